What follows belongs to an exercise in optimizing a design on an open flow for a short achievable clock period and few clock cycles; a production flow would make more cautious choices. At most, simulation tests tie the RTL to the original design; equivalence was not proved. Order is by start time. A run may have started before the one above it ended, and the first run may already hold edits. Not every run is shown, and edits may drop behaviour that the tests do not exercise. Function not checked in runs 2 to 4: the RTL went through the layout flow alone. Power is estimated from default activity; no workload was simulated.

$ cat flow/config.mk
export PLATFORM = sky130hd
export DESIGN_NAME = proc
export DESIGN_NICKNAME = proc
export VERILOG_FILES = /design/flow/design.v
export SDC_FILE = /design/flow/constraint.sdc
export NUM_CORES = 4
export LEC_CHECK = 0
export CAP_MARGIN = 20
export CORE_MARGIN = 2
export CORE_UTILIZATION = 40
export SLEW_MARGIN = 20
$ cat flow/constraint.sdc
create_clock -name core_clock -period 10.0 [get_ports {clk}]
set_input_delay 2.0000 -clock core_clock [delete_from_list [all_inputs] [get_ports {clk}]]
set_output_delay 2.0000 -clock core_clock [all_outputs]
set_load 0.01 [all_outputs]
$ cat flow/design.v
module dff (q, d, clk, rst);
    output         q;
    input          d;
    input          clk;
    input          rst;
    reg            state;
    assign q = state;
    always @(posedge clk) begin
      state <= rst? 1'b0 : d;
    end
endmodule
module reg_cell(q, in, en, clk, rst);
	output q;
	input in, en, clk, rst;
	wire w1;
	wire            state;
    	assign q = state;
    	mux2_1 mux0(.Out(w1), .S(en), .InA(state), .InB(in));
	dff dff0(.q(state), .d(w1), .clk(clk), .rst(rst));
endmodule
module register(in, clk, rst, en, out);
	input [15:0] in;
	input clk, rst, en;
	output [15:0] out;
	reg_cell r0(.q(out[0]), .in(in[0]), .en(en), .clk(clk), .rst(rst));
	reg_cell r1(.q(out[1]), .in(in[1]), .en(en), .clk(clk), .rst(rst));
	reg_cell r2(.q(out[2]), .in(in[2]), .en(en), .clk(clk), .rst(rst));
	reg_cell r3(.q(out[3]), .in(in[3]), .en(en), .clk(clk), .rst(rst));
	reg_cell r4(.q(out[4]), .in(in[4]), .en(en), .clk(clk), .rst(rst));
	reg_cell r5(.q(out[5]), .in(in[5]), .en(en), .clk(clk), .rst(rst));
	reg_cell r6(.q(out[6]), .in(in[6]), .en(en), .clk(clk), .rst(rst));
	reg_cell r7(.q(out[7]), .in(in[7]), .en(en), .clk(clk), .rst(rst));
	reg_cell r8(.q(out[8]), .in(in[8]), .en(en), .clk(clk), .rst(rst));
	reg_cell r9(.q(out[9]), .in(in[9]), .en(en), .clk(clk), .rst(rst));
	reg_cell r10(.q(out[10]), .in(in[10]), .en(en), .clk(clk), .rst(rst));
	reg_cell r11(.q(out[11]), .in(in[11]), .en(en), .clk(clk), .rst(rst));
	reg_cell r12(.q(out[12]), .in(in[12]), .en(en), .clk(clk), .rst(rst));
	reg_cell r13(.q(out[13]), .in(in[13]), .en(en), .clk(clk), .rst(rst));
	reg_cell r14(.q(out[14]), .in(in[14]), .en(en), .clk(clk), .rst(rst));
	reg_cell r15(.q(out[15]), .in(in[15]), .en(en), .clk(clk), .rst(rst));
endmodule
module mux2_1(Out, S, InA, InB);
	output Out;
	input S, InA, InB;
	wire W1, W2, W3;
	not1 NOT0(.out(W3), .in1(S));
	nor2 NOR0(.out(W1), .in1(InA), .in2(S)),
	     NOR1(.out(W2), .in1(InB), .in2(W3)),
	     NOR2(.out(Out), .in1(W1), .in2(W2));
endmodule 
module mux4_1(Out, S, InA, InB, InC, InD);
	input [1:0] S;
	input InA, InB, InC, InD;
	output Out;
	wire W1, W2;
	mux2_1 mux0(.Out(W1), .S(S[0]),
		    .InA(InA), .InB(InB));
	mux2_1 mux1(.Out(W2), .S(S[0]),
		    .InA(InC), .InB(InD));
	mux2_1 mux2(.Out(Out), .S(S[1]),
		    .InA(W1), .InB(W2));
endmodule
module mux8_1(Out, S, InA, InB, InC, InD, InE, InF, InG, InH);
	output Out;
	input [2:0] S;
	input InA, InB, InC, InD, InE, InF, InG, InH;
	wire w1, w2;
	mux4_1 mux1(.Out(w2), .S(S[1:0]), .InA(InE), .InB(InF),
		.InC(InG), .InD(InH)); 
	mux4_1 mux0(.Out(w1), .S(S[1:0]), .InA(InA), .InB(InB), 
		.InC(InC), .InD(InD));
	mux2_1 mux2(.Out(Out), .S(S[2]), .InA(w1), .InB(w2));
endmodule
module eightmux8_1(Out, S, InA, InB, InC, InD, InE, InF, InG, InH);
	input [2:0] S;
	input [15:0] InA, InB, InC, InD, InE, InF, InG, InH;
	output [15:0] Out;
	mux8_1 mux15(.Out(Out[15]), .S(S[2:0]), .InA(InA[15]), .InB(InB[15]), .InC(InC[15]),
		.InD(InD[15]), .InE(InE[15]), .InF(InF[15]), .InG(InG[15]),
		.InH(InH[15]));
	mux8_1 mux14(.Out(Out[14]), .S(S[2:0]), .InA(InA[14]), .InB(InB[14]), .InC(InC[14]),
		.InD(InD[14]), .InE(InE[14]), .InF(InF[14]), .InG(InG[14]),
		.InH(InH[14]));
	mux8_1 mux13(.Out(Out[13]), .S(S[2:0]), .InA(InA[13]), .InB(InB[13]), .InC(InC[13]),
		.InD(InD[13]), .InE(InE[13]), .InF(InF[13]), .InG(InG[13]),
		.InH(InH[13]));
	mux8_1 mux12(.Out(Out[12]), .S(S[2:0]), .InA(InA[12]), .InB(InB[12]), .InC(InC[12]),
		.InD(InD[12]), .InE(InE[12]), .InF(InF[12]), .InG(InG[12]),
		.InH(InH[12]));
	mux8_1 mux11(.Out(Out[11]), .S(S[2:0]), .InA(InA[11]), .InB(InB[11]), .InC(InC[11]),
		.InD(InD[11]), .InE(InE[11]), .InF(InF[11]), .InG(InG[11]),
		.InH(InH[11]));
	mux8_1 mux10(.Out(Out[10]), .S(S[2:0]), .InA(InA[10]), .InB(InB[10]), .InC(InC[10]),
		.InD(InD[10]), .InE(InE[10]), .InF(InF[10]), .InG(InG[10]),
		.InH(InH[10]));
	mux8_1 mux9(.Out(Out[9]), .S(S[2:0]), .InA(InA[9]), .InB(InB[9]), .InC(InC[9]),
		.InD(InD[9]), .InE(InE[9]), .InF(InF[9]), .InG(InG[9]),
		.InH(InH[9]));
	mux8_1 mux8(.Out(Out[8]), .S(S[2:0]), .InA(InA[8]), .InB(InB[8]), .InC(InC[8]),
		.InD(InD[8]), .InE(InE[8]), .InF(InF[8]), .InG(InG[8]),
		.InH(InH[8]));
	mux8_1 mux7(.Out(Out[7]), .S(S[2:0]), .InA(InA[7]), .InB(InB[7]), .InC(InC[7]),
		.InD(InD[7]), .InE(InE[7]), .InF(InF[7]), .InG(InG[7]),
		.InH(InH[7]));
	mux8_1 mux6(.Out(Out[6]), .S(S[2:0]), .InA(InA[6]), .InB(InB[6]), .InC(InC[6]),
		.InD(InD[6]), .InE(InE[6]), .InF(InF[6]), .InG(InG[6]),
		.InH(InH[6]));
	mux8_1 mux5(.Out(Out[5]), .S(S[2:0]), .InA(InA[5]), .InB(InB[5]), .InC(InC[5]),
		.InD(InD[5]), .InE(InE[5]), .InF(InF[5]), .InG(InG[5]),
		.InH(InH[5]));
	mux8_1 mux4(.Out(Out[4]), .S(S[2:0]), .InA(InA[4]), .InB(InB[4]), .InC(InC[4]),
		.InD(InD[4]), .InE(InE[4]), .InF(InF[4]), .InG(InG[4]),
		.InH(InH[4]));
	mux8_1 mux3(.Out(Out[3]), .S(S[2:0]), .InA(InA[3]), .InB(InB[3]), .InC(InC[3]),
		.InD(InD[3]), .InE(InE[3]), .InF(InF[3]), .InG(InG[3]),
		.InH(InH[3]));
	mux8_1 mux2(.Out(Out[2]), .S(S[2:0]), .InA(InA[2]), .InB(InB[2]), .InC(InC[2]),
		.InD(InD[2]), .InE(InE[2]), .InF(InF[2]), .InG(InG[2]),
		.InH(InH[2]));
	mux8_1 mux1(.Out(Out[1]), .S(S[2:0]), .InA(InA[1]), .InB(InB[1]), .InC(InC[1]),
		.InD(InD[1]), .InE(InE[1]), .InF(InF[1]), .InG(InG[1]),
		.InH(InH[1]));
	mux8_1 mux0(.Out(Out[0]), .S(S[2:0]), .InA(InA[0]), .InB(InB[0]), .InC(InC[0]),
		.InD(InD[0]), .InE(InE[0]), .InF(InF[0]), .InG(InG[0]),
		.InH(InH[0]));
endmodule
module decoder3_8(Out, InA, InB, InC);
	output [7:0] Out;
	input InA, InB, InC;
	assign Out[7] = (~InC) & (~InB) & (~InA);
	assign Out[6] = (~InC) & (~InB) & (InA);
	assign Out[5] = (~InC) & (InB) & (~InA);
	assign Out[4] = (~InC) & (InB) & (InA);
	assign Out[3] = (InC) & (~InB) & (~InA);
	assign Out[2] = (InC) & (~InB) & (InA);
	assign Out[1] = (InC) & (InB) & (~InA);
	assign Out[0] = (InC) & (InB) & (InA);
endmodule 
module not1 (in1,out);
input in1;
output out;
assign out = ~in1;
endmodule
module nor2 (in1,in2,out);
input in1,in2;
output out;
assign out = ~(in1 | in2);
endmodule
module nor3 (in1,in2,in3,out);
input in1,in2,in3;
output out;
assign out = ~(in1 | in2 | in3);
endmodule
module nand2 (in1,in2,out);
input in1,in2;
output out;
assign out = ~(in1 & in2);
endmodule
module nand3 (in1,in2,in3,out);
   input in1,in2,in3;
   output out;
   assign out = ~(in1 & in2 & in3);
endmodule
module xor2 (in1,in2,out);
input in1,in2;
output out;
assign out = in1 ^ in2;
endmodule
module xor3 (in1,in2,in3,out);
   input in1,in2,in3;
   output out;
   assign out = in1 ^ in2 ^ in3;
endmodule
module cla4 (a, b, cin, sum, cout, pg, gg);
input [3:0] a, b;
input cin;
output [3:0] sum;
output pg, gg, cout;
wire c1, c2, c3, p0, p1, p2, p3, g0, g1, g2, g3;
assign sum[0] = a[0] ^ b[0] ^ cin;
assign p0 = (a[0] | b[0]);
assign g0 = (a[0] & b[0]);
assign c1 = g0 | ( p0 & cin);
assign sum[1] = a[1] ^ b[1] ^ c1;
assign p1 = (a[1] | b[1]);
assign g1 = (a[1] & b[1]);
assign c2 = g1 | ( p1 & c1 );
assign sum[2] = a[2] ^ b[2] ^ c2;
assign p2 = (a[2] | b[2]);
assign g2 = (a[2] & b[2]);
assign c3 = g2 | ( p2 & c2 );
assign sum[3] = a[3] ^ b[3] ^ c3;
assign p3 = (a[3] | b[3]);
assign g3 = (a[3] & b[3]);
assign cout = g3 | ( p3 & c3 );
assign gg = g3 | (g2 & p3) | (g1 & p3 & p2) | (g0 & p3 & p2 & p1);
assign pg = p0 & p1 & p2 & p3;
endmodule
module cla16 (a, b, cin, sum, cout, ofl, sign);
	input [15:0] a, b;
	input cin, sign;
	output cout;
	output ofl;
	output [15:0] sum;
	wire c4, c8, c12, 
	     g0, g1, g2, g3, 
             p0, p1, p2, p3;
	assign c4 = g0 | (p0 & cin);
	assign c8 = g1 | (p1 & c4);
	assign c12 = g2 | (p2 & c8);
	cla4 cl0(.a(a[3:0]), .b(b[3:0]),
		 .cin(cin), .gg(g0), .pg(p0),
		 .sum(sum[3:0]), .cout());
	cla4 cl1(.a(a[7:4]), .b(b[7:4]),
		 .cin(c4), .gg(g1), .pg(p1),
		 .sum(sum[7:4]), .cout());
	cla4 cl2(.a(a[11:8]), .b(b[11:8]),
		 .cin(c8), .gg(g2), .pg(p2),
		 .sum(sum[11:8]), .cout());
	cla4 cl3(.a(a[15:12]), .b(b[15:12]),
		 .cin(c12), .gg(g3), .pg(p3),
		 .sum(sum[15:12]), .cout());
	assign cout = g3 | ( p3 & c12 );
	assign ofl = 1'b0;
endmodule
module addr16(A, B, Sub, Ofl, Sign, Out, Cout);
	input [15:0] A, B;
	input Sub, Sign;
	output [15:0] Out;
	output Ofl, Cout;
	wire [15:0] b_sub;
	assign b_sub = Sub ? ~B : B;
	cla16 adder(.a(A), .b(b_sub), .cin(Sub), .sum(Out), .cout(Cout), 
		    .ofl(Ofl), .sign(Sign));
endmodule
module alu_arith_block(A, B, isAdd, isCompare, Ofl, Cout, Out, eq, neq, ge, lt);
	input [15:0] A, B;
	input isAdd, isCompare;
	output eq, neq, ge, lt;
	output [15:0] Out;
	output Ofl, Cout;
	wire [15:0] adder_out;
	addr16 add_or_sub (.A(A), .B(B), .Sub(~isAdd), .Ofl(Ofl), .Sign(1'b1), .Out(adder_out), .Cout(Cout));
	assign eq = (adder_out == 0);
	assign neq = (adder_out != 0);
	assign ge = ~((adder_out[15] & ~A[15] & ~B[15]) | (adder_out[15] & A[15] & B[15]) | (A[15] & ~B[15]));
	assign lt = ( (adder_out[15] & ~A[15] & ~B[15]) | (adder_out[15] & A[15] & B[15]) | (A[15] & ~B[15]));
	assign Out = adder_out; 
endmodule
module shift_rotate_0(Out, In, Op, Cnt);
	input [15:0] In;
	input [3:0] Cnt;
	input [1:0] Op;
	output[15:0] Out;
	wire[15:0] op_res;
	assign op_res = Op[0] ? 
			(Op[1] ? {In[14:0], In[15]} 
			: {In[0], In[15:1]}) : 
			(Op[1] ? {1'b0, In[15:1]} : 
			{In[14:0], 1'b0});
	assign Out = Cnt[0] ? op_res : In;
endmodule
module shift_rotate_2(Out, In, Op, Cnt);
	input [15:0] In;
	input [3:0] Cnt;
	input [1:0] Op;
	output[15:0] Out;
	wire[15:0] op_res;
	assign op_res = Op[0] ? 
			(Op[1] ? {In[13:0], In[15:14]} 
			: {In[1:0], In[15:2]}) : 
			(Op[1] ? {{2{1'b0}}, In[15:2]} : 
			{In[13:0], {2{1'b0}}});
	assign Out = Cnt[1] ? op_res : In;
endmodule
module shift_rotate_4(Out, In, Op, Cnt);
	input [15:0] In;
	input [3:0] Cnt;
	input [1:0] Op;
	output[15:0] Out;
	wire[15:0] op_res;
	assign op_res = Op[0] ? 
			(Op[1] ? {In[11:0], In[15:12]} 
			: {In[3:0], In[15:4]}) : 
			(Op[1] ? {{4{1'b0}}, In[15:4]} : 
			{In[11:0], {4{1'b0}}});
	assign Out = Cnt[2] ? op_res : In;
endmodule
module shift_rotate_8(Out, In, Op, Cnt);
	input [15:0] In;
	input [3:0] Cnt;
	input [1:0] Op;
	output[15:0] Out;
	wire[15:0] op_res;
	assign op_res = Op[0] ? 
			(Op[1] ? {In[7:0], In[15:8]} 
			: {In[7:0], In[15:8]}) : 
			(Op[1] ? {{8{1'b0}}, In[15:8]} : 
			{In[7:0], {8{1'b0}}});
	assign Out = Cnt[3] ? op_res : In;
endmodule
module shift_rotate(In, Cnt, Op, Out);
	input [15:0] In;
	input [3:0]  Cnt;
	input [1:0]  Op;
	output [15:0] Out;
	wire [15:0] s0_s2, s2_s4, s4_s8;
	shift_rotate_0 s0(.Out(s0_s2), .In(In), .Op(Op), .Cnt(Cnt));
	shift_rotate_2 s2(.Out(s2_s4), .In(s0_s2), .Op(Op), .Cnt(Cnt));
	shift_rotate_4 s4(.Out(s4_s8), .In(s2_s4), .Op(Op), .Cnt(Cnt));
	shift_rotate_8 s8(.Out(Out), .In(s4_s8), .Op(Op), .Cnt(Cnt));
endmodule
module alu(A, B, Op, Out, Ofl, Eqz, Nez, Ltz, Gez);
	input [15:0] A, B;
	input [3:0] Op;
	output reg [15:0] Out;
	output Ofl, Eqz, Nez, Ltz, Gez; 
	reg isAdd, isCompare, eq, neq, ge, lt;
	wire [15:0] arith_out, shift_out;
	wire Cout;
	reg [15:0] tmp_A, tmp_B;
	alu_arith_block arith_block(.A(tmp_A), .B(tmp_B), .isAdd(isAdd), .isCompare(isCompare), .Ofl(Ofl), .Cout(Cout), .Out(arith_out), .eq(Eqz), .neq(Nez), .ge(Gez), .lt(Ltz));
	shift_rotate shifter(.In(A), .Cnt(B[3:0]), .Op(Op[1:0]), .Out(shift_out));
	always @ (*) begin
		isAdd = 1'b0;
		isCompare = 1'b0;
		eq = 1'b0;
		neq = 1'b0;
		ge = 1'b0;
		lt = 1'b0;
		Out = 16'h0000;
		tmp_A = A;
		tmp_B = B;
		casex(Op)
			4'b0000: begin
				isAdd = 1'b1;
				Out = arith_out;
			end
			4'b0001: begin
				isAdd = 1'b0;
				Out = arith_out;
				tmp_A = B;
				tmp_B = A;
			end
			4'b0010: begin
				isAdd = 1'b0;
				Out = A^B;
			end
			4'b0011: begin
				isAdd = 1'b0;
				Out = A & ~B;
			end
			4'b0100: begin
				Out = shift_out;
			end
			4'b0101: begin
				Out = shift_out;			
			end
			4'b0110: begin
				Out = shift_out;
			end
			4'b0111: begin
				Out = shift_out;
			end
			4'b1000: begin
				isAdd = 1'b0;
				isCompare = 1'b1; 
			end
			4'b1001: begin
				isAdd = 1'b0;
				isCompare = 1'b1;
			end
			4'b1010: begin
				isAdd = 1'b0;
				isCompare = 1'b1;
			end
			4'b1011: begin
				isAdd = 1'b0;
				isCompare = 1'b1;
			end
			4'b1100: begin
				isAdd = 1'b1;
				Out = {{15{1'b0}}, Cout};
			end
			4'b1101: begin
				isAdd = 1'b0;
				isCompare = 1'b1;
				Out = {{15{1'b0}}, Eqz};
			end
			4'b1110: begin
				isAdd = 1'b0;
				isCompare = 1'b1;
				Out = {{15{1'b0}}, Ltz};			
			end
			4'b1111: begin
				isAdd = 1'b0;
				isCompare = 1'b1;
				Out = {{15{1'b0}}, (Eqz | Ltz)};
			end
		endcase
	end
endmodule
module alu_control(Instr, instr_type, alu_op);
	input [15:0] Instr;
	input [1:0] instr_type;
	output reg [3:0] alu_op;
	always @ (*) begin
		alu_op = 4'b0000;
		casex({instr_type, Instr[15:11], Instr[1:0]})
			9'b00_xxxxx_xx: alu_op = 4'b0000;
			9'b01_01000_xx: alu_op = 4'b0000;
			9'b01_10000_xx: alu_op = 4'b0000;
			9'b01_10001_xx: alu_op = 4'b0000;
			9'b01_10011_xx: alu_op = 4'b0000;
			9'b01_01001_xx: alu_op = 4'b0001;
			9'b01_01010_xx: alu_op = 4'b0010;
			9'b01_01011_xx: alu_op = 4'b0011;
			9'b01_10100_xx: alu_op = 4'b0111;
			9'b01_10101_xx: alu_op = 4'b0100;
			9'b01_10110_xx: alu_op = 4'b0101;
			9'b01_10111_xx: alu_op = 4'b0110;		
			9'b10_01100_xx: alu_op = 4'b1000;
			9'b10_01101_xx: alu_op = 4'b1001;
			9'b10_01110_xx: alu_op = 4'b1010; 
			9'b10_01111_xx: alu_op = 4'b1011;
			9'b10_00101_xx: alu_op = 4'b0000;
			9'b10_00111_XX: alu_op = 4'b0000;
			9'b11_11011_00: alu_op = 4'b0000;
			9'b11_11011_01: alu_op = 4'b0001;
			9'b11_11011_10: alu_op = 4'b0010;
			9'b11_11011_11: alu_op = 4'b0011;
			9'b11_11010_00: alu_op = 4'b0111;
			9'b11_11010_01: alu_op = 4'b0100;
			9'b11_11010_10: alu_op = 4'b0101;
			9'b11_11010_11: alu_op = 4'b0110;
			9'b11_11100_xx: alu_op = 4'b1101;
			9'b11_11101_xx: alu_op = 4'b1110;
			9'b11_11110_xx: alu_op = 4'b1111;
			9'b11_11111_xx: alu_op = 4'b1100;
		endcase
	end
endmodule
module non_alu(read_data, instr, non_alu_res, ALU_res_ctrl);
	input [15:0] read_data;
	input [15:0] instr;
	output reg [15:0] non_alu_res;
	output ALU_res_ctrl;
	assign ALU_res_ctrl = (instr[15:11] == 5'b11001) || (instr[15:11] == 5'b11000) || (instr[15:11] == 5'b10010);
	always @ (*) begin
		non_alu_res = 16'h0000;
		casex(instr[15:11])
			5'b11001: begin
				non_alu_res = {read_data[0], read_data[1], read_data[2], read_data[3], 
						read_data[4], read_data[5], read_data[6], read_data[7], 
						read_data[8], read_data[9], read_data[10], read_data[11], 
						read_data[12], read_data[13], read_data[14], read_data[15]}	;
			end
			5'b11000: begin
				non_alu_res = {{8{instr[7]}}, instr[7:0]};
			end
			5'b10010: begin
				non_alu_res = {read_data[7:0], {8{1'b0}}} | {{8{1'b0}}, instr[7:0]};
			end
		endcase
	end
endmodule 
module branch_control(eqz, neqz, ltz, gez, taken, instr);
	input [4:0] instr;
	input eqz, neqz, ltz, gez;
	output reg taken;
	always @ (*) begin
		taken = 0;
		casex(instr)
			5'b01100: begin
				taken = eqz;
			end
			5'b01101: begin
				taken = neqz;
			end
			5'b01110: begin
				taken = ltz;
			end
			5'b01111: begin
				taken = gez;
			end
			default: begin
				taken = 0;
			end
		endcase
	end
endmodule
module control(Instr, jumpType, regWrite, RegDst, isSTU, jmp, Branch, memWrite, memRead, memToReg, ALUSrc, instrType, noOp);
	input [15:0] Instr;
	output reg jumpType, regWrite, RegDst, isSTU, jmp, Branch, memWrite, memRead, memToReg, ALUSrc, noOp;
	output reg [1:0] instrType;
	always @(*) begin
		jumpType = 1'b0;
		regWrite = 1'b0;
		RegDst = 1'b0;
		isSTU = 1'b0;
		jmp = 1'b0;
		Branch = 1'b0;
		memWrite = 1'b0;
		memRead = 1'b0;
		memToReg = 1'b0;
		ALUSrc = 1'b0;
		noOp = 1'b0;
		instrType = 2'b00;
		casex({Instr[15:11], Instr[1:0]})
			7'b0_1000_xx: begin
				instrType = 2'b01;
				jumpType = 1'b0;
				regWrite = 1'b1;
				RegDst = 1'b0;
				isSTU = 1'b0;
				jmp = 1'b0;
				Branch = 1'b0;
				memWrite = 1'b0;
				memRead = 1'b0;
				memToReg = 1'b0;
				ALUSrc = 1'b1;
				noOp = 1'b0;
			end
			7'b0_1001_xx: begin
				instrType = 2'b01;
				jumpType = 1'b0;
				regWrite = 1'b1;
				RegDst = 1'b0;
				isSTU = 1'b0;
				jmp = 1'b0;
				Branch = 1'b0;
				memWrite = 1'b0;
				memRead = 1'b0;
				memToReg = 1'b0;
				ALUSrc = 1'b1;
				noOp = 1'b0;
			end
			7'b0_1010_xx: begin
				instrType = 2'b01;
				jumpType = 1'b0;
				regWrite = 1'b1;
				RegDst = 1'b0;
				isSTU = 1'b0;
				jmp = 1'b0;
				Branch = 1'b0;
				memWrite = 1'b0;
				memRead = 1'b0;
				memToReg = 1'b0;
				ALUSrc = 1'b1;
				noOp = 1'b0;
			end
			7'b0_1011_xx: begin
				instrType = 2'b01;
				jumpType = 1'b0;
				regWrite = 1'b1;
				RegDst = 1'b0;
				isSTU = 1'b0;
				jmp = 1'b0;
				Branch = 1'b0;
				memWrite = 1'b0;
				memRead = 1'b0;
				memToReg = 1'b0;
				ALUSrc = 1'b1;
				noOp = 1'b0;
			end	
			7'b1_0100_xx: begin
				instrType = 2'b01;
				jumpType = 1'b0;
				regWrite = 1'b1;
				RegDst = 1'b0;
				isSTU = 1'b0;
				jmp = 1'b0;
				Branch = 1'b0;
				memWrite = 1'b0;
				memRead = 1'b0;
				memToReg = 1'b0;
				ALUSrc = 1'b1;
				noOp = 1'b0;
			end	
			7'b1_0101_xx: begin
				instrType = 2'b01;
				jumpType = 1'b0;
				regWrite = 1'b1;
				RegDst = 1'b0;
				isSTU = 1'b0;
				jmp = 1'b0;
				Branch = 1'b0;
				memWrite = 1'b0;
				memRead = 1'b0;
				memToReg = 1'b0;
				ALUSrc = 1'b1;
				noOp = 1'b0;
			end	
			7'b1_0110_xx: begin
				instrType = 2'b01;
				jumpType = 1'b0;
				regWrite = 1'b1;
				RegDst = 1'b0;
				isSTU = 1'b0;
				jmp = 1'b0;
				Branch = 1'b0;
				memWrite = 1'b0;
				memRead = 1'b0;
				memToReg = 1'b0;
				ALUSrc = 1'b1;
				noOp = 1'b0;
			end
			7'b1_0111_xx: begin
				instrType = 2'b01;
				jumpType = 1'b0;
				regWrite = 1'b1;
				RegDst = 1'b0;
				isSTU = 1'b0;
				jmp = 1'b0;
				Branch = 1'b0;
				memWrite = 1'b0;
				memRead = 1'b0;
				memToReg = 1'b0;
				ALUSrc = 1'b1;
				noOp = 1'b0;
			end
			7'b1_0000_xx: begin
				instrType = 2'b01;
				jumpType = 1'b0;
				regWrite = 1'b0;
				RegDst = 1'b0;
				isSTU = 1'b0;
				jmp = 1'b0;
				Branch = 1'b0;
				memWrite = 1'b1;
				memRead = 1'b0;
				memToReg = 1'b0;
				ALUSrc = 1'b1;
				noOp = 1'b0;
			end
			7'b1_0001_xx: begin
				instrType = 2'b01;
				jumpType = 1'b0;
				regWrite = 1'b1;
				RegDst = 1'b0;
				isSTU = 1'b0;
				jmp = 1'b0;
				Branch = 1'b0;
				memWrite = 1'b0;
				memRead = 1'b1;
				memToReg = 1'b1;
				ALUSrc = 1'b1;
				noOp = 1'b0;
			end
			7'b1_0011_xx: begin
				instrType = 2'b01;
				jumpType = 1'b0;
				regWrite = 1'b1;
				RegDst = 1'b0;
				isSTU = 1'b1;
				jmp = 1'b0;
				Branch = 1'b0;
				memWrite = 1'b1;
				memRead = 1'b0;
				memToReg = 1'b0;
				ALUSrc = 1'b1;
				noOp = 1'b0;
			end
			7'b1_1011_00: begin
				instrType = 2'b11;
				jumpType = 1'b0;
				regWrite = 1'b1;
				RegDst = 1'b1;
				isSTU = 1'b0;
				jmp = 1'b0;
				Branch = 1'b0;
				memWrite = 1'b0;
				memRead = 1'b0;
				memToReg = 1'b0;
				ALUSrc = 1'b0;
				noOp = 1'b0;
			end
			7'b1_1011_01: begin
				instrType = 2'b11;
				jumpType = 1'b0;
				regWrite = 1'b1;
				RegDst = 1'b1;
				isSTU = 1'b0;
				jmp = 1'b0;
				Branch = 1'b0;
				memWrite = 1'b0;
				memRead = 1'b0;
				memToReg = 1'b0;
				ALUSrc = 1'b0;
				noOp = 1'b0;
			end
			7'b1_1011_10: begin
				instrType = 2'b11;
				jumpType = 1'b0;
				regWrite = 1'b1;
				RegDst = 1'b1;
				isSTU = 1'b0;
				jmp = 1'b0;
				Branch = 1'b0;
				memWrite = 1'b0;
				memRead = 1'b0;
				memToReg = 1'b0;
				ALUSrc = 1'b0;
				noOp = 1'b0;
			end
			7'b1_1011_11: begin
				instrType = 2'b11;
				jumpType = 1'b0;
				regWrite = 1'b1;
				RegDst = 1'b1;
				isSTU = 1'b0;
				jmp = 1'b0;
				Branch = 1'b0;
				memWrite = 1'b0;
				memRead = 1'b0;
				memToReg = 1'b0;
				ALUSrc = 1'b0;
				noOp = 1'b0;
			end
			7'b1_1010_00: begin
				instrType = 2'b11;
				jumpType = 1'b0;
				regWrite = 1'b1;
				RegDst = 1'b1;
				isSTU = 1'b0;
				jmp = 1'b0;
				Branch = 1'b0;
				memWrite = 1'b0;
				memRead = 1'b0;
				memToReg = 1'b0;
				ALUSrc = 1'b0;
				noOp = 1'b0;
			end
			7'b1_1010_01: begin
				instrType = 2'b11;
				jumpType = 1'b0;
				regWrite = 1'b1;
				RegDst = 1'b1;
				isSTU = 1'b0;
				jmp = 1'b0;
				Branch = 1'b0;
				memWrite = 1'b0;
				memRead = 1'b0;
				memToReg = 1'b0;
				ALUSrc = 1'b0;
				noOp = 1'b0;
			end
			7'b1_1010_10: begin
				instrType = 2'b11;
				jumpType = 1'b0;
				regWrite = 1'b1;
				RegDst = 1'b1;
				isSTU = 1'b0;
				jmp = 1'b0;
				Branch = 1'b0;
				memWrite = 1'b0;
				memRead = 1'b0;
				memToReg = 1'b0;
				ALUSrc = 1'b0;
				noOp = 1'b0;
			end
			7'b1_1010_11: begin
				instrType = 2'b11;
				jumpType = 1'b0;
				regWrite = 1'b1;
				RegDst = 1'b1;
				isSTU = 1'b0;
				jmp = 1'b0;
				Branch = 1'b0;
				memWrite = 1'b0;
				memRead = 1'b0;
				memToReg = 1'b0;
				ALUSrc = 1'b0;
				noOp = 1'b0;
			end
			7'b1_1100_xx: begin
				instrType = 2'b11;
				jumpType = 1'b0;
				regWrite = 1'b1;
				RegDst = 1'b1;
				isSTU = 1'b0;
				jmp = 1'b0;
				Branch = 1'b0;
				memWrite = 1'b0;
				memRead = 1'b0;
				memToReg = 1'b0;
				ALUSrc = 1'b0;
				noOp = 1'b0;
			end
			7'b1_1101_xx: begin
				instrType = 2'b11;
				jumpType = 1'b0;
				regWrite = 1'b1;
				RegDst = 1'b1;
				isSTU = 1'b0;
				jmp = 1'b0;
				Branch = 1'b0;
				memWrite = 1'b0;
				memRead = 1'b0;
				memToReg = 1'b0;
				ALUSrc = 1'b0;
				noOp = 1'b0;
			end
			7'b1_1110_xx: begin
				instrType = 2'b11;
				jumpType = 1'b0;
				regWrite = 1'b1;
				RegDst = 1'b1;
				isSTU = 1'b0;
				jmp = 1'b0;
				Branch = 1'b0;
				memWrite = 1'b0;
				memRead = 1'b0;
				memToReg = 1'b0;
				ALUSrc = 1'b0;
				noOp = 1'b0;
			end
			7'b1_1111_xx: begin
				instrType = 2'b11;
				jumpType = 1'b0;
				regWrite = 1'b1;
				RegDst = 1'b1;
				isSTU = 1'b0;
				jmp = 1'b0;
				Branch = 1'b0;
				memWrite = 1'b0;
				memRead = 1'b0;
				memToReg = 1'b0;
				ALUSrc = 1'b0;
				noOp = 1'b0;
			end
			7'b1_1001_xx: begin
				instrType = 2'b11;
				jumpType = 1'b0;
				regWrite = 1'b1;
				RegDst = 1'b1;
				isSTU = 1'b0;
				jmp = 1'b0;
				Branch = 1'b0;
				memWrite = 1'b0;
				memRead = 1'b0;
				memToReg = 1'b0;
				ALUSrc = 1'b0;
				noOp = 1'b0;
			end
			7'b1_1000_xx: begin
				instrType = 2'b10;
				jumpType = 1'b0;
				regWrite = 1'b1;
				RegDst = 1'b1;
				isSTU = 1'b1;
				jmp = 1'b0;
				Branch = 1'b0;
				memWrite = 1'b0;
				memRead = 1'b0;
				memToReg = 1'b0;
				ALUSrc = 1'b0;
				noOp = 1'b0;
			end
			7'b1_0010_xx: begin
				instrType = 2'b10;
				jumpType = 1'b0;
				regWrite = 1'b1;
				RegDst = 1'b1;
				isSTU = 1'b1;
				jmp = 1'b0;
				Branch = 1'b0;
				memWrite = 1'b0;
				memRead = 1'b0;
				memToReg = 1'b0;
				ALUSrc = 1'b0;
				noOp = 1'b0;
			end
			7'b0_1100_xx: begin
				instrType = 2'b10;
				jumpType = 1'b0;
				regWrite = 1'b0;
				RegDst = 1'b0;
				isSTU = 1'b0;
				jmp = 1'b0;
				Branch = 1'b1;
				memWrite = 1'b0;
				memRead = 1'b0;
				memToReg = 1'b0;
				ALUSrc = 1'b1;
				noOp = 1'b0;
			end
			7'b0_1101_xx: begin
				instrType = 2'b10;
				jumpType = 1'b0;
				regWrite = 1'b0;
				RegDst = 1'b0;
				isSTU = 1'b0;
				jmp = 1'b0;
				Branch = 1'b1;
				memWrite = 1'b0;
				memRead = 1'b0;
				memToReg = 1'b0;
				ALUSrc = 1'b1;
				noOp = 1'b0;
			end	
			7'b0_1110_xx: begin
				instrType = 2'b10;
				jumpType = 1'b0;
				regWrite = 1'b0;
				RegDst = 1'b0;
				isSTU = 1'b0;
				jmp = 1'b0;
				Branch = 1'b1;
				memWrite = 1'b0;
				memRead = 1'b0;
				memToReg = 1'b0;
				ALUSrc = 1'b1;
				noOp = 1'b0;
			end
			7'b0_1111_xx: begin
				instrType = 2'b10;
				jumpType = 1'b0;
				regWrite = 1'b0;
				RegDst = 1'b0;
				isSTU = 1'b0;
				jmp = 1'b0;
				Branch = 1'b1;
				memWrite = 1'b0;
				memRead = 1'b0;
				memToReg = 1'b0;
				ALUSrc = 1'b1;
				noOp = 1'b0;
			end
			7'b0_0111_xx: begin
				instrType = 2'b10;
				jumpType = 1'b0;
				regWrite = 1'b1;
				RegDst = 1'b0;
				isSTU = 1'b0;
				jmp = 1'b1;
				Branch = 1'b0;
				memWrite = 1'b0;
				memRead = 1'b0;
				memToReg = 1'b0;
				ALUSrc = 1'b1;
				noOp = 1'b0;
			end
			7'b0_0101_xx: begin
				instrType = 2'b10;
				jumpType = 1'b0;
				regWrite = 1'b0;
				RegDst = 1'b0;
				isSTU = 1'b0;
				jmp = 1'b1;
				Branch = 1'b0;
				memWrite = 1'b0;
				memRead = 1'b0;
				memToReg = 1'b0;
				ALUSrc = 1'b1;
				noOp = 1'b0;
			end
			7'b0_0100_xx: begin
				instrType = 2'b00;
				jumpType = 1'b1;
				regWrite = 1'b0;
				RegDst = 1'b0;
				isSTU = 1'b0;
				jmp = 1'b1;
				Branch = 1'b0;
				memWrite = 1'b0;
				memRead = 1'b0;
				memToReg = 1'b0;
				ALUSrc = 1'b0;
				noOp = 1'b0;
			end
			7'b0_0110_xx: begin
				instrType = 2'b00;
				jumpType = 1'b1;
				regWrite = 1'b1;
				RegDst = 1'b0;
				isSTU = 1'b0;
				jmp = 1'b1;
				Branch = 1'b0;
				memWrite = 1'b0;
				memRead = 1'b0;
				memToReg = 1'b0;
				ALUSrc = 1'b0;
				noOp = 1'b0;
			end
			7'b0_0001_xx: begin
				instrType = 2'b00;
				jumpType = 1'b0;
				regWrite = 1'b0;
				RegDst = 1'b0;
				isSTU = 1'b0;
				jmp = 1'b0;
				Branch = 1'b0;
				memWrite = 1'b0;
				memRead = 1'b0;
				memToReg = 1'b0;
				ALUSrc = 1'b0;
				noOp = 1'b0;
			end
		endcase
	end
endmodule
module sign_extend( Instr, instr5, instr8, instr_type, out);
	input [15:0] Instr;
	input [4:0] instr5;
	input [7:0] instr8;
	input [1:0] instr_type;
	output [15:0] out;
	wire is_zero_ext;
	assign is_zero_ext = (Instr[15:11]==5'b0_1011) | (Instr[15:11]==5'b0_1010);
	assign out = is_zero_ext ? {{11{1'b0}}, instr5} :
			((instr_type == 2'b10)? {{8{instr8[7]}}, instr8} : {{11{instr5[4]}}, instr5});
endmodule
module computewritereg(Instr, RegDst, isSTU, jmp, writereg);
	input [15:0] Instr;
	input RegDst, isSTU, jmp;
	output [2:0] writereg;
	assign writereg = jmp ? 3'b111 : (isSTU ? Instr[10:8] : (RegDst ? Instr[4:2] : Instr[7:5]));
endmodule
module rf (
           read1data, read2data, err,
           clk, rst, read1regsel, read2regsel, writeregsel, writedata, write
           );
   input clk, rst;
   input [2:0] read1regsel;
   input [2:0] read2regsel;
   input [2:0] writeregsel;
   input [15:0] writedata;
   input        write;
   output [15:0] read1data;
   output [15:0] read2data;
   output        err;
   assign err = 1'b0;
   wire [7:0] w1;
   wire [7:0] w2;
   wire [15:0] w3, w4, w5, w6, w7, w8, w9, w10;
   decoder3_8 d0(.Out(w1), .InA(writeregsel[0]), .InB(writeregsel[1]),
   	.InC(writeregsel[2]));
   assign w2 = w1 & {8{write}};
   register r7(.in(writedata), .clk(clk), .rst(rst), .en(w2[0]), .out(w10));
   register r6(.in(writedata), .clk(clk), .rst(rst), .en(w2[1]), .out(w9));
   register r5(.in(writedata), .clk(clk), .rst(rst), .en(w2[2]), .out(w8));
   register r4(.in(writedata), .clk(clk), .rst(rst), .en(w2[3]), .out(w7));
   register r3(.in(writedata), .clk(clk), .rst(rst), .en(w2[4]), .out(w6));
   register r2(.in(writedata), .clk(clk), .rst(rst), .en(w2[5]), .out(w5));
   register r1(.in(writedata), .clk(clk), .rst(rst), .en(w2[6]), .out(w4));
   register r0(.in(writedata), .clk(clk), .rst(rst), .en(w2[7]), .out(w3));
   eightmux8_1 mux1(.Out(read2data), .S(read2regsel), .InA(w3), .InB(w4),
   	.InC(w5), .InD(w6), .InE(w7), .InF(w8), .InG(w9), .InH(w10));
   eightmux8_1 mux0(.Out(read1data), .S(read1regsel), .InA(w3), .InB(w4),
   	.InC(w5), .InD(w6), .InE(w7), .InF(w8), .InG(w9), .InH(w10));
endmodule
module rf_bypass (
           read1data, read2data, err,
           clk, rst, read1regsel, read2regsel, writeregsel, writedata, write
           );
   input clk, rst;
   input [2:0] read1regsel;
   input [2:0] read2regsel;
   input [2:0] writeregsel;
   input [15:0] writedata;
   input        write;
   output [15:0] read1data;
   output [15:0] read2data;
   output        err;
   assign err = 1'b0;
   wire [15:0] bypass1, bypass2, reg_read1data, reg_read2data;
   wire reg_err;
   rf regfile(.read1data(reg_read1data), .read2data(reg_read2data), .err(reg_err), .clk(clk), .rst(rst), .read1regsel(read1regsel), .read2regsel(read2regsel), .writeregsel(writeregsel), .writedata(writedata), .write(write));
   assign bypass1 = {16{(read1regsel == writeregsel) & write}};
   assign bypass2 = {16{(read2regsel == writeregsel) & write}};
   mux2_1 mux0 [15:0](.Out(read1data), .S(bypass1), .InA(reg_read1data), .InB(writedata));
   mux2_1 mux1 [15:0](.Out(read2data), .S(bypass2), .InA(reg_read2data), .InB(writedata));
endmodule
module decode(Instr, memOut, clk, rst, regWrite_in, WBwriteReg, sign_ext, read1data, read2data, 
		jumpType, jmp, Branch, memWrite, memRead, memToReg, ALUSrc, noOp, instrType, regWrite_out, writereg);
	input [15:0] Instr, memOut;
	input [2:0] WBwriteReg;
	input clk, rst, regWrite_in;
	output jumpType, jmp, Branch, memWrite, memRead, memToReg, ALUSrc, noOp, regWrite_out;
	output [1:0] instrType;
	output [2:0] writereg;
	output [15:0] sign_ext, read1data, read2data;
	wire [2:0] read2regsel, read1regsel;
	wire RegDst, isSTU;
	assign read1regsel = Instr[10:8];
	assign read2regsel = Instr[7:5];
  	rf_bypass reg_file(.read1data(read1data), .read2data(read2data), 
			.read2regsel(read2regsel),.read1regsel(read1regsel), .writeregsel(WBwriteReg), 
			.writedata(memOut), .write(regWrite_in), .clk(clk), .rst(rst) , .err(reg_err));
	control superHugeCaseStament(.Instr(Instr), .jumpType(jumpType), .regWrite(regWrite_out), 
					.RegDst(RegDst), .isSTU(isSTU), .jmp(jmp), 
					.Branch(Branch), .memWrite(memWrite), 
					.memRead(memRead), .memToReg(memToReg), .ALUSrc(ALUSrc), 
					.instrType(instrType), .noOp(noOp));
	sign_extend sign_extend0( .Instr(Instr), .instr5(Instr[4:0]), .instr8(Instr[7:0]), .instr_type(instrType), .out(sign_ext));
	computewritereg computeregwrite0(.Instr(Instr), .RegDst(RegDst), .isSTU(isSTU), .jmp(jmp), .writereg(writereg));
endmodule
module branchjump(Instr, dest, alu_out, jump_type, sign_ext, taken, jump, pc_in, pc_2_w, IE_pc_2_w_out);
	input [15:0] Instr, alu_out, sign_ext, IE_pc_2_w_out;
	input [10:0] dest;
	input jump_type, taken, jump;
	output [15:0] pc_in, pc_2_w;
	wire [15:0] pc_2_dest_w;
	wire [15:0] jump_addr, branch_addr, branch_res;
	wire cout1, cout2, cout3, ofl1, ofl2, ofl3;
	cla16 pc_2_jmp(.a(Instr), .b(16'h0002), .cin(1'b0), .cout(cout1), .ofl(ofl1), .sign(1'b0), .sum(pc_2_w));
	cla16 pc_2_dest_jmp(.a(IE_pc_2_w_out), .b({{5{dest[10]}},dest[10:0]}), .cin(1'b0), .cout(cout2), .ofl(ofl2), .sign(1'b0), .sum(pc_2_dest_w));
	assign jump_addr = jump_type ? pc_2_dest_w : alu_out;
	cla16 pc_2_branch(.a(IE_pc_2_w_out), .b(sign_ext), .cin(1'b0), .cout(cout3), .ofl(ofl3), .sign(1'b0), .sum(branch_addr));
	assign branch_res = taken ? branch_addr : pc_2_w;
	assign pc_in = jump ? jump_addr : branch_res;
endmodule
module fetch(imem_addr, imem_rdata, jumpType, ALU_res, sign_ext, BranchTaken, jmp, Instr, pc_2_w, clk, rst, stall, halt, PC_stall, PC_val, PC_next, IE_pc_2_w_out, IE_Instr_out);
	input jumpType, BranchTaken, jmp, clk, rst, stall;
	output halt;
	input [15:0] ALU_res, sign_ext, PC_stall, IE_pc_2_w_out, IE_Instr_out;
	output [15:0] Instr, pc_2_w, PC_val, PC_next;
	output [15:0] imem_addr;
	input [15:0] imem_rdata;
	assign halt = (Instr[15:11] == 5'b00000) & !rst;
	branchjump branch_datapath(.Instr(PC_val), .dest(IE_Instr_out[10:0]), 
			.alu_out(ALU_res), .jump_type(jumpType), .sign_ext(sign_ext), 
			.taken(BranchTaken), .jump(jmp), .pc_in(PC_next), .pc_2_w(pc_2_w), .IE_pc_2_w_out(IE_pc_2_w_out));
	assign imem_addr = PC_val;
	assign Instr = imem_rdata;
	dff PC[15:0](.d(PC_stall), .q(PC_val), .clk(clk), .rst(rst));
endmodule
module execute(ALUSrc, Branch, sign_ext, read1data, read2data, Instr, instrType, ALU_res, BranchTaken);
	input ALUSrc, Branch;
	input [1:0] instrType;
	input [15:0] read1data, read2data, Instr, sign_ext;
	output BranchTaken;
	output [15:0] ALU_res;
	wire Eqz, Nez, Ltz, Gez, ALU_res_ctrl;
	wire [3:0] alu_op;
	wire [15:0] ALU_out, non_ALU_res, alu_b;
	assign alu_b = Branch ? (16'h0000) :
			(ALUSrc ? sign_ext : read2data);
   	alu_control alu_ctrl(.Instr(Instr), .instr_type(instrType), .alu_op(alu_op));
	alu alu0(.A(read1data), .B(alu_b), .Op(alu_op), 
			.Out(ALU_out), .Ofl(Ofl), .Eqz(Eqz), .Nez(Nez), .Ltz(Ltz), .Gez(Gez));
	non_alu non_alu0(.read_data(read1data), .instr(Instr), .non_alu_res(non_ALU_res), .ALU_res_ctrl(ALU_res_ctrl));
	assign ALU_res = ALU_res_ctrl ? non_ALU_res : ALU_out;
	branch_control branch_control0(.eqz(Eqz), .neqz(Nez), .ltz(Ltz), .gez(Gez), .taken(BranchTaken), .instr(Instr[15:11]));
endmodule
module memory(ALU_res, memWrite, read2data, clk, rst, memtoRegMux,
		dmem_addr, dmem_wdata, dmem_we, dmem_rdata);
	input clk, rst, memWrite;
	input [15:0] ALU_res, read2data;
	output [15:0] memtoRegMux;
	output [15:0] dmem_addr, dmem_wdata;
	output dmem_we;
	input [15:0] dmem_rdata;
	assign dmem_addr = ALU_res;
	assign dmem_wdata = read2data;
	assign dmem_we = memWrite;
	assign memtoRegMux = dmem_rdata;
endmodule
module writeback(memToReg, ALU_res, noOp, jmp, pc_2_w, memToRegMux, memOut);
	input memToReg, noOp, jmp;
	input [15:0] ALU_res, pc_2_w, memToRegMux;
	output [15:0] memOut;
	assign memOut = jmp ? pc_2_w :
				(noOp ? 16'h0000 : (
				memToReg ? memToRegMux : ALU_res));
endmodule
module forwarding (IE_Instr_out, IE_read1data_out, IE_read2data_out,
			M_regWrite_out, M_writereg_out, M_ALU_res_out,
			WB_regWrite_out, WB_writereg_out, memOut,
			forward_A_data, forward_B_data);
	input M_regWrite_out;
	input [2:0] M_writereg_out;
	input [15:0] IE_Instr_out, M_ALU_res_out;
	wire [1:0] forward_A;
	input WB_regWrite_out;
	input [2:0] WB_writereg_out;
	input [15:0] memOut;
	wire [1:0] forward_B;
	input [15:0] IE_read1data_out, IE_read2data_out;
	output reg [15:0] forward_A_data, forward_B_data;
	assign forward_A = M_regWrite_out && (M_writereg_out == IE_Instr_out[10:8]) ? 2'b10
			   : (WB_regWrite_out && !(M_regWrite_out && (M_writereg_out == IE_Instr_out[10:8])) && (WB_writereg_out == IE_Instr_out[10:8])) ? 2'b01 : 2'b00;
	assign forward_B = M_regWrite_out && (M_writereg_out == IE_Instr_out[7:5]) ? 2'b10 
			   : (WB_regWrite_out && !(M_regWrite_out && (M_writereg_out == IE_Instr_out[7:5])) && (WB_writereg_out == IE_Instr_out[7:5])) ? 2'b01 : 2'b00;
	always @ (*) begin
		casex(forward_A)
			2'b10: forward_A_data = M_ALU_res_out;		
			2'b01: forward_A_data = memOut;
			default: forward_A_data = IE_read1data_out;
		endcase	
	end
	always @ (*) begin
		casex(forward_B)
			2'b10: forward_B_data = M_ALU_res_out;		
			2'b01: forward_B_data = memOut;
			default: forward_B_data = IE_read2data_out;
		endcase	
	end
endmodule
module stall(ID_Instr_out, IE_Instr_out, IE_memRead_out, 
		rst, clk, stall, 
		PC_stall, PC_val, PC_next, 
		IF_Instr_in, Instr_stall, 
		IF_pc_2_w_in, ID_pc_2_w_out, pc_2_w_stall,
		IF_halt_in, ID_halt_out, halt_stall, 
		ID_Branch_in, ID_ALUsrc_in, ID_memWrite_in, ID_memRead_in, ID_memToReg_in,
	        ID_noOp_in, ID_jmp_in, ID_jumpType_in, ID_regWrite_in, ID_halt_in,
                ID_instrType_in, ID_Instr_in,
		ID_writereg_in, ID_read2data_in, ID_read1data_in, ID_pc_2_w_in, ID_sign_ext_in,
		Branch_bubble, ALUsrc_bubble, memWrite_bubble, memRead_bubble, memToReg_bubble, 
	        noOp_bubble, jmp_bubble, jumpType_bubble, regWrite_bubble, halt_bubble,
		instrType_bubble, Instr_bubble, writereg_bubble, read2data_bubble, read1data_bubble, 
		sign_ext_bubble, pc_2_w_bubble);
	input rst, clk;
	input IE_memRead_out, IF_halt_in, ID_halt_out;
	input [15:0] IE_Instr_out, ID_Instr_out;
	input [15:0] PC_val, PC_next;
	input [15:0] IF_Instr_in, IF_pc_2_w_in, ID_pc_2_w_out;
	output stall, halt_stall;
	output [15:0] PC_stall, Instr_stall, pc_2_w_stall;
	input ID_Branch_in, ID_ALUsrc_in, ID_memWrite_in, ID_memRead_in, ID_memToReg_in,
	      ID_noOp_in, ID_jmp_in, ID_jumpType_in, ID_regWrite_in, ID_halt_in;
	input [1:0] ID_instrType_in;
	input [2:0] ID_writereg_in;
	input [15:0] ID_Instr_in, ID_read2data_in, ID_read1data_in, ID_sign_ext_in, ID_pc_2_w_in;
	output Branch_bubble, ALUsrc_bubble, memWrite_bubble, memRead_bubble, memToReg_bubble, 
	       noOp_bubble, jmp_bubble, jumpType_bubble, regWrite_bubble, halt_bubble;
	output [1:0] instrType_bubble;
	output [2:0] writereg_bubble;
	output [15:0] Instr_bubble, read2data_bubble, read1data_bubble, sign_ext_bubble, pc_2_w_bubble;
        assign stall = IE_memRead_out && ((IE_Instr_out[7:5] == ID_Instr_out[10:8]) || (IE_Instr_out[7:5] == ID_Instr_out[7:5]));
	assign PC_stall = stall ?  PC_val : PC_next;
	assign Instr_stall = stall ?  ID_Instr_out : IF_Instr_in;
	assign pc_2_w_stall = stall ? ID_pc_2_w_out : IF_pc_2_w_in;
	assign halt_stall = stall ? ID_halt_out : IF_halt_in;
	assign Instr_bubble = stall ? 16'h0000 : ID_Instr_in;
	assign Branch_bubble = stall ? 1'b0 : ID_Branch_in; 
        assign instrType_bubble = stall ? 2'b00 : ID_instrType_in;
        assign ALUsrc_bubble = stall ? 1'b0 : ID_ALUsrc_in;  
        assign memWrite_bubble = stall ? 1'b0 : ID_memWrite_in; 
        assign memRead_bubble = stall ? 1'b0 : ID_memRead_in; 
        assign memToReg_bubble = stall ? 1'b0 : ID_memToReg_in; 
 	assign noOp_bubble = stall ? 1'b0 : ID_noOp_in; 
        assign jmp_bubble = stall ? 1'b0 : ID_jmp_in; 
        assign jumpType_bubble = stall ? 1'b0 : ID_jumpType_in; 
        assign regWrite_bubble = stall ? 1'b0 : ID_regWrite_in; 
        assign halt_bubble = stall ? 1'b0 : ID_halt_in; 
	assign writereg_bubble = stall ? 3'b000: ID_writereg_in;
        assign read2data_bubble = stall ? 16'h0000 : ID_read2data_in;
	assign read1data_bubble = stall ? 16'h0000 : ID_read1data_in;
        assign sign_ext_bubble = stall ? 16'h0000 : ID_sign_ext_in;
        assign pc_2_w_bubble = stall ? 16'h0000 : ID_pc_2_w_in;
endmodule
module flush(	BranchTaken, jmp,
		IF_Instr_in, IF_Instr_flush,
		IF_pc_2_w_in, IF_pc_2_w_flush, 
		IF_halt_in, IF_halt_flush,
		ID_Instr_in, ID_Instr_flush,
		ID_read2data_in, ID_read2data_flush,
		ID_read1data_in, ID_read1data_flush,
		ID_sign_ext_in, ID_sign_ext_flush,
		ID_Branch_in, ID_Branch_flush,
		ID_instrType_in, ID_instrType_flush,
		ID_ALUsrc_in, ID_ALUsrc_flush,
		ID_memWrite_in, ID_memWrite_flush,
		ID_memRead_in, ID_memRead_flush,
		ID_memToReg_in, ID_memToReg_flush,
		ID_noOp_in, ID_noOp_flush,
		ID_jmp_in, ID_jmp_flush,
		ID_pc_2_w_in, ID_pc_2_w_flush,
		ID_jumpType_in, ID_jumpType_flush,
		ID_regWrite_in, ID_regWrite_flush,
		ID_writereg_in, ID_writereg_flush,
		ID_halt_in, ID_halt_flush,
		branch_or_jmp);
	input BranchTaken, jmp;	
	input [15:0] IF_Instr_in, IF_pc_2_w_in; 
	input IF_halt_in;
	output [15:0] IF_Instr_flush, IF_pc_2_w_flush;
	output IF_halt_flush;
	input [15:0] ID_Instr_in, ID_read2data_in, ID_read1data_in,ID_sign_ext_in, ID_pc_2_w_in;
	input ID_Branch_in, ID_ALUsrc_in, ID_memWrite_in, ID_memRead_in, ID_memToReg_in, ID_noOp_in, ID_jmp_in, ID_jumpType_in, ID_regWrite_in, ID_halt_in;
	input [1:0] ID_instrType_in;
	input [2:0] ID_writereg_in;
	output [15:0] ID_Instr_flush, ID_read2data_flush, ID_read1data_flush,ID_sign_ext_flush, ID_pc_2_w_flush;
	output ID_Branch_flush, ID_ALUsrc_flush, ID_memWrite_flush, ID_memRead_flush, ID_memToReg_flush, ID_noOp_flush, ID_jmp_flush, ID_jumpType_flush, ID_regWrite_flush, ID_halt_flush;
	output [1:0] ID_instrType_flush;
	output [2:0] ID_writereg_flush;
	output branch_or_jmp;
	assign branch_or_jmp = BranchTaken | jmp;
	assign IF_Instr_flush = branch_or_jmp ? 16'h0000 : IF_Instr_in;
	assign IF_pc_2_w_flush = branch_or_jmp ? 16'h0000 : IF_pc_2_w_in;
	assign IF_halt_flush = branch_or_jmp ? 1'b0 : IF_halt_in;
	assign ID_Instr_flush = branch_or_jmp ? 16'h0000 : ID_Instr_in;
	assign ID_read2data_flush = branch_or_jmp ? 16'h0000 : ID_read2data_in;
	assign ID_read1data_flush = branch_or_jmp ? 16'h0000: ID_read1data_in;
	assign ID_sign_ext_flush = branch_or_jmp ? 16'h0000 : ID_sign_ext_in;
	assign ID_pc_2_w_flush = branch_or_jmp ? 16'h0000: ID_pc_2_w_in;
	assign ID_Branch_flush = branch_or_jmp ? 1'b0 : ID_Branch_in;
	assign ID_ALUsrc_flush = branch_or_jmp ? 1'b0 : ID_ALUsrc_in;
	assign ID_memWrite_flush = branch_or_jmp ? 1'b0 : ID_memWrite_in;
	assign ID_memRead_flush = branch_or_jmp ? 1'b0 : ID_memRead_in;
	assign ID_memToReg_flush = branch_or_jmp ? 1'b0 : ID_memToReg_in;
	assign ID_noOp_flush = branch_or_jmp ? 1'b0 : ID_noOp_in;
	assign ID_jmp_flush = branch_or_jmp ? 1'b0 : ID_jmp_in;
	assign ID_jumpType_flush = branch_or_jmp ? 1'b0 : ID_jumpType_in;
	assign ID_regWrite_flush = branch_or_jmp ? 1'b0 : ID_regWrite_in;
	assign ID_halt_flush = branch_or_jmp ? 1'b0 : ID_halt_in;
	assign ID_instrType_flush = branch_or_jmp ? 2'b00 : ID_instrType_in;
	assign ID_writereg_flush = branch_or_jmp ? 3'b000 : ID_writereg_in;	
endmodule
module stall_flush(
		ID_Instr_out, IE_Instr_out, IE_memRead_out, 
		rst, clk, stall, 
		IF_PC_sf, PC_val, PC_next, 
		IF_Instr_in, IF_Instr_sf, 
		IF_pc_2_w_in, ID_pc_2_w_out, IF_pc_2_w_sf,
		IF_halt_in, ID_halt_out, IF_halt_sf, 
		ID_Branch_in, ID_ALUsrc_in, ID_memWrite_in, ID_memRead_in, ID_memToReg_in,
	        ID_noOp_in, ID_jmp_in, ID_jumpType_in, ID_regWrite_in, ID_halt_in,
                ID_instrType_in, ID_Instr_in,
		ID_writereg_in, ID_read2data_in, ID_read1data_in, ID_pc_2_w_in, ID_sign_ext_in,
		ID_Branch_sf, ID_ALUsrc_sf, ID_memWrite_sf, ID_memRead_sf, ID_memToReg_sf, 
	        ID_noOp_sf, ID_jmp_sf, ID_jumpType_sf, ID_regWrite_sf, ID_halt_sf,
		ID_instrType_sf, ID_Instr_sf, ID_writereg_sf, ID_read2data_sf, ID_read1data_sf, 
		ID_sign_ext_sf, ID_pc_2_w_sf,
		IE_BranchTaken_out, IE_jmp_out);
        input rst, clk;
	input IE_memRead_out, IF_halt_in, ID_halt_out;
	input [15:0] IE_Instr_out, ID_Instr_out;
	input [15:0] PC_val, PC_next;
	input [15:0] IF_Instr_in, IF_pc_2_w_in, ID_pc_2_w_out;
	output stall;
	wire halt_stall;
	wire [15:0] PC_stall, Instr_stall, pc_2_w_stall;
	input ID_Branch_in, ID_ALUsrc_in, ID_memWrite_in, ID_memRead_in, ID_memToReg_in,
	      ID_noOp_in, ID_jmp_in, ID_jumpType_in, ID_regWrite_in, ID_halt_in;
	input [1:0] ID_instrType_in;
	input [2:0] ID_writereg_in;
	input [15:0] ID_Instr_in, ID_read2data_in, ID_read1data_in, ID_pc_2_w_in, ID_sign_ext_in;
	wire Branch_bubble, ALUsrc_bubble, memWrite_bubble, memRead_bubble, memToReg_bubble, 
	       noOp_bubble, jmp_bubble, jumpType_bubble, regWrite_bubble, halt_bubble;
	wire [1:0] instrType_bubble;
	wire [2:0] writereg_bubble;
	wire [15:0] Instr_bubble, read2data_bubble, read1data_bubble, 
		sign_ext_bubble, pc_2_w_bubble;
        stall stall0(.ID_Instr_out(ID_Instr_out), .IE_Instr_out(IE_Instr_out), 
			.IE_memRead_out(IE_memRead_out), 
			.rst(rst), .clk(clk), 
			.stall(stall), 
			.PC_stall(PC_stall), .PC_val(PC_val), .PC_next(PC_next), 
			.IF_Instr_in(IF_Instr_in), .Instr_stall(Instr_stall), 
			.IF_pc_2_w_in(IF_pc_2_w_in), .ID_pc_2_w_out(ID_pc_2_w_out), .pc_2_w_stall(pc_2_w_stall),
			.IF_halt_in(IF_halt_in), .ID_halt_out(ID_halt_out), .halt_stall(halt_stall), 
			.ID_Branch_in(ID_Branch_in), .Branch_bubble(Branch_bubble),
			.ID_ALUsrc_in(ID_ALUsrc_in), .ALUsrc_bubble(ALUsrc_bubble),
			.ID_memWrite_in(ID_memWrite_in), .memWrite_bubble(memWrite_bubble),
	        	.ID_memRead_in(ID_memRead_in), .memRead_bubble(memRead_bubble),
			.ID_memToReg_in(ID_memToReg_in), .memToReg_bubble(memToReg_bubble),
			.ID_noOp_in(ID_noOp_in), .noOp_bubble(noOp_bubble),
			.ID_jmp_in(ID_jmp_in), .jmp_bubble(jmp_bubble),
			.ID_jumpType_in(ID_jumpType_in), .jumpType_bubble(jumpType_bubble),
			.ID_regWrite_in(ID_regWrite_in), .regWrite_bubble(regWrite_bubble),
			.ID_halt_in(ID_halt_in), .halt_bubble(halt_bubble), 
			.ID_instrType_in(ID_instrType_in), .instrType_bubble(instrType_bubble),
			.ID_Instr_in(ID_Instr_in), .Instr_bubble(Instr_bubble),
			.ID_writereg_in(ID_writereg_in), .writereg_bubble(writereg_bubble),
			.ID_read2data_in(ID_read2data_in), .read2data_bubble(read2data_bubble),
			.ID_read1data_in(ID_read1data_in), .read1data_bubble(read1data_bubble),
			.ID_pc_2_w_in(ID_pc_2_w_in), .pc_2_w_bubble(pc_2_w_bubble),
			.ID_sign_ext_in(ID_sign_ext_in), .sign_ext_bubble(sign_ext_bubble));
	input IE_BranchTaken_out, IE_jmp_out;	
	wire [15:0] IF_Instr_flush, IF_pc_2_w_flush;
	wire IF_halt_flush;
	wire [15:0] ID_Instr_flush, ID_read2data_flush, ID_read1data_flush, ID_sign_ext_flush, ID_pc_2_w_flush;
	wire ID_Branch_flush, ID_ALUsrc_flush, ID_memWrite_flush, ID_memRead_flush, ID_memToReg_flush, ID_noOp_flush, ID_jmp_flush, ID_jumpType_flush, ID_regWrite_flush, ID_halt_flush;
	wire [1:0] ID_instrType_flush;
	wire [2:0] ID_writereg_flush;
	wire branch_or_jmp;
	flush flush0(	.BranchTaken(IE_BranchTaken_out), .jmp(IE_jmp_out),
		.IF_Instr_in(IF_Instr_in), .IF_Instr_flush(IF_Instr_flush),
		.IF_pc_2_w_in(IF_pc_2_w_in), .IF_pc_2_w_flush(IF_pc_2_w_flush), 
		.IF_halt_in(IF_halt_in), .IF_halt_flush(IF_halt_flush),
		.ID_Instr_in(ID_Instr_in), .ID_Instr_flush(ID_Instr_flush),
		.ID_read2data_in(ID_read2data_in), .ID_read2data_flush(ID_read2data_flush),
		.ID_read1data_in(ID_read1data_in), .ID_read1data_flush(ID_read1data_flush),
		.ID_sign_ext_in(ID_sign_ext_in), .ID_sign_ext_flush(ID_sign_ext_flush),
		.ID_Branch_in(ID_Branch_in), .ID_Branch_flush(ID_Branch_flush),
		.ID_instrType_in(ID_instrType_in), .ID_instrType_flush(ID_instrType_flush),
		.ID_ALUsrc_in(ID_ALUsrc_in), .ID_ALUsrc_flush(ID_ALUsrc_flush),
		.ID_memWrite_in(ID_memWrite_in), .ID_memWrite_flush(ID_memWrite_flush),
		.ID_memRead_in(ID_memRead_in), .ID_memRead_flush(ID_memRead_flush),
		.ID_memToReg_in(ID_memToReg_in), .ID_memToReg_flush(ID_memToReg_flush),
		.ID_noOp_in(ID_noOp_in), .ID_noOp_flush(ID_noOp_flush),
		.ID_jmp_in(ID_jmp_in), .ID_jmp_flush(ID_jmp_flush),
		.ID_pc_2_w_in(ID_pc_2_w_in), .ID_pc_2_w_flush(ID_pc_2_w_flush),
		.ID_jumpType_in(ID_jumpType_in), .ID_jumpType_flush(ID_jumpType_flush),
		.ID_regWrite_in(ID_regWrite_in), .ID_regWrite_flush(ID_regWrite_flush),
		.ID_writereg_in(ID_writereg_in), .ID_writereg_flush(ID_writereg_flush),
		.ID_halt_in(ID_halt_in), .ID_halt_flush(ID_halt_flush),
		.branch_or_jmp(branch_or_jmp));
	output IF_halt_sf;
	output [15:0] IF_PC_sf, IF_Instr_sf, IF_pc_2_w_sf;
	output ID_Branch_sf, ID_ALUsrc_sf, ID_memWrite_sf, ID_memRead_sf, ID_memToReg_sf, 
	       ID_noOp_sf, ID_jmp_sf, ID_jumpType_sf, ID_regWrite_sf, ID_halt_sf;
	output [1:0] ID_instrType_sf;
	output [2:0] ID_writereg_sf;
	output [15:0] ID_Instr_sf, ID_read2data_sf, ID_read1data_sf, 
		ID_sign_ext_sf, ID_pc_2_w_sf;
	assign IF_halt_sf = branch_or_jmp ? IF_halt_flush : 
				stall ? halt_stall : 
				IF_halt_in;
	assign IF_PC_sf = PC_stall;
	assign IF_Instr_sf = branch_or_jmp ? IF_Instr_flush :
				stall ? Instr_stall :
				IF_Instr_in;
	assign IF_pc_2_w_sf = branch_or_jmp ? IF_pc_2_w_flush :
				stall ? pc_2_w_stall :
				IF_pc_2_w_in;
	assign ID_Branch_sf = branch_or_jmp ? ID_Branch_flush :
				stall ? Branch_bubble :
				ID_Branch_in;
	assign ID_ALUsrc_sf = branch_or_jmp ? ID_ALUsrc_flush :
				stall ? ALUsrc_bubble :
				ID_ALUsrc_in;
	assign ID_memWrite_sf = branch_or_jmp ? ID_memWrite_flush :
				stall ? memWrite_bubble :
				ID_memWrite_in;
	assign ID_memRead_sf = branch_or_jmp ? ID_memRead_flush :
				stall ? memRead_bubble :
				ID_memRead_in;
	assign ID_memToReg_sf = branch_or_jmp ? ID_memToReg_flush :
				stall ? memToReg_bubble :
				ID_memToReg_in;
	assign ID_noOp_sf = branch_or_jmp ? ID_noOp_flush :
				stall ? noOp_bubble :
				ID_noOp_in;
	assign ID_jmp_sf = branch_or_jmp ? ID_jmp_flush :
				stall ? jmp_bubble :
				ID_jmp_in;
	assign ID_jumpType_sf = branch_or_jmp ? ID_jumpType_flush :
				stall ? jumpType_bubble :
				ID_jumpType_in;
	assign ID_regWrite_sf = branch_or_jmp ? ID_regWrite_flush :
				stall ? regWrite_bubble :
				ID_regWrite_in;
	assign ID_halt_sf = branch_or_jmp ? ID_halt_flush :
				stall ? halt_bubble :
				ID_halt_in;
	assign ID_instrType_sf = branch_or_jmp ? ID_instrType_flush :
				stall ? instrType_bubble :
				ID_instrType_in;
	assign ID_writereg_sf = branch_or_jmp ? ID_writereg_flush :
				stall ? writereg_bubble :
				ID_writereg_in;
	assign ID_Instr_sf = branch_or_jmp ? ID_Instr_flush :
				stall ? Instr_bubble :
				ID_Instr_in;
	assign ID_read2data_sf = branch_or_jmp ? ID_read2data_flush :
				stall ? read2data_bubble :
				ID_read2data_in;
	assign ID_read1data_sf = branch_or_jmp ? ID_read1data_flush :
				stall ? read1data_bubble :
				ID_read1data_in;
	assign ID_sign_ext_sf = branch_or_jmp ? ID_sign_ext_flush :
				stall ? sign_ext_bubble :
				ID_sign_ext_in;
	assign ID_pc_2_w_sf = branch_or_jmp ? ID_pc_2_w_flush :
				stall ? pc_2_w_bubble :
				ID_pc_2_w_in;
endmodule
module proc ( 
   halt, imem_addr, dmem_addr, dmem_wdata, dmem_we,
   clk, rst, imem_rdata, dmem_rdata
   );
   input clk;
   input rst;
   output [15:0] imem_addr;
   input [15:0] imem_rdata;
   output [15:0] dmem_addr, dmem_wdata;
   output dmem_we;
   input [15:0] dmem_rdata;
   output halt;
   wire err;
  assign err = 1'b0;
  wire jumpType, BranchTaken, jmp, stall;
   wire IF_halt_sf;
   wire [15:0] ALU_res, memOut, sign_ext;
   wire [15:0] IF_PC_sf, PC_val, PC_next, IF_Instr_sf, IF_pc_2_w_sf;
	wire ID_Branch_sf, ID_ALUsrc_sf, ID_memWrite_sf, ID_memRead_sf, ID_memToReg_sf, 
	       ID_noOp_sf, ID_jmp_sf, ID_jumpType_sf, ID_regWrite_sf, ID_halt_sf;
	wire [1:0] ID_instrType_sf;
	wire [2:0] ID_writereg_sf;
	wire [15:0] ID_Instr_sf, ID_read2data_sf, ID_read1data_sf, 
		ID_sign_ext_sf, ID_pc_2_w_sf;
   wire [15:0] forward_A_data, forward_B_data;
   wire [15:0] IF_Instr_in, ID_Instr_out, IF_pc_2_w_in, ID_pc_2_w_out;
   wire IF_halt_in, ID_halt_out;
   dff IF_ID_Instr [15:0](.d(IF_Instr_sf), .q(ID_Instr_out), .clk(clk), .rst(rst));
   dff IF_ID_pc_2_w [15:0] (.d(IF_pc_2_w_sf), .q(ID_pc_2_w_out), .clk(clk), .rst(rst));
   dff IF_ID_halt (.d(IF_halt_sf), .q(ID_halt_out), .clk(clk), .rst(rst));
   wire [15:0] ID_Instr_in, IE_Instr_out, ID_read2data_in, IE_read2data_out, ID_read1data_in, IE_read1data_out, 
	       ID_sign_ext_in, IE_sign_ext_out, ID_pc_2_w_in, IE_pc_2_w_out;
   wire ID_Branch_in, IE_Branch_out, ID_ALUsrc_in, IE_ALUsrc_out, ID_memWrite_in, IE_memWrite_out,
	ID_memToReg_in, IE_memToReg_out, ID_noOp_in, IE_noOp_out, ID_jmp_in, IE_jmp_out, ID_memRead_in, IE_memRead_out,
	ID_jumpType_in, IE_jumpType_out, ID_regWrite_in, IE_regWrite_out, ID_halt_in, IE_halt_out;
   wire [2:0] ID_writereg_in, IE_writereg_out;
   wire [1:0] ID_instrType_in, IE_instrType_out;
   assign ID_pc_2_w_in = ID_pc_2_w_out;
   assign ID_Instr_in = ID_Instr_out;
   assign ID_halt_in = ID_halt_out;
   dff ID_IE_Instr [15:0] (.d(ID_Instr_sf), .q(IE_Instr_out), .clk(clk), .rst(rst));
   dff ID_IE_read2data [15:0] (.d(ID_read2data_sf), .q(IE_read2data_out), .clk(clk), .rst(rst));
   dff ID_IE_read1data [15:0] (.d(ID_read1data_sf), .q(IE_read1data_out), .clk(clk), .rst(rst));
   dff ID_IE_sign_ext [15:0] (.d(ID_sign_ext_sf), .q(IE_sign_ext_out), .clk(clk), .rst(rst));
   dff ID_IE_Branch (.d(ID_Branch_sf), .q(IE_Branch_out), .clk(clk), .rst(rst));
   dff ID_IE_instrType [1:0] (.d(ID_instrType_sf), .q(IE_instrType_out), .clk(clk), .rst(rst));
   dff ID_IE_ALUsrc (.d(ID_ALUsrc_sf), .q(IE_ALUsrc_out), .clk(clk), .rst(rst));
   dff ID_IE_regWrite (.d(ID_regWrite_sf), .q(IE_regWrite_out), .clk(clk), .rst(rst));
   dff ID_IE_writereg [2:0] (.d(ID_writereg_sf), .q(IE_writereg_out), .clk(clk), .rst(rst));
   dff ID_IE_halt (.d(ID_halt_sf), .q(IE_halt_out), .clk(clk), .rst(rst));
   dff ID_IE_memWrite (.d(ID_memWrite_sf), .q(IE_memWrite_out), .clk(clk), .rst(rst));
   dff ID_IE_pc_2_w [15:0] (.d(ID_pc_2_w_sf), .q(IE_pc_2_w_out), .clk(clk), .rst(rst));
   dff ID_IE_memToReg (.d(ID_memToReg_sf), .q(IE_memToReg_out), .clk(clk), .rst(rst));
   dff ID_IE_noOp (.d(ID_noOp_sf), .q(IE_noOp_out), .clk(clk), .rst(rst));
   dff ID_IE_jmp (.d(ID_jmp_sf), .q(IE_jmp_out), .clk(clk), .rst(rst));
   dff ID_IE_memRead (.d(ID_memRead_sf), .q(IE_memRead_out), .clk(clk), .rst(rst));
   dff ID_IE_jumpType (.d(ID_jumpType_sf), .q(IE_jumpType_out), .clk(clk), .rst(rst));
   wire [15:0] IE_ALU_res_in, M_ALU_res_out, IE_read2data_in, M_read2data_out, IE_pc_2_w_in, M_pc_2_w_out;
   wire IE_memWrite_in, M_memWrite_out, IE_memToReg_in, M_memToReg_out, IE_noOp_in, M_noOp_out,
        IE_jmp_in, M_jmp_out, IE_memRead_in, M_memRead_out, IE_regWrite_in, M_regWrite_out,
	IE_halt_in, M_halt_out;
   wire [2:0] IE_writereg_in, M_writereg_out;
   assign IE_read2data_in = forward_B_data; 
   assign IE_memWrite_in = IE_memWrite_out;
   assign IE_memToReg_in = IE_memToReg_out;
   assign IE_noOp_in = IE_noOp_out;
   assign IE_jmp_in = IE_jmp_out;
   assign IE_pc_2_w_in = IE_pc_2_w_out;
   assign IE_regWrite_in = IE_regWrite_out;
   assign IE_writereg_in = IE_writereg_out;
   assign IE_halt_in = IE_halt_out;
   assign IE_memRead_in = IE_memRead_out;
   dff IE_M_ALU_res [15:0] (.d(IE_ALU_res_in), .q(M_ALU_res_out), .clk(clk), .rst(rst));
   dff IE_M_read2data [15:0] (.d(IE_read2data_in), .q(M_read2data_out), .clk(clk), .rst(rst));
   dff IE_M_memWrite (.d(IE_memWrite_in), .q(M_memWrite_out), .clk(clk), .rst(rst));
   dff IE_M_regWrite (.d(IE_regWrite_in), .q(M_regWrite_out), .clk(clk), .rst(rst));
   dff IE_M_writereg [2:0] (.d(IE_writereg_in), .q(M_writereg_out), .clk(clk), .rst(rst));
   dff IE_M_halt (.d(IE_halt_in), .q(M_halt_out), .clk(clk), .rst(rst));
   dff IE_M_memRead (.d(IE_memRead_in), .q(M_memRead_out), .clk(clk), .rst(rst));
   dff IE_M_pc_2_w [15:0] (.d(IE_pc_2_w_in), .q(M_pc_2_w_out), .clk(clk), .rst(rst));
   dff IE_M_memToReg (.d(IE_memToReg_in), .q(M_memToReg_out), .clk(clk), .rst(rst));
   dff IE_M_noOp (.d(IE_noOp_in), .q(M_noOp_out), .clk(clk), .rst(rst));
   dff IE_M_jmp (.d(IE_jmp_in), .q(M_jmp_out), .clk(clk), .rst(rst));
   wire [15:0] M_ALU_res_in, WB_ALU_res_out, M_pc_2_w_in, WB_pc_2_w_out, M_memToRegMux_in, WB_memToRegMux_out;
   wire M_memToReg_in, WB_memToReg_out, M_noOp_in, WB_noOp_out, M_jmp_in, WB_jmp_out,
	M_regWrite_in, WB_regWrite_out, M_halt_in, WB_halt_out;
   wire [2:0] M_writereg_in, WB_writereg_out;
   assign M_ALU_res_in = M_ALU_res_out;
   assign M_pc_2_w_in = M_pc_2_w_out;
   assign M_memToReg_in = M_memToReg_out;
   assign M_noOp_in = M_noOp_out;
   assign M_jmp_in = M_jmp_out;
   assign M_regWrite_in = M_regWrite_out;
   assign M_writereg_in = M_writereg_out;
   assign M_halt_in = M_halt_out;
   dff M_WB_ALU_res [15:0] (.d(M_ALU_res_in), .q(WB_ALU_res_out), .clk(clk), .rst(rst));
   dff M_WB_pc_2_w [15:0] (.d(M_pc_2_w_in), .q(WB_pc_2_w_out), .clk(clk), .rst(rst));
   dff M_WB_memToReg (.d(M_memToReg_in), .q(WB_memToReg_out), .clk(clk), .rst(rst));
   dff M_WB_noOp (.d(M_noOp_in), .q(WB_noOp_out), .clk(clk), .rst(rst));
   dff M_WB_jmp (.d(M_jmp_in), .q(WB_jmp_out), .clk(clk), .rst(rst));
   dff M_WB_memToRegMux [15:0] (.d(M_memToRegMux_in), .q(WB_memToRegMux_out), .clk(clk), .rst(rst));
   dff M_WB_regWrite (.d(M_regWrite_in), .q(WB_regWrite_out), .clk(clk), .rst(rst));
   dff M_WB_writereg [2:0] (.d(M_writereg_in), .q(WB_writereg_out), .clk(clk), .rst(rst));
   dff M_WB_halt (.d(M_halt_in), .q(WB_halt_out), .clk(clk), .rst(rst));
   assign ALU_res = IE_ALU_res_in;
   assign jumpType = IE_jumpType_out;
   assign sign_ext = IE_sign_ext_out;
   assign jmp = IE_jmp_out;
	wire proc_halt;
	assign proc_halt = WB_halt_out || (IE_memWrite_in && M_halt_in);
	assign halt = WB_halt_out;
	stall_flush stall_flush0(.ID_Instr_out(ID_Instr_out), .IE_Instr_out(IE_Instr_out), .IE_memRead_out(IE_memRead_out), 
		.rst(rst), .clk(clk), .stall(stall), 
		.IF_PC_sf(IF_PC_sf), .PC_val(PC_val), .PC_next(PC_next), 
		.IF_Instr_in(IF_Instr_in), .IF_Instr_sf(IF_Instr_sf), 
		.IF_pc_2_w_in(IF_pc_2_w_in), .ID_pc_2_w_out(ID_pc_2_w_out), .IF_pc_2_w_sf(IF_pc_2_w_sf),
		.IF_halt_in(IF_halt_in), .ID_halt_out(ID_halt_out), .IF_halt_sf(IF_halt_sf), 
		.ID_Branch_in(ID_Branch_in), .ID_ALUsrc_in(ID_ALUsrc_in), .ID_memWrite_in(ID_memWrite_in), .ID_memRead_in(ID_memRead_in), .ID_memToReg_in(ID_memToReg_in),
	        .ID_noOp_in(ID_noOp_in), .ID_jmp_in(ID_jmp_in), .ID_jumpType_in(ID_jumpType_in), .ID_regWrite_in(ID_regWrite_in), .ID_halt_in(ID_halt_in),
                .ID_instrType_in(ID_instrType_in), .ID_Instr_in(ID_Instr_in),
		.ID_writereg_in(ID_writereg_in), .ID_read2data_in(ID_read2data_in), .ID_read1data_in(ID_read1data_in), .ID_pc_2_w_in(ID_pc_2_w_in), .ID_sign_ext_in(ID_sign_ext_in),
		.ID_Branch_sf(ID_Branch_sf), .ID_ALUsrc_sf(ID_ALUsrc_sf), .ID_memWrite_sf(ID_memWrite_sf), .ID_memRead_sf(ID_memRead_sf), .ID_memToReg_sf(ID_memToReg_sf), 
	        .ID_noOp_sf(ID_noOp_sf), .ID_jmp_sf(ID_jmp_sf), .ID_jumpType_sf(ID_jumpType_sf), .ID_regWrite_sf(ID_regWrite_sf), .ID_halt_sf(ID_halt_sf),
		.ID_instrType_sf(ID_instrType_sf), .ID_Instr_sf(ID_Instr_sf), .ID_writereg_sf(ID_writereg_sf), .ID_read2data_sf(ID_read2data_sf), .ID_read1data_sf(ID_read1data_sf), 
		.ID_sign_ext_sf(ID_sign_ext_sf), .ID_pc_2_w_sf(ID_pc_2_w_sf),
		.IE_BranchTaken_out(BranchTaken), .IE_jmp_out(IE_jmp_out));
   forwarding forward_module(.IE_Instr_out(IE_Instr_out), .IE_read1data_out(IE_read1data_out), .IE_read2data_out(IE_read2data_out),
			.M_regWrite_out(M_regWrite_out), .M_writereg_out(M_writereg_out), .M_ALU_res_out(M_ALU_res_out),
			.WB_regWrite_out(WB_regWrite_out), .WB_writereg_out(WB_writereg_out), .memOut(memOut),
			.forward_A_data(forward_A_data), .forward_B_data(forward_B_data));
   fetch fetch0(.imem_addr(imem_addr), .imem_rdata(imem_rdata), .jumpType(IE_jumpType_out), .ALU_res(IE_ALU_res_in), .sign_ext(IE_sign_ext_out), .BranchTaken(BranchTaken), 
		.jmp(IE_jmp_out), .Instr(IF_Instr_in), .pc_2_w(IF_pc_2_w_in), .clk(clk), .rst(rst), .stall(stall), .halt(IF_halt_in), 
		.PC_stall(IF_PC_sf), .PC_val(PC_val), .PC_next(PC_next), .IE_pc_2_w_out(IE_pc_2_w_out), .IE_Instr_out(IE_Instr_out));
   decode decode0(.Instr(ID_Instr_out), .memOut(memOut), .clk(clk), .rst(rst), 
		  .regWrite_in(WB_regWrite_out), .WBwriteReg(WB_writereg_out), 
		  .sign_ext(ID_sign_ext_in), .read1data(ID_read1data_in), .read2data(ID_read2data_in), 
		  .jumpType(ID_jumpType_in), .jmp(ID_jmp_in), .Branch(ID_Branch_in), .memWrite(ID_memWrite_in), 
		  .memRead(ID_memRead_in), .memToReg(ID_memToReg_in), .ALUSrc(ID_ALUsrc_in), .noOp(ID_noOp_in), 
		  .instrType(ID_instrType_in), .regWrite_out(ID_regWrite_in), .writereg(ID_writereg_in));
   execute execute0(.ALUSrc(IE_ALUsrc_out), .Branch(IE_Branch_out), .sign_ext(IE_sign_ext_out), .read1data(forward_A_data), 
		    .read2data(forward_B_data), .Instr(IE_Instr_out), .instrType(IE_instrType_out), 
		    .ALU_res(IE_ALU_res_in), .BranchTaken(BranchTaken));
   memory memory0(.ALU_res(M_ALU_res_out), .memWrite(M_memWrite_out), .read2data(M_read2data_out), 
		  .clk(clk), .rst(rst), .memtoRegMux(M_memToRegMux_in),
		  .dmem_addr(dmem_addr), .dmem_wdata(dmem_wdata), .dmem_we(dmem_we), .dmem_rdata(dmem_rdata));
   writeback writeback0(.memToReg(WB_memToReg_out), .ALU_res(WB_ALU_res_out), .noOp(WB_noOp_out), .jmp(WB_jmp_out), 
			.pc_2_w(WB_pc_2_w_out), .memToRegMux(WB_memToRegMux_out), .memOut(memOut));
endmodule  
$ cat flow/run.sh
#!/bin/bash
# synth_recipe.tcl (not shown) runs the flow's synth.tcl, then flattens the netlist and writes it again
# the make line also repeats each setting of config.mk as NAME=value (left out here)
make -C /OpenROAD-flow-scripts/flow DESIGN_CONFIG=/design/flow/config.mk WORK_HOME=/design/flow/orfs CLKGATE_MAP_FILE= SYNTH_SCRIPT=/design/flow/synth_recipe.tcl finish
==> results of run 1 <==
## area by class of cell
cell class / count / area, um^2
well taps: 756 / 946
fillers: 5405 / 31100
clock buffers: 57 / 1200
multi-input cells: 1899 / 13500
inverters: 97 / 364
diodes: 1 / 2.50
clock inverters: 14 / 205
repair buffers: 151 / 1360
flip-flops and latches: 368 / 7370
## worst max-delay path, delay by kind of cell, from the launching register on
family	cells	cell delay (ps)
XOR/XNOR	2	610
adder cells (fa/ha/maj)	4	1570
multiplexers	1	470
AND/OR/NAND/NOR	7	1940
buffers and inverters	4	830
flip-flops	1	870
AO/OA/AOI/OAI	12	2810
## layer usage
metal | up-vias | global-route usage | wire (um) | part of all wire
met3 | 210 | 0.0498 | 5960 | 0.071
met5 | - | 0 | 25 | 0.00030
met4 | 4 | 0.151 | 4860 | 0.058
li1 | 8968 | - | - | -
met1 | 9591 | 0.368 | 34500 | 0.41
met2 | 886 | 0.454 | 38000 | 0.46
## through the flow
step                total power, uW  hold slack (ps)  setup WS [ps]  area (um^2)
finish                         3670              435            791        25000
global route                   3800              451           99.4        25000
CTS                            3680              432            856        25000
detailed placement             2110              420            898        23600
global placement               2110              416           1250        23500
floorplan                      1910              414           2820        22500
## path summary, 6_finish.rpt
| kind | from | endpoint | slack [ps] | cells after the start |
|---|---|---|---|---|
| max | M_WB_writereg[1].state | ID_IE_read1data[4].state | 790 | 30 |
| min | IE_M_pc_2_w[11].state | M_WB_pc_2_w[11].state | 440 | 1 |
| max reg2reg | M_WB_writereg[1].state | ID_IE_read1data[4].state | 790 | 30 |
| min reg2reg | IE_M_pc_2_w[11].state | M_WB_pc_2_w[11].state | 440 | 1 |
## placed cells by master, fill, tap and decap left out, drive strengths merged, types with 17 or more instances in the layout
| cell | count |
|---|---|
| nor3 | 39 |
| ha | 95 |
| nand2b | 17 |
| o221ai | 19 |
| o21ai | 118 |
| nand3 | 26 |
| a221oi | 24 |
| nor2b | 70 |
| dfxtp | 368 |
| nand4 | 19 |
| nand2 | 439 |
| a21oi | 243 |
| nor2 | 181 |
| clkbuf | 57 |
| mux4 | 64 |
| mux2i | 87 |
| o22ai | 22 |
| xnor2 | 57 |
| and2 | 46 |
| buf | 69 |
| clkdlybuf4s50 | 82 |
| a211oi | 68 |
| fa | 30 |
| o211ai | 20 |
| inv | 94 |
## where the power goes
part	total [uW]	switching, uW	internal [uW]
sequential	1560	58.2	1500
combinational	534	341	192
clock	1580	655	923
## Yosys cell counts, drive strengths merged (8+ instances only)
cell type	number
nor4	14
nor2	181
o22ai	22
nand2	439
fa	30
a221oi	24
a211oi	68
clkbuf	140
o32ai	12
buf	113
or2	16
nand2b	17
o21a	9
mux2	8
o31ai	13
and2	46
o211ai	20
nand4	19
nor2b	70
dfxtp	368
nand3	26
a21oi	243
o21ai	118
mux4	64
ha	95
xnor2	57
o221ai	19
inv	92
o221a	8
a31oi	16
mux2i	87
o21bai	11
and3	14
nor3	39
## logic make-up (layout without fill, tap and decap cells)
kind of cell / after synthesis / after routing
AO/OA/AOI/OAI: 640 / 640
XOR/XNOR: 62 / 62
adder cells (fa/ha/maj): 125 / 125
buffers and inverters: 350 / 319
flip-flops: 368 / 368
multiplexers: 159 / 159
other: 0 / 1
AND/OR/NAND/NOR: 913 / 913
==> summary.txt, run 1 <==
- TNS Setup: 0 ps
- Crit Path Max Fanout: 27
- Critical Path AT: 9690 ps
- WL final: around 83000 um
- DIE WIDTH: approximately 240 um
- Synth Flop Type: dfxtp_1
- Area Growth Syn to Fin: 10.9%
- Max Slew Vio Count: 0
- Vias in the first global route: 19000
- Flops & latches, synth: 368
- Layout cells sized above 1: 0.133
- Total Routing Usage GR: 0.285
- Die Height: ~240 um
- Worst Hold Class: reg2reg
- Crit Path Class: reg2reg
- PD cells: approximately 150 nW/um^2
- CTS max path bufs: 3
- Clock sink count: roughly 370
- Nets: about 2700
- Setup crit start kind: flop
- Initial DRC Count: about 2000
- Fin crit period: ~9000 ps
- CTS tree: done
- RSZ-0062 raised after global routing: no
- DR WL/cell: roughly 25 um
- Net Count, Synth: roughly 2800
- Root buf cell: clkbuf_16
- Leakage: just over 0.009 uW
- # H-tree levels: 2
- DRC Markers: 0
- Slowest-stage cell, CP: dfxtp_1
- Fin crit share: 0.921
- Top post-synthesis cells by area: dfxtp_1 33%, nand2_1 7.2%, mux4_2 6.4%, a21oi_1 5.3%, ha_1 5.3%
- Initial antenna violation count: 6
- Status: finished clean
- Grt total ovfl: 0
- Crit. End Element: flop
- Synth area leader: dfxtp_1
- Setup Viol. Count Final: 0
- Drt pass-1 iters: 6
- First-pass GRT wire length: around 120000 um
- Util after Layout: 0.446
- Final hold vios: 0
- Via density per instance: a little under 6
- Seq/Total Area, Yosys: 0.327
- Clock Pin Slew Worst Setup and Hold Paths: ~60 ps
- CP peak stage delay: roughly 870 ps
- Post_cts resized: 0
- CP required: between 10000 and 15000 ps
- Clk_skew: around 35 ps
- Largest family of logic cells by synthesized area: compound AO/OA/AOI/OAI gates
- Largest net degree at the start of global routing: about 110
- Max Fclk: 0.109 GHz
- Number of flops mapped to enable cells by yosys: 0
- MaxCap Viol Count: 0
- Cts hold-fix bufs: 0
- Clk latency of the worst-skew pair: between 500 and 600 ps
- Post-Synth Simple-Gate Area: 0.188
- Via count: slightly below 20000
- Least-Margin Pin Slew: 1150 ps
- Yosys top cell area share: 0.327
- Placer congestion estimate: about 1
- VDD IR max: roughly 0.11 mV
- Post-synthesis adder-cell area fraction: 0.0794
- Syn Inst Count: between 2000 and 3000
- Initial Util: 0.402
- Post-synthesis mux area share: 0.107
- Post-synthesis compound-gate area fraction: 0.198
- Top-Level Pins: 84
- Post-CTS Setup Repair Bufs: 0
- DRT antenna net count: 0
- Non-Filler Instances: 3343
- CORE AREA: around 56000 um^2
- FFs w/ async S/R, synth: 0
- Synth Area in XOR/XNOR: 0.0261
- Most used cell, CP: fa_1
- Dpl hpwl: about 60000 um
- Yosys cell types: 113
- Syn Area/Cell: 8.61 um^2
- Synthesis Warnings: 9
- Rows: 87
- Dpl cells: 3271
- Port buffer count: 83
- Rel. slew slack: 0.224
- DIE AREA: around 58000 um^2
- CTS buffer count: 42
- Synth Cell Area: 22500 um^2
Testbench counts, summed over its fixed seeds: cycles 115,842.
==> inputs of run 2 (changes only) <==
==> flow/design.v (replaced) <==
module proc (
   halt, imem_addr, dmem_addr, dmem_wdata, dmem_we,
   clk, rst, imem_rdata, dmem_rdata
   );
   input clk;
   input rst;
   output [15:0] imem_addr;
   input [15:0] imem_rdata;
   output [15:0] dmem_addr, dmem_wdata;
   output dmem_we;
   input [15:0] dmem_rdata;
   output halt;
   localparam BTB_IW = 5;               
   localparam BTB_N  = 1 << BTB_IW;
   localparam TAG_W  = 15 - BTB_IW;     
   reg [15:0] pc;
   reg        d_valid;
   reg [15:0] d_instr;
   reg [15:0] d_pc;
   reg        d_hit;         
   reg        d_ptaken;      
   reg        e_valid;
   reg        e_wr;
   reg [2:0]  e_dst;
   reg        e_load, e_store, e_halt;
   reg        e_bcond;       
   reg [1:0]  e_bop;         
   reg        e_ctl;         
   reg        e_ptaken;
   reg [15:0] e_pc, e_pc2, e_target;
   reg [15:0] e_a, e_b, e_s;
   reg        e_fa_m, e_fa_w, e_fb_m, e_fb_w, e_fs_m, e_fs_w;
   reg        e_r_add, e_r_sub, e_r_xor, e_r_andn, e_r_shift, e_r_btr,
              e_r_slbi, e_r_b, e_r_link, e_r_seq, e_r_slt, e_r_sle, e_r_sco;
   reg [1:0]  e_shop;        
   reg        m_wr, m_load, m_we, m_halt;
   reg [2:0]  m_dst;
   reg [15:0] m_result, m_sdata;
   reg        w_wr;
   reg [2:0]  w_dst;
   reg [15:0] w_data;
   reg [15:0] rf [0:7];
   reg              btb_v   [0:BTB_N-1];
   reg [TAG_W-1:0]  btb_tag [0:BTB_N-1];
   reg [15:0]       btb_tgt [0:BTB_N-1];
   reg [1:0]        btb_ctr [0:BTB_N-1];
   reg        u_en, u_taken;
   reg [15:0] u_pc, u_tgt;
   assign imem_addr = pc;
   wire [BTB_IW-1:0] f_idx = pc[BTB_IW:1];
   wire f_hit    = btb_v[f_idx] & (btb_tag[f_idx] == pc[15:BTB_IW+1]);
   wire f_ptaken = f_hit & btb_ctr[f_idx][1];
   wire [15:0] f_pc2 = pc + 16'd2;
   wire [15:0] f_next = f_ptaken ? btb_tgt[f_idx] : f_pc2;
   wire [4:0] op = d_instr[15:11];
   wire [2:0] rs = d_instr[10:8];
   wire [2:0] rt = d_instr[7:5];
   wire [2:0] rd = d_instr[4:2];
   wire i_halt  = (op == 5'b00000);
   wire i_j     = (op == 5'b00100);
   wire i_jr    = (op == 5'b00101);
   wire i_jal   = (op == 5'b00110);
   wire i_jalr  = (op == 5'b00111);
   wire i_alui  = (op[4:2] == 3'b010);           
   wire i_bcnd  = (op[4:2] == 3'b011);           
   wire i_st    = (op == 5'b10000);
   wire i_ld    = (op == 5'b10001);
   wire i_slbi  = (op == 5'b10010);
   wire i_stu   = (op == 5'b10011);
   wire i_shi   = (op[4:2] == 3'b101);           
   wire i_lbi   = (op == 5'b11000);
   wire i_btr   = (op == 5'b11001);
   wire i_shr   = (op == 5'b11010);
   wire i_alur  = (op == 5'b11011);
   wire i_cmp   = (op[4:2] == 3'b111);           
   wire [15:0] imm5s = {{11{d_instr[4]}}, d_instr[4:0]};
   wire [15:0] imm5z = {11'd0, d_instr[4:0]};
   wire [15:0] imm8s = {{8{d_instr[7]}}, d_instr[7:0]};
   wire [15:0] imm8z = {8'd0, d_instr[7:0]};
   wire [15:0] disps = {{5{d_instr[10]}}, d_instr[10:0]};
   wire use1 = ~(i_halt | (op == 5'b00001) | i_lbi | i_j | i_jal |
                 (op == 5'b00010) | (op == 5'b00011));
   wire use2 = i_alur | i_shr | i_cmp | i_st | i_stu;
   wire x_wr = i_alur | i_shr | i_cmp | i_btr | i_alui | i_shi | i_ld |
               i_stu | i_lbi | i_slbi | i_jal | i_jalr;
   wire [2:0] x_dst = (i_alur | i_shr | i_cmp | i_btr) ? rd :
                      (i_alui | i_shi | i_ld) ? rt :
                      (i_jal | i_jalr) ? 3'd7 : rs;
   wire [15:0] rf1 = (w_wr & (w_dst == rs)) ? w_data : rf[rs];
   wire [15:0] rf2 = (w_wr & (w_dst == rt)) ? w_data : rf[rt];
   wire hz1_e = e_valid & e_wr & (e_dst == rs);
   wire hz2_e = e_valid & e_wr & (e_dst == rt);
   wire hz1_m = m_wr & (m_dst == rs);
   wire hz2_m = m_wr & (m_dst == rt);
   wire ld_use = e_valid & e_load & ((use1 & hz1_e) | (use2 & hz2_e));
   wire jr_any = i_jr | i_jalr;
   wire jr_hz  = jr_any & (hz1_e | (hz1_m & m_load));
   wire d_stall = d_valid & (ld_use | jr_hz);
   wire [15:0] d_pc2 = d_pc + 16'd2;
   wire [15:0] br_tgt = d_pc2 + imm8s;
   wire [15:0] j_tgt  = d_pc2 + disps;
   wire [15:0] jr_a   = hz1_m ? m_result : rf1;
   wire [15:0] jr_tgt = jr_a + imm8s;
   wire bcnd_eff = i_bcnd & (d_instr[7:0] != 8'd0);
   wire jmp_eff  = (i_j | i_jal) & (d_instr[10:0] != 11'd0);
   wire [15:0] ctl_tgt = i_bcnd ? br_tgt : j_tgt;
   wire s_taken = jmp_eff | (bcnd_eff & d_instr[7]);
   wire d_redir_pred = d_valid & ~d_hit & s_taken;
   wire d_redir_jr   = d_valid & jr_any;
   wire d_redirect = d_redir_pred | d_redir_jr;
   wire [15:0] d_redir_pc = jr_any ? jr_tgt : ctl_tgt;
   wire x_ptaken = d_hit ? d_ptaken : s_taken;
   wire [15:0] w_fwd = w_data;
   wire [15:0] a = e_fa_m ? m_result : e_fa_w ? w_fwd : e_a;
   wire [15:0] b = e_fb_m ? m_result : e_fb_w ? w_fwd : e_b;
   wire [15:0] s = e_fs_m ? m_result : e_fs_w ? w_fwd : e_s;
   wire [16:0] sum  = {1'b0, a} + {1'b0, b};
   wire [15:0] diff = b - a;
   wire        seq  = (a == b);
   wire        slt  = ($signed(a) < $signed(b));
   wire [31:0] rl   = {a, a} << b[3:0];
   wire [31:0] rr   = {a, a} >> b[3:0];
   wire [15:0] sh_rol = rl[31:16];
   wire [15:0] sh_sll = a << b[3:0];
   wire [15:0] sh_ror = rr[15:0];
   wire [15:0] sh_srl = a >> b[3:0];
   wire [15:0] shv = (e_shop == 2'b00) ? sh_rol :
                     (e_shop == 2'b01) ? sh_sll :
                     (e_shop == 2'b10) ? sh_ror : sh_srl;
   wire [15:0] btr;
   genvar gi;
   generate for (gi = 0; gi < 16; gi = gi + 1) begin : g_btr
      assign btr[gi] = a[15 - gi];
   end endgenerate
   wire cbit = (e_r_seq & seq) | (e_r_slt & slt) | (e_r_sle & (slt | seq)) |
               (e_r_sco & sum[16]);
   wire [15:0] result =
        ({16{e_r_add}}   & sum[15:0]) |
        ({16{e_r_sub}}   & diff) |
        ({16{e_r_xor}}   & (a ^ b)) |
        ({16{e_r_andn}}  & (a & ~b)) |
        ({16{e_r_shift}} & shv) |
        ({16{e_r_btr}}   & btr) |
        ({16{e_r_slbi}}  & {a[7:0], e_b[7:0]}) |
        ({16{e_r_b}}     & e_b) |
        ({16{e_r_link}}  & e_pc2) |
        {15'd0, cbit};
   wire a_zero = (a == 16'd0);
   wire taken = (e_bop == 2'b00) ? a_zero :
                (e_bop == 2'b01) ? ~a_zero :
                (e_bop == 2'b10) ? a[15] : ~a[15];
   wire e_mispredict = e_valid & e_bcond & (taken ^ e_ptaken);
   wire [15:0] e_fix_pc = taken ? e_target : e_pc2;
   wire [15:0] pc_next = e_mispredict ? e_fix_pc :
                         d_stall ? pc :
                         d_redirect ? d_redir_pc : f_next;
   always @(posedge clk) begin
      if (rst) pc <= 16'd0;
      else pc <= pc_next;
   end
   always @(posedge clk) begin
      if (rst) begin
         d_valid <= 1'b0;
      end else if (e_mispredict) begin
         d_valid <= 1'b0;
      end else if (!d_stall) begin
         d_valid <= ~d_redirect;
      end
   end
   always @(posedge clk) begin
      if (!d_stall) begin
         d_instr  <= imem_rdata;
         d_pc     <= pc;
         d_hit    <= f_hit;
         d_ptaken <= f_ptaken;
      end
   end
   wire x_go = d_valid & ~d_stall & ~e_mispredict;
   always @(posedge clk) begin
      if (rst) e_valid <= 1'b0;
      else e_valid <= x_go;
   end
   always @(posedge clk) begin
      e_wr     <= x_go & x_wr;
      e_load   <= x_go & i_ld;
      e_store  <= x_go & (i_st | i_stu);
      e_halt   <= x_go & i_halt;
      e_bcond  <= x_go & bcnd_eff;
      e_ctl    <= x_go & (bcnd_eff | jmp_eff);
      e_dst    <= x_dst;
      e_bop    <= op[1:0];
      e_ptaken <= x_ptaken;
      e_pc     <= d_pc;
      e_pc2    <= d_pc2;
      e_target <= ctl_tgt;
      e_a      <= rf1;
      e_b      <= (i_alui & ~op[1]) ? imm5s :
                  i_alui ? imm5z :
                  (i_shi | i_st | i_ld | i_stu) ? imm5s :
                  i_lbi ? imm8s :
                  i_slbi ? imm8z : rf2;
      e_s      <= rf2;
      e_fa_m   <= hz1_e;
      e_fa_w   <= ~hz1_e & hz1_m;
      e_fb_m   <= use2 & ~i_st & ~i_stu & hz2_e;
      e_fb_w   <= use2 & ~i_st & ~i_stu & ~hz2_e & hz2_m;
      e_fs_m   <= hz2_e;
      e_fs_w   <= ~hz2_e & hz2_m;
      e_r_add  <= (i_alui & op[1:0] == 2'b00) | (i_alur & d_instr[1:0] == 2'b00) |
                  i_st | i_ld | i_stu;
      e_r_sub  <= (i_alui & op[1:0] == 2'b01) | (i_alur & d_instr[1:0] == 2'b01);
      e_r_xor  <= (i_alui & op[1:0] == 2'b10) | (i_alur & d_instr[1:0] == 2'b10);
      e_r_andn <= (i_alui & op[1:0] == 2'b11) | (i_alur & d_instr[1:0] == 2'b11);
      e_r_shift<= i_shi | i_shr;
      e_shop   <= i_shi ? op[1:0] : d_instr[1:0];
      e_r_btr  <= i_btr;
      e_r_slbi <= i_slbi;
      e_r_b    <= i_lbi;
      e_r_link <= i_jal | i_jalr;
      e_r_seq  <= (op == 5'b11100);
      e_r_slt  <= (op == 5'b11101);
      e_r_sle  <= (op == 5'b11110);
      e_r_sco  <= (op == 5'b11111);
   end
   always @(posedge clk) begin
      if (rst) begin
         m_wr   <= 1'b0;
         m_we   <= 1'b0;
         m_halt <= 1'b0;
         m_load <= 1'b0;
      end else begin
         m_wr   <= e_valid & e_wr;
         m_we   <= e_valid & e_store;
         m_halt <= e_valid & e_halt;
         m_load <= e_valid & e_load;
      end
   end
   always @(posedge clk) begin
      m_dst    <= e_dst;
      m_result <= result;
      m_sdata  <= s;
   end
   assign dmem_addr  = m_result;
   assign dmem_wdata = m_sdata;
   assign dmem_we    = m_we;
   assign halt       = m_halt;
   always @(posedge clk) begin
      if (rst) w_wr <= 1'b0;
      else w_wr <= m_wr;
   end
   always @(posedge clk) begin
      w_dst  <= m_dst;
      w_data <= m_load ? dmem_rdata : m_result;
   end
   integer k;
   always @(posedge clk) begin
      if (rst) begin
         for (k = 0; k < 8; k = k + 1) rf[k] <= 16'd0;
      end else if (w_wr) begin
         rf[w_dst] <= w_data;
      end
   end
   always @(posedge clk) begin
      if (rst) u_en <= 1'b0;
      else u_en <= e_valid & e_ctl;
      u_taken <= e_bcond ? taken : 1'b1;
      u_pc    <= e_pc;
      u_tgt   <= e_target;
   end
   wire [BTB_IW-1:0] u_idx = u_pc[BTB_IW:1];
   wire u_match = btb_v[u_idx] & (btb_tag[u_idx] == u_pc[15:BTB_IW+1]);
   wire [1:0] u_ctr = btb_ctr[u_idx];
   integer j;
   always @(posedge clk) begin
      if (rst) begin
         for (j = 0; j < BTB_N; j = j + 1) btb_v[j] <= 1'b0;
      end else if (u_en) begin
         if (u_taken) begin
            btb_v[u_idx]   <= 1'b1;
            btb_tag[u_idx] <= u_pc[15:BTB_IW+1];
            btb_tgt[u_idx] <= u_tgt;
            btb_ctr[u_idx] <= u_match ? (u_ctr == 2'b11 ? 2'b11 : u_ctr + 2'b01) : 2'b11;
         end else if (u_match) begin
            btb_ctr[u_idx] <= (u_ctr == 2'b00) ? 2'b00 : u_ctr - 2'b01;
         end
      end
   end
endmodule
--- a/flow/config.mk
+++ b/flow/config.mk
@@ -5,7 +5,9 @@
 export SDC_FILE = /design/flow/constraint.sdc
 export NUM_CORES = 4
 export LEC_CHECK = 0
+export ABC_CLOCK_PERIOD_IN_PS = 2500
 export CAP_MARGIN = 20
 export CORE_MARGIN = 2
 export CORE_UTILIZATION = 40
+export SETUP_SLACK_MARGIN = 5
 export SLEW_MARGIN = 20
==> summary.txt, run 2 <==
- Number of flops mapped to enable cells by yosys: 1058
- Fin crit period: about 4700 ps
- Crit. End Element: flop
- Worst setup path startpoint: e_fb_w
- Yosys top cell area share: 0.519
- Synth area leader: edfxtp_1
- Synth Flop Type: edfxtp_1
- Fin crit share: 0.472
- Worst Hold Class: reg2reg
- Antenna diode count: 0
- RR Endpoint: m_result[14]
- CTS tree: done
- WL final: 183000 um
- Via count: 37300
- Final instance area: 69500 um^2
- Drt pass-1 iters: 8
- Crit Path Class: reg2reg
- VDD IR max: between 0.15 and 0.2 mV
- Non-Filler Instances: 6256
- Port buffer count: 83
- # H-tree levels: 4
- Area Growth Syn to Fin: 13.6%
- Setup Viol. Count Final: 0
- Final hold vios: 0
- DRT antenna net count: 0
- CTS buffer count: 145
- Largest net degree at the start of global routing: 106
- Syn Area/Cell: roughly 15 um^2
- Least-Margin Pin Slew: between 1000 and 1500 ps
- CORE AREA: roughly 150000 um^2
- Tot Pwr: ~14000 uW
- Initial Util: 0.403
- Total Routing Usage GR: 0.230
- Max Fclk: 0.212 GHz
- PD cells: around 200 nW/um^2
- First-pass GRT wire length: roughly 260000 um
- Most common cell in the netlist: edfxtp_1
- Largest regs: btb_tgt x512, btb_tag x320, rf x128
- CTS max path bufs: 3
- Nets: about 4200
- Placed Instance Area: roughly 65000 um^2
- Root buf cell: clkbuf_16
- Vias in the first global route: around 37000
- Synthesis Warnings: 1
- FFs w/ async S/R, synth: 0
- Dpl hpwl: approximately 110000 um
- Synth Cell Area: about 61000 um^2
- Leakage: between 0.02 and 0.025 uW
- DIE WIDTH: ~400 um
- Biggest register: btb_tgt
- Most common cell after layout, fill and taps aside: edfxtp_1
- Synth top cells by count: 1058 x edfxtp_1, 400 x mux4_2, 281 x dfxtp_1
- Crit Path Max Fanout: 22
- Rows: approximately 140
- Largest register FFs: between 500 and 600
- Initial antenna violation count: 3
- Grt total ovfl: 0
- Hold path depth: 0
- Clk latency of the worst-skew pair: just under 800 ps
- Top-Level Pins: 84
- Most frequent cells in the layout: 1058 x edfxtp_1, 400 x mux4_2, 261 x dfxtp_1
- TNS Setup: 0 ps
- DR WL/cell: between 20 and 30 um
- Clock sink count: around 1300
- DIE AREA: between 150000 and 200000 um^2
- Net Count, Synth: just over 4000
- Syn Inst Count: 4024
- CP required: around 11000 ps
- Critical Path AT: ~5300 ps
- MaxCap Viol Count: 0
- RSZ-0062 raised after global routing: yes
- Crit path to: m_result[14]
- Setup slack after layout: approximately 5300 ps
- Placer congestion estimate: ~0.93
- Top post-synthesis cells by area: edfxtp_1 52%, mux4_2 15%, dfxtp_1 9.2%, mux2i_1 3.7%, ha_1 1.7%
- Place WS: around 4500 ps
- Dpl cells: between 5000 and 6000
- Worst r2r src: e_fb_w
- Via density per instance: between 5 and 6
- Layout cells sized above 1: 0.216
- Seq/Total Area, Yosys: 0.611
- DRC Markers: 0
- R2R cell count: 17
- Rel. slew slack: 0.139
- Initial DRC Count: around 4300
- Yosys cell types: 81
- Setup crit start kind: flop
- Flops & latches, synth: between 1000 and 1500
- Max Slew Vio Count: 0
- Clock Pin Slew Worst Setup and Hold Paths: roughly 60 ps
- Die Height: 395 um
- Status: finished clean
- Worst reg2reg setup slack: approximately 5300 ps
- Clk_skew: ~54 ps
==> run 2: cell count changes after synthesis, moves of 74 or more <==
cell / change
a22oi_1: +74
a21oi_1: -111
mux4_2: +336
nand2_1: -247
dfxtp_1: -87
and2_1: +115
mux2i_1: +141
edfxtp_1: +1058
==> run 2: stage by stage <==
stage                      util  hold slack [ps]
final                     0.458              324
after global routing      0.458              328
after floorplan               -              310
after detailed placement  0.425              312
after global placement    0.425              313
after CTS                 0.457              323
==> run 2: repair_timing <==
action | in CTS | in global routing
endpoints found under the setup margin | 103 | 120
hold buffers | 0 | 0
setup buffers | 0 | 1
cloned | 0 | 1
gates resized for setup | 6 | 10
==> run 2: where the power goes <==
group          internal (uW)  switching [uW]
clock                   3050            2300
sequential              6290             438
combinational            796             997
total                  10100            3740
==> run 2: cell type report <==
type,instances,area (um^2)
clock buffer,189,3950
clock inverter,82,801
fill,13100,82400
inverter,102,384
multi-input combinational,2313,22600
sequential,1339,37400
tap,2030,2540
timing repair buffer,201,1790
==> run 2: logic make-up (layout without fill, tap and decap cells) <==
| logic type | Yosys count | after routing | share of synthesized area |
|---|---|---|---|
| flip-flops | 1339 | 1339 | 0.611 |
| AND/OR/NAND/NOR | 817 | 817 | 0.0665 |
| multiplexers | 703 | 703 | 0.198 |
| AO/OA/AOI/OAI | 614 | 614 | 0.0674 |
| buffers and inverters | 372 | 574 | 0.0250 |
| XOR/XNOR | 93 | 93 | 0.0137 |
| adder cells (fa/ha/maj) | 86 | 86 | 0.0181 |
==> run 2: worst min path at each step <==
stage / from / endpoint / slack [ps]
after global routing: e_pc[5] / u_pc[5] / 330
final: e_pc[5] / u_pc[5] / 320
after detailed placement: e_pc[13] / u_pc[13] / 310
after global placement: e_pc[4] / u_pc[4] / 310
after CTS: e_pc[7] / u_pc[7] / 320
after floorplan: e_pc[10] / u_pc[10] / 310
==> run 2: routing by layer <==
layer  up-vias  wire (um)  track usage
met5         -          0            0
met4         0       5790       0.0739
met3       308      16000       0.0479
met2      1779      83100        0.352
met1     19200      77700        0.328
li1      16000          -            -
==> run 2: worst max-delay path, cell delays in order, from the launching register on <==
cell and delay [ps]:
dfxtp_2 650, mux2i_1 140, o21a_1 190, buf_4 240
inv_2 390, ha_1 250, inv_1 70, fa_1 460
o21ba_2 230, o21bai_1 220, a21oi_1 140, o31ai_1 360
a211oi_1 140, nor2_1 180, o41ai_1 140, o31ai_1 440
xor2_1 180, o2111ai_1 120
==> inputs of run 3 (changes only) <==
==> flow/flow/run.sh (new file) <==
#!/bin/bash
# The standard layout, with repair_timing aiming for a larger setup margin
# (the clock period and the constraints are unchanged).
sed 's/SETUP_SLACK_MARGIN=[0-9.]*/SETUP_SLACK_MARGIN=7/' standard.sh > standard_margin.sh
bash standard_margin.sh > standard.log 2>&1
==> flow/standard.sh (new file) <==
#!/bin/bash
# synth_recipe.tcl (not shown) runs the flow's synth.tcl, then flattens the netlist and writes it again
# the make line also repeats each setting of config.mk as NAME=value (left out here)
make -C /OpenROAD-flow-scripts/flow DESIGN_CONFIG=/design/flow/config.mk WORK_HOME=/design/flow/orfs CLKGATE_MAP_FILE= SYNTH_SCRIPT=/design/flow/synth_recipe.tcl "${@:-finish}"
removed: flow/run.sh
==> summary.txt, run 3 <==
- CP delay by family, top: compound AO/OA/AOI/OAI gates
- Synth area leader: edfxtp_1
- Dpl hpwl: ~110000 um
- WL final: between 200000 and 250000 um
- Number of flops mapped to enable cells by yosys: 1058
- Clock Pin Slew Worst Setup and Hold Paths: ~70 ps
- Area Growth Syn to Fin: 24.8%
- Total Routing Usage GR: 0.248
- CTS buffer count: about 140
- Rel. slew slack: 0.238
- Net switching power: roughly 4000 uW
- DIE AREA: approximately 160000 um^2
- Port buffer count: a little over 80
- Crit Path Max Fanout: 6
- Cts hold-fix bufs: 0
- CTS tree: done
- Largest register FFs: 512
- Syn Area/Cell: roughly 15 um^2
- Setup crit start kind: flop
- Max Fclk: about 0.25 GHz
- Grt total ovfl: 0
- Non-Filler Instances: roughly 6600
- Synthesis Warnings: 1
- First-pass GRT wire length: roughly 280000 um
- Fin crit period: 3990 ps
- CP required: 10700 ps
- DR WL/cell: about 30 um
- DIE WIDTH: around 400 um
- CP Cell Sequence: buf_12 -> mux4_2 -> mux2i_4 -> a21oi_2 -> mux2_4 -> ha_4 -> or4_4 -> o311ai_4 -> o22ai_2 -> buf_4 -> nor2_4 -> xnor2_2 -> nand2_2 -> a31oi_4 -> a221oi_2 -> a311oi_1
- Status: finished clean
- Flops & latches, synth: 1339
- Initial DRC Count: between 4000 and 5000
- CTS max path bufs: 3
- Root buf cell: clkbuf_16
- # H-tree levels: 4
- Yosys top cell area share: 0.519
- Rows: roughly 140
- Most common cell in the netlist: edfxtp_1
- Via count: approximately 40000
- Clock sink count: approximately 1300
- Setup Viol. Count Final: 0
- PD cells: around 190 nW/um^2
- Clk_skew: between 50 and 60 ps
- Initial antenna violation count: 7
- Most common cell after layout, fill and taps aside: edfxtp_1
- Layout cells sized above 1: 0.356
- Top-Level Pins: 84
- Synth Flop Type: edfxtp_1
- CORE AREA: approximately 150000 um^2
- Worst Hold Class: reg2reg
- Util after Layout: 0.503
- Nets: roughly 4600
- Vias in the first global route: approximately 38000
- Net Count, Synth: approximately 4100
- Crit. End Element: flop
- FFs w/ async S/R, synth: 0
- Largest net degree at the start of global routing: 57
- Seq/Total Area, Yosys: 0.611
- Least-Margin Pin Slew: between 1000 and 1500 ps
- DRC Markers: 0
- Syn Inst Count: 4024
- Int Pwr: 10500 uW
- Sw Ratio: 0.275
- Gate power share: 0.169
- Dpl cells: between 5000 and 6000
- VDD IR max: 0.152 mV
- Clk pwr share: 0.370
- MaxCap Viol Count: 0
- Placer congestion estimate: ~0.95
- Drt pass-1 iters: 9
- Synth top cells by count: 1058 x edfxtp_1, 400 x mux4_2, 281 x dfxtp_1
- Critical Path AT: between 4000 and 5000 ps
- Biggest register: btb_tgt
- Most frequent cells in the layout: 1058 x edfxtp_1, 400 x mux4_2, 263 x buf_4
- Synth Cell Area: between 60000 and 70000 um^2
- TNS Setup: 0 ps
- Top post-synthesis cells by area: edfxtp_1 52%, mux4_2 15%, dfxtp_1 9.2%, mux2i_1 3.7%, ha_1 1.7%
- Leakage: 0.0262 uW
- Final hold vios: 0
- CP peak stage delay: 560 ps
- Hold Startpoint: e_pc[4]
- Largest regs: btb_tgt x512, btb_tag x320, rf x128
- Max Slew Vio Count: 0
- Yosys cell types: 81
- Via density per instance: slightly above 6
- RSZ-0062 raised after global routing: yes
- Slowest-stage cell, CP: or4_4
- Crit Path Class: reg2reg
- DRT antenna net count: 0
- Die Height: a little under 400 um
- Initial Util: 0.403
- Tot Pwr: ~14000 uW
- Fin crit share: 0.399
- Clk latency of the worst-skew pair: roughly 800 ps
- Critical path buffers and inverters: 2
- Seq pwr share: 0.461
- Worst reg2reg setup slack: about 6000 ps
[run 3: cell counts after synthesis]
No cell type changed its count.
[run 3: logic make-up after synthesis]
family / after synthesis / synth area share
buffers and inverters: 372 / 0.0250
AND/OR/NAND/NOR: 817 / 0.0665
AO/OA/AOI/OAI: 614 / 0.0674
multiplexers: 703 / 0.198
adder cells (fa/ha/maj): 86 / 0.0181
XOR/XNOR: 93 / 0.0137
flip-flops: 1339 / 0.611
[run 3: final timing paths]
| path | depth (start not counted) | endpoint |
|---|---|---|
| setup / recovery | 16 | pc[11] |
| hold / removal | 0 | u_pc[4] |
| setup reg to reg | 16 | pc[11] |
| hold reg to reg | 0 | u_pc[4] |
[run 3: what timing repair did]
action                                  in CTS  in global routing
buffers inserted                           220                 85
endpoints found under the setup margin    1292                745
cloned                                      32                 15
pin swaps                                  110                100
endpoints found under the hold margin        0                  0
resized for setup                          759                186
[run 3: final cells by class]
type / count / area, um^2
clock buffers: 178 / 3860
repair buffers: 535 / 6440
multi-input cells: 2319 / 24600
repair inverters: 1 / 5.00
inverters: 102 / 434
clock inverters: 86 / 882
well taps: 2030 / 2540
flip-flops and latches: 1339 / 37600
diodes: 3 / 7.51
fillers: 12400 / 75500
[run 3: metal layers]
metal / vias up / GRT usage / share of wire
met5: - / 0 / 0.00035
met4: 7 / 0.0908 / 0.045
met3: 454 / 0.0517 / 0.096
met2: 2161 / 0.386 / 0.46
met1: 20500 / 0.343 / 0.40
li1: 16700 / - / -
[run 3: power groups by stage]
stage / clock network [uW] / registers [uW] / logic (uW)
final: 5360 / 6680 / 2450
after global routing: 5660 / 6700 / 2560
after CTS: 5440 / 6680 / 2250
after detailed placement: 0 / 6840 / 1800
after global placement: 0 / 6830 / 1790
after floorplan: 0 / 6570 / 1350
[run 3: per-stage QoR]
step           worst slack, ps  hold slack, ps  instance area, um^2
2_1_floorplan             6230             310                62200
3_3_place_gp              5120             313                64900
3_5_place_dp              5210             314                64900
4_1_cts                   5980             323                74500
5_1_grt                   5870             328                76400
6_report                  6010             324                76400
==> inputs of run 4 (changes only) <==
--- a/flow/design.v
+++ b/flow/design.v
@@ -10,22 +10,25 @@
    output dmem_we;
    input [15:0] dmem_rdata;
    output halt;
-   localparam BTB_IW = 5;               
-   localparam BTB_N  = 1 << BTB_IW;
-   localparam TAG_W  = 15 - BTB_IW;     
+   localparam BTB_N  = 8;               
    reg [15:0] pc;
    reg        d_valid;
    reg [15:0] d_instr;
    reg [15:0] d_pc;
    reg        d_hit;         
    reg        d_ptaken;      
+   reg [15:0] d_ptgt;        
    reg        e_valid;
    reg        e_wr;
    reg [2:0]  e_dst;
    reg        e_load, e_store, e_halt;
    reg        e_bcond;       
+   reg        e_jr;          
+   reg        e_imm0;        
    reg [1:0]  e_bop;         
    reg        e_ctl;         
+   reg        e_dtaken;      
+   reg        e_ret;         
    reg        e_ptaken;
    reg [15:0] e_pc, e_pc2, e_target;
    reg [15:0] e_a, e_b, e_s;
@@ -39,19 +42,37 @@
    reg        w_wr;
    reg [2:0]  w_dst;
    reg [15:0] w_data;
-   reg [15:0] rf [0:7];
-   reg              btb_v   [0:BTB_N-1];
-   reg [TAG_W-1:0]  btb_tag [0:BTB_N-1];
+   reg [15:0] rf  [0:7];
+   reg        rfz [0:7];
+   reg [15:0] ras;
+   reg [BTB_N-1:0]  btb_v;
+   reg [14:0]       btb_tag [0:BTB_N-1];    
    reg [15:0]       btb_tgt [0:BTB_N-1];
    reg [1:0]        btb_ctr [0:BTB_N-1];
-   reg        u_en, u_taken;
+   reg              btb_ret [0:BTB_N-1];
+   reg [2:0]        btb_rr;
+   reg        p_valid;
+   reg [15:0] p_tgt;
+   reg        rst_r;
+   reg        u_en, u_taken, u_ret;
    reg [15:0] u_pc, u_tgt;
    assign imem_addr = pc;
-   wire [BTB_IW-1:0] f_idx = pc[BTB_IW:1];
-   wire f_hit    = btb_v[f_idx] & (btb_tag[f_idx] == pc[15:BTB_IW+1]);
-   wire f_ptaken = f_hit & btb_ctr[f_idx][1];
+   reg [BTB_N-1:0] f_hitv;
+   reg [BTB_N-1:0] f_tkv;
+   reg [15:0]      f_ptgt;
+   integer fi;
+   always @(*) begin
+      f_ptgt = 16'd0;
+      for (fi = 0; fi < BTB_N; fi = fi + 1) begin
+         f_hitv[fi] = btb_v[fi] & (btb_tag[fi] == pc[15:1]);
+         f_tkv[fi]  = f_hitv[fi] & btb_ctr[fi][1];
+         f_ptgt = f_ptgt | ({16{f_hitv[fi]}} & (btb_ret[fi] ? ras : btb_tgt[fi]));
+      end
+   end
+   wire f_hit    = |f_hitv;
+   wire f_ptaken = |f_tkv;
    wire [15:0] f_pc2 = pc + 16'd2;
-   wire [15:0] f_next = f_ptaken ? btb_tgt[f_idx] : f_pc2;
+   wire [15:0] f_next = f_ptaken ? f_ptgt : f_pc2;
    wire [4:0] op = d_instr[15:11];
    wire [2:0] rs = d_instr[10:8];
    wire [2:0] rt = d_instr[7:5];
@@ -86,34 +107,41 @@
    wire [2:0] x_dst = (i_alur | i_shr | i_cmp | i_btr) ? rd :
                       (i_alui | i_shi | i_ld) ? rt :
                       (i_jal | i_jalr) ? 3'd7 : rs;
-   wire [15:0] rf1 = (w_wr & (w_dst == rs)) ? w_data : rf[rs];
-   wire [15:0] rf2 = (w_wr & (w_dst == rt)) ? w_data : rf[rt];
+   wire w_hit1 = w_wr & (w_dst == rs);
+   wire w_hit2 = w_wr & (w_dst == rt);
+   wire [15:0] rf1 = w_hit1 ? w_data : rf[rs];
+   wire [15:0] rf2 = w_hit2 ? w_data : rf[rt];
    wire hz1_e = e_valid & e_wr & (e_dst == rs);
    wire hz2_e = e_valid & e_wr & (e_dst == rt);
    wire hz1_m = m_wr & (m_dst == rs);
    wire hz2_m = m_wr & (m_dst == rt);
    wire ld_use = e_valid & e_load & ((use1 & hz1_e) | (use2 & hz2_e));
-   wire jr_any = i_jr | i_jalr;
-   wire jr_hz  = jr_any & (hz1_e | (hz1_m & m_load));
-   wire d_stall = d_valid & (ld_use | jr_hz);
-   wire [15:0] d_pc2 = d_pc + 16'd2;
+   wire d_stall = d_valid & ld_use;
+   reg  [15:0] d_pc2;
    wire [15:0] br_tgt = d_pc2 + imm8s;
    wire [15:0] j_tgt  = d_pc2 + disps;
-   wire [15:0] jr_a   = hz1_m ? m_result : rf1;
-   wire [15:0] jr_tgt = jr_a + imm8s;
    wire bcnd_eff = i_bcnd & (d_instr[7:0] != 8'd0);
    wire jmp_eff  = (i_j | i_jal) & (d_instr[10:0] != 11'd0);
+   wire jr_any   = i_jr | i_jalr;
    wire [15:0] ctl_tgt = i_bcnd ? br_tgt : j_tgt;
+   wire w_zero = (w_data == 16'd0);
+   wire m_zero = (m_result == 16'd0);
+   wire d_zero = hz1_m ? m_zero : w_hit1 ? w_zero : rfz[rs];
+   wire d_sign = hz1_m ? m_result[15] : rf1[15];
+   wire d_ready = ~hz1_e & ~(hz1_m & m_load);
+   wire d_taken = (op[1:0] == 2'b00) ? d_zero :
+                  (op[1:0] == 2'b01) ? ~d_zero :
+                  (op[1:0] == 2'b10) ? d_sign : ~d_sign;
+   wire d_bres = bcnd_eff & d_ready;
    wire s_taken = jmp_eff | (bcnd_eff & d_instr[7]);
-   wire d_redir_pred = d_valid & ~d_hit & s_taken;
-   wire d_redir_jr   = d_valid & jr_any;
-   wire d_redirect = d_redir_pred | d_redir_jr;
-   wire [15:0] d_redir_pc = jr_any ? jr_tgt : ctl_tgt;
+   wire d_redir_res  = d_bres & (d_taken ^ d_ptaken);
+   wire d_redir_pred = ~d_bres & ~d_hit & s_taken;
+   wire d_redirect   = d_valid & (d_redir_res | d_redir_pred);
+   wire [15:0] d_redir_pc = (d_bres & ~d_taken) ? d_pc2 : ctl_tgt;
    wire x_ptaken = d_hit ? d_ptaken : s_taken;
-   wire [15:0] w_fwd = w_data;
-   wire [15:0] a = e_fa_m ? m_result : e_fa_w ? w_fwd : e_a;
-   wire [15:0] b = e_fb_m ? m_result : e_fb_w ? w_fwd : e_b;
-   wire [15:0] s = e_fs_m ? m_result : e_fs_w ? w_fwd : e_s;
+   wire [15:0] a = e_fa_m ? m_result : e_fa_w ? w_data : e_a;
+   wire [15:0] b = e_fb_m ? m_result : e_fb_w ? w_data : e_b;
+   wire [15:0] s = e_fs_m ? m_result : e_fs_w ? w_data : e_s;
    wire [16:0] sum  = {1'b0, a} + {1'b0, b};
    wire [15:0] diff = b - a;
    wire        seq  = (a == b);
@@ -149,11 +177,19 @@
    wire taken = (e_bop == 2'b00) ? a_zero :
                 (e_bop == 2'b01) ? ~a_zero :
                 (e_bop == 2'b10) ? a[15] : ~a[15];
-   wire e_mispredict = e_valid & e_bcond & (taken ^ e_ptaken);
-   wire [15:0] e_fix_pc = taken ? e_target : e_pc2;
-   wire [15:0] pc_next = e_mispredict ? e_fix_pc :
-                         d_stall ? pc :
-                         d_redirect ? d_redir_pc : f_next;
+   wire jr_ok = e_ptaken & e_imm0 & (a == e_target);
+   wire e_mispredict = e_valid & ((e_bcond & (taken ^ e_ptaken)) |
+                                  (e_jr & ~jr_ok));
+   wire [15:0] e_fix_pc = e_jr ? a : taken ? e_target : e_pc2;
+   wire [15:0] pc_d = d_stall ? pc : d_redirect ? d_redir_pc : f_next;
+   wire [15:0] pc_next = p_valid ? p_tgt : e_mispredict ? e_fix_pc : pc_d;
+   wire kill_d = p_valid | e_mispredict;
+   always @(posedge clk) begin
+      if (rst) p_valid <= 1'b0;
+      else p_valid <= e_valid & e_jr & ~e_imm0;
+      p_tgt <= sum[15:0];
+      rst_r <= rst;
+   end
    always @(posedge clk) begin
       if (rst) pc <= 16'd0;
       else pc <= pc_next;
@@ -161,7 +197,7 @@
    always @(posedge clk) begin
       if (rst) begin
          d_valid <= 1'b0;
-      end else if (e_mispredict) begin
+      end else if (kill_d) begin
          d_valid <= 1'b0;
       end else if (!d_stall) begin
          d_valid <= ~d_redirect;
@@ -171,33 +207,43 @@
       if (!d_stall) begin
          d_instr  <= imem_rdata;
          d_pc     <= pc;
+         d_pc2    <= f_pc2;
          d_hit    <= f_hit;
          d_ptaken <= f_ptaken;
+         d_ptgt   <= f_ptgt;
       end
    end
-   wire x_go = d_valid & ~d_stall & ~e_mispredict;
+   wire x_go = d_valid & ~d_stall;
+   always @(posedge clk) begin
+      if (rst) ras <= 16'd0;
+      else if (x_go & (i_jal | i_jalr)) ras <= d_pc2;
+   end
    always @(posedge clk) begin
       if (rst) e_valid <= 1'b0;
-      else e_valid <= x_go;
+      else e_valid <= x_go & ~kill_d;
    end
    always @(posedge clk) begin
       e_wr     <= x_go & x_wr;
       e_load   <= x_go & i_ld;
       e_store  <= x_go & (i_st | i_stu);
       e_halt   <= x_go & i_halt;
-      e_bcond  <= x_go & bcnd_eff;
-      e_ctl    <= x_go & (bcnd_eff | jmp_eff);
+      e_bcond  <= x_go & bcnd_eff & ~d_ready;
+      e_jr     <= x_go & jr_any;
+      e_imm0   <= (d_instr[7:0] == 8'd0);
+      e_ret    <= i_jr & (rs == 3'd7);
+      e_ctl    <= x_go & (bcnd_eff | jmp_eff | jr_any);
+      e_dtaken <= jmp_eff | d_taken;
       e_dst    <= x_dst;
       e_bop    <= op[1:0];
       e_ptaken <= x_ptaken;
       e_pc     <= d_pc;
       e_pc2    <= d_pc2;
-      e_target <= ctl_tgt;
+      e_target <= jr_any ? d_ptgt : ctl_tgt;
       e_a      <= rf1;
       e_b      <= (i_alui & ~op[1]) ? imm5s :
                   i_alui ? imm5z :
                   (i_shi | i_st | i_ld | i_stu) ? imm5s :
-                  i_lbi ? imm8s :
+                  (i_lbi | jr_any) ? imm8s :
                   i_slbi ? imm8z : rf2;
       e_s      <= rf2;
       e_fa_m   <= hz1_e;
@@ -254,34 +300,56 @@
    end
    integer k;
    always @(posedge clk) begin
-      if (rst) begin
-         for (k = 0; k < 8; k = k + 1) rf[k] <= 16'd0;
+      if (rst_r) begin
+         for (k = 0; k < 8; k = k + 1) begin
+            rf[k]  <= 16'd0;
+            rfz[k] <= 1'b1;
+         end
       end else if (w_wr) begin
-         rf[w_dst] <= w_data;
+         rf[w_dst]  <= w_data;
+         rfz[w_dst] <= w_zero;
       end
    end
    always @(posedge clk) begin
       if (rst) u_en <= 1'b0;
       else u_en <= e_valid & e_ctl;
-      u_taken <= e_bcond ? taken : 1'b1;
+      u_taken <= e_jr | (e_bcond ? taken : e_dtaken);
+      u_ret   <= e_ret;
       u_pc    <= e_pc;
-      u_tgt   <= e_target;
+      u_tgt   <= e_jr ? sum[15:0] : e_target;
+   end
+   reg [BTB_N-1:0] u_hitv;
+   reg [1:0]       u_ctr;
+   integer ui;
+   always @(*) begin
+      u_ctr = 2'b00;
+      for (ui = 0; ui < BTB_N; ui = ui + 1) begin
+         u_hitv[ui] = btb_v[ui] & (btb_tag[ui] == u_pc[15:1]);
+         u_ctr = u_ctr | ({2{u_hitv[ui]}} & btb_ctr[ui]);
+      end
    end
-   wire [BTB_IW-1:0] u_idx = u_pc[BTB_IW:1];
-   wire u_match = btb_v[u_idx] & (btb_tag[u_idx] == u_pc[15:BTB_IW+1]);
-   wire [1:0] u_ctr = btb_ctr[u_idx];
+   wire u_match = |u_hitv;
+   wire [1:0] u_inc = (u_ctr == 2'b11) ? 2'b11 : u_ctr + 2'b01;
+   wire [1:0] u_dec = (u_ctr == 2'b00) ? 2'b00 : u_ctr - 2'b01;
    integer j;
    always @(posedge clk) begin
       if (rst) begin
-         for (j = 0; j < BTB_N; j = j + 1) btb_v[j] <= 1'b0;
+         btb_v  <= {BTB_N{1'b0}};
+         btb_rr <= 3'd0;
       end else if (u_en) begin
-         if (u_taken) begin
-            btb_v[u_idx]   <= 1'b1;
-            btb_tag[u_idx] <= u_pc[15:BTB_IW+1];
-            btb_tgt[u_idx] <= u_tgt;
-            btb_ctr[u_idx] <= u_match ? (u_ctr == 2'b11 ? 2'b11 : u_ctr + 2'b01) : 2'b11;
-         end else if (u_match) begin
-            btb_ctr[u_idx] <= (u_ctr == 2'b00) ? 2'b00 : u_ctr - 2'b01;
+         if (u_match) begin
+            for (j = 0; j < BTB_N; j = j + 1) if (u_hitv[j]) begin
+               btb_tgt[j] <= u_taken ? u_tgt : btb_tgt[j];
+               btb_ret[j] <= u_taken ? u_ret : btb_ret[j];
+               btb_ctr[j] <= u_taken ? u_inc : u_dec;
+            end
+         end else if (u_taken) begin
+            btb_v[btb_rr]   <= 1'b1;
+            btb_tag[btb_rr] <= u_pc[15:1];
+            btb_tgt[btb_rr] <= u_tgt;
+            btb_ret[btb_rr] <= u_ret;
+            btb_ctr[btb_rr] <= 2'b11;
+            btb_rr <= btb_rr + 3'd1;
          end
       end
    end
==> summary.txt, run 4 <==
- Leakage: roughly 0.019 uW
- RR Endpoint: m_result[0]
- CORE AREA: roughly 97000 um^2
- Max Fclk: 0.288 GHz
- Clock sink count: about 770
- Top-Level Pins: 84
- Root buf cell: clkbuf_16
- Net switching power: approximately 2700 uW
- Total Routing Usage GR: 0.272
- Util after Layout: 0.518
- Clk latency of the worst-skew pair: about 670 ps
- Metal-1 WL: roughly 58000 um
- Top layer in use: met5
- Synth top cells by count: 449 x edfxtp_1, 318 x dfxtp_1, 303 x mux2i_1
- WL final: between 100000 and 150000 um
- Initial antenna violation count: 4
- Syn Area/Cell: between 10 and 15 um^2
- Seq pwr share: 0.437
- Crit Path Class: reg2reg
- Layout cells sized above 1: 0.294
- DRC Markers: 0
- Int Pwr: between 6000 and 7000 uW
- TNS Setup: 0 ps
- Met2 WL: 64100 um
- Drt pass-1 iters: 6
- Clock Pin Slew Worst Setup and Hold Paths: ~70 ps
- Gate power share: 0.218
- Hold Path End: u_pc[11]
- Tot Pwr: ~8900 uW
- DRT antenna net count: 0
- Seq/Total Area, Yosys: 0.510
- Synth Cell Area: about 39000 um^2
- Port buffer count: 83
- Initial Util: 0.403
- Flops & latches, synth: roughly 770
- Crit. End Element: flop
- Net Count, Synth: 3577
- Top post-synthesis cells by area: edfxtp_1 35%, dfxtp_1 16%, mux2i_1 7.8%, xnor2_1 6.7%, mux4_2 3.9%
- CTS buffer count: 82
- Die Height: approximately 320 um
- RSZ-0062 raised after global routing: yes
- Status: finished clean
- DIE AREA: 99800 um^2
- Synthesis Warnings: 1
- Synth Flop Type: edfxtp_1
- Antenna diode count: 0
- Most frequent cells in the layout: 449 x edfxtp_1, 309 x buf_4, 293 x mux2i_1
- Vias in the first global route: roughly 29000
- Yosys cell types: 93
- Fin crit share: 0.347
- Largest regs: btb_tgt x128, rf x128, btb_tag x120
- Setup Viol. Count Final: 0
- MaxCap Viol Count: 0
- Final hold vios: 0
- Clk pwr share: 0.344
- Placed Instance Area: around 41000 um^2
- Placer congestion estimate: 0.971
- CTS tree: done
- CTS max path bufs: 3
- Most common cell in the netlist: edfxtp_1
- Sw Ratio: 0.305
- # H-tree levels: 3
- Worst reg2reg setup slack: around 6500 ps
- Least-Margin Pin Slew: around 1100 ps
- VDD IR max: between 0.1 and 0.15 mV
- DIE WIDTH: approximately 320 um
- Critical Path AT: ~4000 ps
- FFs w/ async S/R, synth: 0
- Dpl hpwl: 86700 um
- Most common cell after layout, fill and taps aside: edfxtp_1
- Setup crit start kind: flop
- Rows: around 110
- Hold Startpoint: e_pc[11]
- Final instance area: approximately 50000 um^2
- Nets: between 3000 and 4000
- Worst r2r src: e_fa_w
- Syn Inst Count: approximately 3500
- Number of flops mapped to enable cells by yosys: around 450
- DR WL/cell: approximately 27 um
- Yosys top cell area share: 0.346
- R2R cell count: 15
- First-pass GRT wire length: roughly 200000 um
- Via count: a little over 30000
- Max Slew Vio Count: 0
- PD cells: between 150 and 200 nW/um^2
- Hold path depth: 0
- Via density per instance: approximately 6
- Metal3 WL: ~12000 um
- Initial DRC Count: roughly 3400
- Clk_skew: between 50 and 60 ps
- Grt total ovfl: 0
- Worst Hold Class: reg2reg
- Synth area leader: edfxtp_1
- CP required: around 11000 ps
- Crit Path Max Fanout: 7
- Rel. slew slack: 0.235
- Area Growth Syn to Fin: 28.5%
- Largest net degree at the start of global routing: 62
- Fin crit period: approximately 3500 ps
==> run 4: cell count changes after synthesis, moves of 57 or more <==
cell / previous run / this run
xnor2_1: 53 / 297
o21ai_0: 95 / 152
a22oi_1: 78 / 15
edfxtp_1: 1058 / 449
nand4_1: 30 / 88
mux2i_1: 228 / 303
mux4_2: 400 / 67
==> run 4: kinds of logic after synthesis <==
family	after synthesis	share of synthesized area
AOI/OAI and AO/OA	636	0.107
buffers and inverters	364	0.0389
muxes	434	0.135
DFF	767	0.510
and+or+nand+nor	878	0.113
xor gates and xnor gates	320	0.0725
adders and majority gates	73	0.0239
==> run 4: how the worst max path moves through the flow <==
stage                                end  slack, ps   start
after CTS                    m_result[0]       6610  e_fa_w
after floorplan              m_result[0]       6280  e_fb_w
after global routing         m_result[0]       6400  e_fa_w
after global placement     btb_tgt[4][3]       5470     rst
final                        m_result[0]       6530  e_fa_w
after detailed placement  btb_tgt[4][15]       5410     rst
==> run 4: power by group through the flow <==
| stage | combinational, uW | clock (uW) | sequential, uW |
|---|---|---|---|
| floorplan | 886 | 0 | 3770 |
| global placement | 1330 | 0 | 3950 |
| detailed placement | 1330 | 0 | 3950 |
| CTS | 1710 | 3090 | 3870 |
| global route | 2020 | 3210 | 3880 |
| finish | 1940 | 3060 | 3880 |
==> run 4: per-stage QoR <==
step | instances | hold slack [ps] | setup WS [ps]
final | 5202 | 315 | 6530
after global placement | 4659 | 310 | 5470
after floorplan | 3472 | 310 | 6280
after detailed placement | 4659 | 312 | 5410
after CTS | 5094 | 319 | 6610
after global routing | 5202 | 329 | 6400
==> run 4: area by class of cell <==
| class | instances | area (um^2) |
|---|---|---|
| clock buffers | 102 | 2220 |
| clock inverters | 50 | 464 |
| fillers | 8248 | 46500 |
| inverters | 110 | 509 |
| multi-input cells | 2347 | 19400 |
| flip-flops and latches | 767 | 20000 |
| well taps | 1276 | 1600 |
| repair buffers | 549 | 5770 |
| repair inverters | 1 | 8.76 |
==> run 4: repair_timing <==
item,4_1_cts,5_1_grt
hold buffers,0,0
gates resized for setup,702,206
endpoints found under the setup margin,475,299
pin swaps,98,107
cloned,13,9
buffers inserted,270,99
==> run 4: metal layers <==
layer / vias to the layer above / GRT usage
li1: 13500 / -
met1: 15200 / 0.370
met2: 1616 / 0.425
met3: 420 / 0.0426
met4: 4 / 0.132
met5: - / 0
==> run 4: worst max-delay path, cell delays in order (launching register included) <==
cell and delay [ps]:
dfxtp_4 410, mux2i_1 190, o21a_1 190, clkinvlp_4 160, ha_4 200, fa_2 360
nand2b_1 90, a21oi_2 60, o21bai_1 200, a221oi_2 100, o21bai_1 170, a21oi_2 110
o41ai_4 340, o31ai_4 100, a221o_1 330, a2111o_1 360
==> inputs of run 5 (changes only) <==
--- a/flow/design.v
+++ b/flow/design.v
@@ -32,6 +32,8 @@
    reg        e_ptaken;
    reg [15:0] e_pc, e_pc2, e_target;
    reg [15:0] e_a, e_b, e_s;
+   reg        e_az;          
+   reg        e_aeqt;        
    reg        e_fa_m, e_fa_w, e_fb_m, e_fb_w, e_fs_m, e_fs_w;
    reg        e_r_add, e_r_sub, e_r_xor, e_r_andn, e_r_shift, e_r_btr,
               e_r_slbi, e_r_b, e_r_link, e_r_seq, e_r_slt, e_r_sle, e_r_sco;
@@ -145,7 +147,8 @@
    wire [16:0] sum  = {1'b0, a} + {1'b0, b};
    wire [15:0] diff = b - a;
    wire        seq  = (a == b);
-   wire        slt  = ($signed(a) < $signed(b));
+   wire        ltu  = (a[14:0] < b[14:0]);
+   wire        slt  = (a[15] & ~b[15]) | (~(a[15] ^ b[15]) & ltu);    
    wire [31:0] rl   = {a, a} << b[3:0];
    wire [31:0] rr   = {a, a} >> b[3:0];
    wire [15:0] sh_rol = rl[31:16];
@@ -173,11 +176,13 @@
         ({16{e_r_b}}     & e_b) |
         ({16{e_r_link}}  & e_pc2) |
         {15'd0, cbit};
-   wire a_zero = (a == 16'd0);
+   wire a_zero = e_fa_m ? m_zero : e_fa_w ? w_zero : e_az;
+   wire a_eqt  = e_fa_m ? (m_result == e_target) :
+                 e_fa_w ? (w_data == e_target) : e_aeqt;
    wire taken = (e_bop == 2'b00) ? a_zero :
                 (e_bop == 2'b01) ? ~a_zero :
                 (e_bop == 2'b10) ? a[15] : ~a[15];
-   wire jr_ok = e_ptaken & e_imm0 & (a == e_target);
+   wire jr_ok = e_ptaken & e_imm0 & a_eqt;
    wire e_mispredict = e_valid & ((e_bcond & (taken ^ e_ptaken)) |
                                   (e_jr & ~jr_ok));
    wire [15:0] e_fix_pc = e_jr ? a : taken ? e_target : e_pc2;
@@ -240,6 +245,8 @@
       e_pc2    <= d_pc2;
       e_target <= jr_any ? d_ptgt : ctl_tgt;
       e_a      <= rf1;
+      e_az     <= w_hit1 ? w_zero : rfz[rs];
+      e_aeqt   <= (rf1 == d_ptgt);
       e_b      <= (i_alui & ~op[1]) ? imm5s :
                   i_alui ? imm5z :
                   (i_shi | i_st | i_ld | i_stu) ? imm5s :
==> summary.txt, run 5 <==
- Net switching power: 2670 uW
- Largest family of logic cells by synthesized area: multiplexers
- FFs w/ async S/R, synth: 0
- Synth area leader: edfxtp_1
- Fin crit share: 0.347
- Synthesis Warnings: 1
- RSZ-0062 raised after global routing: yes
- Fin crit period: approximately 3500 ps
- CTS max path bufs: 3
- Vias in the first global route: between 20000 and 30000
- Via count: just over 30000
- Non-Filler Instances: between 5000 and 6000
- Nets: ~3900
- Most common cell in the netlist: edfxtp_1
- Via density per instance: 5.91
- Syn Area/Cell: between 10 and 15 um^2
- Number of flops mapped to enable cells by yosys: 449
- Clk latency of the worst-skew pair: between 600 and 700 ps
- Drt pass-1 iters: 6
- Root buf cell: clkbuf_16
- Dpl hpwl: ~88000 um
- First-pass GRT wire length: roughly 200000 um
- Int Pwr: ~6200 uW
- Crit Path Max Fanout: 8
- Largest regs: btb_tgt x128, rf x128, btb_tag x120
- Gate power share: 0.205
- Critical path buffers and inverters: 3
- Largest net degree at the start of global routing: 61
- Hold Path End: u_pc[8]
- RR Endpoint: m_result[8]
- Net Count, Synth: between 3000 and 4000
- Grt total ovfl: 0
- Max Fclk: 0.288 GHz
- Most common cell after layout, fill and taps aside: edfxtp_1
- Top-Level Pins: between 80 and 90
- Yosys top cell area share: 0.344
- Initial Util: 0.405
- Max Slew Vio Count: 0
- Yosys cell types: 80
- Synth Cell Area: slightly below 40000 um^2
- Rows: roughly 110
- Post-synthesis compound-gate area fraction: 0.106
- CORE AREA: a little under 100000 um^2
- Util after Layout: 0.506
- CTS tree: done
- Crit. End Element: flop
- Layout cells sized above 1: 0.265
- VDD IR max: ~0.18 mV
- Initial DRC Count: ~3400
- TNS Setup: 0 ps
- Most frequent cells in the layout: 449 x edfxtp_1, 324 x xnor2_1, 267 x buf_4
- Worst Hold Class: reg2reg
- Seq pwr share: 0.435
- Synth Flop Type: edfxtp_1
- WL final: roughly 140000 um
- Clock sink count: between 700 and 800
- R2R cell count: 16
- CP delay by family, top: compound AO/OA/AOI/OAI gates
- DRC Markers: 0
- Post-synthesis mux area share: 0.137
- Synth Area in XOR/XNOR: 0.0808
- Placer congestion estimate: between 0.9 and 1
- Tot Pwr: roughly 9000 uW
- CTS buffer count: 86
- Area Growth Syn to Fin: 25.2%
- DR WL/cell: ~27 um
- MaxCap Viol Count: 0
- Setup Viol. Count Final: 0
- Clk_skew: roughly 53 ps
- Crit path depth: 16
- Port buffer count: 83
- Worst reg2reg setup slack: between 6000 and 7000 ps
- Clk pwr share: 0.360
- Crit Path Class: reg2reg
- Total Routing Usage GR: 0.273
- CP required: 10560 ps
- Hold path depth: 0
- Worst r2r src: e_fb_w
- Setup crit start kind: flop
- Leakage: 0.0185 uW
- Slowest-stage cell, CP: dfxtp_4
- Status: finished clean
- Post-synthesis adder-cell area fraction: 0.0237
- Cts hold-fix bufs: 0
- Sw Ratio: 0.300
- DRT antenna net count: 0
- Critical Path AT: between 4000 and 5000 ps
- CP peak stage delay: between 400 and 500 ps
- Die Height: roughly 320 um
- Final hold vios: 0
- CP Cell Sequence: mux2i_1 -> o21a_2 -> buf_12 -> ha_4 -> fa_2 -> o21ai_2 -> a21o_1 -> a21o_1 -> a221o_1 -> buf_4 -> buf_6 -> a21oi_4 -> nor2_1 -> a211oi_1 -> a21oi_1 -> or3_1
- Initial antenna violation count: 5
- Flops & latches, synth: 769
- Most used cell, CP: a21o_1
- Hold Startpoint: e_pc[8]
- Rel. slew slack: 0.264
- Dpl cells: between 4000 and 5000
- Clock Pin Slew Worst Setup and Hold Paths: approximately 70 ps
- Syn Inst Count: 3498
- DIE AREA: a little over 100000 um^2
- Top post-synthesis cells by area: edfxtp_1 34%, dfxtp_1 16%, xnor2_1 7.4%, mux2i_1 6.9%, mux4_2 3.8%
- Post-Synth Simple-Gate Area: 0.109
- Synth top cells by count: 449 x edfxtp_1, 332 x xnor2_1, 320 x dfxtp_1
- Least-Margin Pin Slew: 1100 ps
- DIE WIDTH: 317 um
- # H-tree levels: 3
- PD cells: 181 nW/um^2
- Seq/Total Area, Yosys: 0.507
## run 5: cell count changes after synthesis, moves of 12 or more
cell / delta
a211oi_1: +12
clkbuf_2: +14
mux2_2: +42
mux2i_1: -31
nand2_1: -29
nor2b_1: +12
nor3_1: +13
o2111ai_1: +12
o211ai_1: -12
o21ai_0: +12
o22ai_1: -25
or4_1: -15
xnor2_1: +35
## run 5: per-stage QoR
| step | instance area, um^2 | hold slack, ps | setup slack [ps] |
|---|---|---|---|
| final | 49100 | 317 | 6530 |
| after global routing | 49100 | 319 | 6470 |
| after CTS | 47800 | 320 | 6610 |
| after detailed placement | 41600 | 312 | 4940 |
| after global placement | 41600 | 310 | 4980 |
| after floorplan | 39800 | 310 | 6110 |
## run 5: metal layers
metal / vias to the layer above / share of wire / global-route usage
met5: - / 0.00039 / 0
met4: 8 / 0.052 / 0.125
li1: 13400 / - / -
met3: 382 / 0.084 / 0.0559
met2: 1493 / 0.45 / 0.428
met1: 15100 / 0.41 / 0.365
## run 5: worst max path at each step
stage	start	endpoint	slack [ps]
2_1_floorplan	rst	btb_ret[4]	6110
3_3_place_gp	rst	btb_tgt[6][0]	4980
3_5_place_dp	rst	btb_tgt[6][0]	4940
4_1_cts	e_fa_w	m_result[14]	6610
5_1_grt	e_fa_w	m_result[8]	6470
6_report	e_fb_w	m_result[8]	6530
## run 5: power groups by stage
stage	registers (uW)	logic, uW	clock network [uW]
floorplan	3780	916	0
global placement	3960	1340	0
detailed placement	3960	1340	0
CTS	3860	1670	3240
global route	3880	1900	3380
finish	3870	1820	3210
## run 5: final cells by class
cell class,instances,area (um^2)
diodes,1,2.50
clock buffers,109,2350
clock inverters,50,478
fillers,8553,47900
inverters,98,457
multi-input cells,2376,19300
flip-flops and latches,769,20100
well taps,1276,1600
repair buffers,459,4850
repair inverters,1,5.00
## run 5: repair_timing
item	in CTS	in global routing
resized for setup	581	141
endpoints found under the hold margin	0	0
setup buffers	214	71
gates cloned	13	3
setup endpoints to repair	508	238
pin swaps	73	46
## run 5: logic make-up after synthesis
family,Yosys count
and+or+nand+nor,856
DFF,769
AOI/OAI and AO/OA,646
muxes,441
xor gates and xnor gates,358
buffers and inverters,355
adders and majority gates,73
Testbench counts for the RTL of run 5, summed over its fixed seeds: cycles 93,096.
==> inputs of run 6 (changes only) <==
--- a/flow/design.v
+++ b/flow/design.v
@@ -36,9 +36,12 @@
    reg        e_aeqt;        
    reg        e_fa_m, e_fa_w, e_fb_m, e_fb_w, e_fs_m, e_fs_w;
    reg        e_r_add, e_r_sub, e_r_xor, e_r_andn, e_r_shift, e_r_btr,
-              e_r_slbi, e_r_b, e_r_link, e_r_seq, e_r_slt, e_r_sle, e_r_sco;
+              e_r_slbi, e_r_b, e_r_link, e_cmp;
    reg [1:0]  e_shop;        
    reg        m_wr, m_load, m_we, m_halt;
+   reg        m_cmp;         
+   reg [15:0] m_ca, m_cb;
+   reg [1:0]  m_cop;         
    reg [2:0]  m_dst;
    reg [15:0] m_result, m_sdata;
    reg        w_wr;
@@ -117,7 +120,8 @@
    wire hz2_e = e_valid & e_wr & (e_dst == rt);
    wire hz1_m = m_wr & (m_dst == rs);
    wire hz2_m = m_wr & (m_dst == rt);
-   wire ld_use = e_valid & e_load & ((use1 & hz1_e) | (use2 & hz2_e));
+   wire e_late = e_load | e_cmp;
+   wire ld_use = e_valid & e_late & ((use1 & hz1_e) | (use2 & hz2_e));
    wire d_stall = d_valid & ld_use;
    reg  [15:0] d_pc2;
    wire [15:0] br_tgt = d_pc2 + imm8s;
@@ -130,7 +134,7 @@
    wire m_zero = (m_result == 16'd0);
    wire d_zero = hz1_m ? m_zero : w_hit1 ? w_zero : rfz[rs];
    wire d_sign = hz1_m ? m_result[15] : rf1[15];
-   wire d_ready = ~hz1_e & ~(hz1_m & m_load);
+   wire d_ready = ~hz1_e & ~(hz1_m & (m_load | m_cmp));
    wire d_taken = (op[1:0] == 2'b00) ? d_zero :
                   (op[1:0] == 2'b01) ? ~d_zero :
                   (op[1:0] == 2'b10) ? d_sign : ~d_sign;
@@ -144,11 +148,8 @@
    wire [15:0] a = e_fa_m ? m_result : e_fa_w ? w_data : e_a;
    wire [15:0] b = e_fb_m ? m_result : e_fb_w ? w_data : e_b;
    wire [15:0] s = e_fs_m ? m_result : e_fs_w ? w_data : e_s;
-   wire [16:0] sum  = {1'b0, a} + {1'b0, b};
+   wire [15:0] sum  = a + b;
    wire [15:0] diff = b - a;
-   wire        seq  = (a == b);
-   wire        ltu  = (a[14:0] < b[14:0]);
-   wire        slt  = (a[15] & ~b[15]) | (~(a[15] ^ b[15]) & ltu);    
    wire [31:0] rl   = {a, a} << b[3:0];
    wire [31:0] rr   = {a, a} >> b[3:0];
    wire [15:0] sh_rol = rl[31:16];
@@ -163,10 +164,8 @@
    generate for (gi = 0; gi < 16; gi = gi + 1) begin : g_btr
       assign btr[gi] = a[15 - gi];
    end endgenerate
-   wire cbit = (e_r_seq & seq) | (e_r_slt & slt) | (e_r_sle & (slt | seq)) |
-               (e_r_sco & sum[16]);
    wire [15:0] result =
-        ({16{e_r_add}}   & sum[15:0]) |
+        ({16{e_r_add}}   & sum) |
         ({16{e_r_sub}}   & diff) |
         ({16{e_r_xor}}   & (a ^ b)) |
         ({16{e_r_andn}}  & (a & ~b)) |
@@ -174,8 +173,7 @@
         ({16{e_r_btr}}   & btr) |
         ({16{e_r_slbi}}  & {a[7:0], e_b[7:0]}) |
         ({16{e_r_b}}     & e_b) |
-        ({16{e_r_link}}  & e_pc2) |
-        {15'd0, cbit};
+        ({16{e_r_link}}  & e_pc2);
    wire a_zero = e_fa_m ? m_zero : e_fa_w ? w_zero : e_az;
    wire a_eqt  = e_fa_m ? (m_result == e_target) :
                  e_fa_w ? (w_data == e_target) : e_aeqt;
@@ -192,7 +190,7 @@
    always @(posedge clk) begin
       if (rst) p_valid <= 1'b0;
       else p_valid <= e_valid & e_jr & ~e_imm0;
-      p_tgt <= sum[15:0];
+      p_tgt <= sum;
       rst_r <= rst;
    end
    always @(posedge clk) begin
@@ -265,15 +263,12 @@
       e_r_xor  <= (i_alui & op[1:0] == 2'b10) | (i_alur & d_instr[1:0] == 2'b10);
       e_r_andn <= (i_alui & op[1:0] == 2'b11) | (i_alur & d_instr[1:0] == 2'b11);
       e_r_shift<= i_shi | i_shr;
-      e_shop   <= i_shi ? op[1:0] : d_instr[1:0];
+      e_shop   <= i_shi ? op[1:0] : i_cmp ? op[1:0] : d_instr[1:0];
       e_r_btr  <= i_btr;
       e_r_slbi <= i_slbi;
       e_r_b    <= i_lbi;
       e_r_link <= i_jal | i_jalr;
-      e_r_seq  <= (op == 5'b11100);
-      e_r_slt  <= (op == 5'b11101);
-      e_r_sle  <= (op == 5'b11110);
-      e_r_sco  <= (op == 5'b11111);
+      e_cmp    <= i_cmp;
    end
    always @(posedge clk) begin
       if (rst) begin
@@ -281,15 +276,20 @@
          m_we   <= 1'b0;
          m_halt <= 1'b0;
          m_load <= 1'b0;
+         m_cmp  <= 1'b0;
       end else begin
          m_wr   <= e_valid & e_wr;
          m_we   <= e_valid & e_store;
          m_halt <= e_valid & e_halt;
          m_load <= e_valid & e_load;
+         m_cmp  <= e_valid & e_cmp;
       end
    end
    always @(posedge clk) begin
       m_dst    <= e_dst;
+      m_ca     <= a;
+      m_cb     <= b;
+      m_cop    <= e_shop;
       m_result <= result;
       m_sdata  <= s;
    end
@@ -297,13 +297,20 @@
    assign dmem_wdata = m_sdata;
    assign dmem_we    = m_we;
    assign halt       = m_halt;
+   wire [16:0] csum = {1'b0, m_ca} + {1'b0, m_cb};
+   wire        ceq  = (m_ca == m_cb);
+   wire        cltu = (m_ca[14:0] < m_cb[14:0]);
+   wire        clt  = (m_ca[15] & ~m_cb[15]) | (~(m_ca[15] ^ m_cb[15]) & cltu);
+   wire        cbit = (m_cop == 2'b00) ? ceq :
+                      (m_cop == 2'b01) ? clt :
+                      (m_cop == 2'b10) ? (clt | ceq) : csum[16];
    always @(posedge clk) begin
       if (rst) w_wr <= 1'b0;
       else w_wr <= m_wr;
    end
    always @(posedge clk) begin
       w_dst  <= m_dst;
-      w_data <= m_load ? dmem_rdata : m_result;
+      w_data <= m_load ? dmem_rdata : m_cmp ? {15'd0, cbit} : m_result;
    end
    integer k;
    always @(posedge clk) begin
@@ -323,7 +330,7 @@
       u_taken <= e_jr | (e_bcond ? taken : e_dtaken);
       u_ret   <= e_ret;
       u_pc    <= e_pc;
-      u_tgt   <= e_jr ? sum[15:0] : e_target;
+      u_tgt   <= e_jr ? a : e_target;
    end
    reg [BTB_N-1:0] u_hitv;
    reg [1:0]       u_ctr;
==> summary.txt, run 6 <==
- Seq/Total Area, Yosys: 0.508
- Initial antenna violation count: 2
- Setup Viol. Count Final: 0
- Rows: 116
- RSZ-0062 raised after global routing: yes
- VDD IR max: between 0.15 and 0.2 mV
- Most common cell after layout, fill and taps aside: edfxtp_1
- Hold slack: about 320 ps
- Initial DRC Count: between 3000 and 4000
- Vias in the first global route: 30800
- Status: finished clean
- CTS max path bufs: 3
- Via count: around 32000
- Initial Util: 0.404
- Rel. slew slack: 0.261
- TNS Setup: 0 ps
- # H-tree levels: 3
- Nets: ~4100
- Crit Path Max Fanout: 8
- CTS tree: done
- Number of flops mapped to enable cells by yosys: approximately 450
- Total Routing Usage GR: 0.284
- Yosys cell types: 79
- CP Cell Sequence: mux2i_1 -> o21a_2 -> buf_12 -> clkinvlp_4 -> ha_4 -> nor2b_2 -> o21a_1 -> o21bai_2 -> a21oi_2 -> a221oi_2 -> a221o_1 -> o31a_1 -> o31ai_2 -> xnor2_1 -> a221o_1
- CORE AREA: between 100000 and 150000 um^2
- Hold path depth: 0
- R2R cell count: 15
- Max Fclk: around 0.30 GHz
- Critical path buffers and inverters: 2
- Worst reg2reg setup slack: between 6000 and 7000 ps
- Placer congestion estimate: about 1.0
- Layout cells sized above 1: 0.291
- Synth area leader: edfxtp_1
- DR WL/cell: 28.4 um
- Synthesis Warnings: 1
- Area Growth Syn to Fin: 28.4%
- Synth top cells by count: 449 x edfxtp_1, 352 x dfxtp_1, 315 x xnor2_1
- Max Slew Vio Count: 0
- Root buf cell: clkbuf_16
- Largest net degree at the start of global routing: 53
- Clock Pin Slew Worst Setup and Hold Paths: about 60 ps
- Grt total ovfl: 0
- RR Endpoint: m_result[15]
- Synth Cell Area: around 40000 um^2
- Fin crit period: between 3000 and 4000 ps
- Slowest-stage cell, CP: dfxtp_4
- FFs w/ async S/R, synth: 0
- Clk_skew: 39.2 ps
- Leakage: 0.0194 uW
- CP delay by family, top: compound AO/OA/AOI/OAI gates
- Fin crit share: 0.338
- Most used cell, CP: a221o_1
- Flops & latches, synth: 801
- Worst r2r src: e_fb_w
- Most common cell in the netlist: edfxtp_1
- Critical Path AT: 3960 ps
- Top post-synthesis cells by area: edfxtp_1 33%, dfxtp_1 17%, xnor2_1 6.8%, mux2i_1 5.4%, mux4_2 3.8%
- Clk latency of the worst-skew pair: roughly 700 ps
- Syn Area/Cell: between 10 and 15 um^2
- Clock sink count: roughly 800
- DRC Markers: 0
- Die Height: between 300 and 400 um
- Final hold vios: 0
- First-pass GRT wire length: 215000 um
- Yosys top cell area share: 0.334
- Crit Path Class: reg2reg
- Worst Hold Class: reg2reg
- Net Count, Synth: ~3800
- CP required: roughly 11000 ps
- DRT antenna net count: 0
- Most frequent cells in the layout: 449 x edfxtp_1, 309 x buf_4, 304 x xnor2_1
- MaxCap Viol Count: 0
- Drt pass-1 iters: 6
- WL final: 152000 um
- Crit. End Element: flop
- Synth Flop Type: edfxtp_1
- Least-Margin Pin Slew: between 1000 and 1500 ps
- Hold Startpoint: e_pc[13]
- Largest regs: btb_tgt x128, rf x128, btb_tag x120
- Via density per instance: approximately 6
- Setup crit start kind: flop
- Port buffer count: 83
- CP peak stage delay: roughly 410 ps
- Top-Level Pins: 84
- PD cells: about 180 nW/um^2
- DIE WIDTH: between 300 and 400 um
- DIE AREA: between 100000 and 150000 um^2
- CTS buffer count: between 80 and 90
- Cts hold-fix bufs: 0
- Hold Path End: u_pc[13]
- Dpl hpwl: between 90000 and 100000 um
- Fillers: 8587
- Syn Inst Count: 3616
-- run 6: cell types whose count changed in the layout (fill, tap and decap cells not counted), sizes merged, moves of 31 or more --
cell,previous run,this run
buf,418,496
mux2i,272,217
o21ai,179,137
nand2,213,246
dfxtp,320,352
a21oi,148,179
ha,68,99
-- run 6: final cells by class --
type,instances,area (um^2),area share
Timing Repair Buffer,541,5880,0.113
Sequential cell,801,20700,0.399
Antenna cell,2,5.00,0.0000964
Tap cell,1298,1620,0.0313
Multi-Input combinational cell,2447,19900,0.382
Inverter,117,576,0.0111
Clock inverter,56,742,0.0143
Timing Repair inverter,3,35.0,0.000675
Clock buffer,109,2450,0.0473
-- run 6: what timing repair did --
item / 4_1_cts / 5_1_grt
pin swaps: 79 / 78
cloned: 16 / 11
setup endpoints to repair: 499 / 379
resized for setup: 589 / 176
setup buffers: 302 / 65
-- run 6: worst max path at each step --
| stage | from | to | slack (ps) | cells after the start |
|---|---|---|---|---|
| after CTS | flop | pc[10] | 6690 | 11 |
| after detailed placement | u_pc[6] | btb_tgt[5][7] | 4840 | 11 |
| after global routing | e_fb_w | m_result[15] | 6510 | 15 |
| after global placement | u_pc[6] | btb_tgt[5][6] | 4840 | 11 |
| after floorplan | rst | btb_ret[5] | 6060 | 5 |
| final | e_fb_w | m_result[15] | 6620 | 15 |
-- run 6: per-layer routing --
| layer | vias up | part of all wire | track usage |
|---|---|---|---|
| li1 | 14000 | - | - |
| met1 | 15800 | 0.40 | 0.381 |
| met2 | 1916 | 0.44 | 0.429 |
| met4 | 0 | 0.055 | 0.143 |
| met5 | - | 0 | 0 |
| met3 | 447 | 0.11 | 0.0665 |
-- run 6: where the power goes --
part           switching (uW)  leakage [uW]  internal (uW)  total (uW)
sequential                273       0.00737           3730        4010
clock                    1460       0.00155           2100        3560
combinational            1120        0.0105            846        1970
total                    2860        0.0194           6680        9540
-- run 6: metrics by stage --
step / instances / utilization / area [um^2] / worst slack (ps) / power [uW]
CTS: 5296 / 0.503 / 50400 / 6690 / 9370
global route: 5372 / 0.518 / 51900 / 6510 / 9780
detailed placement: 4813 / 0.428 / 42900 / 4840 / 5510
global placement: 4813 / 0.428 / 42900 / 4840 / 5510
finish: 5374 / 0.518 / 51900 / 6620 / 9540
floorplan: 3616 / - / 41100 / 6060 / 4890
-- run 6: cell families (layout without fill, tap and decap cells) --
| kind of cell | Yosys count | count (layout) | share of synthesized area |
|---|---|---|---|
| simple gates | 924 | 929 | 0.115 |
| flops | 801 | 801 | 0.508 |
| compound gates | 656 | 656 | 0.106 |
| mux | 402 | 402 | 0.124 |
| buf+inv | 373 | 826 | 0.0362 |
| xor+xnor | 355 | 355 | 0.0778 |
| fa+ha+maj | 105 | 105 | 0.0329 |
| other cells | 0 | 2 | 0 |
Testbench counts for the RTL of run 6, summed over its fixed seeds: cycles 93,622.
==> inputs of run 7 (changes only) <==
--- a/flow/design.v
+++ b/flow/design.v
@@ -18,6 +18,7 @@
    reg        d_hit;         
    reg        d_ptaken;      
    reg [15:0] d_ptgt;        
+   reg [7:0]  d_rs1h, d_rt1h;    
    reg        e_valid;
    reg        e_wr;
    reg [2:0]  e_dst;
@@ -35,6 +36,7 @@
    reg        e_az;          
    reg        e_aeqt;        
    reg        e_fa_m, e_fa_w, e_fb_m, e_fb_w, e_fs_m, e_fs_w;
+   reg        e_faa_m, e_faa_w, e_fba_m, e_fba_w;
    reg        e_r_add, e_r_sub, e_r_xor, e_r_andn, e_r_shift, e_r_btr,
               e_r_slbi, e_r_b, e_r_link, e_cmp;
    reg [1:0]  e_shop;        
@@ -107,6 +109,8 @@
    wire use1 = ~(i_halt | (op == 5'b00001) | i_lbi | i_j | i_jal |
                  (op == 5'b00010) | (op == 5'b00011));
    wire use2 = i_alur | i_shr | i_cmp | i_st | i_stu;
+   wire x_addsub = (i_alui & ~op[1]) | (i_alur & ~d_instr[1]) | i_st | i_ld | i_stu |
+                   i_jr | i_jalr;
    wire x_wr = i_alur | i_shr | i_cmp | i_btr | i_alui | i_shi | i_ld |
                i_stu | i_lbi | i_slbi | i_jal | i_jalr;
    wire [2:0] x_dst = (i_alur | i_shr | i_cmp | i_btr) ? rd :
@@ -114,8 +118,21 @@
                       (i_jal | i_jalr) ? 3'd7 : rs;
    wire w_hit1 = w_wr & (w_dst == rs);
    wire w_hit2 = w_wr & (w_dst == rt);
-   wire [15:0] rf1 = w_hit1 ? w_data : rf[rs];
-   wire [15:0] rf2 = w_hit2 ? w_data : rf[rt];
+   reg  [15:0] rf_rs, rf_rt;
+   reg         rfz_rs;
+   integer ri;
+   always @(*) begin
+      rf_rs = 16'd0;
+      rf_rt = 16'd0;
+      rfz_rs = 1'b0;
+      for (ri = 0; ri < 8; ri = ri + 1) begin
+         rf_rs = rf_rs | ({16{d_rs1h[ri]}} & rf[ri]);
+         rf_rt = rf_rt | ({16{d_rt1h[ri]}} & rf[ri]);
+         rfz_rs = rfz_rs | (d_rs1h[ri] & rfz[ri]);
+      end
+   end
+   wire [15:0] rf1 = w_hit1 ? w_data : rf_rs;
+   wire [15:0] rf2 = w_hit2 ? w_data : rf_rt;
    wire hz1_e = e_valid & e_wr & (e_dst == rs);
    wire hz2_e = e_valid & e_wr & (e_dst == rt);
    wire hz1_m = m_wr & (m_dst == rs);
@@ -132,7 +149,7 @@
    wire [15:0] ctl_tgt = i_bcnd ? br_tgt : j_tgt;
    wire w_zero = (w_data == 16'd0);
    wire m_zero = (m_result == 16'd0);
-   wire d_zero = hz1_m ? m_zero : w_hit1 ? w_zero : rfz[rs];
+   wire d_zero = hz1_m ? m_zero : w_hit1 ? w_zero : rfz_rs;
    wire d_sign = hz1_m ? m_result[15] : rf1[15];
    wire d_ready = ~hz1_e & ~(hz1_m & (m_load | m_cmp));
    wire d_taken = (op[1:0] == 2'b00) ? d_zero :
@@ -148,8 +165,10 @@
    wire [15:0] a = e_fa_m ? m_result : e_fa_w ? w_data : e_a;
    wire [15:0] b = e_fb_m ? m_result : e_fb_w ? w_data : e_b;
    wire [15:0] s = e_fs_m ? m_result : e_fs_w ? w_data : e_s;
-   wire [15:0] sum  = a + b;
-   wire [15:0] diff = b - a;
+   wire [15:0] aa = e_faa_m ? m_result : e_faa_w ? w_data : e_a;
+   wire [15:0] ba = e_fba_m ? m_result : e_fba_w ? w_data : e_b;
+   wire [15:0] sum  = aa + ba;
+   wire [15:0] diff = ba - aa;
    wire [31:0] rl   = {a, a} << b[3:0];
    wire [31:0] rr   = {a, a} >> b[3:0];
    wire [15:0] sh_rol = rl[31:16];
@@ -214,6 +233,8 @@
          d_hit    <= f_hit;
          d_ptaken <= f_ptaken;
          d_ptgt   <= f_ptgt;
+         d_rs1h   <= 8'd1 << imem_rdata[10:8];
+         d_rt1h   <= 8'd1 << imem_rdata[7:5];
       end
    end
    wire x_go = d_valid & ~d_stall;
@@ -243,7 +264,7 @@
       e_pc2    <= d_pc2;
       e_target <= jr_any ? d_ptgt : ctl_tgt;
       e_a      <= rf1;
-      e_az     <= w_hit1 ? w_zero : rfz[rs];
+      e_az     <= w_hit1 ? w_zero : rfz_rs;
       e_aeqt   <= (rf1 == d_ptgt);
       e_b      <= (i_alui & ~op[1]) ? imm5s :
                   i_alui ? imm5z :
@@ -255,6 +276,10 @@
       e_fa_w   <= ~hz1_e & hz1_m;
       e_fb_m   <= use2 & ~i_st & ~i_stu & hz2_e;
       e_fb_w   <= use2 & ~i_st & ~i_stu & ~hz2_e & hz2_m;
+      e_faa_m  <= x_addsub & hz1_e;
+      e_faa_w  <= x_addsub & ~hz1_e & hz1_m;
+      e_fba_m  <= x_addsub & use2 & ~i_st & ~i_stu & hz2_e;
+      e_fba_w  <= x_addsub & use2 & ~i_st & ~i_stu & ~hz2_e & hz2_m;
       e_fs_m   <= hz2_e;
       e_fs_w   <= ~hz2_e & hz2_m;
       e_r_add  <= (i_alui & op[1:0] == 2'b00) | (i_alur & d_instr[1:0] == 2'b00) |
==> summary.txt, run 7 <==
- Status: finished clean
- DIE WIDTH: ~330 um
- CORE AREA: between 100000 and 150000 um^2
- Most common cell after layout, fill and taps aside: edfxtp_1
- Port buffer count: just over 80
- Largest net degree at the start of global routing: 44
- Placed Instance Area: around 44000 um^2
- Most frequent cells in the layout: 465 x edfxtp_1, 297 x xnor2_1, 284 x nand2_1
- CTS max path bufs: 3
- Via count: around 34000
- R2R cell count: 15
- Initial antenna violation count: 8
- Clock sink count: just over 800
- Flops & latches, synth: a little over 800
- Layout cells sized above 1: 0.226
- Vias in the first global route: 31700
- Leakage: between 0.015 and 0.02 uW
- Most common cell in the netlist: edfxtp_1
- Crit Path Max Fanout: 5
- DRT antenna net count: 0
- Crit. End Element: flop
- Max Slew Vio Count: 0
- Yosys cell types: ~100
- Die Height: 327 um
- Least-Margin Pin Slew: between 1000 and 1500 ps
- Syn Area/Cell: around 11 um^2
- Setup crit start kind: flop
- Fin crit period: approximately 3300 ps
- Worst Hold Class: reg2reg
- MaxCap Viol Count: 0
- PD cells: approximately 180 nW/um^2
- Place WS: just over 5000 ps
- Clk latency of the worst-skew pair: around 700 ps
- Setup Viol. Count Final: 0
- Placer congestion estimate: approximately 0.94
- Crit Path Class: reg2reg
- Area Growth Syn to Fin: 23.0%
- Final instance area: 51300 um^2
- Rows: 118
- TNS Setup: 0 ps
- Syn Inst Count: 3913
- Grt total ovfl: 0
- DR WL/cell: ~27 um
- Net Count, Synth: 4049
- CTS buffer count: 89
- Final hold vios: 0
- DRC Markers: 0
- Cts hold-fix bufs: 0
- CP required: approximately 11000 ps
- Drt pass-1 iters: 7
- Largest regs: btb_tgt x128, rf x128, btb_tag x120
- Synth top cells by count: 465 x edfxtp_1, 350 x dfxtp_1, 309 x xnor2_1
- Setup slack after layout: between 6000 and 7000 ps
- Max Fclk: 0.301 GHz
- Synth area leader: edfxtp_1
- Yosys top cell area share: 0.335
- Seq/Total Area, Yosys: 0.503
- Clock Pin Slew Worst Setup and Hold Paths: 60 ps
- Synth Cell Area: about 42000 um^2
- Root buf cell: clkbuf_16
- VDD IR max: around 0.15 mV
- Rel. slew slack: 0.307
- Initial DRC Count: between 4000 and 5000
- Clk_skew: between 70 and 80 ps
- Fin crit share: 0.332
- Nets: 4271
- Top-Level Pins: 84
- RSZ-0062 raised after global routing: yes
- Synth Flop Type: edfxtp_1
- Top post-synthesis cells by area: edfxtp_1 33%, dfxtp_1 17%, mux2i_1 6.9%, xnor2_1 6.5%, ha_1 3.0%
- Via density per instance: around 6
- Total Routing Usage GR: 0.278
- Tot Pwr: between 9000 and 10000 uW
- FFs w/ async S/R, synth: 0
- # H-tree levels: 3
- CTS tree: done
- First-pass GRT wire length: 219000 um
- Dpl hpwl: ~100000 um
- Hold path depth: 0
- Number of flops mapped to enable cells by yosys: ~470
- Initial Util: 0.403
- WL final: about 150000 um
- DIE AREA: approximately 110000 um^2
- Critical Path AT: between 3000 and 4000 ps
- Synthesis Warnings: 1
==> run 7: final cells by class <==
type | instances | area [um^2]
multi-input combinational | 2657 | 20300
tap | 1380 | 1730
timing repair buffer | 435 | 4480
inverter | 136 | 557
timing repair inverter | 1 | 7.51
sequential | 815 | 21100
clock buffer | 126 | 2670
fill | 9163 | 52200
clock inverter | 42 | 460
antenna | 1 | 2.50
==> run 7: cell families after synthesis <==
family,Yosys count,share of synthesized area
muxes,344,0.0846
and+or+nand+nor,1008,0.123
AOI/OAI and AO/OA,844,0.138
DFF,815,0.503
xor gates and xnor gates,352,0.0748
adders and majority gates,105,0.0319
buffers and inverters,445,0.0447
==> run 7: worst paths after layout <==
| path | startpoint | to | slack (ps) |
|---|---|---|---|
| worst max-delay path | d_instr[15] | pc[12] | 6680 |
| worst max register to register | d_instr[15] | pc[12] | 6680 |
| worst min-delay path | e_pc[14] | u_pc[14] | 320 |
| worst min register to register | e_pc[14] | u_pc[14] | 320 |
==> run 7: through the flow <==
stage,hold WS [ps],util,cells
floorplan,310,-,3913
global placement,309,0.424,5169
detailed placement,312,0.424,5169
CTS,326,0.484,5533
global route,332,0.496,5592
finish,324,0.496,5593
==> run 7: power breakdown <==
group	switching, uW	leakage (uW)	internal [uW]
registers	327	0.00754	3790
clock network	1470	0.00155	2000
logic	1110	0.0101	768
total	2910	0.0192	6560
==> run 7: what timing repair did <==
| action | CTS | global route |
|---|---|---|
| cloned | 9 | 1 |
| setup endpoints to repair | 495 | 398 |
| setup buffers | 187 | 58 |
| gates resized for setup | 603 | 143 |
| pin swaps | 84 | 67 |
==> run 7: per-layer routing <==
metal,track usage,up-vias,routed length [um]
met2,0.419,1918,66800
met3,0.0606,455,16000
li1,-,14700,-
met1,0.384,16500,62800
met5,0,-,34
met4,0.121,6,7220
==> run 7: worst max-delay path, stage by stage, from the launching register on <==
cell and delay (ps):
edfxtp_1 460, buf_12 170, and2b_2 290, nand2_4 90, nand2_2 80, nand2_2 80, ha_4 240, a211oi_2 240
nor2_2 80, buf_4 140, a211o_1 280, a211oi_2 220, nor3_1 90, mux2_2 280, a311oi_2 320, a21oi_1 110
Testbench counts for the RTL of run 7, summed over its fixed seeds: cycles 93,622.
==> inputs of run 8 (changes only) <==
--- a/flow/design.v
+++ b/flow/design.v
@@ -10,7 +10,7 @@
    output dmem_we;
    input [15:0] dmem_rdata;
    output halt;
-   localparam BTB_N  = 8;               
+   localparam BTB_N  = 16;               
    reg [15:0] pc;
    reg        d_valid;
    reg [15:0] d_instr;
@@ -34,9 +34,13 @@
    reg [15:0] e_pc, e_pc2, e_target;
    reg [15:0] e_a, e_b, e_s;
    reg        e_az;          
+   reg        e_zf;          
+   reg [15:0] e_zk;
+   reg        e_azk;         
    reg        e_aeqt;        
-   reg        e_fa_m, e_fa_w, e_fb_m, e_fb_w, e_fs_m, e_fs_w;
-   reg        e_faa_m, e_faa_w, e_fba_m, e_fba_w;
+   reg        e_fa_m, e_fb_m, e_fs_m;
+   reg        e_faa_m, e_fba_m;
+   reg        e_alate;       
    reg        e_r_add, e_r_sub, e_r_xor, e_r_andn, e_r_shift, e_r_btr,
               e_r_slbi, e_r_b, e_r_link, e_cmp;
    reg [1:0]  e_shop;        
@@ -57,7 +61,7 @@
    reg [15:0]       btb_tgt [0:BTB_N-1];
    reg [1:0]        btb_ctr [0:BTB_N-1];
    reg              btb_ret [0:BTB_N-1];
-   reg [2:0]        btb_rr;
+   reg [3:0]        btb_rr;
    reg        p_valid;
    reg [15:0] p_tgt;
    reg        rst_r;
@@ -109,6 +113,8 @@
    wire use1 = ~(i_halt | (op == 5'b00001) | i_lbi | i_j | i_jal |
                  (op == 5'b00010) | (op == 5'b00011));
    wire use2 = i_alur | i_shr | i_cmp | i_st | i_stu;
+   wire [15:0] x_zk = (op[1:0] == 2'b00) ? (16'd0 - imm5s) :
+                      (op[1:0] == 2'b01) ? imm5s : imm5z;
    wire x_addsub = (i_alui & ~op[1]) | (i_alur & ~d_instr[1]) | i_st | i_ld | i_stu |
                    i_jr | i_jalr;
    wire x_wr = i_alur | i_shr | i_cmp | i_btr | i_alui | i_shi | i_ld |
@@ -133,40 +139,54 @@
    end
    wire [15:0] rf1 = w_hit1 ? w_data : rf_rs;
    wire [15:0] rf2 = w_hit2 ? w_data : rf_rt;
+   wire [15:0] wd_next;
    wire hz1_e = e_valid & e_wr & (e_dst == rs);
    wire hz2_e = e_valid & e_wr & (e_dst == rt);
    wire hz1_m = m_wr & (m_dst == rs);
    wire hz2_m = m_wr & (m_dst == rt);
+   wire [15:0] rf2_f = hz2_m ? wd_next : rf2;
    wire e_late = e_load | e_cmp;
    wire ld_use = e_valid & e_late & ((use1 & hz1_e) | (use2 & hz2_e));
    wire d_stall = d_valid & ld_use;
    reg  [15:0] d_pc2;
-   wire [15:0] br_tgt = d_pc2 + imm8s;
-   wire [15:0] j_tgt  = d_pc2 + disps;
+   reg  [7:0]  d_hi8_p1, d_hi8_m1;
+   reg  [4:0]  d_hi5_p1, d_hi5_m1;
+   wire [8:0]  br_lo = {1'b0, d_pc2[7:0]} + {1'b0, d_instr[7:0]};
+   wire [7:0]  br_hi = d_instr[7] ? (br_lo[8] ? d_pc2[15:8] : d_hi8_m1)
+                                  : (br_lo[8] ? d_hi8_p1 : d_pc2[15:8]);
+   wire [15:0] br_tgt = {br_hi, br_lo[7:0]};
+   wire [11:0] j_lo = {1'b0, d_pc2[10:0]} + {1'b0, d_instr[10:0]};
+   wire [4:0]  j_hi = d_instr[10] ? (j_lo[11] ? d_pc2[15:11] : d_hi5_m1)
+                                  : (j_lo[11] ? d_hi5_p1 : d_pc2[15:11]);
+   wire [15:0] j_tgt = {j_hi, j_lo[10:0]};
    wire bcnd_eff = i_bcnd & (d_instr[7:0] != 8'd0);
    wire jmp_eff  = (i_j | i_jal) & (d_instr[10:0] != 11'd0);
    wire jr_any   = i_jr | i_jalr;
-   wire [15:0] ctl_tgt = i_bcnd ? br_tgt : j_tgt;
+   wire [15:0] ctl_tgt = ({16{i_bcnd}} & br_tgt) | ({16{~i_bcnd}} & j_tgt);
    wire w_zero = (w_data == 16'd0);
    wire m_zero = (m_result == 16'd0);
-   wire d_zero = hz1_m ? m_zero : w_hit1 ? w_zero : rfz_rs;
+   wire z_e = e_azk;
+   wire d_zero = hz1_e ? z_e : hz1_m ? m_zero : w_hit1 ? w_zero : rfz_rs;
    wire d_sign = hz1_m ? m_result[15] : rf1[15];
    wire d_ready = ~hz1_e & ~(hz1_m & (m_load | m_cmp));
    wire d_taken = (op[1:0] == 2'b00) ? d_zero :
                   (op[1:0] == 2'b01) ? ~d_zero :
                   (op[1:0] == 2'b10) ? d_sign : ~d_sign;
-   wire d_bres = bcnd_eff & d_ready;
+   wire d_bres = bcnd_eff & (d_ready | (hz1_e & e_zf & ~op[1]));
    wire s_taken = jmp_eff | (bcnd_eff & d_instr[7]);
    wire d_redir_res  = d_bres & (d_taken ^ d_ptaken);
    wire d_redir_pred = ~d_bres & ~d_hit & s_taken;
-   wire d_redirect   = d_valid & (d_redir_res | d_redir_pred);
-   wire [15:0] d_redir_pc = (d_bres & ~d_taken) ? d_pc2 : ctl_tgt;
-   wire x_ptaken = d_hit ? d_ptaken : s_taken;
-   wire [15:0] a = e_fa_m ? m_result : e_fa_w ? w_data : e_a;
-   wire [15:0] b = e_fb_m ? m_result : e_fb_w ? w_data : e_b;
-   wire [15:0] s = e_fs_m ? m_result : e_fs_w ? w_data : e_s;
-   wire [15:0] aa = e_faa_m ? m_result : e_faa_w ? w_data : e_a;
-   wire [15:0] ba = e_fba_m ? m_result : e_fba_w ? w_data : e_b;
+   wire [15:0] jr_val = hz1_m ? m_result : rf1;
+   wire d_jr_go = jr_any & ~d_ptaken & (d_instr[7:0] == 8'd0) & d_ready;
+   wire [15:0] d_jtgt = d_ptaken ? d_ptgt : jr_val;
+   wire d_redirect   = d_valid & (d_redir_res | d_redir_pred | d_jr_go);
+   wire [15:0] d_redir_pc = jr_any ? jr_val : (d_bres & ~d_taken) ? d_pc2 : ctl_tgt;
+   wire x_ptaken = d_jr_go | (d_hit ? d_ptaken : s_taken);
+   wire [15:0] a = e_fa_m ? m_result : e_a;
+   wire [15:0] b = e_fb_m ? m_result : e_b;
+   wire [15:0] s = e_fs_m ? m_result : e_s;
+   wire [15:0] aa = e_faa_m ? m_result : e_a;
+   wire [15:0] ba = e_fba_m ? m_result : e_b;
    wire [15:0] sum  = aa + ba;
    wire [15:0] diff = ba - aa;
    wire [31:0] rl   = {a, a} << b[3:0];
@@ -193,9 +213,9 @@
         ({16{e_r_slbi}}  & {a[7:0], e_b[7:0]}) |
         ({16{e_r_b}}     & e_b) |
         ({16{e_r_link}}  & e_pc2);
-   wire a_zero = e_fa_m ? m_zero : e_fa_w ? w_zero : e_az;
+   wire a_zero = e_fa_m ? m_zero : e_alate ? (e_a == 16'd0) : e_az;
    wire a_eqt  = e_fa_m ? (m_result == e_target) :
-                 e_fa_w ? (w_data == e_target) : e_aeqt;
+                 e_alate ? (e_a == e_target) : e_aeqt;
    wire taken = (e_bop == 2'b00) ? a_zero :
                 (e_bop == 2'b01) ? ~a_zero :
                 (e_bop == 2'b10) ? a[15] : ~a[15];
@@ -230,6 +250,10 @@
          d_instr  <= imem_rdata;
          d_pc     <= pc;
          d_pc2    <= f_pc2;
+         d_hi8_p1 <= f_pc2[15:8] + 8'd1;
+         d_hi8_m1 <= f_pc2[15:8] - 8'd1;
+         d_hi5_p1 <= f_pc2[15:11] + 5'd1;
+         d_hi5_m1 <= f_pc2[15:11] - 5'd1;
          d_hit    <= f_hit;
          d_ptaken <= f_ptaken;
          d_ptgt   <= f_ptgt;
@@ -251,7 +275,7 @@
       e_load   <= x_go & i_ld;
       e_store  <= x_go & (i_st | i_stu);
       e_halt   <= x_go & i_halt;
-      e_bcond  <= x_go & bcnd_eff & ~d_ready;
+      e_bcond  <= x_go & bcnd_eff & ~d_bres;
       e_jr     <= x_go & jr_any;
       e_imm0   <= (d_instr[7:0] == 8'd0);
       e_ret    <= i_jr & (rs == 3'd7);
@@ -262,26 +286,25 @@
       e_ptaken <= x_ptaken;
       e_pc     <= d_pc;
       e_pc2    <= d_pc2;
-      e_target <= jr_any ? d_ptgt : ctl_tgt;
-      e_a      <= rf1;
-      e_az     <= w_hit1 ? w_zero : rfz_rs;
-      e_aeqt   <= (rf1 == d_ptgt);
+      e_target <= jr_any ? d_jtgt : ctl_tgt;
+      e_a      <= hz1_m ? wd_next : rf1;
+      e_alate  <= hz1_m & (m_load | m_cmp);
+      e_az     <= hz1_m ? m_zero : w_hit1 ? w_zero : rfz_rs;
+      e_zf     <= i_alui & ~(op[1] & op[0]) & ~hz1_e & ~(hz1_m & (m_load | m_cmp));
+      e_zk     <= x_zk;
+      e_azk    <= ((hz1_m ? m_result : rf1) == x_zk);    
+      e_aeqt   <= ((hz1_m ? m_result : rf1) == d_jtgt);
       e_b      <= (i_alui & ~op[1]) ? imm5s :
                   i_alui ? imm5z :
                   (i_shi | i_st | i_ld | i_stu) ? imm5s :
                   (i_lbi | jr_any) ? imm8s :
-                  i_slbi ? imm8z : rf2;
-      e_s      <= rf2;
+                  i_slbi ? imm8z : rf2_f;
+      e_s      <= rf2_f;
       e_fa_m   <= hz1_e;
-      e_fa_w   <= ~hz1_e & hz1_m;
       e_fb_m   <= use2 & ~i_st & ~i_stu & hz2_e;
-      e_fb_w   <= use2 & ~i_st & ~i_stu & ~hz2_e & hz2_m;
       e_faa_m  <= x_addsub & hz1_e;
-      e_faa_w  <= x_addsub & ~hz1_e & hz1_m;
       e_fba_m  <= x_addsub & use2 & ~i_st & ~i_stu & hz2_e;
-      e_fba_w  <= x_addsub & use2 & ~i_st & ~i_stu & ~hz2_e & hz2_m;
       e_fs_m   <= hz2_e;
-      e_fs_w   <= ~hz2_e & hz2_m;
       e_r_add  <= (i_alui & op[1:0] == 2'b00) | (i_alur & d_instr[1:0] == 2'b00) |
                   i_st | i_ld | i_stu;
       e_r_sub  <= (i_alui & op[1:0] == 2'b01) | (i_alur & d_instr[1:0] == 2'b01);
@@ -329,13 +352,14 @@
    wire        cbit = (m_cop == 2'b00) ? ceq :
                       (m_cop == 2'b01) ? clt :
                       (m_cop == 2'b10) ? (clt | ceq) : csum[16];
+   assign wd_next = m_load ? dmem_rdata : m_cmp ? {15'd0, cbit} : m_result;
    always @(posedge clk) begin
       if (rst) w_wr <= 1'b0;
       else w_wr <= m_wr;
    end
    always @(posedge clk) begin
       w_dst  <= m_dst;
-      w_data <= m_load ? dmem_rdata : m_cmp ? {15'd0, cbit} : m_result;
+      w_data <= wd_next;
    end
    integer k;
    always @(posedge clk) begin
@@ -374,7 +398,7 @@
    always @(posedge clk) begin
       if (rst) begin
          btb_v  <= {BTB_N{1'b0}};
-         btb_rr <= 3'd0;
+         btb_rr <= 4'd0;
       end else if (u_en) begin
          if (u_match) begin
             for (j = 0; j < BTB_N; j = j + 1) if (u_hitv[j]) begin
@@ -388,7 +412,7 @@
             btb_tgt[btb_rr] <= u_tgt;
             btb_ret[btb_rr] <= u_ret;
             btb_ctr[btb_rr] <= 2'b11;
-            btb_rr <= btb_rr + 3'd1;
+            btb_rr <= btb_rr + 4'd1;
          end
       end
    end
==> flow/flow/run.sh (replaced) <==
#!/bin/bash
# The standard layout, with two changes to how it is made (the clock
# period and the constraints are unchanged):
#  - repair_timing aims for a larger setup margin;
#  - synthesis leaves adders to ABC instead of mapping them to the
#    library's full/half adder cells (registers are unchanged).
sed 's/SETUP_SLACK_MARGIN=[0-9.]*/SETUP_SLACK_MARGIN=7 ADDER_MAP_FILE=/' standard.sh > standard_margin.sh
bash standard_margin.sh > standard.log 2>&1
==> summary.txt, run 8 <==
- Status: finished clean
- Largest regs: btb_tgt x256, btb_tag x240, rf x128
- Largest register FFs: between 200 and 300
- # H-tree levels: 3
- Fin crit share: 0.346
- Fin crit period: between 3000 and 4000 ps
- Worst setup path startpoint: pc[2]
- Synthesis Warnings: 1
- Setup Viol. Count Final: 0
- Cts hold-fix bufs: 0
- Grt total ovfl: 0
- Clk latency of the worst-skew pair: 790 ps
- Setup slack after layout: about 6500 ps
- Register area: 30100 um^2
- Layout cells sized above 1: 0.310
- Synth Flop Type: edfxtp_1
- DR WL/cell: 31.6 um
- Yosys cell types: 100
- Syn Inst Count: 5073
- Drt pass-1 iters: 11
- Most common cell after layout, fill and taps aside: edfxtp_1
- Critical Path AT: around 4100 ps
- R2R cell count: 16
- Initial Util: 0.404
- First-pass GRT wire length: roughly 330000 um
- PD cells: 173 nW/um^2
- Syn Area/Cell: between 10 and 15 um^2
- Seq/Total Area, Yosys: 0.528
- CTS tree: done
- Port buffer count: 83
- Biggest register: btb_tgt
- CP required: between 10000 and 15000 ps
- TNS Setup: 0 ps
- Rows: 137
- Largest net degree at the start of global routing: slightly below 70
- Crit. End Element: flop
- Place WS: about 5400 ps
- Initial DRC Count: 7535
- Clock Pin Slew Worst Setup and Hold Paths: about 70 ps
- Top-Level Pins: 84
- DRC Markers: 0
- Leakage: around 0.028 uW
- MaxCap Viol Count: 0
- Least-Margin Pin Slew: 1180 ps
- Placer congestion estimate: ~1.0
- FFs w/ async S/R, synth: 0
- Synth Cell Area: 56500 um^2
- WL final: between 200000 and 250000 um
- Vias in the first global route: approximately 45000
- Worst r2r src: pc[2]
- Flops & latches, synth: ~1100
- DIE WIDTH: ~380 um
- RR Endpoint: pc[15]
- Initial antenna violation count: 5
- Most common cell in the netlist: edfxtp_1
- Fillers: 11400
- Crit path to: pc[15]
- Clk_skew: just over 60 ps
- Die Height: ~380 um
- Worst reg2reg setup slack: 6540 ps
- VDD IR max: about 0.19 mV
- Root buf cell: clkbuf_16
- Worst Hold Class: reg2reg
- Area Growth Syn to Fin: 34.4%
- Total Routing Usage GR: 0.317
- Crit Path Max Fanout: 11
- Net Count, Synth: just over 5000
- Top post-synthesis cells by area: edfxtp_1 40%, dfxtp_1 13%, xnor2_1 7.7%, mux2i_1 4.8%, mux2_2 3.2%
- Via count: 48400
- Final hold vios: 0
- Number of flops mapped to enable cells by yosys: about 750
- CORE AREA: ~140000 um^2
- Max Fclk: approximately 0.29 GHz
- RSZ-0062 raised after global routing: yes
- Crit Path Class: reg2reg
- Nets: around 5700
- Setup crit start kind: flop
- Synth top cells by count: 745 x edfxtp_1, 498 x xnor2_1, 373 x dfxtp_1
- CTS max path bufs: 3
- Via density per instance: ~6.3
- Clock sink count: 1118
- Yosys top cell area share: 0.396
- DRT antenna net count: 0
- Dpl hpwl: 133000 um
- Most frequent cells in the layout: 745 x edfxtp_1, 492 x buf_4, 468 x xnor2_1
- Max Slew Vio Count: 0
- CTS buffer count: approximately 120
- Rel. slew slack: 0.213
- Area of the multi-input gates: 27800 um^2
- DIE AREA: around 140000 um^2
- Synth area leader: edfxtp_1
run 8: changes by cell type after synthesis, sizes merged, moves of 34 or more:
| cell | delta |
|---|---|
| xnor2 | +187 |
| nor2 | +61 |
| ha | -99 |
| edfxtp | +280 |
| a22oi | +59 |
| a22o | -34 |
| nand4 | +93 |
| clkbuf | +62 |
| xor2 | +146 |
| mux2 | +105 |
| nor4 | +60 |
| a21oi | +41 |
run 8: through the flow:
stage / instance area (um^2) / util / power [uW] / std cells / hold slack, ps
2_1_floorplan: 57400 / - / 6630 / 5073 / 309
3_3_place_gp: 59600 / 0.426 / 7390 / 6755 / 310
3_5_place_dp: 59600 / 0.426 / 7390 / 6755 / 312
4_1_cts: 72900 / 0.521 / 12800 / 7539 / 325
5_1_grt: 75900 / 0.543 / 13400 / 7694 / 332
6_report: 75900 / 0.543 / 13100 / 7697 / 325
run 8: area by class of cell:
class,instances,share of cell area
flip-flops and latches,1118,0.396
multi-input cells,3458,0.367
repair buffers,899,0.141
clock buffers,149,0.0440
well taps,1876,0.0309
clock inverters,74,0.0138
inverters,118,0.00747
repair inverters,2,0.000165
diodes,3,0.0000989
run 8: cell families (layout without fill, tap and decap cells):
family                   count (synthesis)  count (layout)  share of synthesized area
AO/OA/AOI/OAI                         1042            1044                      0.128
XOR/XNOR                               685             685                      0.107
adder cells (fa/ha/maj)                 15              17                    0.00266
buffers and inverters                  509            1242                     0.0371
flip-flops                            1118            1118                      0.528
multiplexers                           436             436                     0.0815
other                                    0               3                          0
AND/OR/NAND/NOR                       1268            1276                      0.115
run 8: layer usage:
metal / global-route usage / vias up / part of all wire
met5: 0 / - / 0.000082
met4: 0.175 / 2 / 0.074
met3: 0.0694 / 951 / 0.12
met2: 0.492 / 3663 / 0.44
met1: 0.410 / 23700 / 0.37
li1: - / 20100 / -
run 8: how the worst min path moves through the flow:
stage,startpoint,endpoint,depth (start not counted)
CTS,e_pc[4],u_pc[4],0
detailed placement,e_pc[9],u_pc[9],0
global placement,e_pc[6],u_pc[6],0
finish,e_pc[11],u_pc[11],0
floorplan,e_pc[11],u_pc[11],0
global route,e_pc[5],u_pc[5],0
run 8: report_power, final:
| group | internal (uW) | switching (uW) |
|---|---|---|
| combinational | 1080 | 1430 |
| clock | 2940 | 2030 |
| sequential | 5230 | 432 |
| total | 9250 | 3890 |
run 8: worst max-delay path, cell delays in order (launching register included):
cell and delay (ps):
dfxtp_4 360, buf_4 140, buf_12 120, buf_16 160
xnor2_2 150, nand4_1 120, buf_4 120, nor4_2 30
buf_4 160, a22oi_2 180, o211ai_1 160, buf_4 160
or4_4 650, mux2i_1 160, or3_1 360, o311ai_2 110
o22ai_1 140
run 8: timing repair:
| action | in CTS | in global routing |
|---|---|---|
| endpoints found under the hold margin | 0 | 0 |
| gates resized for setup | 864 | 317 |
| cloned | 50 | 23 |
| setup buffers | 511 | 132 |
| pin swaps | 173 | 169 |
| endpoints found under the setup margin | 834 | 650 |
Testbench counts for the RTL of run 8, summed over its fixed seeds: cycles 91,433.
==> inputs of run 9 (changes only) <==
--- a/flow/design.v
+++ b/flow/design.v
@@ -10,7 +10,7 @@
    output dmem_we;
    input [15:0] dmem_rdata;
    output halt;
-   localparam BTB_N  = 16;               
+   localparam BTB_N  = 8;               
    reg [15:0] pc;
    reg        d_valid;
    reg [15:0] d_instr;
@@ -61,7 +61,7 @@
    reg [15:0]       btb_tgt [0:BTB_N-1];
    reg [1:0]        btb_ctr [0:BTB_N-1];
    reg              btb_ret [0:BTB_N-1];
-   reg [3:0]        btb_rr;
+   reg [2:0]        btb_rr;
    reg        p_valid;
    reg [15:0] p_tgt;
    reg        rst_r;
@@ -398,7 +398,7 @@
    always @(posedge clk) begin
       if (rst) begin
          btb_v  <= {BTB_N{1'b0}};
-         btb_rr <= 4'd0;
+         btb_rr <= 3'd0;
       end else if (u_en) begin
          if (u_match) begin
             for (j = 0; j < BTB_N; j = j + 1) if (u_hitv[j]) begin
@@ -412,7 +412,7 @@
             btb_tgt[btb_rr] <= u_tgt;
             btb_ret[btb_rr] <= u_ret;
             btb_ctr[btb_rr] <= 2'b11;
-            btb_rr <= btb_rr + 4'd1;
+            btb_rr <= btb_rr + 3'd1;
          end
       end
    end
==> summary.txt, run 9 <==
- Nets: 4549
- Setup Viol. Count Final: 0
- Rel. slew slack: 0.272
- DRC Markers: 0
- Clock sink count: 837
- Synth top cells by count: 489 x edfxtp_1, 348 x dfxtp_1, 308 x xnor2_1
- Status: finished clean
- First-pass GRT wire length: 236000 um
- Clk latency of the worst-skew pair: between 700 and 800 ps
- Setup crit start kind: flop
- Worst Hold Class: reg2reg
- Synth Cell Area: about 43000 um^2
- Largest net degree at the start of global routing: 58
- Flops & latches, synth: 837
- # H-tree levels: 3
- Rows: 120
- TNS Setup: 0 ps
- Number of flops mapped to enable cells by yosys: about 500
- Drt pass-1 iters: 13
- Initial Util: 0.403
- Via count: roughly 37000
- Most common cell after layout, fill and taps aside: edfxtp_1
- Least-Margin Pin Slew: approximately 1100 ps
- Top post-synthesis cells by area: edfxtp_1 34%, dfxtp_1 16%, xnor2_1 6.3%, mux2i_1 4.8%, mux2_2 2.7%
- Slowest-stage cell, CP: dfxtp_2
- Synth area leader: edfxtp_1
- CORE AREA: roughly 110000 um^2
- MaxCap Viol Count: 0
- Synth Flop Type: edfxtp_1
- Root buf cell: clkbuf_16
- Most common cell in the netlist: edfxtp_1
- Worst reg2reg setup slack: around 6700 ps
- DR WL/cell: roughly 28 um
- CTS buffer count: 94
- CP delay by family, top: flip-flops
- DIE AREA: 110000 um^2
- Top-Level Pins: between 80 and 90
- Syn Inst Count: a little over 4000
- Hold slack: 324 ps
- Most frequent cells in the layout: 489 x edfxtp_1, 374 x buf_4, 297 x xnor2_1
- Critical Path AT: around 1300 ps
- Fin crit share: 0.332
- Total Routing Usage GR: 0.287
- Crit Path Class: reg2out
- CP Cell Sequence: buf_12 -> buf_6
- Net Count, Synth: ~4000
- Via density per instance: between 6 and 7
- Port buffer count: between 80 and 90
- Initial antenna violation count: 9
- Die Height: ~330 um
- Tot Pwr: between 9000 and 10000 uW
- CTS max path bufs: 3
- Initial DRC Count: 5201
- Fillers: ~9100
- DRT antenna net count: 0
- Crit Path Max Fanout: 4
- Yosys top cell area share: 0.342
- FFs w/ async S/R, synth: 0
- RSZ-0062 raised after global routing: yes
- Leakage: around 0.021 uW
- Max Fclk: between 0.3 and 0.4 GHz
- Area Growth Syn to Fin: 30.3%
- Placed Instance Area: between 40000 and 50000 um^2
- Clk_skew: between 50 and 60 ps
- CP peak stage delay: roughly 360 ps
- Syn Area/Cell: approximately 11 um^2
- Largest regs: btb_tgt x128, rf x128, btb_tag x120
- Final instance area: approximately 56000 um^2
- Placer congestion estimate: slightly below 1
- VDD IR max: around 0.15 mV
- Critical path buffers and inverters: 2
- PD cells: around 180 nW/um^2
- Fin crit period: between 3000 and 4000 ps
- Synthesis Warnings: 1
- Final hold vios: 0
- Dpl hpwl: just over 100000 um
- CP required: ~8000 ps
- DIE WIDTH: 332 um
- WL final: roughly 170000 um
- Layout cells sized above 1: 0.289
- Crit. End Element: primary output
- Seq/Total Area, Yosys: 0.504
- Max Slew Vio Count: 0
- Yosys cell types: 113
- Grt total ovfl: 0
- Clock Pin Slew Worst Setup and Hold Paths: 60 ps
- Vias in the first global route: between 30000 and 40000
- CTS tree: done
run 9: cell types whose count changed after synthesis, moves of 57 or more:
| cell | before | now |
|---|---|---|
| xor2_1 | 185 | 124 |
| clkbuf_1 | 287 | 215 |
| mux2_2 | 159 | 102 |
| edfxtp_1 | 745 | 489 |
| xnor2_1 | 498 | 308 |
| mux2i_1 | 269 | 206 |
| nand4_1 | 185 | 110 |
run 9: what timing repair did:
item,4_1_cts,5_1_grt
gates cloned,21,13
gates resized for setup,755,233
hold endpoints to repair,0,0
setup endpoints to repair,524,389
pin swaps,138,98
hold buffers,0,0
setup buffers,338,106
run 9: worst register-to-register path: stages (launching register included):
cell and delay, ps:
dfxtp_4 360, buf_12 130, buf_4 190, xnor2_1 220
nand4_1 170, or4_4 530, buf_12 170, o22a_1 200
o221ai_4 110, nor2_4 120, buf_4 160, mux2i_1 130
a211oi_2 290, o31ai_2 130, a2111oi_2 280
run 9: routing by layer:
metal,global-route usage,part of all wire,up-vias
met2,0.431,0.43,2440
met4,0.147,0.060,8
li1,-,-,15900
met5,0,0.00029,-
met1,0.383,0.39,17900
met3,0.0735,0.12,590
run 9: logic make-up after synthesis:
family / synth area share
AND/OR/NAND/NOR: 0.133
multiplexers: 0.0770
adder cells (fa/ha/maj): 0.00577
XOR/XNOR: 0.0887
buffers and inverters: 0.0439
flip-flops: 0.504
AO/OA/AOI/OAI: 0.148
run 9: worst paths after layout:
kind           start             to  cells past startpoint
max           pc[11]  imem_addr[11]                      2
min          e_pc[9]        u_pc[9]                      0
max reg2reg    pc[6]          pc[9]                     14
min reg2reg  e_pc[9]        u_pc[9]                      0
run 9: area by class of cell:
type                            instances  area, um^2  share of cell area
Sequential cell                       837       21800               0.390
Multi-Input combinational cell       2819       21700               0.388
Timing Repair Buffer                  647        6920               0.124
Clock buffer                          118        2580              0.0460
Tap cell                             1403        1760              0.0314
Clock inverter                         58         614              0.0110
Inverter                              112         519             0.00927
Timing Repair inverter                  4        73.8             0.00132
Antenna cell                            2        5.00           0.0000894
run 9: metrics by stage:
stage | cells | worst slack (ps) | util
2_1_floorplan | 4087 | 6060 | -
3_3_place_gp | 5344 | 5510 | 0.422
3_5_place_dp | 5344 | 5470 | 0.422
4_1_cts | 5879 | 6680 | 0.504
5_1_grt | 5998 | 6620 | 0.524
6_report | 6000 | 6680 | 0.524
run 9: report_power, final:
group	leakage [uW]	internal [uW]	total [uW]	switching, uW
combinational	0.0117	917	2090	1170
clock	0.00154	2050	3580	1530
sequential	0.00777	3910	4300	384
total	0.0210	6880	9970	3080
Testbench counts for the RTL of run 9, summed over its fixed seeds: cycles 91,842.
==> inputs of run 10 (changes only) <==
--- a/flow/design.v
+++ b/flow/design.v
@@ -151,11 +151,18 @@
    reg  [15:0] d_pc2;
    reg  [7:0]  d_hi8_p1, d_hi8_m1;
    reg  [4:0]  d_hi5_p1, d_hi5_m1;
-   wire [8:0]  br_lo = {1'b0, d_pc2[7:0]} + {1'b0, d_instr[7:0]};
+   wire [4:0]  lo4   = {1'b0, d_pc2[3:0]} + {1'b0, d_instr[3:0]};
+   wire [4:0]  mid0  = {1'b0, d_pc2[7:4]} + {1'b0, d_instr[7:4]};
+   wire [4:0]  mid1  = {1'b0, d_pc2[7:4]} + {1'b0, d_instr[7:4]} + 5'd1;
+   wire [4:0]  mid   = lo4[4] ? mid1 : mid0;
+   wire [3:0]  top0  = {1'b0, d_pc2[10:8]} + {1'b0, d_instr[10:8]};
+   wire [3:0]  top1  = {1'b0, d_pc2[10:8]} + {1'b0, d_instr[10:8]} + 4'd1;
+   wire [3:0]  top   = mid[4] ? top1 : top0;
+   wire [8:0]  br_lo = {mid, lo4[3:0]};
    wire [7:0]  br_hi = d_instr[7] ? (br_lo[8] ? d_pc2[15:8] : d_hi8_m1)
                                   : (br_lo[8] ? d_hi8_p1 : d_pc2[15:8]);
    wire [15:0] br_tgt = {br_hi, br_lo[7:0]};
-   wire [11:0] j_lo = {1'b0, d_pc2[10:0]} + {1'b0, d_instr[10:0]};
+   wire [11:0] j_lo = {top, mid[3:0], lo4[3:0]};
    wire [4:0]  j_hi = d_instr[10] ? (j_lo[11] ? d_pc2[15:11] : d_hi5_m1)
                                   : (j_lo[11] ? d_hi5_p1 : d_pc2[15:11]);
    wire [15:0] j_tgt = {j_hi, j_lo[10:0]};
@@ -163,7 +170,7 @@
    wire jmp_eff  = (i_j | i_jal) & (d_instr[10:0] != 11'd0);
    wire jr_any   = i_jr | i_jalr;
    wire [15:0] ctl_tgt = ({16{i_bcnd}} & br_tgt) | ({16{~i_bcnd}} & j_tgt);
-   wire w_zero = (w_data == 16'd0);
+   reg  w_zero;              
    wire m_zero = (m_result == 16'd0);
    wire z_e = e_azk;
    wire d_zero = hz1_e ? z_e : hz1_m ? m_zero : w_hit1 ? w_zero : rfz_rs;
@@ -360,6 +367,7 @@
    always @(posedge clk) begin
       w_dst  <= m_dst;
       w_data <= wd_next;
+      w_zero <= (wd_next == 16'd0);
    end
    integer k;
    always @(posedge clk) begin
@@ -382,16 +390,22 @@
       u_tgt   <= e_jr ? a : e_target;
    end
    reg [BTB_N-1:0] u_hitv;
+   reg [BTB_N-1:0] e_match;
    reg [1:0]       u_ctr;
    integer ui;
    always @(*) begin
       u_ctr = 2'b00;
       for (ui = 0; ui < BTB_N; ui = ui + 1) begin
-         u_hitv[ui] = btb_v[ui] & (btb_tag[ui] == u_pc[15:1]);
+         e_match[ui] = btb_v[ui] & (btb_tag[ui] == e_pc[15:1]);
          u_ctr = u_ctr | ({2{u_hitv[ui]}} & btb_ctr[ui]);
       end
    end
    wire u_match = |u_hitv;
+   wire u_alloc = u_en & ~u_match & u_taken;
+   wire [BTB_N-1:0] alloc_oh = u_alloc ? ({{(BTB_N-1){1'b0}}, 1'b1} << btb_rr) : {BTB_N{1'b0}};
+   always @(posedge clk) begin
+      u_hitv <= (u_alloc & (e_pc == u_pc)) ? alloc_oh : (e_match & ~alloc_oh);
+   end
    wire [1:0] u_inc = (u_ctr == 2'b11) ? 2'b11 : u_ctr + 2'b01;
    wire [1:0] u_dec = (u_ctr == 2'b00) ? 2'b00 : u_ctr - 2'b01;
    integer j;
==> summary.txt, run 10 <==
- DIE AREA: around 110000 um^2
- Flops & latches, synth: 847
- Top post-synthesis cells by area: edfxtp_1 34%, dfxtp_1 17%, xnor2_1 6.0%, mux2i_1 4.2%, xor2_1 3.1%
- Syn Area/Cell: 10.4 um^2
- Critical Path AT: 3970 ps
- Max Slew Vio Count: 0
- Setup crit start kind: flop
- VDD IR max: between 0.1 and 0.15 mV
- Clk_skew: ~41 ps
- DR WL/cell: about 28 um
- Syn Inst Count: between 4000 and 5000
- Synth area leader: edfxtp_1
- Rel. slew slack: 0.245
- Fin crit period: between 3000 and 4000 ps
- Clk latency of the worst-skew pair: a little under 700 ps
- Final hold vios: 0
- Via density per instance: approximately 6.2
- Area Growth Syn to Fin: 24.1%
- CORE AREA: about 110000 um^2
- Rows: between 100 and 150
- PD cells: 186 nW/um^2
- Fin crit share: 0.345
- Initial DRC Count: slightly below 5000
- Clock Pin Slew Worst Setup and Hold Paths: ~60 ps
- Worst Hold Class: reg2reg
- Yosys cell types: 108
- Die Height: 333 um
- Root buf cell: clkbuf_16
- Initial Util: 0.404
- Leakage: about 0.02 uW
- Vias in the first global route: about 34000
- Setup Viol. Count Final: 0
- Clock sink count: ~850
- Synthesis Warnings: 1
- Largest regs: btb_tgt x128, rf x128, btb_tag x120
- RSZ-0062 raised after global routing: yes
- CTS tree: done
- Total Routing Usage GR: 0.289
- DRC Markers: 0
- WL final: ~170000 um
- First-pass GRT wire length: between 200000 and 250000 um
- TNS Setup: 0 ps
- FFs w/ async S/R, synth: 0
- Crit Path Max Fanout: 5
- Crit Path Class: reg2reg
- Drt pass-1 iters: 9
- Seq/Total Area, Yosys: 0.505
- Initial antenna violation count: 3
- # H-tree levels: 3
- Synth Cell Area: 43300 um^2
- Crit. End Element: flop
- Top-Level Pins: 84
- Sw Ratio: 0.304
- Grt total ovfl: 0
- Int Pwr: 6960 uW
- Nets: around 4500
- Net Count, Synth: 4190
- Dpl hpwl: approximately 100000 um
- Via count: between 30000 and 40000
- Most common cell in the netlist: edfxtp_1
- Port buffer count: just over 80
- Gate power share: 0.197
- CTS max path bufs: 3
- Layout cells sized above 1: 0.244
- DIE WIDTH: between 300 and 400 um
- Seq pwr share: 0.435
- Largest net degree at the start of global routing: around 110
- Synth top cells by count: 489 x edfxtp_1, 358 x dfxtp_1, 305 x nor2_1
- Max Fclk: slightly below 0.3 GHz
- MaxCap Viol Count: 0
- Net switching power: ~3000 uW
- CP required: 10520 ps
- Most common cell after layout, fill and taps aside: edfxtp_1
- Most frequent cells in the layout: 489 x edfxtp_1, 289 x buf_4, 286 x xnor2_1
- Yosys top cell area share: 0.339
- DRT antenna net count: 0
- Least-Margin Pin Slew: about 1100 ps
- Clk pwr share: 0.368
- Number of flops mapped to enable cells by yosys: 489
- CTS buffer count: 90
- Placer congestion estimate: 0.987
- Synth Flop Type: edfxtp_1
- Status: finished clean
- Tot Pwr: around 10000 uW
run 10: path summary, 6_finish.rpt:
kind	cells after the start	to	startpoint	slack, ps
worst min register to register	0	e_pc[12]	d_pc[12]	340
worst max-delay path	13	p_tgt[15]	e_fba_m	6550
worst max register to register	13	p_tgt[15]	e_fba_m	6550
worst min-delay path	0	e_pc[12]	d_pc[12]	340
run 10: power by group through the flow:
| stage | Sequential (uW) | Combinational, uW | Clock, uW |
|---|---|---|---|
| floorplan | 4160 | 1020 | 0 |
| global placement | 4450 | 1420 | 0 |
| detailed placement | 4450 | 1420 | 0 |
| CTS | 4320 | 1750 | 3710 |
| global route | 4350 | 2060 | 3850 |
| finish | 4350 | 1970 | 3680 |
run 10: area by class of cell:
class,instances,area (um^2)
Timing Repair Buffer,475,4670
Clock buffer,117,2510
Tap cell,1403,1760
Timing Repair inverter,3,30.0
Fill cell,9580,53500
Multi-Input combinational cell,2904,21500
Sequential cell,847,22000
Clock inverter,53,757
Antenna cell,1,2.50
Inverter,98,455
run 10: critical path, cell delays in order, from the launching register on:
cell,delay [ps]
dfxtp_4,400
buf_12,130
buf_12,120
or2_4,120
o211ai_1,110
a32oi_1,260
or4b_4,560
nand3b_1,220
a31oi_4,120
maj3_2,360
a211oi_4,320
a21oi_2,90
maj3_2,320
xor2_1,140
run 10: metal layers:
layer / track usage / share of wire / wire [um]
met2: 0.436 / 0.43 / 72600
met1: 0.401 / 0.41 / 68400
met3: 0.0566 / 0.11 / 17600
met5: 0 / 0.00012 / 20
met4: 0.132 / 0.055 / 9260
run 10: cell families (layout without fill, tap and decap cells):
kind of cell | Yosys count | after routing | share of synthesized area
compound gates | 925 | 926 | 0.148
buf+inv | 408 | 746 | 0.0386
flops | 847 | 847 | 0.505
other cells | 0 | 1 | 0
fa+ha+maj | 21 | 21 | 0.00494
simple gates | 1208 | 1210 | 0.140
xor+xnor | 448 | 448 | 0.0906
mux | 299 | 299 | 0.0728
run 10: repair_timing:
action                     CTS  global route
hold endpoints to repair     0             0
pin swaps                   84           111
hold buffers                 0             0
buffers inserted           204            92
setup endpoints to repair  447           141
cloned                      11             5
resized for setup          615           206
run 10: through the flow:
stage / hold WS, ps / util / setup slack (ps) / area [um^2] / instances
2_1_floorplan: 310 / - / 6840 / 43600 / 4156
3_3_place_gp: 324 / 0.424 / 5830 / 45500 / 5418
3_5_place_dp: 327 / 0.424 / 5670 / 45500 / 5418
4_1_cts: 336 / 0.486 / 6690 / 52100 / 5803
5_1_grt: 350 / 0.501 / 6450 / 53700 / 5900
6_report: 338 / 0.501 / 6550 / 53700 / 5901
Testbench counts for the RTL of run 10, summed over its fixed seeds: cycles 91,842.
==> inputs of run 11 (changes only) <==
==> flow/design.v: back to that of run 9 <==
--- a/flow/config.mk
+++ b/flow/config.mk
@@ -8,6 +8,6 @@
 export ABC_CLOCK_PERIOD_IN_PS = 2500
 export CAP_MARGIN = 20
 export CORE_MARGIN = 2
-export CORE_UTILIZATION = 40
+export CORE_UTILIZATION = 50
 export SETUP_SLACK_MARGIN = 5
 export SLEW_MARGIN = 20
==> summary.txt, run 11 <==
- Most common cell in the netlist: edfxtp_1
- Clock Pin Slew Worst Setup and Hold Paths: ~60 ps
- Yosys cell types: around 110
- Vias in the first global route: between 30000 and 40000
- Initial Util: 0.505
- Final hold vios: 0
- Crit Path Class: reg2reg
- Area Growth Syn to Fin: 25.8%
- CTS tree: done
- Hold slack: ~320 ps
- Flops & latches, synth: about 840
- WL final: between 150000 and 200000 um
- FFs w/ async S/R, synth: 0
- # H-tree levels: 3
- Critical Path AT: 3940 ps
- Fin crit period: 3340 ps
- DRT antenna net count: 0
- DIE AREA: about 90000 um^2
- Fillers: between 6000 and 7000
- Leakage: ~0.020 uW
- Clock sink count: between 800 and 900
- Least-Margin Pin Slew: 1140 ps
- Rows: ~110
- DRC Markers: 0
- Port buffer count: just over 80
- Via density per instance: roughly 6.4
- Register area: 21800 um^2
- Yosys top cell area share: 0.342
- Post-synthesis adder-cell area fraction: 0.00577
- Top-Level Pins: 84
- CORE AREA: 85100 um^2
- Synth Flop Type: edfxtp_1
- Synth top cells by count: 489 x edfxtp_1, 348 x dfxtp_1, 308 x xnor2_1
- Synthesis Warnings: 1
- Hold Startpoint: e_ret
- Via count: 36100
- Largest family of logic cells by synthesized area: compound AO/OA/AOI/OAI gates
- Slowest-stage cell, CP: or4_4
- CP required: 10600 ps
- Worst setup path startpoint: d_instr[8]
- Clk pwr share: 0.354
- CTS buffer count: 90
- Crit. End Element: flop
- Status: finished clean
- First-pass GRT wire length: about 230000 um
- Sw Ratio: 0.303
- Drt pass-1 iters: 8
- Nets: 4434
- Most frequent cells in the layout: 489 x edfxtp_1, 315 x buf_4, 300 x xnor2_1
- TNS Setup: 0 ps
- Post-synthesis mux area share: 0.0770
- Synth area leader: edfxtp_1
- Dpl hpwl: ~100000 um
- Initial DRC Count: 4869
- Setup crit start kind: flop
- Total Routing Usage GR: 0.354
- Largest regs: btb_tgt x128, rf x128, btb_tag x120
- Area of the multi-input gates: around 22000 um^2
- Post-Synth Simple-Gate Area: 0.133
- Worst r2r src: d_instr[8]
- Number of flops mapped to enable cells by yosys: around 500
- Layout cells sized above 1: 0.259
- Cts hold-fix bufs: 0
- Dpl cells: approximately 5100
- DIE WIDTH: about 300 um
- Net switching power: slightly below 3000 uW
- Post-synthesis compound-gate area fraction: 0.148
- MaxCap Viol Count: 0
- Setup Viol. Count Final: 0
- Gate power share: 0.206
- Net Count, Synth: 4121
- Int Pwr: around 6800 uW
- CTS max path bufs: 3
- Syn Area/Cell: 10.5 um^2
- Most common cell after layout, fill and taps aside: edfxtp_1
- Max Fclk: 0.299 GHz
- PD cells: around 180 nW/um^2
- Syn Inst Count: roughly 4100
- Synth Cell Area: between 40000 and 50000 um^2
- Seq/Total Area, Yosys: 0.504
- Fin crit share: 0.334
- Placer congestion estimate: roughly 1.0
- Top post-synthesis cells by area: edfxtp_1 34%, dfxtp_1 16%, xnor2_1 6.3%, mux2i_1 4.8%, mux2_2 2.7%
- Crit Path Max Fanout: 6
- Max Slew Vio Count: 0
- CP Cell Sequence: buf_6 -> xor2_1 -> or4_4 -> o21ai_4 -> a2bb2oi_4 -> mux2i_4 -> buf_12 -> nor2_4 -> xor2_1 -> a21oi_2 -> or4_4 -> a41oi_2
- Synth Area in XOR/XNOR: 0.0887
- Hold path depth: 0
- Largest net degree at the start of global routing: 58
- Grt total ovfl: 0
- Clk latency of the worst-skew pair: between 600 and 700 ps
- Die Height: 297 um
- Initial antenna violation count: 10
- Seq pwr share: 0.440
- VDD IR max: around 0.14 mV
- Non-Filler Instances: between 5000 and 6000
- DR WL/cell: 28.9 um
- Root buf cell: clkbuf_16
- R2R cell count: 12
- Worst Hold Class: reg2reg
- RSZ-0062 raised after global routing: yes
- CP peak stage delay: around 600 ps
- Clk_skew: between 30 and 40 ps
- Rel. slew slack: 0.238
-- run 11: cell types whose count changed after synthesis, moves of 13 or more --
cell      change
nor2_1       -21
o32a_1       -14
inv_1        +14
nand2b_1     -13
buf_4        +19
xor2_1       -28
nand3_1      -29
mux2i_1      +23
-- run 11: power groups by stage --
stage               Clock [uW]  Sequential [uW]  Combinational [uW]
finish                    3450             4280                2000
global route              3610             4290                2080
CTS                       3460             4250                1780
detailed placement           0             4380                1400
global placement             0             4380                1400
floorplan                    0             4110                1030
-- run 11: layer usage --
metal	vias to the layer above	routed length, um	global-route usage
met3	504	18900	0.0940
met5	-	48	0
li1	15700	-	-
met1	17600	65900	0.490
met4	8	8220	0.157
met2	2282	69700	0.522
-- run 11: logic make-up (layout without fill, tap and decap cells) --
logic type / Yosys count / in the layout
adders and majority gates: 24 / 24
buffers and inverters: 435 / 820
DFF: 837 / 837
other: 0 / 2
AOI/OAI and AO/OA: 912 / 912
and+or+nand+nor: 1132 / 1135
xor gates and xnor gates: 433 / 433
muxes: 314 / 314
-- run 11: final timing paths --
kind         endpoint  slack, ps
max             pc[5]       6660
min             u_ret        320
max reg2reg     pc[5]       6660
min reg2reg     u_ret        320
-- run 11: per-stage QoR --
stage	utilization	instance area, um^2	setup slack, ps	total power (uW)
after floorplan	-	43200	6060	5140
after global placement	0.525	44700	5450	5780
after detailed placement	0.525	44700	5370	5780
after CTS	0.614	52300	6680	9500
after global routing	0.635	54000	6600	9980
final	0.635	54000	6660	9730
-- run 11: timing repair --
item                       4_1_cts  5_1_grt
pin swaps                      108       98
cloned                          18        6
setup endpoints to repair      530      462
resized for setup              710      196
setup buffers                  261       82
-- run 11: cell type report --
cell class / count / share of cell area
inverter: 112 / 0.00926
antenna: 2 / 0.0000926
sequential: 837 / 0.404
clock buffer: 125 / 0.0480
timing repair inverter: 5 / 0.00176
tap: 1144 / 0.0265
timing repair buffer: 536 / 0.105
clock inverter: 42 / 0.00778
multi-input combinational: 2818 / 0.398
-- run 11: worst max-delay path, delay by kind of cell (launching register included) --
family / cells / cell delay [ps]
AND/OR/NAND/NOR: 3 / 1070
AO/OA/AOI/OAI: 4 / 710
flip-flops: 1 / 470
XOR/XNOR: 2 / 350
buffers and inverters: 2 / 340
multiplexers: 1 / 320
Testbench counts for the RTL of run 11, summed over its fixed seeds: cycles 91,842.
==> inputs of run 12 (changes only) <==
==> flow/flow/run.sh (replaced) <==
#!/bin/bash
# The standard layout, with two changes to how it is made (the clock
# period and the constraints are unchanged):
#  - repair_timing aims for a larger setup margin (8 ns);
#  - synthesis leaves adders to ABC instead of mapping them to the
#    library's full/half adder cells (registers are unchanged).
sed 's/SETUP_SLACK_MARGIN=[0-9.]*/SETUP_SLACK_MARGIN=8 ADDER_MAP_FILE=/' standard.sh > standard_margin.sh
bash standard_margin.sh > standard.log 2>&1
--- a/flow/config.mk
+++ b/flow/config.mk
@@ -8,6 +8,6 @@
 export ABC_CLOCK_PERIOD_IN_PS = 2500
 export CAP_MARGIN = 20
 export CORE_MARGIN = 2
-export CORE_UTILIZATION = 50
+export CORE_UTILIZATION = 40
 export SETUP_SLACK_MARGIN = 5
 export SLEW_MARGIN = 20
==> summary.txt, run 12 <==
- Worst setup path startpoint: d_pc2[1]
- Clock Pin Slew Worst Setup and Hold Paths: approximately 70 ps
- Critical Path AT: just over 4000 ps
- Largest regs: btb_tgt x128, rf x128, btb_tag x120
- Net Count, Synth: a little over 4000
- Most common cell after layout, fill and taps aside: edfxtp_1
- CP Cell Sequence: a22oi_2 -> o31ai_4 -> maj3_2 -> a221o_2 -> a31oi_4 -> o21ai_4 -> a21oi_4 -> mux2i_1 -> a31oi_2 -> o41a_1 -> o22ai_1
- Register area: around 22000 um^2
- Area Growth Syn to Fin: 45.2%
- Dpl hpwl: 101000 um
- Final instance area: ~62000 um^2
- Nets: between 4000 and 5000
- Drt pass-1 iters: 9
- Via count: between 30000 and 40000
- Leakage: around 0.024 uW
- Fin crit period: ~3400 ps
- Layout cells sized above 1: 0.408
- Initial Util: 0.403
- Initial DRC Count: between 5000 and 6000
- Synthesis Warnings: 1
- Crit Path Class: reg2reg
- Vias in the first global route: ~36000
- Largest net degree at the start of global routing: 55
- Worst reg2reg setup slack: around 6600 ps
- Max Fclk: approximately 0.29 GHz
- Crit Path Max Fanout: 5
- Rows: between 100 and 150
- WL final: roughly 180000 um
- Final hold vios: 0
- CP required: roughly 11000 ps
- Clk_skew: just over 60 ps
- CP delay by family, top: compound AO/OA/AOI/OAI gates
- R2R cell count: 11
- Synth top cells by count: 489 x edfxtp_1, 348 x dfxtp_1, 308 x xnor2_1
- Syn Area/Cell: approximately 11 um^2
- Crit. End Element: flop
- Critical path buffers and inverters: 0
- Status: finished clean
- DR WL/cell: around 29 um
- First-pass GRT wire length: roughly 250000 um
- Root buf cell: clkbuf_16
- Most frequent cells in the layout: 489 x edfxtp_1, 476 x buf_4, 277 x xnor2_1
- Via density per instance: between 6 and 7
- Top-Level Pins: 84
- Fin crit share: 0.344
- Die Height: around 330 um
- Initial antenna violation count: 7
- Hold path depth: 0
- RSZ-0062 raised after global routing: yes
- Yosys cell types: between 100 and 150
- Most common cell in the netlist: edfxtp_1
- Rel. slew slack: 0.210
- DIE AREA: approximately 110000 um^2
- Top post-synthesis cells by area: edfxtp_1 34%, dfxtp_1 16%, xnor2_1 6.3%, mux2i_1 4.8%, mux2_2 2.7%
- Synth area leader: edfxtp_1
- MaxCap Viol Count: 0
- # H-tree levels: 3
- Max Slew Vio Count: 0
- PD cells: 167 nW/um^2
- Crit path depth: 11
- Util after Layout: 0.585
- Placed Instance Area: between 40000 and 50000 um^2
- Yosys top cell area share: 0.342
- Worst r2r src: d_pc2[1]
- Least-Margin Pin Slew: 1170 ps
- Syn Inst Count: between 4000 and 5000
- VDD IR max: about 0.14 mV
- CORE AREA: ~110000 um^2
- Clk latency of the worst-skew pair: 700 ps
- Total Routing Usage GR: 0.306
- Clock sink count: 837
- DIE WIDTH: between 300 and 400 um
- Number of flops mapped to enable cells by yosys: 489
- Synth Cell Area: around 43000 um^2
- TNS Setup: 0 ps
- CTS buffer count: just over 90
- DRT antenna net count: 0
- Seq/Total Area, Yosys: 0.504
- Place WS: 5250 ps
- DRC Markers: 0
- Setup slack after layout: between 6000 and 7000 ps
- CTS max path bufs: 3
- Synth Flop Type: edfxtp_1
- Slowest-stage cell, CP: edfxtp_1
- Port buffer count: between 80 and 90
- Setup Viol. Count Final: 0
- Fillers: 8194
- Hold slack: 319 ps
- Grt total ovfl: 0
- Worst Hold Class: reg2reg
- Placer congestion estimate: 0.962
- FFs w/ async S/R, synth: 0
- RR Endpoint: pc[11]
- Setup crit start kind: flop
- Crit path to: pc[11]
- Area of the multi-input gates: around 24000 um^2
- Flops & latches, synth: approximately 840
- CP peak stage delay: about 530 ps
- CTS tree: done
==> run 12: what timing repair did <==
| action | 4_1_cts | 5_1_grt |
|---|---|---|
| pin swaps | 272 | 262 |
| buffers inserted | 549 | 203 |
| setup endpoints to repair | 821 | 695 |
| hold buffers | 0 | 0 |
| resized for setup | 1198 | 455 |
| cloned | 41 | 10 |
==> run 12: worst min path at each step <==
stage | from | endpoint | slack [ps]
floorplan | e_pc[10] | u_pc[10] | 310
global placement | e_pc[8] | u_pc[8] | 310
detailed placement | e_pc[10] | u_pc[10] | 310
CTS | e_pc[13] | u_pc[13] | 310
global route | e_pc[13] | u_pc[13] | 320
finish | e_pc[13] | u_pc[13] | 320
==> run 12: cells by family (layout without fill, tap and decap cells) <==
family          after synthesis  count (layout)  synth area share
other cells                   0               1                 0
fa+ha+maj                    24              24           0.00577
compound gates              912             912             0.148
buf+inv                     435            1231            0.0439
xor+xnor                    433             433            0.0887
mux                         314             316            0.0770
flops                       837             837             0.504
simple gates               1132            1138             0.133
==> run 12: area by class of cell <==
class	count	area share
Clock buffer	129	0.0429
Inverter	112	0.00898
Clock inverter	47	0.00932
Timing Repair Buffer	930	0.165
Antenna cell	1	0.0000401
Sequential cell	837	0.350
Tap cell	1403	0.0281
Timing Repair inverter	13	0.00411
Multi-Input combinational cell	2823	0.391
==> run 12: per-stage QoR <==
| step | std cells | power (uW) |
|---|---|---|
| final | 6295 | 10400 |
| after global routing | 6294 | 10700 |
| after CTS | 6081 | 10000 |
| after detailed placement | 5315 | 5860 |
| after global placement | 5315 | 5850 |
| after floorplan | 4087 | 5250 |
==> run 12: report_power, final <==
part           internal, uW  switching, uW  total, uW
Clock                  2150           1520       3670
Sequential             3910            381       4290
Combinational          1120           1340       2460
Total                  7180           3240      10400
==> run 12: metal layers <==
| layer | wire length [um] | part of all wire | up-vias | global-route usage |
|---|---|---|---|---|
| met2 | 79100 | 0.44 | 2648 | 0.462 |
| li1 | - | - | 16500 | - |
| met4 | 9890 | 0.055 | 8 | 0.137 |
| met3 | 20800 | 0.12 | 647 | 0.0782 |
| met5 | 79 | 0.00044 | - | 0 |
| met1 | 70500 | 0.39 | 19300 | 0.413 |

## separate check: timing with driven ports
The flow's constraints put no driver on any port. The routed layouts listed below were extracted and timed again, unchanged, in two steps.
Step 1 (the two cells are an assumption about what drives the block):
set clk [get_ports {clk}]
set_driving_cell -lib_cell sky130_fd_sc_hd__clkbuf_16 $clk
set_driving_cell -lib_cell sky130_fd_sc_hd__buf_2 [delete_from_list [all_inputs] $clk]
Step 2 also shifts input and output timing later by t, the mid clock arrival at the registers, as if the neighbouring blocks saw the same clock.
Three values: no drivers, after step 1, after step 2; two values: the first two.
| run | t (ns) | setup WS [ns] | slew at the worst register clock pin (ns) | worst data-port slew with drivers (ns) |
|---|---|---|---|---|
| run 1 | 0.634 | 0.791 / 0.791 / 0.791 | 0.08 / 0.08 | 0.05 |
| run 2 | 0.831 | 5.283 / 5.283 / 4.973 | 0.07 / 0.07 | 0.07 |
| run 3 | 0.848 | 6.008 / 6.008 / 6.008 | 0.07 / 0.07 | 0.07 |
| run 4 | 0.714 | 6.526 / 6.526 / 6.258 | 0.07 / 0.07 | 0.07 |
| run 5 | 0.723 | 6.525 / 6.525 / 6.208 | 0.07 / 0.07 | 0.06 |
| run 6 | 0.746 | 6.622 / 6.622 / 6.113 | 0.07 / 0.07 | 0.05 |
| run 7 | 0.734 | 6.677 / 6.620 / 6.221 | 0.08 / 0.08 | 0.05 |
| run 8 | 0.837 | 6.539 / 6.503 / 5.944 | 0.08 / 0.08 | 0.08 |
| run 9 | 0.757 | 6.677 / 6.606 / 6.005 | 0.07 / 0.07 | 0.12 |
| run 10 | 0.739 | 6.553 / 6.553 / 6.303 | 0.07 / 0.07 | 0.04 |
| run 11 | 0.731 | 6.659 / 6.623 / 6.290 | 0.07 / 0.07 | 0.08 |
| run 12 | 0.743 | 6.561 / 6.561 / 6.146 | 0.07 / 0.07 | 0.16 |
After both steps every run listed still meets setup and hold. The setup slack of run 9, which loses most, moves by -0.071 ns with the drivers and by -0.672 ns with both steps.
